Source: an optimization exercise on an open RTL-to-GDS flow (aim: small area). Production flows keep margins and buffers that such runs may drop.
In this exercise RTL edits were held to simulation tests only and were not proved equivalent to the original.
The runs stand in the order in which they began. Some may have run side by side, so a run need not build on the results above it, and the first need not be the original design.
Not every run is shown, and edits may drop behaviour that the tests do not exercise.
In runs 13 to 26 the design's own scripts or RTL, not TritonCTS, make the clock network.
No driver is modelled on the clock port, so clock power and skew are understated where the tree is cut down; a real chip needs a root buffer or a tree.

==> flow/design.v <==
module Bin_to_Display #(parameter INLEN = 4)(
	input [INLEN-1:0] b_num,
	output reg [6:0] seg
);
	always @(*) begin
		case (b_num)
			4'd0: seg = 7'b1000000;
			4'd1: seg = 7'b1111001;
			4'd2: seg = 7'b0100100;
			4'd3: seg = 7'b0110000;
			4'd4: seg = 7'b0011001;
			4'd5: seg = 7'b0010010;
			4'd6: seg = 7'b0000010;
			4'd7: seg = 7'b1111000;
			4'd8: seg = 7'b0000000;
			4'd9: seg = 7'b0010000;
			default: seg = 7'b1111111;
		endcase
	end
endmodule
module ServoController (
	input clk,
	input reset,
	input gate_trigger,
	output pwm,
	output reg done_moving
);
	reg [9:0] counter;
	reg [6:0] current_threshold;
	reg [15:0] step_timer;
	assign pwm = (counter < current_threshold);
	always @(posedge clk or negedge reset) begin
		if (!reset) begin
			counter <= 0;
			current_threshold <= 7'd50;
			step_timer <= 0;
			done_moving <= 1'b0;
		end else begin
		if (counter == 10'd1000)
			counter <= 0;
		else
			counter <= counter + 1;
		if ((gate_trigger && current_threshold < 100) || (!gate_trigger && current_threshold > 50)) begin
			done_moving <= 1'b0;
		end
		step_timer <= step_timer + 1;
		if (step_timer >= 16'd1000) begin
			step_timer <= 0;
			if (gate_trigger && current_threshold < 7'd100) begin
				current_threshold <= current_threshold + 1;
				done_moving <= 0;
			end else if (!gate_trigger && current_threshold > 7'd50) begin
				current_threshold <= current_threshold - 1;
				done_moving <= 0;
			end else begin
				done_moving <= 1;
			end
		end
		end
	end
endmodule
module CarParking (
    input clk,
    input InSig,
    input OutSig,
    input reset,
    output [6:0] HEX0,
    output [6:0] HEX1,
	 output [6:0] HEX4,
    output ClosedLight,
    output OpenLight,
    output reg WarningLight,
    output motor
);
    reg [3:0] tens;
    reg [3:0] ones;
    reg [6:0] CarCount;
    parameter IDLE = 1'b0;
    parameter OPEN = 1'b1;
    reg state;
    always @(*) begin
        tens = 0;
        ones = 0;
        if (CarCount >= 30) begin
            tens = 3;
            ones = CarCount - 30;
        end else if (CarCount >= 20) begin
            tens = 2;
            ones = CarCount - 20;
        end else if (CarCount >= 10) begin
            tens = 1;
            ones = CarCount - 10;
        end else begin
            tens = 0;
            ones = CarCount[3:0];
        end
    end
    assign ClosedLight = (CarCount >= 35);
    assign OpenLight   = !ClosedLight;
    Bin_to_Display Display0 (.b_num(ones), .seg(HEX0));
    Bin_to_Display Display1 (.b_num(tens), .seg(HEX1));
	 Bin_to_Display #(.INLEN(1)) Display4 (.b_num(state), .seg(HEX4));
	 wire done_moving;
    reg gate_trigger;
    ServoController Motor1 (
        .clk(clk),
        .reset(reset),
        .gate_trigger(gate_trigger),
        .pwm(motor),
        .done_moving(done_moving)
    );
    reg [9:0] in_db, out_db;
    reg In_Button, Out_Button;
    reg In_Prev, Out_Prev;
    always @(posedge clk or negedge reset) begin
        if (!reset) begin
            in_db <= 0;
            out_db <= 0;
            In_Button <= 0;
            Out_Button <= 0;
        end else begin
            if (!InSig)
                in_db <= (in_db < 10'd1_000) ? in_db + 1 : in_db;
            else
                in_db <= 0;
				if (!OutSig)
                out_db <= (out_db < 10'd1_000) ? out_db + 1 : out_db;
            else
                out_db <= 0;
            In_Button <= (in_db >= 10'd1_000);
				Out_Button <= (out_db >= 10'd1_000);
        end
    end
    reg [14:0] blink_count;
    always @(posedge clk or negedge reset) begin
        if (!reset) begin
            blink_count <= 0;
            WarningLight <= 0;
        end else begin
            blink_count <= blink_count + 1;
            if (blink_count >= 15'd25_000) begin
                blink_count <= 0;
                if (CarCount > 30 && CarCount < 35)
                    WarningLight <= ~WarningLight;
                else
                    WarningLight <= 0;
            end
        end
    end
	 reg [16:0] open_timer;
    always @(posedge clk or negedge reset) begin
        if (!reset) begin
            state <= IDLE;
            CarCount <= 0;
				gate_trigger <= 0;
        end else begin
            case (state)
               IDLE: begin
						gate_trigger <= 0;
						if ((In_Button && !In_Prev && CarCount < 35) || (Out_Button && !Out_Prev && CarCount > 0)) begin
							if (In_Button) CarCount <= CarCount + 1;
							else CarCount <= CarCount - 1;
							gate_trigger <= 1;
							open_timer   <= 0;  
							state        <= OPEN;
						end
					end
                OPEN: begin
						if (open_timer < 100000)    
							open_timer <= open_timer + 1;
						else if (!In_Button && !Out_Button) begin
							gate_trigger <= 0;
							state <= IDLE;
						end
					 end
            endcase
            In_Prev  <= In_Button;
            Out_Prev <= Out_Button;
        end
    end
endmodule
==> flow/run.sh <==
#!/bin/bash
# synth_recipe.tcl (not shown) runs the flow's synth.tcl, then flattens the netlist and writes it again
# the make line also repeats each setting of config.mk as NAME=value (left out here)
make -C /OpenROAD-flow-scripts/flow DESIGN_CONFIG=/design/flow/config.mk WORK_HOME=/design/flow/orfs CLKGATE_MAP_FILE= SYNTH_SCRIPT=/design/flow/synth_recipe.tcl finish
==> flow/config.mk <==
export PLATFORM = sky130hd
export DESIGN_NAME = CarParking
export DESIGN_NICKNAME = CarParking
export VERILOG_FILES = /design/flow/design.v
export SDC_FILE = /design/flow/constraint.sdc
export NUM_CORES = 4
export LEC_CHECK = 0
export CAP_MARGIN = 20
export CORE_MARGIN = 2
export CORE_UTILIZATION = 40
export SLEW_MARGIN = 20
==> flow/constraint.sdc <==
create_clock -name core_clock -period 10.0 [get_ports {clk}]
set_input_delay 2.0000 -clock core_clock [delete_from_list [all_inputs] [get_ports {clk}]]
set_output_delay 2.0000 -clock core_clock [all_outputs]
set_load 0.01 [all_outputs]
==> results.cfg, run 1 <==
[global_routing]
antenna_found_initial = 0
grt_first_pass_wirelength_um = 17600
grt_pass1_vias = 3908
grt_usage = 0.142
grt_overflow_total = 0
grt_max_degree = 64

[synthesis]
ys_warn_count = 4
synth_top_cell_by_area = dfrtp_1
seq_area_frac_synth = 0.449
synth_edf_count = 19
netlist_area_sq_um = 5730
async_flop_share = 0.808
ys_ff_latch = 99
synthCells = 580
synth_area_leaders = dfrtp_1 (34%), edfxtp_1 (9.9%), ha_1 (8.1%)
postSynthAreaPerCell_sq_um = 9.89
synth_ff_type = dfrtp_1
yosysTopAreaCellShare = 0.336
synth.distinct_cells = 61

[floorplan]
initial_core_util = 0.412
core-area_sq_um = 13900
die_w_um = 124
row_count = 43
die_area_sq_um = 15300
die_h_um = 124
ios = 29

[final_layout]
nNetsFinal = 646
drive_gt1_frac = 0.0658
final_cell_mix = dfrtp_1 (77), nor2_1 (61), nand2_1 (43)
final_common_cell = dfrtp_1
synthToLayoutAreaGrowth_pct = 11.8
fin_util = 0.460
num_antenna_cells = 0

[clocking]
cts.clk_slew.worst_paths_ns = 0.07
htree_levels = 3
cts_resized = 0
cts_buffer_depth = 2
cts_sinks = 99
cts_buffers = 9
clkLatencyLatePin_ns = 0.35
cts-root-buf = clkbuf_16
hold_buffers = 0
post_cts_buffers = 0
cts_tree = done

[sta]
finalCritPeriodShare = 0.588
fin_ws_ns = 4.12
finalSetupTns_ns = 0
hold_viol = 0
max_freq_ghz = 0.170
fin_worst_skew_ns = 0.0118
rsz0062_at_grt = false
relSlewSlack = 0.362
tightest_slew_ns = 0.949
final.min_clock_period_ns = 5.88
setup_violations = 0
slew_violations = 0

[critical_path]
worstSetupStartpointType = flop
critPathKind = reg -> out
path_max_fanout = 13
crit_arrival_ns = 3.88
cp.required_ns = 8.00
endpoint_kind = output port

[route]
drt_iter0_drc = 241
postRouteAntennaNets = 0
drt-total-wl_um = 9940
routedWlPerCell_um = 12.6
vias_per_cell = 5.12
drc = 0
vias = 4038
first_pass_iters = 4

[place]
pre_cts_ws_ns = 4.49
port_buffers = 24
dp_hpwl_um = 6850
gp_congestion = 0.837

[status]
status = complete, no violations

[worst_hold_path]
hp-class = reg -> reg

[job]
maxCapViolations = 0
-- worst paths after layout --
check / start / endpoint / slack [ns] / cells after the start
max reg2reg: CarCount[2] / open_timer[6] / 7.37 / 8
min in group asynchronous: reset / Motor1.step_timer[3] / 1.53 / 1
max in group asynchronous: reset / blink_count[11] / 7.38 / 2
max: CarCount[3] / HEX0[5] / 4.12 / 13
min: WarningLight / WarningLight / 0.47 / 1
min reg2reg: WarningLight / WarningLight / 0.47 / 1
-- registers in the layout, summed over array words and instances (netlist names), 7 cells and up --
name,count
CarCount,7
Motor1.counter,10
Motor1.current_threshold,7
Motor1.step_timer,16
blink_count,15
in_db,10
open_timer,17
out_db,10
-- through the flow --
step | cell area (sq um) | hold slack [ns] | std cells
after floorplan | 5760 | 0.450 | 588
after global placement | 6120 | 0.462 | 772
after detailed placement | 6120 | 0.470 | 772
after CTS | 6410 | 0.480 | 788
after global routing | 6410 | 0.508 | 788
final | 6410 | 0.473 | 788
-- routing by layer --
layer | vias up | GRT usage | wire length, um
met5 | - | 0 | 0
met4 | 0 | 0.0696 | 210
met3 | 15 | 0.0234 | 306
met2 | 64 | 0.222 | 4460
met1 | 1927 | 0.192 | 4960
li1 | 2032 | - | -
-- critical path, stage by stage, from the launching register on --
cell and delay, ns:
dfrtp_1 0.54, inv_1 0.14, ha_1 0.14, or3b_4 0.40, a21oi_4 0.21, inv_2 0.08
o21ai_0 0.16, nand2_1 0.16, xnor2_1 0.28, inv_1 0.12, ha_1 0.20, or3_1 0.38
a22oi_2 0.15, clkdlybuf4s50_1 0.56
-- synth_stat cells, types with 2 or more instances --
master / count
a31oi_1: 5
a2111oi_2: 2
edfxtp_1: 19
a21oi_1: 21
o21ai_0: 25
ha_1: 37
nor2b_1: 7
a211o_1: 2
nor3_1: 9
nor4_1: 5
dfrtp_1: 77
and2_1: 16
buf_2: 3
nor2_1: 61
o211ai_1: 2
clkbuf_1: 9
nand4_1: 16
nand2_1: 43
fa_1: 2
buf_4: 9
and4_1: 3
a21o_1: 10
a21boi_0: 5
o311ai_0: 2
or3_1: 9
a22oi_1: 2
xor2_1: 35
and3_1: 13
o21a_1: 3
xnor2_1: 32
inv_1: 34
o21bai_1: 3
mux2_2: 2
dfstp_2: 3
a31o_2: 2
mux2i_1: 3
nand2b_1: 3
buf_1: 2
nand3_1: 21
conb_1: 2
-- cells by family after synthesis --
| family | share of synthesized area |
|---|---|
| and+or+nand+nor | 0.187 |
| buffers and inverters | 0.0465 |
| DFF | 0.449 |
| adders and majority gates | 0.0877 |
| other | 0.00131 |
| muxes | 0.00916 |
| AOI/OAI and AO/OA | 0.117 |
| xor gates and xnor gates | 0.102 |
-- cell type report --
class	instances	area, sq um
clock inverters	5	33.8
clock buffers	11	254
repair buffers	28	268
inverters	35	131
fillers	1312	7520
flip-flops and latches	99	2580
well taps	180	225
multi-input cells	430	2920
Power of run 1 is not shown: the default activity estimate is doubtful for this run.
==> run 2: changes to the inputs <==
==> flow/design.v (replaced) <==
module Bin_to_Display #(parameter INLEN = 4)(
	input [INLEN-1:0] b_num,
	output reg [6:0] seg
);
	always @(*) begin
		case (b_num)
			4'd0: seg = 7'b1000000;
			4'd1: seg = 7'b1111001;
			4'd2: seg = 7'b0100100;
			4'd3: seg = 7'b0110000;
			4'd4: seg = 7'b0011001;
			4'd5: seg = 7'b0010010;
			4'd6: seg = 7'b0000010;
			4'd7: seg = 7'b1111000;
			4'd8: seg = 7'b0000000;
			4'd9: seg = 7'b0010000;
			default: seg = 7'b1111111;
		endcase
	end
endmodule
module ServoController (
	input clk,
	input reset,
	input gate_trigger,
	output pwm
);
	reg [9:0] counter;
	reg [6:0] current_threshold;
	wire wrap = counter[9] & counter[8] & counter[7] & counter[6] & counter[5] & counter[3];
	assign pwm = !reset || (counter < current_threshold);
	always @(posedge clk)
		counter <= (wrap || !reset) ? 10'd0 : counter + 10'd1;
	always @(posedge clk or negedge reset) begin
		if (!reset) begin
			current_threshold <= 7'd50;
		end else if (wrap) begin
			if (gate_trigger && current_threshold < 7'd100)
				current_threshold <= current_threshold + 7'd1;
			else if (!gate_trigger && current_threshold > 7'd50)
				current_threshold <= current_threshold - 7'd1;
		end
	end
endmodule
module CarParking (
    input clk,
    input InSig,
    input OutSig,
    input reset,
    output [6:0] HEX0,
    output [6:0] HEX1,
    output [6:0] HEX4,
    output ClosedLight,
    output OpenLight,
    output reg WarningLight,
    output motor
);
    reg [3:0] tens;
    reg [3:0] ones;
    reg [6:0] CarCount;
    reg state;
    always @(*) begin
        if (CarCount >= 30) begin
            tens = 3;
            ones = CarCount - 30;
        end else if (CarCount >= 20) begin
            tens = 2;
            ones = CarCount - 20;
        end else if (CarCount >= 10) begin
            tens = 1;
            ones = CarCount - 10;
        end else begin
            tens = 0;
            ones = CarCount[3:0];
        end
    end
    assign ClosedLight = (CarCount >= 35);
    assign OpenLight   = !ClosedLight;
    Bin_to_Display Display0 (.b_num(ones), .seg(HEX0));
    Bin_to_Display Display1 (.b_num(tens), .seg(HEX1));
    Bin_to_Display #(.INLEN(1)) Display4 (.b_num(state), .seg(HEX4));
    ServoController Motor1 (
        .clk(clk),
        .reset(reset),
        .gate_trigger(state),
        .pwm(motor)
    );
    reg [9:0] in_lfsr, out_lfsr;
    reg in_full, out_full;
    reg In_Button, Out_Button;
    reg In_Prev, Out_Prev;
    wire in_clr  = InSig  || !reset;
    wire out_clr = OutSig || !reset;
    always @(posedge clk) begin
        in_lfsr  <= in_clr  ? 10'd0 : {in_lfsr[8:0],  ~(in_lfsr[9]  ^ in_lfsr[6])};
        out_lfsr <= out_clr ? 10'd0 : {out_lfsr[8:0], ~(out_lfsr[9] ^ out_lfsr[6])};
        in_full  <= !in_clr  && (in_full  || in_lfsr  == 10'h2b2);
        out_full <= !out_clr && (out_full || out_lfsr == 10'h2b2);
        In_Button  <= reset && in_full;
        Out_Button <= reset && out_full;
        In_Prev  <= reset && In_Button;
        Out_Prev <= reset && Out_Button;
    end
    reg [14:0] blink_lfsr;
    wire blink_end = (blink_lfsr == 15'h6f73);
    always @(posedge clk)
        blink_lfsr <= (blink_end || !reset) ? 15'd0 :
                      {blink_lfsr[13:0], ~(blink_lfsr[14] ^ blink_lfsr[13])};
    always @(posedge clk or negedge reset) begin
        if (!reset)
            WarningLight <= 0;
        else if (blink_end)
            WarningLight <= (CarCount > 30 && CarCount < 35) ? ~WarningLight : 1'b0;
    end
    reg [16:0] open_lfsr;
    reg timer_seen;
    wire timer_end = timer_seen || (open_lfsr == 17'ha8d7);
    wire accept = !state && ((In_Button && !In_Prev && CarCount < 35) ||
                             (Out_Button && !Out_Prev && CarCount != 0));
    always @(posedge clk) begin
        open_lfsr  <= accept ? 17'd0 : {open_lfsr[15:0], ~(open_lfsr[16] ^ open_lfsr[13])};
        timer_seen <= !accept && timer_end;
    end
    always @(posedge clk or negedge reset) begin
        if (!reset) begin
            state <= 1'b0;
            CarCount <= 0;
        end else begin
            if (accept) begin
                CarCount <= In_Button ? CarCount + 7'd1 : CarCount - 7'd1;
                state <= 1'b1;
            end else if (state && timer_end && !In_Button && !Out_Button)
                state <= 1'b0;
        end
    end
endmodule
==> results.cfg, run 2 <==
[critical_path]
cpMaxStageDelayCell = a311oi_2
r2r_cells = 9
worstPathBufferInverterCount = 3
max_stage_delay_ns = 0.55
path_cells = ha_1 -> a311oi_2 -> o21ai_1 -> o22ai_1 -> xnor2_2 -> inv_2 -> ha_1 -> inv_1 -> mux2i_1 -> a21oi_1 -> clkdlybuf4s50_1
worst_path_most_repeated_cell = ha_1
critPathKind = reg -> out
endpoint_kind = output port
worstSetupStartpointType = flop
r2r_slack_ns = 7.39
path_max_fanout = 9
cpLargestDelayFamily = compound AO/OA/AOI/OAI gates
cp.required_ns = 8.00
r2r_start = Motor1.current_threshold[3]
worstReg2RegEnd = Motor1.current_threshold[6]
crit_arrival_ns = 3.58

[global_routing]
grt_pass1_vias = 2564
grt_first_pass_wirelength_um = 12000
grt_overflow_total = 0
grt_usage = 0.136
antenna_found_initial = 0
grt_max_degree = 29

[synthesis]
ys_ff_latch = 85
ys_top_cells_by_count = dfxtp_1 (69), and2_1 (39), nor2_1 (30)
postSynthAreaPerCell_sq_um = 10.0
ys_warn_count = 4
netlist_area_sq_um = 3970
seq_area_frac_synth = 0.450
synth_ff_type = dfxtp_1
yosysMostFrequentCell = dfxtp_1
synth_top_cell_by_area = dfxtp_1
synthCells = 396
async_flop_share = 0.188
synth.distinct_cells = 54
synth_area_leaders = dfxtp_1 (35%), ha_1 (8.8%), dfrtp_1 (8.2%)
synth_edf_count = 0
yosysTopAreaCellShare = 0.348

[status]
status = complete, no violations

[sta]
whs_ns = 0.454
setup_violations = 0
final.min_clock_period_ns = 5.58
max_freq_ghz = 0.179
rsz0062_at_grt = false
tightest_slew_ns = 0.633
slew_violations = 0
relSlewSlack = 0.577
hold_viol = 0
finalSetupTns_ns = 0
fin_worst_skew_ns = 0.0100
finalCritPeriodShare = 0.558

[final_layout]
synthToLayoutAreaGrowth_pct = 13.8
num_antenna_cells = 0
stdcell_area_sq_um = 4510
regArea_sq_um = 1790
reg_top3 = open_lfsr x17, blink_lfsr x15
nNetsFinal = 451
drive_gt1_frac = 0.0758
multiInputGateArea_sq_um = 2020
final_common_cell = dfxtp_1
largest_register = open_lfsr
largest_register_ffs = 17
fill_cells = 924
fin_util = 0.466
final_cell_mix = dfxtp_1 (69), and2_1 (39), nor2_1 (30)

[place]
port_buffers = 24
placed_cell_area_sq_um = 4290
dp_hpwl_um = 4740
gp_congestion = 0.794

[clocking]
cts_resized = 0
cts_tree = done
cts_buffer_depth = 2
cts-root-buf = clkbuf_8
hold_buffers = 0
cts_buffers = 9
cts.clk_slew.worst_paths_ns = 0.08
htree_levels = 3
clkLatencyLatePin_ns = 0.35
cts_sinks = 85
post_cts_buffers = 0

[floorplan]
die_w_um = 104
initial_core_util = 0.410
core-area_sq_um = 9680
ios = 29
die_h_um = 104
die_area_sq_um = 10700
row_count = 36

[route]
drt_iter0_drc = 114
first_pass_iters = 4
postRouteAntennaNets = 0
vias_per_cell = 4.74
drt-total-wl_um = 6570
vias = 2630
drc = 0
routedWlPerCell_um = 11.8

[worst_hold_path]
min_from = blink_lfsr[2]
min_path_cells = 1
hold_path_end = blink_lfsr[3]
hp-class = reg -> reg

[job]
maxCapViolations = 0
## run 2: worst register-to-register path: cells and delay by family (launching register included)
kind,cells,cell delay (ns)
AOI/OAI and AO/OA,4,0.91
adders and majority gates,1,0.49
DFF,1,0.43
and+or+nand+nor,2,0.37
muxes,1,0.17
xor gates and xnor gates,1,0.14
## run 2: cell families after synthesis
family,count (synthesis),synth area share
simple gates,149,0.212
flops,85,0.450
compound gates,53,0.0949
buf+inv,36,0.0438
fa+ha+maj,30,0.0984
xor+xnor,25,0.0571
mux,16,0.0419
other cells,2,0.00189
## run 2: worst max path at each step
stage,depth (start not counted),startpoint,slack (ns),endpoint
after detailed placement,4,reset,4.57,motor
final,11,CarCount[1],4.42,HEX0[5]
after floorplan,10,CarCount[1],5.59,HEX0[5]
after global placement,4,reset,4.59,motor
after CTS,11,CarCount[1],4.41,HEX0[5]
after global routing,11,CarCount[1],4.08,HEX0[5]
## run 2: per-layer routing
layer  GRT usage  part of all wire
met4      0.0627             0.020
met3      0.0390             0.036
met5           0                 0
met2       0.192              0.40
met1       0.191              0.54
## run 2: metrics by stage
stage                     cells  setup WS, ns
after floorplan             398          5.59
after global routing        555          4.08
after global placement      539          4.59
after CTS                   555          4.41
after detailed placement    539          4.57
final                       555          4.42
## run 2: final cells by class
type / instances / share of cell area
clock inverters: 7 / 0.0213
inverters: 19 / 0.0158
multi-input cells: 277 / 0.448
clock buffers: 9 / 0.0274
well taps: 133 / 0.0369
flip-flops and latches: 85 / 0.396
repair buffers: 25 / 0.0549
Power of run 2 is not shown: the default activity estimate is doubtful for this run.
==> run 3: changes to the inputs <==
--- a/flow/design.v
+++ b/flow/design.v
@@ -28,15 +28,17 @@
 	reg [6:0] current_threshold;
 	wire wrap = counter[9] & counter[8] & counter[7] & counter[6] & counter[5] & counter[3];
-	assign pwm = !reset || (counter < current_threshold);
-	always @(posedge clk)
-		counter <= (wrap || !reset) ? 10'd0 : counter + 10'd1;
+	assign pwm = (counter < current_threshold);
 	always @(posedge clk or negedge reset) begin
 		if (!reset) begin
+			counter <= 0;
 			current_threshold <= 7'd50;
-		end else if (wrap) begin
-			if (gate_trigger && current_threshold < 7'd100)
-				current_threshold <= current_threshold + 7'd1;
-			else if (!gate_trigger && current_threshold > 7'd50)
-				current_threshold <= current_threshold - 7'd1;
+		end else begin
+			counter <= wrap ? 10'd0 : counter + 10'd1;
+			if (wrap) begin
+				if (gate_trigger && current_threshold < 7'd100)
+					current_threshold <= current_threshold + 7'd1;
+				else if (!gate_trigger && current_threshold > 7'd50)
+					current_threshold <= current_threshold - 7'd1;
+			end
 		end
 	end
@@ -85,40 +87,46 @@
         .pwm(motor)
     );
-    reg [9:0] in_lfsr, out_lfsr;
-    reg in_full, out_full;
+    reg [9:0] in_db, out_db;
     reg In_Button, Out_Button;
     reg In_Prev, Out_Prev;
-    wire in_clr  = InSig  || !reset;
-    wire out_clr = OutSig || !reset;
-    always @(posedge clk) begin
-        in_lfsr  <= in_clr  ? 10'd0 : {in_lfsr[8:0],  ~(in_lfsr[9]  ^ in_lfsr[6])};
-        out_lfsr <= out_clr ? 10'd0 : {out_lfsr[8:0], ~(out_lfsr[9] ^ out_lfsr[6])};
-        in_full  <= !in_clr  && (in_full  || in_lfsr  == 10'h2b2);
-        out_full <= !out_clr && (out_full || out_lfsr == 10'h2b2);
-        In_Button  <= reset && in_full;
-        Out_Button <= reset && out_full;
-        In_Prev  <= reset && In_Button;
-        Out_Prev <= reset && Out_Button;
+    wire in_full  = in_db[9] & in_db[8] & in_db[7] & in_db[6] & in_db[5] & in_db[3];
+    wire out_full = out_db[9] & out_db[8] & out_db[7] & out_db[6] & out_db[5] & out_db[3];
+    always @(posedge clk or negedge reset) begin
+        if (!reset) begin
+            in_db <= 0;
+            out_db <= 0;
+            In_Button <= 0;
+            Out_Button <= 0;
+            In_Prev <= 0;
+            Out_Prev <= 0;
+        end else begin
+            in_db  <= InSig  ? 10'd0 : in_db + {9'd0, !in_full};
+            out_db <= OutSig ? 10'd0 : out_db + {9'd0, !out_full};
+            In_Button  <= in_full;
+            Out_Button <= out_full;
+            In_Prev  <= In_Button;
+            Out_Prev <= Out_Button;
+        end
     end
-    reg [14:0] blink_lfsr;
-    wire blink_end = (blink_lfsr == 15'h6f73);
-    always @(posedge clk)
-        blink_lfsr <= (blink_end || !reset) ? 15'd0 :
-                      {blink_lfsr[13:0], ~(blink_lfsr[14] ^ blink_lfsr[13])};
+    reg [14:0] blink_count;
+    wire blink_end = blink_count[14] & blink_count[13] & blink_count[8] &
+                     blink_count[7] & blink_count[5] & blink_count[3];
     always @(posedge clk or negedge reset) begin
-        if (!reset)
+        if (!reset) begin
+            blink_count <= 0;
             WarningLight <= 0;
-        else if (blink_end)
-            WarningLight <= (CarCount > 30 && CarCount < 35) ? ~WarningLight : 1'b0;
+        end else begin
+            blink_count <= blink_end ? 15'd0 : blink_count + 15'd1;
+            if (blink_end)
+                WarningLight <= (CarCount > 30 && CarCount < 35) ? ~WarningLight : 1'b0;
+        end
     end
-    reg [16:0] open_lfsr;
-    reg timer_seen;
-    wire timer_end = timer_seen || (open_lfsr == 17'ha8d7);
+    reg [16:0] open_timer;
+    wire timer_end = open_timer[16] & open_timer[15] & open_timer[10] &
+                     open_timer[9] & open_timer[7] & open_timer[5];
     wire accept = !state && ((In_Button && !In_Prev && CarCount < 35) ||
                              (Out_Button && !Out_Prev && CarCount != 0));
-    always @(posedge clk) begin
-        open_lfsr  <= accept ? 17'd0 : {open_lfsr[15:0], ~(open_lfsr[16] ^ open_lfsr[13])};
-        timer_seen <= !accept && timer_end;
-    end
+    always @(posedge clk)
+        open_timer <= accept ? 17'd0 : open_timer + {16'd0, !timer_end};
     always @(posedge clk or negedge reset) begin
         if (!reset) begin
==> results.cfg, run 3 <==
[final_layout]
num_antenna_cells = 0
largest_register = open_timer
largest_register_ffs = 17
final_common_cell = nor2_1
nNetsFinal = 557
final_cell_mix = nor2_1 (65), dfrtp_1 (62), ha_1 (34)
drive_gt1_frac = 0.0709
synthToLayoutAreaGrowth_pct = 12.3
reg_top3 = open_timer x17, blink_count x15

[route]
drt-total-wl_um = 8440
drc = 0
postRouteAntennaNets = 0
vias = 3436
drt_iter0_drc = 154
first_pass_iters = 4
vias_per_cell = 5.17
routedWlPerCell_um = 12.7

[floorplan]
initial_core_util = 0.411
die_h_um = 113
row_count = 39
ios = 29
core-area_sq_um = 11500
die_w_um = 113
die_area_sq_um = 12700

[clocking]
clkLatencyLatePin_ns = 0.34
cts.clk_slew.worst_paths_ns = 0.06
htree_levels = 3
cts_resized = 0
cts-root-buf = clkbuf_16
cts_tree = done
cts_buffer_depth = 2
cts_sinks = 82
post_cts_buffers = 0
hold_buffers = 0
cts_buffers = 9

[place]
port_buffers = 24
pre_cts_ws_ns = 4.92
gp_congestion = 0.832
dp_hpwl_um = 5920

[sta]
hold_viol = 0
finalSetupTns_ns = 0
setup_violations = 0
fin_ws_ns = 4.58
slew_violations = 0
finalCritPeriodShare = 0.542
max_freq_ghz = 0.184
relSlewSlack = 0.314
rsz0062_at_grt = false
tightest_slew_ns = 1.02
final.min_clock_period_ns = 5.42
fin_worst_skew_ns = 0.00615

[global_routing]
antenna_found_initial = 0
grt_pass1_vias = 3365
grt_usage = 0.143
grt_first_pass_wirelength_um = 14900
grt_max_degree = 66
grt_overflow_total = 0

[critical_path]
cpMaxStageDelayCell = clkdlybuf4s50_1
critPathKind = reg -> out
cp.required_ns = 8.00
path_cells = inv_1 -> ha_1 -> nor3b_4 -> nor3_2 -> o22ai_1 -> xnor2_1 -> inv_1 -> ha_1 -> mux2_4 -> a22oi_2 -> clkdlybuf4s50_1
path_max_fanout = 8
worstSetupStartpointType = flop
endpoint_kind = output port
max_stage_delay_ns = 0.55
crit_arrival_ns = 3.42

[synthesis]
seq_area_frac_synth = 0.418
postSynthAreaPerCell_sq_um = 9.41
async_flop_share = 0.793
netlist_area_sq_um = 4710
yosysTopAreaCellShare = 0.329
ys_warn_count = 4
ys_top_cells_by_count = nor2_1 (65), dfrtp_1 (62), ha_1 (34)
ys_ff_latch = 82
synth_area_leaders = dfrtp_1 (33%), ha_1 (9.0%), dfxtp_1 (7.2%)
yosysMostFrequentCell = nor2_1
synth.distinct_cells = 56
synth_edf_count = 0
synth_ff_type = dfrtp_1
synth_top_cell_by_area = dfrtp_1
synthCells = 501

[job]
maxCapViolations = 0

[status]
status = complete, no violations

[worst_hold_path]
hp-class = reg -> reg
## run 3: changes by cell type after synthesis, sizes merged, moves of 6 or more
cell   before  now
dfxtp      69   17
dfrtp      13   62
and2       39    3
nor2       30   66
nand3      11   31
xor2        9   29
nand2      15   31
and3        4   15
nor2b      22   11
o21ai      10   21
nand4       3   12
xnor2      16   25
or3         2   10
ha         28   34
## run 3: worst max-delay path, delay by kind of cell, from the launching register on
| family | cells | cell delay, ns |
|---|---|---|
| AO/OA/AOI/OAI | 2 | 0.26 |
| adder cells (fa/ha/maj) | 2 | 0.45 |
| multiplexers | 1 | 0.27 |
| flip-flops | 1 | 0.49 |
| AND/OR/NAND/NOR | 2 | 0.36 |
| buffers and inverters | 3 | 0.91 |
| XOR/XNOR | 1 | 0.35 |
## run 3: cell families (layout without fill, tap and decap cells)
family | count (synthesis) | after routing | share of synthesized area
AOI/OAI and AO/OA | 71 | 71 | 0.0953
xor gates and xnor gates | 54 | 54 | 0.100
adders and majority gates | 36 | 36 | 0.0988
buffers and inverters | 46 | 65 | 0.0502
DFF | 82 | 82 | 0.418
muxes | 11 | 11 | 0.0255
other | 2 | 4 | 0.00159
and+or+nand+nor | 199 | 199 | 0.210
## run 3: final timing paths
kind	cells after the start	endpoint	from	slack, ns
min in group asynchronous	2	Motor1.counter[1]	reset	1.84
worst max-delay path	11	HEX0[4]	CarCount[3]	4.58
worst max register to register	9	Motor1.current_threshold[6]	Motor1.current_threshold[2]	7.40
max in group asynchronous	2	Motor1.counter[9]	reset	7.61
worst min register to register	0	Out_Prev	Out_Button	0.42
worst min-delay path	0	Out_Prev	Out_Button	0.42
## run 3: stage by stage
step | std cells | utilization | area (sq um) | hold WS, ns
after global routing | 665 | 0.461 | 5290 | 0.434
after global placement | 649 | 0.436 | 5000 | 0.390
after CTS | 665 | 0.461 | 5290 | 0.418
after floorplan | 503 | - | 4720 | 0.375
final | 665 | 0.461 | 5290 | 0.415
after detailed placement | 649 | 0.436 | 5000 | 0.404
## run 3: per-layer routing
metal  up-vias  track usage  routed length (um)
met3         8       0.0319                 292
li1       1740            -                   -
met1      1626        0.189                4200
met2        62        0.230                3790
met4         0       0.0561                 150
met5         -            0                   0
## run 3: cell type report
| type | count | area, sq um |
|---|---|---|
| Clock buffer | 9 | 225 |
| Clock inverter | 7 | 70.1 |
| Fill cell | 1049 | 6180 |
| Inverter | 24 | 90.1 |
| Multi-Input combinational cell | 375 | 2510 |
| Sequential cell | 82 | 1970 |
| Tap cell | 143 | 179 |
| Timing Repair Buffer | 25 | 243 |
Power of run 3 is not shown: the default activity estimate is doubtful for this run.
==> run 4: changes to the inputs <==
==> flow/design.v (replaced) <==
module Bin_to_Display #(parameter INLEN = 4)(
	input [INLEN-1:0] b_num,
	output reg [6:0] seg
);
	always @(*) begin
		case (b_num)
			4'd0: seg = 7'b1000000;
			4'd1: seg = 7'b1111001;
			4'd2: seg = 7'b0100100;
			4'd3: seg = 7'b0110000;
			4'd4: seg = 7'b0011001;
			4'd5: seg = 7'b0010010;
			4'd6: seg = 7'b0000010;
			4'd7: seg = 7'b1111000;
			4'd8: seg = 7'b0000000;
			4'd9: seg = 7'b0010000;
			default: seg = 7'b1111111;
		endcase
	end
endmodule
module ServoController (
	input clk,
	input reset,
	input gate_trigger,
	output pwm
);
	reg [9:0] counter;
	reg [6:0] thr;
	wire wrap = counter[9] & counter[8] & counter[7] & counter[6] & counter[5] & counter[3];
	assign pwm = !reset || (counter[9:7] == 3'd0 && counter[6:0] < thr);
	always @(posedge clk)
		counter <= (wrap || !reset) ? 10'd0 : counter + 10'd1;
	wire at100 = thr[6] & thr[5] & thr[2];
	wire at50  = !thr[6] & thr[5] & thr[4] & thr[1] & !thr[3] & !thr[2] & !thr[0];
	wire up = gate_trigger;
	wire en = wrap & (up ? !at100 : !at50);
	wire [6:0] cu, cd;
	assign cu[0] = 1'b1; assign cd[0] = 1'b1;
	genvar i;
	generate for (i = 1; i < 7; i = i + 1) begin : g
		assign cu[i] = cu[i-1] & thr[i-1];
		assign cd[i] = cd[i-1] & !thr[i-1];
	end endgenerate
	wire [6:0] tg = up ? cu : cd;
	always @(posedge clk or negedge reset)
		if (!reset) thr <= 7'd50;
		else if (en) thr <= thr ^ tg;
endmodule
module CarParking (
    input clk,
    input InSig,
    input OutSig,
    input reset,
    output [6:0] HEX0,
    output [6:0] HEX1,
    output [6:0] HEX4,
    output ClosedLight,
    output OpenLight,
    output reg WarningLight,
    output motor
);
    reg cf;
    reg [6:0] cb;
    reg state;
    wire ge35   = cf && (cb >= 7'd5);           
    wire warn   = cf && cb != 0 && cb < 7'd5;   
    wire nonzero = cf || cb != 0;
    assign ClosedLight = ge35;
    assign OpenLight   = !ge35;
    Bin_to_Display Display0 (.b_num(cb[3:0]), .seg(HEX0));
    Bin_to_Display #(.INLEN(2)) Display1 (.b_num(cf ? 2'd3 : cb[5:4]), .seg(HEX1));
    Bin_to_Display #(.INLEN(1)) Display4 (.b_num(state), .seg(HEX4));
    ServoController Motor1 (
        .clk(clk),
        .reset(reset),
        .gate_trigger(state),
        .pwm(motor)
    );
    reg [9:0] in_q, out_q;
    reg In_Button, Out_Button;
    reg In_Prev, Out_Prev;
    wire in_clr  = InSig  || !reset;
    wire out_clr = OutSig || !reset;
    wire in_m    = (in_q[8:0]  == 9'h0aa);
    wire out_m   = (out_q[8:0] == 9'h0aa);
    wire in_fb   = !in_m  && !(in_q[9]  ^ in_q[6]);
    wire out_fb  = !out_m && !(out_q[9] ^ out_q[6]);
    always @(posedge clk) begin
        in_q  <= in_clr  ? 10'h0a6 : {~in_q[8:0],  in_fb};
        out_q <= out_clr ? 10'h0a6 : {~out_q[8:0], out_fb};
        In_Button  <= reset && in_m  && in_q[9];
        Out_Button <= reset && out_m && out_q[9];
        In_Prev  <= In_Button;
        Out_Prev <= Out_Button;
    end
    reg [14:0] blink_q;
    wire blink_end = (blink_q == 15'h252e);
    always @(posedge clk)
        blink_q <= (blink_end || !reset) ? 15'd0 : {~blink_q[13:0], !(blink_q[14] ^ blink_q[13])};
    always @(posedge clk or negedge reset) begin
        if (!reset)
            WarningLight <= 0;
        else if (blink_end)
            WarningLight <= warn ? ~WarningLight : 1'b0;
    end
    reg [16:0] open_q;
    wire open_m = (open_q[15:0] == 16'haaaa);
    wire timer_end = open_m && !open_q[16];
    wire accept = !state && ((In_Button && !In_Prev && !ge35) ||
                             (Out_Button && !Out_Prev && nonzero));
    always @(posedge clk)
        open_q <= accept ? 17'h1a35c : {~open_q[15:0], !open_m && !(open_q[16] ^ open_q[13])};
    always @(posedge clk or negedge reset) begin
        if (!reset) begin
            state <= 1'b0;
            cf <= 1'b0;
            cb <= 7'd0;
        end else begin
            if (accept) begin
                state <= 1'b1;
                if (In_Button) begin
                    if (!cf && cb[3:0] == 4'd9) begin
                        if (cb[5:4] == 2'd2) begin
                            cf <= 1'b1;
                            cb <= 7'd0;
                        end else
                            cb <= cb + 7'd7;
                    end else if (cf && cb == 7'd97) begin
                        cf <= 1'b0;
                        cb <= 7'd0;
                    end else
                        cb <= cb + 7'd1;
                end else begin
                    if (!cf && cb[3:0] == 4'd0)
                        cb <= cb - 7'd7;
                    else if (cf && cb == 7'd0) begin
                        cf <= 1'b0;
                        cb <= 7'd41;
                    end else
                        cb <= cb - 7'd1;
                end
            end else if (state && timer_end && !In_Button && !Out_Button)
                state <= 1'b0;
        end
    end
endmodule
==> results.cfg, run 4 <==
[status]
status = complete, no violations

[critical_path]
r2r_cells = 7
path_cells = clkdlybuf4s50_1 -> buf_4 -> o41a_1 -> a31oi_1 -> clkdlybuf4s50_1
cpMaxStageDelayCell = clkdlybuf4s50_1
path_max_fanout = 29
r2r_slack_ns = 7.03
r2r_start = cb[1]
worstReg2RegEnd = cb[4]
worstSetupStartpointType = input port
max_stage_delay_ns = 0.50
worst_path_most_repeated_cell = clkdlybuf4s50_1
crit_arrival_ns = 3.55
endpoint_kind = output port
cp.required_ns = 8.00
critPathKind = in -> out

[floorplan]
row_count = 35
die_h_um = 100
ios = 29
core-area_sq_um = 9150
initial_core_util = 0.407
die_w_um = 100
die_area_sq_um = 10100

[job]
maxCapViolations = 0

[synthesis]
postSynthAreaPerCell_sq_um = 8.99
synthCells = 414
ys_warn_count = 5
yosysTopAreaCellShare = 0.355
yosysMostFrequentCell = dfxtp_1
netlist_area_sq_um = 3720
synth_area_leaders = dfxtp_1 (36%), dfrtp_1 (9.4%), nor2_1 (6.5%)
async_flop_share = 0.205
synth_ff_type = dfxtp_1
ys_top_cells_by_count = dfxtp_1 (66), nor2_1 (64), nand2_1 (34)
synth_edf_count = 0
synth.distinct_cells = 66
ys_ff_latch = 83
synth_top_cell_by_area = dfxtp_1
seq_area_frac_synth = 0.470

[clocking]
hold_buffers = 0
cts.clk_slew.worst_paths_ns = 0.08
cts_buffer_depth = 2
cts-root-buf = clkbuf_8
cts_buffers = 9
htree_levels = 3
clkLatencyLatePin_ns = 0.35
cts_sinks = 83
post_cts_buffers = 0
cts_tree = done
cts_resized = 0

[route]
postRouteAntennaNets = 0
drc = 0
first_pass_iters = 5
routedWlPerCell_um = 13.1
vias_per_cell = 5.22
vias = 2801
drt_iter0_drc = 136
drt-total-wl_um = 7060

[place]
dp_hpwl_um = 4870
gp_congestion = 0.850
port_buffers = 24
placed_cell_area_sq_um = 3930

[global_routing]
grt_first_pass_wirelength_um = 12200
grt_max_degree = 30
antenna_found_initial = 0
grt_overflow_total = 0
grt_usage = 0.149
grt_pass1_vias = 2670

[sta]
hold_viol = 0
whs_ns = 0.380
final.min_clock_period_ns = 5.55
rsz0062_at_grt = false
relSlewSlack = 0.353
finalSetupTns_ns = 0
max_freq_ghz = 0.180
setup_violations = 0
slew_violations = 0
tightest_slew_ns = 0.965
fin_worst_skew_ns = 0.0137
finalCritPeriodShare = 0.555

[final_layout]
largest_register = open_q
nNetsFinal = 437
synthToLayoutAreaGrowth_pct = 10.4
stdcell_area_sq_um = 4110
reg_top3 = open_q x17, blink_q x15
final_cell_mix = dfxtp_1 (66), nor2_1 (64), nand2_1 (34)
final_common_cell = dfxtp_1
drive_gt1_frac = 0.0775
largest_register_ffs = 17
num_antenna_cells = 0

[worst_hold_path]
min_from = open_q[7]
hold_path_end = open_q[8]
min_path_cells = 1
hp-class = reg -> reg
run 4: changes by cell type after synthesis, moves of 7 or more:
cell and change:
and3_1 -9, dfrtp_1 -48, xor2_1 -22, nand4_1 -7, nand3_1 -19, or3_1 -8, ha_1 -22, xnor2_1 -13
dfxtp_1 +49, inv_1 -10
run 4: worst max-delay path by stage:
stage                      from    end  slack (ns)
final                     reset  motor        4.45
after global routing      reset  motor        4.33
after CTS                 reset  motor        4.42
after detailed placement  reset  motor        4.43
after global placement    reset  motor        4.43
after floorplan           reset  motor        5.48
run 4: area by class of cell:
cell class / count / area, sq um
fill: 887 / 5050
sequential: 83 / 1750
multi-input combinational: 287 / 1740
timing repair buffer: 25 / 248
tap: 111 / 139
clock buffer: 10 / 128
inverter: 15 / 56.3
clock inverter: 6 / 47.5
run 4: kinds of logic after synthesis:
logic type,count (synthesis),synth area share
mux,1,0.00303
other cells,2,0.00202
simple gates,172,0.235
flops,83,0.470
compound gates,79,0.140
buf+inv,46,0.0646
xor+xnor,19,0.0447
fa+ha+maj,12,0.0403
run 4: routing by layer:
metal | vias up | share of wire | GRT usage
met5 | - | 0 | 0
li1 | 1440 | - | -
met4 | 0 | 0.0072 | 0.0527
met3 | 6 | 0.038 | 0.0340
met2 | 55 | 0.46 | 0.244
met1 | 1300 | 0.50 | 0.194
run 4: stage by stage:
stage / std cells / utilization / worst slack [ns]
finish: 537 / 0.449 / 4.45
global route: 537 / 0.449 / 4.33
CTS: 537 / 0.449 / 4.42
detailed placement: 521 / 0.430 / 4.43
global placement: 521 / 0.430 / 4.43
floorplan: 416 / - / 5.48
run 4: critical path, delay by kind of cell:
kind                   cells  cell delay, ns
buffers and inverters      3            1.28
AOI/OAI and AO/OA          2            0.25
Power of run 4 is not shown: the default activity estimate is doubtful for this run.
==> run 5: changes to the inputs <==
==> flow/flow/run.sh (new file) <==
#!/bin/bash
# Standard ORFS layout with a leaner clock tree (no dummy loads, larger
# clusters) and the smallest buffer on each port. Each tool's output is in
# orfs/logs; standard.sh's own output is in standard.log.
set -e
export CTS_ARGS="-sink_clustering_enable -repair_clock_nets -dont_use_dummy_load -sink_clustering_size 30 -sink_clustering_max_diameter 200 -buf_list {sky130_fd_sc_hd__clkbuf_4 sky130_fd_sc_hd__clkbuf_8}"
export BUFFER_PORTS_ARGS="-buffer_cell sky130_fd_sc_hd__buf_1"
bash standard.sh > standard.log 2>&1
==> flow/standard.sh (new file) <==
#!/bin/bash
# synth_recipe.tcl (not shown) runs the flow's synth.tcl, then flattens the netlist and writes it again
# the make line also repeats each setting of config.mk as NAME=value (left out here)
make -C /OpenROAD-flow-scripts/flow DESIGN_CONFIG=/design/flow/config.mk WORK_HOME=/design/flow/orfs CLKGATE_MAP_FILE= SYNTH_SCRIPT=/design/flow/synth_recipe.tcl "${@:-finish}"
removed: flow/run.sh
==> results.cfg, run 5 <==
[final_layout]
fill_cells = 904
final_common_cell = dfxtp_1
num_antenna_cells = 0
drive_gt1_frac = 0.0644
largest_register = open_q
final_cell_mix = dfxtp_1 (66), nor2_1 (64), nand2_1 (34)
reg_top3 = open_q x17, blink_q x15
stdcell_area_sq_um = 3910
nNetsFinal = 437
multiInputGateArea_sq_um = 1740
synthToLayoutAreaGrowth_pct = 4.94
largest_register_ffs = 17
regArea_sq_um = 1750

[synthesis]
ys_top_cells_by_count = dfxtp_1 (66), nor2_1 (64), nand2_1 (34)
async_flop_share = 0.205
synth.distinct_cells = 66
yosysTopAreaCellShare = 0.355
synth_edf_count = 0
synth_ff_type = dfxtp_1
synth_area_leaders = dfxtp_1 (36%), dfrtp_1 (9.4%), nor2_1 (6.5%)
seq_area_frac_synth = 0.470
ys_ff_latch = 83
yosysMostFrequentCell = dfxtp_1
ys_warn_count = 5
synthCells = 414
synth_top_cell_by_area = dfxtp_1
netlist_area_sq_um = 3720
postSynthAreaPerCell_sq_um = 8.99

[job]
maxCapViolations = 0

[floorplan]
die_h_um = 100
row_count = 35
ios = 29
core-area_sq_um = 9150
initial_core_util = 0.407
die_w_um = 100
die_area_sq_um = 10100

[route]
routedWlPerCell_um = 13.0
first_pass_iters = 5
drc = 0
postRouteAntennaNets = 0
drt-total-wl_um = 6870
vias_per_cell = 5.24
drt_iter0_drc = 120
vias = 2776

[sta]
finalSetupTns_ns = 0
finalCritPeriodShare = 0.482
relSlewSlack = 0.307
max_freq_ghz = 0.208
slew_violations = 0
fin_worst_skew_ns = 0.0217
tightest_slew_ns = 1.03
hold_viol = 0
rsz0062_at_grt = false
setup_violations = 0
final.min_clock_period_ns = 4.82

[critical_path]
r2r_start = cb[1]
path_max_fanout = 29
crit_arrival_ns = 2.82
worstReg2RegEnd = cb[2]
r2r_cells = 7
worstSetupStartpointType = input port
r2r_slack_ns = 7.03
cp.required_ns = 8.00
endpoint_kind = output port
critPathKind = in -> out

[global_routing]
grt_pass1_vias = 2656
grt_overflow_total = 0
grt_usage = 0.150
antenna_found_initial = 0
grt_max_degree = 30
grt_first_pass_wirelength_um = 12100

[clocking]
post_cts_buffers = 0
htree_levels = 3
cts_buffer_depth = 2
cts_buffers = 9
cts.clk_slew.worst_paths_ns = 0.06
cts-root-buf = clkbuf_8
clkLatencyLatePin_ns = 0.34
hold_buffers = 0
cts_resized = 0
cts_tree = done
cts_sinks = 83

[worst_hold_path]
min_from = open_q[1]
hp-class = reg -> reg
hold_path_end = open_q[2]
min_path_cells = 1

[place]
gp_congestion = 0.824
port_buffers = 24
dp_hpwl_um = 4840
placed_cell_area_sq_um = 3780

[status]
status = complete, no violations
[run 5: worst max-delay path, stage by stage]
cell and delay [ns]:
buf_1 0.08, buf_4 0.32, o41a_1 0.21, a31oi_1 0.04
buf_1 0.15
[run 5: how the worst max path moves through the flow]
| stage | startpoint | endpoint |
|---|---|---|
| 3_5_place_dp | reset | motor |
| 6_report | reset | motor |
| 3_3_place_gp | reset | motor |
| 5_1_grt | reset | motor |
| 4_1_cts | reset | motor |
| 2_1_floorplan | reset | motor |
[run 5: kinds of logic after synthesis]
group,Yosys count,share of synthesized area
other,2,0.00202
AO/OA/AOI/OAI,79,0.140
multiplexers,1,0.00303
buffers and inverters,46,0.0646
adder cells (fa/ha/maj),12,0.0403
flip-flops,83,0.470
AND/OR/NAND/NOR,172,0.235
XOR/XNOR,19,0.0447
[run 5: per-layer routing]
metal | GRT usage | vias up | wire (um)
li1 | - | 1430 | -
met1 | 0.186 | 1281 | 3290
met2 | 0.244 | 54 | 3170
met3 | 0.0416 | 11 | 281
met4 | 0.0685 | 0 | 131
met5 | 0 | - | 0
[run 5: through the flow]
step | hold slack [ns] | cells | worst slack (ns) | util
2_1_floorplan | 0.329 | 416 | 5.48 | -
3_3_place_gp | 0.359 | 521 | 5.16 | 0.413
3_5_place_dp | 0.366 | 521 | 5.14 | 0.413
4_1_cts | 0.379 | 530 | 5.14 | 0.427
5_1_grt | 0.398 | 530 | 5.05 | 0.427
6_report | 0.372 | 530 | 5.18 | 0.427
[run 5: area by class of cell]
class | count | share of cell area
clock buffer | 9 | 0.0317
multi-input combinational | 287 | 0.445
sequential | 83 | 0.448
timing repair buffer | 25 | 0.0250
inverter | 15 | 0.0144
tap | 111 | 0.0356
Power of run 5 is not shown: the default activity estimate is doubtful for this run.
==> run 6: changes to the inputs <==
==> flow/flow/run.sh (replaced) <==
#!/bin/bash
set -e
export CTS_ARGS="-sink_clustering_enable -repair_clock_nets -dont_use_dummy_load"
bash standard.sh > standard.log 2>&1
==> results.cfg, run 6 <==
[route]
drt-total-wl_um = 7040
postRouteAntennaNets = 0
routedWlPerCell_um = 13.3
vias_per_cell = 5.27
first_pass_iters = 4
vias = 2792
drt_iter0_drc = 114
drc = 0

[floorplan]
row_count = 35
ios = 29
die_w_um = 100
die_h_um = 100
initial_core_util = 0.407
die_area_sq_um = 10100
core-area_sq_um = 9150

[job]
maxCapViolations = 0

[synthesis]
yosysMostFrequentCell = dfxtp_1
ys_top_cells_by_count = dfxtp_1 (66), nor2_1 (64), nand2_1 (34)
synth_area_leaders = dfxtp_1 (36%), dfrtp_1 (9.4%), nor2_1 (6.5%)
yosysTopAreaCellShare = 0.355
async_flop_share = 0.205
synth_edf_count = 0
synthCells = 414
synth_ff_type = dfxtp_1
ys_ff_latch = 83
seq_area_frac_synth = 0.470
synth_top_cell_by_area = dfxtp_1
netlist_area_sq_um = 3720
postSynthAreaPerCell_sq_um = 8.99
ys_warn_count = 5
synth.distinct_cells = 66

[critical_path]
path_cells = clkdlybuf4s50_1 -> buf_4 -> o41a_1 -> a31oi_1 -> clkdlybuf4s50_1
worstSetupStartpointType = input port
crit_arrival_ns = 3.55
max_stage_delay_ns = 0.50
path_max_fanout = 29
endpoint_kind = output port
worst_path_most_repeated_cell = clkdlybuf4s50_1
critPathKind = in -> out
cp.required_ns = 8.00
cpMaxStageDelayCell = clkdlybuf4s50_1

[sta]
max_freq_ghz = 0.180
fin_worst_skew_ns = 0.0257
setup_violations = 0
slew_violations = 0
hold_viol = 0
rsz0062_at_grt = false
finalSetupTns_ns = 0
relSlewSlack = 0.351
finalCritPeriodShare = 0.555
final.min_clock_period_ns = 5.55
tightest_slew_ns = 0.968
whs_ns = 0.363

[global_routing]
grt_usage = 0.150
grt_max_degree = 30
grt_pass1_vias = 2675
grt_first_pass_wirelength_um = 12300
grt_overflow_total = 0
antenna_found_initial = 0

[place]
gp_congestion = 0.850
dp_hpwl_um = 4870
port_buffers = 24

[final_layout]
drive_gt1_frac = 0.0644
synthToLayoutAreaGrowth_pct = 8.98
largest_register_ffs = 17
final_cell_mix = dfxtp_1 (66), nor2_1 (64), nand2_1 (34)
largest_register = open_q
final_common_cell = dfxtp_1
reg_top3 = open_q x17, blink_q x15
nNetsFinal = 437
num_antenna_cells = 0

[clocking]
clkLatencyLatePin_ns = 0.35
cts_resized = 0
cts_buffer_depth = 2
cts-root-buf = clkbuf_8
hold_buffers = 0
cts_sinks = 83
post_cts_buffers = 0
cts_buffers = 9
cts.clk_slew.worst_paths_ns = 0.08
htree_levels = 3
cts_tree = done

[worst_hold_path]
hp-class = reg -> reg

[status]
status = complete, no violations
run 6: kinds of logic after synthesis:
kind of cell / synth area share
xor+xnor: 0.0447
other cells: 0.00202
compound gates: 0.140
simple gates: 0.235
flops: 0.470
mux: 0.00303
buf+inv: 0.0646
fa+ha+maj: 0.0403
run 6: path summary, 6_finish.rpt:
path | slack, ns | to | start | cells past startpoint
worst min-delay path | 0.36 | open_q[3] | open_q[2] | 1
worst min register to register | 0.36 | open_q[3] | open_q[2] | 1
worst max register to register | 7.00 | cb[4] | cb[1] | 7
worst max-delay path | 4.45 | motor | reset | 5
max in group asynchronous | 7.65 | Motor1.thr[1] | reset | 2
min in group asynchronous | 2.02 | cb[2] | reset | 2
run 6: final cells by class:
| cell class | count | area [sq um] |
|---|---|---|
| Tap cell | 111 | 139 |
| Sequential cell | 83 | 1750 |
| Fill cell | 885 | 5100 |
| Clock buffer | 9 | 124 |
| Inverter | 15 | 56.3 |
| Timing Repair Buffer | 25 | 248 |
| Multi-Input combinational cell | 287 | 1740 |
run 6: through the flow:
step | cell area (sq um) | worst slack (ns) | utilization | instances
5_1_grt | 4060 | 4.33 | 0.443 | 530
3_3_place_gp | 3930 | 4.43 | 0.430 | 521
2_1_floorplan | 3730 | 5.48 | - | 416
3_5_place_dp | 3930 | 4.43 | 0.430 | 521
6_report | 4060 | 4.45 | 0.443 | 530
4_1_cts | 4060 | 4.42 | 0.443 | 530
run 6: layer usage:
metal / track usage / vias up / share of wire
met5: 0 / - / 0
met4: 0.0653 / 0 / 0.019
met3: 0.0298 / 12 / 0.043
met2: 0.244 / 59 / 0.45
met1: 0.195 / 1296 / 0.49
li1: - / 1425 / -
run 6: critical path: cells and delay by family:
kind	cells	cell delay [ns]
AOI/OAI and AO/OA	2	0.25
buffers and inverters	3	1.28
Power of run 6 is not shown: the default activity estimate is doubtful for this run.
==> run 7: changes to the inputs <==
==> flow/flow/run.sh (replaced) <==
#!/bin/bash
set -e
export CTS_ARGS="-dont_use_dummy_load -buf_list {sky130_fd_sc_hd__clkbuf_16} -root_buf sky130_fd_sc_hd__clkbuf_16"
export BUFFER_PORTS_ARGS="-buffer_cell sky130_fd_sc_hd__buf_1"
bash standard.sh > standard.log 2>&1
==> results.cfg, run 7 <==
[sta]
tightest_slew_ns = 1.03
rsz0062_at_grt = false
slew_violations = 0
final.min_clock_period_ns = 4.82
finalSetupTns_ns = 0
setup_violations = 0
max_freq_ghz = 0.208
relSlewSlack = 0.307
finalCritPeriodShare = 0.482
fin_worst_skew_ns = 0.0174
hold_viol = 0

[floorplan]
die_area_sq_um = 10100
die_h_um = 100
row_count = 35
die_w_um = 100
core-area_sq_um = 9150
ios = 29
initial_core_util = 0.407

[synthesis]
netlist_area_sq_um = 3720
postSynthAreaPerCell_sq_um = 8.99
synth_ff_type = dfxtp_1
synth_top_cell_by_area = dfxtp_1
async_flop_share = 0.205
ys_ff_latch = 83
synthCells = 414
yosysMostFrequentCell = dfxtp_1
synth_area_leaders = dfxtp_1 (36%), dfrtp_1 (9.4%), nor2_1 (6.5%)
ys_warn_count = 5
yosysTopAreaCellShare = 0.355
synth.distinct_cells = 66
ys_top_cells_by_count = dfxtp_1 (66), nor2_1 (64), nand2_1 (34)
seq_area_frac_synth = 0.470
synth_edf_count = 0

[route]
vias_per_cell = 5.23
first_pass_iters = 4
drt-total-wl_um = 6870
drc = 0
routedWlPerCell_um = 13.0
drt_iter0_drc = 99
postRouteAntennaNets = 0
vias = 2770

[global_routing]
grt_usage = 0.151
grt_pass1_vias = 2677
grt_use_met2 = 0.245
grt_first_pass_wirelength_um = 12200
gr-usage-met1 = 0.187
grt_overflow_total = 0
use_met3 = 0.0395
antenna_found_initial = 0
grt_most_used_layer = met2
grt_max_degree = 30

[final_layout]
largest_register = open_q
largest_register_ffs = 17
nNetsFinal = 437
reg_top3 = open_q x17, blink_q x15
final_common_cell = dfxtp_1
final_cell_mix = dfxtp_1 (66), nor2_1 (64), nand2_1 (34)
synthToLayoutAreaGrowth_pct = 7.67
num_antenna_cells = 0
drive_gt1_frac = 0.0644
fill_cells = 889

[clocking]
cts_sinks = 83
cts_buffer_depth = 2
cts_tree = done
cts_buffers = 9
htree_levels = 3
hold_buffers = 0
cts_resized = 0
cts-root-buf = clkbuf_16
clkLatencyLatePin_ns = 0.33
cts.clk_slew.worst_paths_ns = 0.05
post_cts_buffers = 0

[critical_path]
r2r_cells = 7
max_stage_delay_ns = 0.32
endpoint = motor
cp.required_ns = 8.00
path_cells = buf_1 -> buf_4 -> o41a_1 -> a31oi_1 -> buf_1
worstReg2RegEnd = cb[2]
crit_start = reset
cpMaxStageDelayCell = buf_4
worst_path_most_repeated_cell = buf_1
crit_arrival_ns = 2.82
critPathKind = in -> out
endpoint_kind = output port
r2r_start = cb[1]
path_max_fanout = 29
worstSetupStartpointType = input port
r2r_slack_ns = 7.04

[place]
port_buffers = 24
dp_hpwl_um = 4840
gp_congestion = 0.824

[job]
maxCapViolations = 0

[status]
status = complete, no violations

[worst_hold_path]
hp-class = reg -> reg
run 7: cell counts after synthesis:
No cell type changed its count.
run 7: how the worst min path moves through the flow:
stage | start | to | slack (ns) | cells past startpoint
2_1_floorplan | In_Button | In_Prev | 0.33 | 0
4_1_cts | out_q[4] | out_q[5] | 0.38 | 1
5_1_grt | in_q[1] | in_q[2] | 0.39 | 1
6_report | open_q[1] | open_q[2] | 0.37 | 1
3_5_place_dp | in_q[1] | in_q[2] | 0.37 | 1
3_3_place_gp | open_q[1] | open_q[2] | 0.36 | 1
run 7: worst max-delay path, delay by kind of cell:
kind | cells | cell delay (ns)
AO/OA/AOI/OAI | 2 | 0.25
buffers and inverters | 3 | 0.55
run 7: stage by stage:
stage / setup WS [ns] / instances / hold WS [ns] / instance area (sq um) / util
floorplan: 5.48 / 416 / 0.329 / 3730 / -
global placement: 5.16 / 521 / 0.359 / 3780 / 0.413
detailed placement: 5.14 / 521 / 0.366 / 3780 / 0.413
CTS: 5.14 / 530 / 0.378 / 4010 / 0.438
global route: 5.05 / 530 / 0.392 / 4010 / 0.438
finish: 5.18 / 530 / 0.371 / 4010 / 0.438
run 7: cell type report:
| class | count | area, sq um | share of cell area |
|---|---|---|---|
| flip-flops and latches | 83 | 1750 | 0.437 |
| multi-input cells | 287 | 1740 | 0.434 |
| clock buffers | 9 | 225 | 0.0562 |
| well taps | 111 | 139 | 0.0347 |
| repair buffers | 25 | 97.6 | 0.0244 |
| inverters | 15 | 56.3 | 0.0141 |
run 7: per-layer routing:
layer  part of all wire  up-vias
met4              0.018        0
met5                  0        -
met2               0.46       45
met1               0.48     1283
li1                   -     1432
met3              0.033       10
run 7: kinds of logic (layout without fill, tap and decap cells):
family          after synthesis  in the layout  synth area share
mux                           1              1           0.00303
flops                        83             83             0.470
compound gates               79             79             0.140
buf+inv                      46             49            0.0646
xor+xnor                     19             19            0.0447
fa+ha+maj                    12             12            0.0403
other cells                   2              4           0.00202
simple gates                172            172             0.235
Power of run 7 is not shown: the default activity estimate is doubtful for this run.
==> run 8: changes to the inputs <==
==> flow/flow/run.sh (replaced) <==
#!/bin/bash
set -e
export CTS_ARGS="-repair_clock_nets -dont_use_dummy_load -buf_list {sky130_fd_sc_hd__clkbuf_8 sky130_fd_sc_hd__clkbuf_16} -root_buf sky130_fd_sc_hd__clkbuf_8 -sink_clustering_enable -sink_clustering_size 40 -sink_clustering_max_diameter 500 -sink_clustering_levels 1"
export BUFFER_PORTS_ARGS="-buffer_cell sky130_fd_sc_hd__buf_1"
bash standard.sh > standard.log 2>&1
==> results.cfg, run 8 <==
[status]
status = complete, no violations

[critical_path]
cp.required_ns = 8.00
critPathKind = in -> out
endpoint_kind = output port
crit_arrival_ns = 2.82
worstSetupStartpointType = input port
path_max_fanout = 29

[synthesis]
yosysMostFrequentCell = dfxtp_1
synth_area_leaders = dfxtp_1 (36%), dfrtp_1 (9.4%), nor2_1 (6.5%)
netlist_area_sq_um = 3720
yosysTopAreaCellShare = 0.355
seq_area_frac_synth = 0.470
synth_top_cell_by_area = dfxtp_1
ys_warn_count = 5
synth_edf_count = 0
ys_ff_latch = 83
ys_top_cells_by_count = dfxtp_1 (66), nor2_1 (64), nand2_1 (34)
synth.distinct_cells = 66
synth_ff_type = dfxtp_1
synthCells = 414
postSynthAreaPerCell_sq_um = 8.99
async_flop_share = 0.205

[sta]
finalCritPeriodShare = 0.482
max_freq_ghz = 0.208
finalSetupTns_ns = 0
hold_viol = 0
slew_violations = 0
fin_worst_skew_ns = 0.0217
rsz0062_at_grt = false
relSlewSlack = 0.307
setup_violations = 0
tightest_slew_ns = 1.03
final.min_clock_period_ns = 4.82

[global_routing]
gr-usage-met1 = 0.186
grt_max_degree = 30
use_met3 = 0.0416
grt_pass1_vias = 2656
grt_use_met2 = 0.244
grt_most_used_layer = met2
grt_first_pass_wirelength_um = 12100
grt_usage = 0.150
grt_overflow_total = 0
antenna_found_initial = 0

[route]
routedWlPerCell_um = 13.0
drc = 0
drt_iter0_drc = 120
drt-total-wl_um = 6870
vias = 2776
first_pass_iters = 5
vias_per_cell = 5.24
postRouteAntennaNets = 0

[final_layout]
regArea_sq_um = 1750
stdcell_area_sq_um = 3910
fill_cells = 904
final_common_cell = dfxtp_1
largest_register = open_q
stdcell_count = 530
largest_register_ffs = 17
multiInputGateArea_sq_um = 1740
nNetsFinal = 437
drive_gt1_frac = 0.0644
num_antenna_cells = 0
final_cell_mix = dfxtp_1 (66), nor2_1 (64), nand2_1 (34)
reg_top3 = open_q x17, blink_q x15
synthToLayoutAreaGrowth_pct = 4.94

[floorplan]
row_count = 35
die_area_sq_um = 10100
ios = 29
core-area_sq_um = 9150
die_h_um = 100
initial_core_util = 0.407
die_w_um = 100

[clocking]
post_cts_buffers = 0
cts_resized = 0
htree_levels = 3
cts-root-buf = clkbuf_8
cts.clk_slew.worst_paths_ns = 0.06
clkLatencyLatePin_ns = 0.34
hold_buffers = 0
cts_buffer_depth = 2
cts_tree = done
cts_sinks = 83
cts_buffers = 9

[place]
placed_cell_area_sq_um = 3780
gp_congestion = 0.824
dp_cells = 521
port_buffers = 24
dp_hpwl_um = 4840

[job]
maxCapViolations = 0

[worst_hold_path]
hp-class = reg -> reg
==> run 8: cell counts after synthesis <==
Identical to the previous run, type by type.
==> run 8: area by class of cell <==
| cell class | count | share of cell area |
|---|---|---|
| Sequential cell | 83 | 0.448 |
| Multi-Input combinational cell | 287 | 0.445 |
| Tap cell | 111 | 0.0356 |
| Clock buffer | 9 | 0.0317 |
| Timing Repair Buffer | 25 | 0.0250 |
| Inverter | 15 | 0.0144 |
==> run 8: metrics by stage <==
step	hold WS, ns	setup slack, ns	utilization
floorplan	0.329	5.48	-
global placement	0.359	5.16	0.413
detailed placement	0.366	5.14	0.413
CTS	0.379	5.14	0.427
global route	0.398	5.05	0.427
finish	0.372	5.18	0.427
==> run 8: final timing paths <==
kind / from / end / slack [ns] / cells after the start
max in group asynchronous: reset / Motor1.thr[4] / 8.02 / 2
max: reset / motor / 5.18 / 5
max reg2reg: cb[1] / cb[2] / 7.03 / 7
min: open_q[1] / open_q[2] / 0.37 / 1
min reg2reg: open_q[1] / open_q[2] / 0.37 / 1
min in group asynchronous: reset / cb[2] / 1.66 / 2
==> run 8: cells by family after synthesis <==
logic type	synth area share
muxes	0.00303
buffers and inverters	0.0646
xor gates and xnor gates	0.0447
and+or+nand+nor	0.235
adders and majority gates	0.0403
AOI/OAI and AO/OA	0.140
DFF	0.470
other	0.00202
==> run 8: critical path, cell delays in order <==
cell and delay [ns]:
buf_1 0.08, buf_4 0.32, o41a_1 0.21, a31oi_1 0.04, buf_1 0.15
==> run 8: layer usage <==
layer / routed length (um) / share of wire
met2: 3170 / 0.46
met5: 0 / 0
met1: 3290 / 0.48
met4: 131 / 0.019
met3: 281 / 0.041
Power of run 8 is not shown: the default activity estimate is doubtful for this run.
==> run 9: changes to the inputs <==
==> flow/design.v (replaced) <==
module Bin_to_Display #(parameter INLEN = 4)(
	input [INLEN-1:0] b_num,
	output reg [6:0] seg
);
	always @(*) begin
		case (b_num)
			4'd0: seg = 7'b1000000;
			4'd1: seg = 7'b1111001;
			4'd2: seg = 7'b0100100;
			4'd3: seg = 7'b0110000;
			4'd4: seg = 7'b0011001;
			4'd5: seg = 7'b0010010;
			4'd6: seg = 7'b0000010;
			4'd7: seg = 7'b1111000;
			4'd8: seg = 7'b0000000;
			4'd9: seg = 7'b0010000;
			default: seg = 7'b1111111;
		endcase
	end
endmodule
module ServoController (
	input clk,
	input reset,
	input gate_trigger,
	output pwm
);
	reg [9:0] k;
	reg [5:0] u;
	wire wrap = k[9] & k[8] & k[7] & !k[6] & k[5] & k[4] & k[2] & k[1];
	assign pwm = !reset || (&k[9:6]) || (k[9:6] == 4'd0 && k[5:0] < u);
	always @(posedge clk)
		k <= (wrap || !reset) ? 10'd974 : k + 10'd1;
	wire at50 = u[5] & u[4] & u[1];     
	wire at0  = (u == 6'd0);
	wire up = gate_trigger;
	wire en = wrap & (up ? !at50 : !at0);
	wire [5:0] cu, cd;
	assign cu[0] = 1'b1;
	assign cd[0] = 1'b1;
	genvar i;
	generate for (i = 1; i < 6; i = i + 1) begin : g
		assign cu[i] = cu[i-1] & u[i-1];
		assign cd[i] = cd[i-1] & !u[i-1];
	end endgenerate
	wire [5:0] tg = up ? cu : cd;
	always @(posedge clk or negedge reset)
		if (!reset) u <= 6'd0;
		else if (en) u <= u ^ tg;
endmodule
module CarParking (
    input clk,
    input InSig,
    input OutSig,
    input reset,
    output [6:0] HEX0,
    output [6:0] HEX1,
    output [6:0] HEX4,
    output ClosedLight,
    output OpenLight,
    output reg WarningLight,
    output motor
);
    reg [3:0] tens;
    reg [3:0] ones;
    reg [6:0] CarCount;
    reg state;
    always @(*) begin
        if (CarCount >= 30) begin
            tens = 3;
            ones = CarCount - 30;
        end else if (CarCount >= 20) begin
            tens = 2;
            ones = CarCount - 20;
        end else if (CarCount >= 10) begin
            tens = 1;
            ones = CarCount - 10;
        end else begin
            tens = 0;
            ones = CarCount[3:0];
        end
    end
    assign ClosedLight = (CarCount >= 35);
    assign OpenLight   = !ClosedLight;
    Bin_to_Display Display0 (.b_num(ones), .seg(HEX0));
    Bin_to_Display Display1 (.b_num(tens), .seg(HEX1));
    Bin_to_Display #(.INLEN(1)) Display4 (.b_num(state), .seg(HEX4));
    ServoController Motor1 (
        .clk(clk),
        .reset(reset),
        .gate_trigger(state),
        .pwm(motor)
    );
    reg [9:0] in_q, out_q;
    reg In_Button, Out_Button;
    reg In_Prev, Out_Prev;
    wire in_clr  = InSig  || !reset;
    wire out_clr = OutSig || !reset;
    wire in_m    = (in_q[8:0]  == 9'h0aa);
    wire out_m   = (out_q[8:0] == 9'h0aa);
    wire in_fb   = !in_m  && !(in_q[9]  ^ in_q[6]);
    wire out_fb  = !out_m && !(out_q[9] ^ out_q[6]);
    always @(posedge clk) begin
        in_q  <= in_clr  ? 10'h0a6 : {~in_q[8:0],  in_fb};
        out_q <= out_clr ? 10'h0a6 : {~out_q[8:0], out_fb};
        In_Button  <= reset && in_m  && in_q[9];
        Out_Button <= reset && out_m && out_q[9];
        In_Prev  <= In_Button;
        Out_Prev <= Out_Button;
    end
    reg [14:0] blink_q;
    wire blink_end = (blink_q == 15'h252e);
    always @(posedge clk)
        blink_q <= (blink_end || !reset) ? 15'd0 : {~blink_q[13:0], !(blink_q[14] ^ blink_q[13])};
    always @(posedge clk or negedge reset) begin
        if (!reset)
            WarningLight <= 0;
        else if (blink_end)
            WarningLight <= (CarCount > 30 && CarCount < 35) ? ~WarningLight : 1'b0;
    end
    reg [16:0] open_q;
    wire open_m = (open_q[15:0] == 16'haaaa);
    wire timer_end = open_m && !open_q[16];
    wire accept = !state && ((In_Button && !In_Prev && CarCount < 35) ||
                             (Out_Button && !Out_Prev && CarCount != 0));
    always @(posedge clk)
        open_q <= accept ? 17'h1a35c : {~open_q[15:0], !open_m && !(open_q[16] ^ open_q[13])};
    wire [6:0] cnt_up, cnt_dn;
    assign cnt_up[0] = 1'b1;
    assign cnt_dn[0] = 1'b1;
    genvar i;
    generate for (i = 1; i < 7; i = i + 1) begin : g_cnt
        assign cnt_up[i] = cnt_up[i-1] & CarCount[i-1];
        assign cnt_dn[i] = cnt_dn[i-1] & !CarCount[i-1];
    end endgenerate
    always @(posedge clk or negedge reset) begin
        if (!reset) begin
            state <= 1'b0;
            CarCount <= 0;
        end else begin
            if (accept) begin
                CarCount <= CarCount ^ (In_Button ? cnt_up : cnt_dn);
                state <= 1'b1;
            end else if (state && timer_end && !In_Button && !Out_Button)
                state <= 1'b0;
        end
    end
endmodule
==> flow/flow/run.sh (replaced) <==
#!/bin/bash
# Layout flow: the standard ORFS flow (standard.sh) with these changes:
#  - synthesis: synth_recipe.tcl unchanged except that ABC maps with an
#    area-oriented script (abc_area.script) and adders are left to ABC
#    instead of being mapped to ha/fa cells first (ADDER_MAP_FILE empty);
#  - each port gets the smallest buffer (buf_1);
#  - clock tree without dummy load cells.
# Each tool's log is in orfs/logs/; make's output is in flow_standard.log.
set -euo pipefail
here=$PWD
export FLOW_ABC_SCRIPT=$here/flow/abc_area.script
cat $here/flow/abc_override.tcl $here/synth_recipe.tcl > $here/flow_synth.tcl
sed -e "s#SYNTH_SCRIPT=[^ ]*#SYNTH_SCRIPT=$here/flow_synth.tcl ADDER_MAP_FILE=#" $here/standard.sh > $here/flow_standard.sh
export CTS_ARGS="${FLOW_CTS_ARGS:--sink_clustering_enable -repair_clock_nets -dont_use_dummy_load -buf_list {sky130_fd_sc_hd__clkbuf_8}}"
export BUFFER_PORTS_ARGS="-buffer_cell sky130_fd_sc_hd__buf_1"
bash $here/flow_standard.sh > $here/flow_standard.log 2>&1
==> flow/flow/abc_area.script (new file) <==
strash
&get -n
&fraig -x
&put
scorr
dc2
strash
&get -n
&dch -f
&nf -R 1000
&put
mfs2
strash
&get -n
&dch -f
&nf -a -R 1000
&put
==> flow/flow/abc_override.tcl (new file) <==
# Map the logic with an area-oriented ABC script (flow/abc_area.script)
# instead of ORFS's delay-oriented one; registers are untouched.
proc abc {args} {
  set i [lsearch -exact $args -script]
  if {$i >= 0} { lset args [expr {$i + 1}] $::env(FLOW_ABC_SCRIPT) }
  yosys abc {*}$args
}
==> results.cfg, run 9 <==
[status]
status = complete, no violations

[clocking]
htree_levels = 3
cts.clk_slew.worst_paths_ns = 0.09
cts_resized = 0
post_cts_buffers = 0
cts_tree = done
cts_buffer_depth = 2
cts_buffers = 9
clkLatencyLatePin_ns = 0.35
cts-root-buf = clkbuf_8
hold_buffers = 0
cts_sinks = 81

[floorplan]
die_area_sq_um = 8350
die_h_um = 91.4
ios = 29
die_w_um = 91.4
core-area_sq_um = 7330
initial_core_util = 0.417
row_count = 31

[synthesis]
synth_ff_type = dfxtp_1
netlist_area_sq_um = 3050
synth_edf_count = 0
synthCells = 327
synth_top_cell_by_area = dfxtp_1
ys_ff_latch = 81
seq_area_frac_synth = 0.556
async_flop_share = 0.185
ys_top_cells_by_count = dfxtp_1 (66), nor2_1 (51), nand2_1 (39)
yosysMostFrequentCell = dfxtp_1
yosysTopAreaCellShare = 0.433
synth_area_leaders = dfxtp_1 (43%), dfrtp_1 (12%), nor2_1 (6.3%)
ys_warn_count = 4
postSynthAreaPerCell_sq_um = 9.34
synth.distinct_cells = 40

[place]
placed_cell_area_sq_um = 3220
port_buffers = 24
gp_congestion = 0.793
dp_hpwl_um = 3550
dp_cells = 444

[final_layout]
synthToLayoutAreaGrowth_pct = 9.34
final_common_cell = dfxtp_1
stdcell_area_sq_um = 3340
fill_cells = 721
stdcell_count = 453
num_antenna_cells = 0
drive_gt1_frac = 0.0282
reg_top3 = open_q x17, blink_q x15
largest_register = open_q
final_cell_mix = dfxtp_1 (66), nor2_1 (51), nand2_1 (39)
nNetsFinal = 360
largest_register_ffs = 17

[global_routing]
grt_first_pass_wirelength_um = 9260
grt_max_degree = 26
antenna_found_initial = 0
grt_usage = 0.137
grt_pass1_vias = 2093
grt_overflow_total = 0

[critical_path]
r2r_slack_ns = 7.22
worstSetupStartpointType = flop
crit_arrival_ns = 3.05
endpoint_kind = output port
critPathKind = reg -> out
path_max_fanout = 13
cp.required_ns = 8.00

[sta]
finalSetupTns_ns = 0
setup_violations = 0
relSlewSlack = 0.590
finalCritPeriodShare = 0.505
rsz0062_at_grt = false
max_freq_ghz = 0.198
slew_violations = 0
whs_ns = 0.369
hold_viol = 0
final.min_clock_period_ns = 5.05
tightest_slew_ns = 0.610
fin_worst_skew_ns = 0.0267

[route]
drt-total-wl_um = 5080
routedWlPerCell_um = 11.2
vias = 2178
vias_per_cell = 4.81
first_pass_iters = 5
drt_iter0_drc = 66
drc = 0
postRouteAntennaNets = 0

[worst_hold_path]
hp-class = reg -> reg

[job]
maxCapViolations = 0
run 9: cell types whose count changed in the layout (fill, tap and decap cells not counted), moves of 6 or more:
cell and change:
a21oi_1 -8, clkinv_1 +9, ha_1 -12, inv_1 -14
nand3_1 -6, nor2_1 -13, o21ai_0 -6, xnor2_1 +7
run 9: through the flow:
step / util / setup WS (ns)
floorplan: - / 5.48
global placement: 0.439 / 5.35
detailed placement: 0.439 / 5.34
CTS: 0.456 / 4.96
global route: 0.456 / 4.67
finish: 0.456 / 4.95
run 9: critical path, stage by stage, from the launching register on:
cell,delay (ns)
dfrtp_1,0.53
o21a_1,0.26
nor3_1,0.31
nor2_1,0.13
or2_0,0.27
xor2_1,0.46
o21ai_0,0.22
xnor2_1,0.19
a41o_1,0.22
buf_1,0.12
run 9: per-layer routing:
layer | vias to the layer above | GRT usage | wire length (um)
met2 | 37 | 0.203 | 2070
met4 | 0 | 0.0682 | 89
met1 | 989 | 0.184 | 2750
met3 | 9 | 0.0349 | 166
met5 | - | 0 | 0
li1 | 1143 | - | -
run 9: final cells by class:
cell class	count	area (sq um)	area share
Inverter	10	37.5	0.0112
Multi-Input combinational cell	229	1260	0.377
Tap cell	99	124	0.0371
Clock buffer	9	124	0.0371
Sequential cell	81	1700	0.508
Timing Repair Buffer	25	97.6	0.0292
run 9: cells by family (layout without fill, tap and decap cells):
group           Yosys count  after routing  share of synthesized area
xor+xnor                 28             28                     0.0803
buf+inv                  19             44                     0.0344
flops                    81             81                      0.556
compound gates           43             43                     0.0852
other cells               2              4                    0.00246
simple gates            151            151                      0.232
fa+ha+maj                 3              3                    0.00983
run 9: final timing paths:
check / depth (start not counted) / end / startpoint
worst min-delay path: 1 / open_q[2] / open_q[1]
worst max register to register: 8 / CarCount[6] / CarCount[2]
worst min register to register: 1 / open_q[2] / open_q[1]
worst max-delay path: 9 / HEX0[3] / CarCount[1]
min in group asynchronous: 2 / WarningLight / reset
max in group asynchronous: 2 / Motor1.u[4] / reset
Power of run 9 is not shown: the default activity estimate is doubtful for this run.
==> run 10: changes to the inputs <==
--- a/flow/flow/run.sh
+++ b/flow/flow/run.sh
@@ -12,5 +12,5 @@
 cat $here/flow/abc_override.tcl $here/synth_recipe.tcl > $here/flow_synth.tcl
 sed -e "s#SYNTH_SCRIPT=[^ ]*#SYNTH_SCRIPT=$here/flow_synth.tcl ADDER_MAP_FILE=#" $here/standard.sh > $here/flow_standard.sh
-export CTS_ARGS="${FLOW_CTS_ARGS:--sink_clustering_enable -repair_clock_nets -dont_use_dummy_load -buf_list {sky130_fd_sc_hd__clkbuf_8}}"
+export CTS_ARGS="${FLOW_CTS_ARGS:--sink_clustering_enable -repair_clock_nets -dont_use_dummy_load -buf_list {sky130_fd_sc_hd__clkbuf_4} -root_buf sky130_fd_sc_hd__clkbuf_8}"
 export BUFFER_PORTS_ARGS="-buffer_cell sky130_fd_sc_hd__buf_1"
 bash $here/flow_standard.sh > $here/flow_standard.log 2>&1
==> results.cfg, run 10 <==
[synthesis]
seq_area_frac_synth = 0.556
synthCells = 327
synth_edf_count = 0
netlist_area_sq_um = 3050
synth.distinct_cells = 40
async_flop_share = 0.185
synth_top_cell_by_area = dfxtp_1
postSynthAreaPerCell_sq_um = 9.34
synth_ff_type = dfxtp_1
yosysTopAreaCellShare = 0.433
ys_ff_latch = 81
synth_area_leaders = dfxtp_1 (43%), dfrtp_1 (12%), nor2_1 (6.3%)
ys_warn_count = 4
ys_top_cells_by_count = dfxtp_1 (66), nor2_1 (51), nand2_1 (39)
yosysMostFrequentCell = dfxtp_1

[floorplan]
die_h_um = 91.4
initial_core_util = 0.417
ios = 29
die_w_um = 91.4
row_count = 31

[place]
port_buffers = 24
gp_congestion = 0.793
pre_cts_ws_ns = 5.34
dp_hpwl_um = 3550

[status]
status = did not finish
stop_error = [ERROR CTS-0126] No physical master cell found for buffer -root_buf.
haltStage = clock tree synthesis
==> run 10: cell counts after synthesis <==
No cell type changed its count.
==> run 10: logic make-up after synthesis <==
| group | synth area share |
|---|---|
| AOI/OAI and AO/OA | 0.0852 |
| and+or+nand+nor | 0.232 |
| DFF | 0.556 |
| xor gates and xnor gates | 0.0803 |
| adders and majority gates | 0.00983 |
| buffers and inverters | 0.0344 |
| other | 0.00246 |
==> run 10: worst max path at each step <==
stage / start / end
after detailed placement: CarCount[5] / HEX0[3]
after global placement: reset / motor
after floorplan: CarCount[1] / HEX0[3]
==> run 10: stage by stage <==
| step | instances | area (sq um) |
|---|---|---|
| after floorplan | 329 | 3060 |
| after detailed placement | 444 | 3220 |
| after global placement | 444 | 3220 |
==> run 11: changes to the inputs <==
--- a/flow/flow/run.sh
+++ b/flow/flow/run.sh
@@ -12,5 +12,5 @@
 cat $here/flow/abc_override.tcl $here/synth_recipe.tcl > $here/flow_synth.tcl
 sed -e "s#SYNTH_SCRIPT=[^ ]*#SYNTH_SCRIPT=$here/flow_synth.tcl ADDER_MAP_FILE=#" $here/standard.sh > $here/flow_standard.sh
-export CTS_ARGS="${FLOW_CTS_ARGS:--sink_clustering_enable -repair_clock_nets -dont_use_dummy_load -buf_list {sky130_fd_sc_hd__clkbuf_4} -root_buf sky130_fd_sc_hd__clkbuf_8}"
+export CTS_ARGS="-sink_clustering_enable -repair_clock_nets -dont_use_dummy_load -buf_list {sky130_fd_sc_hd__clkbuf_8}"
 export BUFFER_PORTS_ARGS="-buffer_cell sky130_fd_sc_hd__buf_1"
 bash $here/flow_standard.sh > $here/flow_standard.log 2>&1
==> results.cfg, run 11 <==
[clocking]
cts-root-buf = clkbuf_8
hold_buffers = 0
cts_tree = done
htree_levels = 3
cts_buffers = 9
clkLatencyLatePin_ns = 0.35
cts_resized = 0
cts.clk_slew.worst_paths_ns = 0.09
cts_buffer_depth = 2
cts_sinks = 81
post_cts_buffers = 0

[critical_path]
worstSetupStartpointType = flop
max_stage_delay_ns = 0.53
cp.required_ns = 8.00
cpLargestDelayFamily = simple AND/OR/NAND/NOR gates
r2r_start = CarCount[2]
cpMaxStageDelayCell = dfrtp_1
crit_start = CarCount[1]
crit_arrival_ns = 3.05
critPathKind = reg -> out
endpoint_kind = output port
path_max_fanout = 13
path_cells = o21a_1 -> nor3_1 -> nor2_1 -> or2_0 -> xor2_1 -> o21ai_0 -> xnor2_1 -> a41o_1 -> buf_1
path_depth = 9
r2r_cells = 8
worstPathBufferInverterCount = 1

[place]
pre_cts_ws_ns = 5.34
port_buffers = 24
gp_congestion = 0.793
dp_hpwl_um = 3550

[global_routing]
grt_usage = 0.137
grt_overflow_total = 0
antenna_found_initial = 0
grt_pass1_vias = 2093
grt_max_degree = 26
grt_first_pass_wirelength_um = 9260

[sta]
setup_violations = 0
finalSetupTns_ns = 0
relSlewSlack = 0.590
hold_viol = 0
final.min_clock_period_ns = 5.05
fin_ws_ns = 4.95
max_freq_ghz = 0.198
fin_worst_skew_ns = 0.0267
slew_violations = 0
rsz0062_at_grt = false
tightest_slew_ns = 0.610
finalCritPeriodShare = 0.505

[job]
maxCapViolations = 0

[final_layout]
drive_gt1_frac = 0.0282
final_common_cell = dfxtp_1
final_cell_mix = dfxtp_1 (66), nor2_1 (51), nand2_1 (39)
nNetsFinal = 360
num_antenna_cells = 0
fin_util = 0.456
synthToLayoutAreaGrowth_pct = 9.34
largest_register_ffs = 17
fill_cells = 721
largest_register = open_q
reg_top3 = open_q x17, blink_q x15

[synthesis]
ys_warn_count = 4
ys_top_cells_by_count = dfxtp_1 (66), nor2_1 (51), nand2_1 (39)
synthXorXnorAreaFrac = 0.0803
synthCells = 327
yosysMostFrequentCell = dfxtp_1
ys_ff_latch = 81
synth_area_leaders = dfxtp_1 (43%), dfrtp_1 (12%), nor2_1 (6.3%)
yosysTopAreaCellShare = 0.433
netlist_area_sq_um = 3050
seq_area_frac_synth = 0.556
synth_ff_type = dfxtp_1
synth_edf_count = 0
synth_top_cell_by_area = dfxtp_1
synth.distinct_cells = 40
async_flop_share = 0.185
synthMuxAreaShare = 0
postSynthAreaPerCell_sq_um = 9.34
synth-compound-area-share = 0.0852
synth_top_family_by_area = simple AND/OR/NAND/NOR gates
yosys.area_share.simple = 0.232
synth_fa_ha_area_frac = 0.00983

[route]
drt-total-wl_um = 5080
drt_iter0_drc = 66
vias_per_cell = 4.81
postRouteAntennaNets = 0
routedWlPerCell_um = 11.2
vias = 2178
first_pass_iters = 5
drc = 0

[floorplan]
row_count = 31
core-area_sq_um = 7330
die_h_um = 91.4
ios = 29
die_w_um = 91.4
initial_core_util = 0.417
die_area_sq_um = 8350

[worst_hold_path]
min_path_cells = 1
min_from = open_q[1]
hp-class = reg -> reg

[status]
status = complete, no violations
-- run 11: cells by family (layout without fill, tap and decap cells) --
kind of cell             count (synthesis)  in the layout
buffers and inverters                   19             44
AND/OR/NAND/NOR                        151            151
adder cells (fa/ha/maj)                  3              3
XOR/XNOR                                28             28
other                                    2              4
AO/OA/AOI/OAI                           43             43
flip-flops                              81             81
-- run 11: area by class of cell --
type	count	area, sq um	area share
multi-input cells	229	1260	0.377
repair buffers	25	97.6	0.0292
well taps	99	124	0.0371
inverters	10	37.5	0.0112
clock buffers	9	124	0.0371
flip-flops and latches	81	1700	0.508
-- run 11: path summary, 6_finish.rpt --
check / end / slack (ns)
worst max-delay path: HEX0[3] / 4.95
worst min-delay path: open_q[2] / 0.37
worst max register to register: CarCount[6] / 7.22
worst min register to register: open_q[2] / 0.37
max in group asynchronous: Motor1.u[4] / 8.14
min in group asynchronous: WarningLight / 1.62
-- run 11: metal layers --
metal	up-vias	GRT usage	wire length [um]	share of wire
met5	-	0	0	0
met4	0	0.0682	89	0.018
met3	9	0.0349	166	0.033
met2	37	0.203	2070	0.41
met1	989	0.184	2750	0.54
li1	1143	-	-	-
-- run 11: worst register-to-register path, stage by stage (launching register included) --
cell,delay (ns)
dfrtp_1,0.49
or2_0,0.32
o31ai_1,0.57
nand3b_1,0.12
o21ai_0,0.12
and2_0,0.48
o21ai_0,0.26
nor2_1,0.18
xor2_1,0.16
-- run 11: per-stage QoR --
stage / instance area (sq um) / hold slack (ns) / std cells
final: 3340 / 0.369 / 453
after global routing: 3340 / 0.383 / 453
after CTS: 3340 / 0.368 / 453
after detailed placement: 3220 / 0.366 / 444
after global placement: 3220 / 0.362 / 444
after floorplan: 3060 / 0.351 / 329
Power of run 11 is not shown: the default activity estimate is doubtful for this run.
==> run 12: changes to the inputs <==
--- a/flow/flow/run.sh
+++ b/flow/flow/run.sh
@@ -12,5 +12,5 @@
 cat $here/flow/abc_override.tcl $here/synth_recipe.tcl > $here/flow_synth.tcl
 sed -e "s#SYNTH_SCRIPT=[^ ]*#SYNTH_SCRIPT=$here/flow_synth.tcl ADDER_MAP_FILE=#" $here/standard.sh > $here/flow_standard.sh
-export CTS_ARGS="-sink_clustering_enable -repair_clock_nets -dont_use_dummy_load -buf_list {sky130_fd_sc_hd__clkbuf_8}"
+export CTS_ARGS="-sink_clustering_enable -repair_clock_nets -dont_use_dummy_load -buf_list {sky130_fd_sc_hd__clkbuf_4} -root_buf sky130_fd_sc_hd__clkbuf_8"
 export BUFFER_PORTS_ARGS="-buffer_cell sky130_fd_sc_hd__buf_1"
 bash $here/flow_standard.sh > $here/flow_standard.log 2>&1
==> results.cfg, run 12 <==
[sta]
setup_violations = 0
hold_viol = 0
final.min_clock_period_ns = 5.05
relSlewSlack = 0.590
finalSetupTns_ns = 0
rsz0062_at_grt = false
slew_violations = 0
whs_ns = 0.369
fin_worst_skew_ns = 0.0267
tightest_slew_ns = 0.610
max_freq_ghz = 0.198
finalCritPeriodShare = 0.505

[global_routing]
antenna_found_initial = 0
grt_max_degree = 26
grt_first_pass_wirelength_um = 9260
grt_usage = 0.137
grt_pass1_vias = 2093
grt_overflow_total = 0

[synthesis]
ys_top_cells_by_count = dfxtp_1 (66), nor2_1 (51), nand2_1 (39)
seq_area_frac_synth = 0.556
yosysTopAreaCellShare = 0.433
ys_warn_count = 4
synth_edf_count = 0
synth_top_cell_by_area = dfxtp_1
synthCells = 327
ys_ff_latch = 81
yosysMostFrequentCell = dfxtp_1
postSynthAreaPerCell_sq_um = 9.34
synth_area_leaders = dfxtp_1 (43%), dfrtp_1 (12%), nor2_1 (6.3%)
async_flop_share = 0.185
synth.distinct_cells = 40
synth_ff_type = dfxtp_1
netlist_area_sq_um = 3050

[final_layout]
num_antenna_cells = 0
largest_register_ffs = 17
nNetsFinal = 360
reg_top3 = open_q x17, blink_q x15
fin_util = 0.456
synthToLayoutAreaGrowth_pct = 9.34
final_cell_mix = dfxtp_1 (66), nor2_1 (51), nand2_1 (39)
multiInputGateArea_sq_um = 1260
regArea_sq_um = 1700
drive_gt1_frac = 0.0282
largest_register = open_q
fill_cells = 721
final_common_cell = dfxtp_1

[critical_path]
cp.required_ns = 8.00
critPathKind = reg -> out
crit_arrival_ns = 3.05
path_max_fanout = 13
endpoint_kind = output port
worstSetupStartpointType = flop

[floorplan]
die_area_sq_um = 8350
core-area_sq_um = 7330
row_count = 31
initial_core_util = 0.417
ios = 29
die_h_um = 91.4
die_w_um = 91.4

[clocking]
hold_buffers = 0
cts.clk_slew.worst_paths_ns = 0.09
cts_buffer_depth = 2
cts_buffers = 9
post_cts_buffers = 0
cts-root-buf = clkbuf_8
clkLatencyLatePin_ns = 0.35
cts_resized = 0
cts_tree = done
cts_sinks = 81
htree_levels = 3

[place]
gp_congestion = 0.793
port_buffers = 24
dp_hpwl_um = 3550

[route]
postRouteAntennaNets = 0
routedWlPerCell_um = 11.2
vias = 2178
drc = 0
vias_per_cell = 4.81
drt-total-wl_um = 5080
first_pass_iters = 5
drt_iter0_drc = 66

[worst_hold_path]
hp-class = reg -> reg

[job]
maxCapViolations = 0

[status]
status = complete, no violations
==> run 12: cell counts after synthesis <==
No cell type changed its count.
==> run 12: worst paths after layout <==
kind,startpoint,to,slack (ns),cells after the start
hold / removal,open_q[1],open_q[2],0.37,1
max in group asynchronous,reset,Motor1.u[4],8.14,2
setup / recovery,CarCount[1],HEX0[3],4.95,9
setup reg to reg,CarCount[2],CarCount[6],7.22,8
min in group asynchronous,reset,WarningLight,1.62,2
hold reg to reg,open_q[1],open_q[2],0.37,1
==> run 12: final cells by class <==
| class | instances | area share |
|---|---|---|
| flip-flops and latches | 81 | 0.508 |
| repair buffers | 25 | 0.0292 |
| well taps | 99 | 0.0371 |
| multi-input cells | 229 | 0.377 |
| clock buffers | 9 | 0.0371 |
| inverters | 10 | 0.0112 |
==> run 12: through the flow <==
stage          std cells  cell area (sq um)  setup slack (ns)
6_report             453               3340              4.95
5_1_grt              453               3340              4.67
3_5_place_dp         444               3220              5.34
4_1_cts              453               3340              4.96
2_1_floorplan        329               3060              5.48
3_3_place_gp         444               3220              5.35
==> run 12: layer usage <==
layer  routed length, um  share of wire  GRT usage
met4                  89          0.018     0.0682
met5                   0              0          0
met2                2070           0.41      0.203
met3                 166          0.033     0.0349
met1                2750           0.54      0.184
==> run 12: kinds of logic after synthesis <==
logic type      share of synthesized area
fa+ha+maj                         0.00983
flops                               0.556
simple gates                        0.232
compound gates                     0.0852
xor+xnor                           0.0803
buf+inv                            0.0344
other cells                       0.00246
==> run 12: worst max-delay path, cell delays in order (launching register included) <==
cell and delay (ns):
dfrtp_1 0.53, o21a_1 0.26, nor3_1 0.31, nor2_1 0.13
or2_0 0.27, xor2_1 0.46, o21ai_0 0.22, xnor2_1 0.19
a41o_1 0.22, buf_1 0.12
Power of run 12 is not shown: the default activity estimate is doubtful for this run.
==> run 13: changes to the inputs <==
==> flow/flow/run.sh (replaced) <==
#!/bin/bash
# Layout flow: the standard ORFS flow (standard.sh) with these changes:
#  - synthesis: synth_recipe.tcl unchanged except that ABC maps with an
#    area-oriented script (abc_area.script) and adders are left to ABC
#    instead of being mapped to ha/fa cells first (ADDER_MAP_FILE empty);
#  - each port gets the smallest buffer (buf_1);
#  - clock tree: one level of clock buffers over balanced sink groups
#    (manual_cts.tcl, run in place of TritonCTS).
# Each tool's log is in orfs/logs/; make's output is in flow_standard.log.
set -euo pipefail
here=$PWD
export FLOW_ABC_SCRIPT=$here/flow/abc_area.script
cat $here/flow/abc_override.tcl $here/synth_recipe.tcl > $here/flow_synth.tcl
sed -e "s#SYNTH_SCRIPT=[^ ]*#SYNTH_SCRIPT=$here/flow_synth.tcl ADDER_MAP_FILE=#" $here/standard.sh > $here/flow_standard.sh
export PRE_CTS_TCL=$here/flow/manual_cts.tcl
export FLOW_CTS_LEVELS=2
export FLOW_CTS_BUF=sky130_fd_sc_hd__clkbuf_8
export BUFFER_PORTS_ARGS="-buffer_cell sky130_fd_sc_hd__buf_1"
bash $here/flow_standard.sh > $here/flow_standard.log 2>&1
==> flow/flow/manual_cts.tcl (new file) <==
# Clock tree for a small design, used in place of TritonCTS: the clock
# sinks are split into FLOW_CTS_CLUSTERS balanced groups by recursive
# bisection of their placement, and each group gets one FLOW_CTS_BUF
# clock buffer, placed at the group's centre and fed from the clock port.
# All sinks are one buffer away from the port; the groups are the same
# size, so the buffers' loads (and the clock arrivals) match closely.
rename clock_tree_synthesis triton_clock_tree_synthesis

proc flow_bisect {items depth} {
  # items: list of {x y iterm}; returns a list of groups
  if {$depth == 0 || [llength $items] < 2} { return [list $items] }
  set xs [lsort -real [lmap i $items {lindex $i 0}]]
  set ys [lsort -real [lmap i $items {lindex $i 1}]]
  set axis [expr {([lindex $xs end] - [lindex $xs 0]) >= ([lindex $ys end] - [lindex $ys 0]) ? 0 : 1}]
  set sorted [lsort -real -index $axis $items]
  set half [expr {[llength $sorted] / 2}]
  set a [lrange $sorted 0 [expr {$half - 1}]]
  set b [lrange $sorted $half end]
  return [concat [flow_bisect $a [expr {$depth - 1}]] [flow_bisect $b [expr {$depth - 1}]]]
}

proc clock_tree_synthesis {args} {
  set levels $::env(FLOW_CTS_LEVELS)
  set block [ord::get_db_block]
  set master [[ord::get_db] findMaster $::env(FLOW_CTS_BUF)]
  foreach clk [all_clocks] {
    foreach src [get_property $clk sources] {
      set bterm [$block findBTerm [get_full_name $src]]
      set root [$bterm getNet]
      set items {}
      foreach it [$root getITerms] {
        set inst [$it getInst]
        set bb [$inst getBBox]
        lappend items [list [expr {([$bb xMin] + [$bb xMax]) / 2.0}] [expr {([$bb yMin] + [$bb yMax]) / 2.0}] $it]
      }
      set k 0
      foreach group [flow_bisect $items $levels] {
        set name "clkbuf_m_${k}_[$root getName]"
        set buf [odb::dbInst_create $block $master $name]
        set net [odb::dbNet_create $block "clknet_m_${k}_[$root getName]"]
        $net setSigType CLOCK
        set sx 0.0; set sy 0.0
        foreach i $group {
          set it [lindex $i 2]
          $it disconnect
          $it connect $net
          set sx [expr {$sx + [lindex $i 0]}]
          set sy [expr {$sy + [lindex $i 1]}]
        }
        set n [llength $group]
        [$buf findITerm A] connect $root
        [$buf findITerm X] connect $net
        set w [[$buf getMaster] getWidth]
        set h [[$buf getMaster] getHeight]
        $buf setLocation [expr {int($sx / $n - $w / 2)}] [expr {int($sy / $n - $h / 2)}]
        $buf setPlacementStatus PLACED
        puts "manual CTS: $name drives $n sinks"
        incr k
      }
    }
  }
  global_connect
  set_propagated_clock [all_clocks]
}
==> results.cfg, run 13 <==
[status]
status = complete, no violations

[route]
vias = 2146
routedWlPerCell_um = 10.9
drt_iter0_drc = 82
first_pass_iters = 4
drc = 0
postRouteAntennaNets = 0
vias_per_cell = 4.79
drt-total-wl_um = 4890

[synthesis]
synth_top_cell_by_area = dfxtp_1
yosysMostFrequentCell = dfxtp_1
synth.distinct_cells = 40
ys_top_cells_by_count = dfxtp_1 (66), nor2_1 (51), nand2_1 (39)
netlist_area_sq_um = 3050
ys_ff_latch = 81
ys_warn_count = 4
synthCells = 327
async_flop_share = 0.185
postSynthAreaPerCell_sq_um = 9.34
synth_area_leaders = dfxtp_1 (43%), dfrtp_1 (12%), nor2_1 (6.3%)
synth_ff_type = dfxtp_1
seq_area_frac_synth = 0.556
synth_edf_count = 0
yosysTopAreaCellShare = 0.433

[critical_path]
crit_start = CarCount[1]
critPathKind = reg -> out
cp.required_ns = 8.00
r2r_start = CarCount[2]
path_max_fanout = 13
crit_arrival_ns = 2.89
worstSetupStartpointType = flop
cpMaxStageDelayCell = dfrtp_1
path_cells = o21a_1 -> nor3_1 -> nor2_1 -> or2_0 -> xor2_1 -> o21ai_0 -> xnor2_1 -> a41o_1 -> buf_1
endpoint_kind = output port
max_stage_delay_ns = 0.54

[clocking]
clkLatencyLatePin_ns = 0.17
cts_resized = 0
hold_buffers = 0
post_cts_buffers = 0
cts.clk_slew.worst_paths_ns = 0.11

[sta]
setup_violations = 0
final.min_clock_period_ns = 4.89
finalCritPeriodShare = 0.489
relSlewSlack = 0.590
fin_worst_skew_ns = 0.00763
hold_viol = 0
rsz0062_at_grt = false
max_freq_ghz = 0.204
slew_violations = 0
tightest_slew_ns = 0.611
finalSetupTns_ns = 0

[place]
gp_congestion = 0.793
port_buffers = 24
dp_hpwl_um = 3550

[job]
maxCapViolations = 0

[global_routing]
antenna_found_initial = 0
grt_max_degree = 26
grt_usage = 0.122
grt_overflow_total = 0
grt_pass1_vias = 2059
grt_first_pass_wirelength_um = 9000

[floorplan]
core-area_sq_um = 7330
die_w_um = 91.4
row_count = 31
initial_core_util = 0.417
die_area_sq_um = 8350
ios = 29
die_h_um = 91.4

[final_layout]
nNetsFinal = 355
reg_top3 = open_q x17, blink_q x15
largest_register_ffs = 17
largest_register = open_q
synthToLayoutAreaGrowth_pct = 7.09
drive_gt1_frac = 0.0143
num_antenna_cells = 0
final_common_cell = dfxtp_1
final_cell_mix = dfxtp_1 (66), nor2_1 (51), nand2_1 (39)

[worst_hold_path]
hp-class = reg -> reg
min_from = in_q[1]
[run 13: worst max-delay path: cells and delay by family (launching register included)]
family                    cells  cell delay (ns)
and+or+nand+nor               3             0.72
AOI/OAI and AO/OA             3             0.70
xor gates and xnor gates      2             0.65
DFF                           1             0.54
buffers and inverters         1             0.12
[run 13: metal layers]
layer | part of all wire | up-vias | routed length [um] | track usage
met4 | 0.013 | 0 | 63 | 0.0126
met3 | 0.032 | 5 | 157 | 0.0108
met2 | 0.41 | 31 | 1990 | 0.200
met1 | 0.55 | 970 | 2690 | 0.179
met5 | 0 | - | 0 | 0
li1 | - | 1140 | - | -
[run 13: worst paths after layout]
check	end	slack, ns	depth (start not counted)
worst max-delay path	HEX0[3]	5.11	9
worst min-delay path	in_q[2]	0.39	1
worst max register to register	CarCount[6]	7.21	8
worst min register to register	in_q[2]	0.39	1
max in group asynchronous	WarningLight	8.01	2
min in group asynchronous	Motor1.u[5]	1.77	2
[run 13: area by class of cell]
type,instances,area [sq um]
fill,723,4060
sequential,81,1700
multi-input combinational,229,1260
tap,99,124
timing repair buffer,25,97.6
buffer,4,55.1
inverter,10,37.5
[run 13: logic make-up (layout without fill, tap and decap cells)]
kind of cell / count (synthesis) / in the layout / synth area share
AOI/OAI and AO/OA: 43 / 43 / 0.0852
xor gates and xnor gates: 28 / 28 / 0.0803
adders and majority gates: 3 / 3 / 0.00983
buffers and inverters: 19 / 39 / 0.0344
DFF: 81 / 81 / 0.556
other: 2 / 4 / 0.00246
and+or+nand+nor: 151 / 151 / 0.232
[run 13: metrics by stage]
step / setup slack [ns] / hold slack (ns) / std cells / util / instance area, sq um
2_1_floorplan: 5.48 / 0.351 / 329 / - / 3060
3_3_place_gp: 5.35 / 0.362 / 444 / 0.439 / 3220
3_5_place_dp: 5.34 / 0.366 / 444 / 0.439 / 3220
4_1_cts: 5.12 / 0.395 / 448 / 0.446 / 3270
5_1_grt: 4.83 / 0.407 / 448 / 0.446 / 3270
6_report: 5.11 / 0.392 / 448 / 0.446 / 3270
Power of run 13 is not shown: the default activity estimate is doubtful for this run.
==> run 14: changes to the inputs <==
--- a/flow/config.mk
+++ b/flow/config.mk
@@ -8,4 +8,4 @@
 export CAP_MARGIN = 20
 export CORE_MARGIN = 2
-export CORE_UTILIZATION = 40
+export CORE_UTILIZATION = 65
 export SLEW_MARGIN = 20
==> results.cfg, run 14 <==
[status]
status = complete, no violations

[route]
first_pass_iters = 4
vias_per_cell = 5.43
drt-total-wl_um = 4810
postRouteAntennaNets = 0
drt_iter0_drc = 130
routedWlPerCell_um = 12.0
vias = 2179
drc = 0

[critical_path]
critPathKind = reg -> out
path_max_fanout = 13
endpoint_kind = output port
crit_arrival_ns = 2.86
worstSetupStartpointType = flop
cp.required_ns = 8.00

[clocking]
post_cts_buffers = 0
hold_buffers = 0
cts_resized = 0
cts.clk_slew.worst_paths_ns = 0.12
clkLatencyLatePin_ns = 0.17

[sta]
final.min_clock_period_ns = 4.86
max_freq_ghz = 0.206
rsz0062_at_grt = false
setup_violations = 0
finalCritPeriodShare = 0.486
tightest_slew_ns = 0.599
fin_worst_skew_ns = 0.0145
slew_violations = 0
relSlewSlack = 0.597
finalSetupTns_ns = 0
hold_viol = 0

[floorplan]
die_w_um = 72.5
die_h_um = 72.5
row_count = 24
die_area_sq_um = 5260
initial_core_util = 0.687
ios = 29
core-area_sq_um = 4440

[synthesis]
async_flop_share = 0.185
synth.distinct_cells = 40
yosysMostFrequentCell = dfxtp_1
synth_top_cell_by_area = dfxtp_1
synthCells = 327
synth_area_leaders = dfxtp_1 (43%), dfrtp_1 (12%), nor2_1 (6.3%)
ys_ff_latch = 81
yosysTopAreaCellShare = 0.433
seq_area_frac_synth = 0.556
postSynthAreaPerCell_sq_um = 9.34
ys_top_cells_by_count = dfxtp_1 (66), nor2_1 (51), nand2_1 (39)
ys_warn_count = 4
synth_edf_count = 0
netlist_area_sq_um = 3050
synth_ff_type = dfxtp_1

[global_routing]
grt_pass1_vias = 1879
grt_usage = 0.181
grt_first_pass_wirelength_um = 8040
antenna_found_initial = 0
grt_max_degree = 26
grt_overflow_total = 0

[final_layout]
final_common_cell = dfxtp_1
fill_cells = 356
largest_register = open_q
num_antenna_cells = 0
reg_top3 = open_q x17, blink_q x15
drive_gt1_frac = 0.0143
final_cell_mix = dfxtp_1 (66), nor2_1 (51), nand2_1 (39)
largest_register_ffs = 17
nNetsFinal = 355
synthToLayoutAreaGrowth_pct = 5.16

[place]
port_buffers = 24
gp_congestion = 0.802
dp_hpwl_um = 3440

[worst_hold_path]
hp-class = reg -> reg

[job]
maxCapViolations = 0
run 14: cell counts in the layout (fill, tap and decap cells not counted):
No cell type changed its count.
run 14: logic make-up after synthesis:
kind of cell | count (synthesis) | synth area share
other cells | 2 | 0.00246
compound gates | 43 | 0.0852
xor+xnor | 28 | 0.0803
flops | 81 | 0.556
buf+inv | 19 | 0.0344
fa+ha+maj | 3 | 0.00983
simple gates | 151 | 0.232
run 14: cell type report:
cell class / instances / area (sq um) / area share
plain buffers: 4 / 55.1 / 0.0171
inverters: 10 / 37.5 / 0.0117
multi-input cells: 229 / 1260 / 0.392
flip-flops and latches: 81 / 1700 / 0.528
well taps: 52 / 65.1 / 0.0203
repair buffers: 25 / 97.6 / 0.0304
run 14: worst paths after layout:
path,from,to,slack (ns),cells after the start
worst max-delay path,CarCount[1],HEX0[3],5.14,9
worst min-delay path,open_q[15],open_q[16],0.38,1
worst max register to register,CarCount[2],CarCount[6],7.15,8
worst min register to register,open_q[15],open_q[16],0.38,1
max in group asynchronous,reset,Motor1.u[0],7.99,2
min in group asynchronous,reset,WarningLight,1.77,2
run 14: routing by layer:
| layer | global-route usage | share of wire | up-vias |
|---|---|---|---|
| met5 | 0 | 0 | - |
| met4 | 0.0144 | 0.0075 | 0 |
| met3 | 0.0167 | 0.035 | 4 |
| met2 | 0.311 | 0.44 | 39 |
| met1 | 0.262 | 0.52 | 995 |
| li1 | - | - | 1141 |
run 14: critical path: stages, from the launching register on:
cell,delay [ns]
dfrtp_1,0.54
o21a_1,0.26
nor3_1,0.31
nor2_1,0.12
or2_0,0.27
xor2_1,0.46
o21ai_0,0.22
xnor2_1,0.18
a41o_1,0.21
buf_1,0.12
run 14: per-stage QoR:
stage | hold WS (ns) | setup slack [ns] | area [sq um] | utilization | cells
6_report | 0.376 | 5.14 | 3210 | 0.723 | 401
5_1_grt | 0.405 | 4.88 | 3210 | 0.723 | 401
4_1_cts | 0.387 | 5.15 | 3210 | 0.723 | 401
3_5_place_dp | 0.369 | 5.32 | 3160 | 0.710 | 397
3_3_place_gp | 0.361 | 5.36 | 3160 | 0.710 | 397
2_1_floorplan | 0.351 | 5.48 | 3060 | - | 329
Power of run 14 is not shown: the default activity estimate is doubtful for this run.
==> run 15: changes to the inputs <==
--- a/flow/flow/run.sh
+++ b/flow/flow/run.sh
@@ -16,4 +16,6 @@
 export FLOW_CTS_LEVELS=2
 export FLOW_CTS_BUF=sky130_fd_sc_hd__clkbuf_8
+export FLOW_CTS_BIG_BUF=sky130_fd_sc_hd__clkbuf_16
+export FLOW_CTS_MAX_SLEW=0.090
 export BUFFER_PORTS_ARGS="-buffer_cell sky130_fd_sc_hd__buf_1"
 bash $here/flow_standard.sh > $here/flow_standard.log 2>&1
--- a/flow/flow/manual_cts.tcl
+++ b/flow/flow/manual_cts.tcl
@@ -5,4 +5,6 @@
 # All sinks are one buffer away from the port; the groups are the same
 # size, so the buffers' loads (and the clock arrivals) match closely.
+# A group whose estimated clock-pin slew exceeds FLOW_CTS_MAX_SLEW (in
+# the STA's user time unit) gets the stronger FLOW_CTS_BIG_BUF instead.
 rename clock_tree_synthesis triton_clock_tree_synthesis
 
@@ -35,4 +37,5 @@
       }
       set k 0
+      set bufs {}
       foreach group [flow_bisect $items $levels] {
         set name "clkbuf_m_${k}_[$root getName]"
@@ -56,4 +59,5 @@
         $buf setPlacementStatus PLACED
         puts "manual CTS: $name drives $n sinks"
+        lappend bufs $buf
         incr k
       }
@@ -62,3 +66,23 @@
   global_connect
   set_propagated_clock [all_clocks]
+  # Upsize any group buffer whose sinks' estimated clock slew is high.
+  estimate_parasitics -placement
+  set big [[ord::get_db] findMaster $::env(FLOW_CTS_BIG_BUF)]
+  foreach buf $bufs {
+    set net [[$buf findITerm X] getNet]
+    set worst 0.0
+    foreach pin [get_pins -of_objects [get_nets [$net getName]]] {
+      if {[get_property $pin direction] ne "input"} { continue }
+      foreach edge {rise fall} {
+        set s [sta::time_sta_ui [get_property $pin slew_max_$edge]]
+        if {$s > $worst} { set worst $s }
+      }
+    }
+    puts "manual CTS: [$buf getName] estimated sink slew $worst"
+    if {$worst > $::env(FLOW_CTS_MAX_SLEW)} {
+      $buf swapMaster $big
+      puts "manual CTS: [$buf getName] upsized to $::env(FLOW_CTS_BIG_BUF)"
+    }
+  }
+  estimate_parasitics -placement
 }
--- a/flow/config.mk
+++ b/flow/config.mk
@@ -8,4 +8,4 @@
 export CAP_MARGIN = 20
 export CORE_MARGIN = 2
-export CORE_UTILIZATION = 65
+export CORE_UTILIZATION = 40
 export SLEW_MARGIN = 20
==> results.cfg, run 15 <==
[worst_hold_path]
hp-class = reg -> reg
min_from = open_q[12]
hold_path_end = open_q[13]
min_path_cells = 1

[critical_path]
r2r_cells = 8
cp.required_ns = 8.00
endpoint_kind = output port
r2r_start = CarCount[2]
crit_arrival_ns = 2.85
r2r_slack_ns = 7.22
path_max_fanout = 13
critPathKind = reg -> out
worstReg2RegEnd = CarCount[6]
worstSetupStartpointType = flop

[global_routing]
grt_usage = 0.121
use_met3 = 0.00664
gr-usage-met1 = 0.178
grt_max_degree = 26
grt_first_pass_wirelength_um = 8960
grt_use_met2 = 0.200
antenna_found_initial = 0
grt_most_used_layer = met2
grt_overflow_total = 0
grt_pass1_vias = 2056

[synthesis]
yosys.area_share.simple = 0.232
ys_warn_count = 4
ys_ff_latch = 81
synth_edf_count = 0
synthMuxAreaShare = 0
synth_top_cell_by_area = dfxtp_1
postSynthAreaPerCell_sq_um = 9.34
synthXorXnorAreaFrac = 0.0803
yosysTopAreaCellShare = 0.433
synth_fa_ha_area_frac = 0.00983
netlist_area_sq_um = 3050
synth-compound-area-share = 0.0852
synthCells = 327
synth_ff_type = dfxtp_1
synth.distinct_cells = 40
synth_area_leaders = dfxtp_1 (43%), dfrtp_1 (12%), nor2_1 (6.3%)
synth_top_family_by_area = simple AND/OR/NAND/NOR gates
async_flop_share = 0.185
yosysMostFrequentCell = dfxtp_1
seq_area_frac_synth = 0.556
ys_top_cells_by_count = dfxtp_1 (66), nor2_1 (51), nand2_1 (39)

[final_layout]
largest_register_ffs = 17
final_common_cell = dfxtp_1
num_antenna_cells = 0
nNetsFinal = 355
fill_cells = 715
reg_top3 = open_q x17, blink_q x15
drive_gt1_frac = 0.0143
final_cell_mix = dfxtp_1 (66), nor2_1 (51), nand2_1 (39)
synthToLayoutAreaGrowth_pct = 8.56
largest_register = open_q

[sta]
finalSetupTns_ns = 0
setup_violations = 0
max_freq_ghz = 0.206
hold_viol = 0
rsz0062_at_grt = false
slew_violations = 0
tightest_slew_ns = 0.607
finalCritPeriodShare = 0.485
fin_worst_skew_ns = 0.00639
final.min_clock_period_ns = 4.85
relSlewSlack = 0.592

[route]
routedWlPerCell_um = 10.9
drt_iter0_drc = 74
first_pass_iters = 4
vias = 2151
vias_per_cell = 4.80
drt-total-wl_um = 4910
postRouteAntennaNets = 0
drc = 0

[clocking]
hold_buffers = 0
clkLatencyLatePin_ns = 0.15
cts.clk_slew.worst_paths_ns = 0.08
post_cts_buffers = 0
cts_resized = 0

[place]
port_buffers = 24
gp_congestion = 0.793
dp_hpwl_um = 3550

[floorplan]
initial_core_util = 0.417
core-area_sq_um = 7330
row_count = 31
ios = 29
die_w_um = 91.4
die_h_um = 91.4
die_area_sq_um = 8350

[job]
maxCapViolations = 0

[status]
status = complete, no violations
-- run 15: cell counts after synthesis --
Identical to the previous run, type by type.
-- run 15: worst max-delay path, cell delays in order (launching register included) --
cell and delay, ns:
dfrtp_1 0.53, o21a_1 0.26, nor3_1 0.32, nor2_1 0.13
or2_0 0.27, xor2_1 0.46, o21ai_0 0.22, xnor2_1 0.19
a41o_1 0.22, buf_1 0.12
-- run 15: stage by stage --
step	setup slack [ns]	hold slack (ns)	util	std cells	cell area [sq um]
2_1_floorplan	5.48	0.351	-	329	3060
5_1_grt	4.88	0.401	0.452	448	3320
4_1_cts	5.16	0.387	0.452	448	3320
3_3_place_gp	5.35	0.362	0.439	444	3220
6_report	5.15	0.384	0.452	448	3320
3_5_place_dp	5.34	0.366	0.439	444	3220
-- run 15: worst max path at each step --
| stage | from | endpoint | slack (ns) | depth (start not counted) |
|---|---|---|---|---|
| detailed placement | CarCount[5] | HEX0[3] | 5.34 | 9 |
| global route | CarCount[1] | HEX0[3] | 4.88 | 9 |
| finish | CarCount[1] | HEX0[3] | 5.15 | 9 |
| floorplan | CarCount[1] | HEX0[3] | 5.48 | 8 |
| CTS | CarCount[5] | HEX0[3] | 5.16 | 9 |
| global placement | reset | motor | 5.35 | 4 |
-- run 15: cell type report --
type                            count  area [sq um]  share of cell area
Inverter                           10          37.5              0.0113
Multi-Input combinational cell    229          1260               0.380
Buffer                              4           100              0.0302
Tap cell                           99           124              0.0374
Sequential cell                    81          1700               0.512
Timing Repair Buffer               25          97.6              0.0294
-- run 15: logic make-up (layout without fill, tap and decap cells) --
group / after synthesis / in the layout
other cells: 2 / 4
fa+ha+maj: 3 / 3
simple gates: 151 / 151
xor+xnor: 28 / 28
buf+inv: 19 / 39
compound gates: 43 / 43
flops: 81 / 81
-- run 15: metal layers --
layer,part of all wire,vias up,routed length [um]
met5,0,-,0
met4,0.019,0,92
met3,0.025,5,125
met2,0.41,31,2010
met1,0.55,978,2680
li1,-,1137,-
Power of run 15 is not shown: the default activity estimate is doubtful for this run.
==> run 16: changes to the inputs <==
==> flow/flow/run.sh (replaced) <==
#!/bin/bash
# Layout flow: the standard ORFS flow (standard.sh) with these changes:
#  - synthesis: synth_recipe.tcl unchanged except that ABC maps with an
#    area-oriented script (abc_area.script) and adders are left to ABC
#    instead of being mapped to ha/fa cells first (ADDER_MAP_FILE empty);
#  - each port gets the smallest buffer (buf_1);
#  - clock tree: a root inverter driving one inverter per group of nearby
#    registers (manual_cts.tcl, run in place of TritonCTS).
# Each tool's log is in orfs/logs/; make's output is in flow_standard.log.
set -euo pipefail
here=$PWD
export FLOW_ABC_SCRIPT=$here/flow/abc_area.script
cat $here/flow/abc_override.tcl $here/synth_recipe.tcl > $here/flow_synth.tcl
sed -e "s#SYNTH_SCRIPT=[^ ]*#SYNTH_SCRIPT=$here/flow_synth.tcl ADDER_MAP_FILE=#" $here/standard.sh > $here/flow_standard.sh
export PRE_CTS_TCL=$here/flow/manual_cts.tcl
export FLOW_CTS_GROUPS=6
export FLOW_CTS_LEAF=sky130_fd_sc_hd__inv_4
export FLOW_CTS_ROOT=sky130_fd_sc_hd__inv_4
export BUFFER_PORTS_ARGS="-buffer_cell sky130_fd_sc_hd__buf_1"
bash $here/flow_standard.sh > $here/flow_standard.log 2>&1
==> flow/flow/manual_cts.tcl (replaced) <==
# Clock tree for a small design, used in place of TritonCTS.
# The clock sinks are split into FLOW_CTS_GROUPS groups of equal size by
# recursive bisection of their placement. Each group is driven by one
# FLOW_CTS_LEAF cell placed at the group's centre; the leaf cells are
# driven by one FLOW_CTS_ROOT cell, which the clock port drives. Both are
# inverters, so the registers see the clock's own polarity, and every
# register is exactly two cells from the port, with equal-sized groups.
rename clock_tree_synthesis triton_clock_tree_synthesis

proc flow_split {items n} {
  # items: list of {x y iterm}; returns n groups of near-equal size
  if {$n <= 1 || [llength $items] < 2} { return [list $items] }
  set xs [lsort -real [lmap i $items {lindex $i 0}]]
  set ys [lsort -real [lmap i $items {lindex $i 1}]]
  set axis [expr {([lindex $xs end] - [lindex $xs 0]) >= ([lindex $ys end] - [lindex $ys 0]) ? 0 : 1}]
  set sorted [lsort -real -index $axis $items]
  set na [expr {$n / 2}]
  set cut [expr {int(round([llength $sorted] * double($na) / $n))}]
  set a [lrange $sorted 0 [expr {$cut - 1}]]
  set b [lrange $sorted $cut end]
  return [concat [flow_split $a $na] [flow_split $b [expr {$n - $na}]]]
}

proc flow_place_at {inst x y} {
  set w [[$inst getMaster] getWidth]
  set h [[$inst getMaster] getHeight]
  $inst setLocation [expr {int($x - $w / 2)}] [expr {int($y - $h / 2)}]
  $inst setPlacementStatus PLACED
}

proc clock_tree_synthesis {args} {
  set block [ord::get_db_block]
  set leaf_master [[ord::get_db] findMaster $::env(FLOW_CTS_LEAF)]
  set root_master [[ord::get_db] findMaster $::env(FLOW_CTS_ROOT)]
  foreach clk [all_clocks] {
    foreach src [get_property $clk sources] {
      set bterm [$block findBTerm [get_full_name $src]]
      set port_net [$bterm getNet]
      set cname [$port_net getName]
      set items {}
      foreach it [$port_net getITerms] {
        set bb [[$it getInst] getBBox]
        lappend items [list [expr {([$bb xMin] + [$bb xMax]) / 2.0}] [expr {([$bb yMin] + [$bb yMax]) / 2.0}] $it]
      }
      set root [odb::dbInst_create $block $root_master "clkroot_m_${cname}"]
      set root_net [odb::dbNet_create $block "clknet_root_m_${cname}"]
      $root_net setSigType CLOCK
      [$root findITerm A] connect $port_net
      [$root findITerm Y] connect $root_net
      set k 0
      set tx 0.0; set ty 0.0
      set groups [flow_split $items $::env(FLOW_CTS_GROUPS)]
      foreach group $groups {
        set leaf [odb::dbInst_create $block $leaf_master "clkleaf_m_${k}_${cname}"]
        set net [odb::dbNet_create $block "clknet_m_${k}_${cname}"]
        $net setSigType CLOCK
        set sx 0.0; set sy 0.0
        foreach i $group {
          set it [lindex $i 2]
          $it disconnect
          $it connect $net
          set sx [expr {$sx + [lindex $i 0]}]
          set sy [expr {$sy + [lindex $i 1]}]
        }
        set n [llength $group]
        [$leaf findITerm A] connect $root_net
        [$leaf findITerm Y] connect $net
        flow_place_at $leaf [expr {$sx / $n}] [expr {$sy / $n}]
        set tx [expr {$tx + $sx / $n}]
        set ty [expr {$ty + $sy / $n}]
        puts "manual CTS: [$leaf getName] drives $n sinks"
        incr k
      }
      flow_place_at $root [expr {$tx / $k}] [expr {$ty / $k}]
    }
  }
  global_connect
  set_propagated_clock [all_clocks]
  estimate_parasitics -placement
  foreach pin [all_registers -clock_pins -edge_triggered] {
    foreach edge {rise fall} {
      set s [get_property $pin slew_max_$edge]
      if {![info exists worst] || $s > $worst} { set worst $s }
    }
  }
  puts "manual CTS: estimated worst register clock slew $worst"
}
==> results.cfg, run 16 <==
[status]
status = complete, no violations

[clocking]
clkLatencyLatePin_ns = 0.20
post_cts_buffers = 0
hold_buffers = 0
cts_resized = 0
cts.clk_slew.worst_paths_ns = 0.11

[worst_hold_path]
hp-class = reg -> reg

[critical_path]
critPathKind = reg -> out
r2r_start = CarCount[2]
crit_start = CarCount[1]
worstSetupStartpointType = flop
r2r_cells = 8
crit_arrival_ns = 2.93
endpoint_kind = output port
worstReg2RegEnd = CarCount[6]
endpoint = HEX0[3]
path_max_fanout = 13
cp.required_ns = 8.00
r2r_slack_ns = 7.20

[sta]
hold_viol = 0
max_freq_ghz = 0.203
tightest_slew_ns = 0.619
slew_violations = 0
finalSetupTns_ns = 0
relSlewSlack = 0.584
fin_worst_skew_ns = 0.0104
finalCritPeriodShare = 0.493
final.min_clock_period_ns = 4.93
setup_violations = 0
rsz0062_at_grt = false
whs_ns = 0.385

[final_layout]
final_cell_mix = dfxtp_1 (66), nor2_1 (51), nand2_1 (39)
largest_register = open_q
multiInputGateArea_sq_um = 1260
nNetsFinal = 358
num_antenna_cells = 0
regArea_sq_um = 1700
stdcell_area_sq_um = 3260
fill_cells = 725
reg_top3 = open_q x17, blink_q x15
drive_gt1_frac = 0.0227
synthToLayoutAreaGrowth_pct = 6.72
largest_register_ffs = 17
final_common_cell = dfxtp_1

[global_routing]
grt_overflow_total = 0
grt_most_used_layer = met2
grt_first_pass_wirelength_um = 9070
grt_pass1_vias = 2078
gr-usage-met1 = 0.177
grt_usage = 0.123
grt_use_met2 = 0.202
antenna_found_initial = 0
grt_max_degree = 26
use_met3 = 0.0166

[floorplan]
initial_core_util = 0.417
row_count = 31
die_area_sq_um = 8350
die_h_um = 91.4
ios = 29
die_w_um = 91.4
core-area_sq_um = 7330

[synthesis]
yosysMostFrequentCell = dfxtp_1
synth_area_leaders = dfxtp_1 (43%), dfrtp_1 (12%), nor2_1 (6.3%)
postSynthAreaPerCell_sq_um = 9.34
synthCells = 327
async_flop_share = 0.185
synth_ff_type = dfxtp_1
ys_warn_count = 4
netlist_area_sq_um = 3050
synth_top_cell_by_area = dfxtp_1
synth.distinct_cells = 40
ys_ff_latch = 81
synth_edf_count = 0
ys_top_cells_by_count = dfxtp_1 (66), nor2_1 (51), nand2_1 (39)
seq_area_frac_synth = 0.556
yosysTopAreaCellShare = 0.433

[route]
drt-total-wl_um = 4930
routedWlPerCell_um = 10.9
vias_per_cell = 4.81
vias = 2171
postRouteAntennaNets = 0
drc = 0
first_pass_iters = 4
drt_iter0_drc = 60

[job]
maxCapViolations = 0

[place]
port_buffers = 24
placed_cell_area_sq_um = 3220
gp_congestion = 0.793
dp_hpwl_um = 3550
[run 16: changes by cell type in the layout (fill, tap and decap cells not counted)]
cell / previous run / this run
inv_4: 0 / 7
clkbuf_16: 4 / 0
[run 16: cells by family after synthesis]
group,count (synthesis),synth area share
simple gates,151,0.232
flops,81,0.556
compound gates,43,0.0852
xor+xnor,28,0.0803
buf+inv,19,0.0344
fa+ha+maj,3,0.00983
other cells,2,0.00246
[run 16: worst max-delay path, stage by stage, from the launching register on]
cell and delay [ns]:
dfrtp_1 0.54, o21a_1 0.26, nor3_1 0.32, nor2_1 0.13
or2_0 0.27, xor2_1 0.46, o21ai_0 0.22, xnor2_1 0.19
a41o_1 0.22, buf_1 0.12
[run 16: worst min-delay path by stage]
stage | start | endpoint | cells past startpoint
2_1_floorplan | Out_Button | Out_Prev | 0
3_3_place_gp | in_q[4] | in_q[5] | 1
3_5_place_dp | open_q[5] | open_q[6] | 1
4_1_cts | Out_Button | Out_Prev | 0
5_1_grt | Out_Button | Out_Prev | 0
6_report | Out_Button | Out_Prev | 0
[run 16: layer usage]
metal / part of all wire / wire length, um
met5: 0 / 0
met4: 0.016 / 78
met3: 0.041 / 201
met2: 0.41 / 2010
met1: 0.54 / 2640
[run 16: area by class of cell]
class | count | share of cell area
inverters | 17 | 0.0250
well taps | 99 | 0.0380
multi-input cells | 229 | 0.387
flip-flops and latches | 81 | 0.521
repair buffers | 25 | 0.0299
[run 16: through the flow]
step           cells  setup WS [ns]  utilization
4_1_cts          451           5.07        0.445
3_5_place_dp     444           5.34        0.439
2_1_floorplan    329           5.48            -
3_3_place_gp     444           5.35        0.439
5_1_grt          451           4.78        0.445
6_report         451           5.07        0.445
Power of run 16 is not shown: the default activity estimate is doubtful for this run.
==> run 17: changes to the inputs <==
--- a/flow/flow/run.sh
+++ b/flow/flow/run.sh
@@ -14,7 +14,7 @@
 sed -e "s#SYNTH_SCRIPT=[^ ]*#SYNTH_SCRIPT=$here/flow_synth.tcl ADDER_MAP_FILE=#" $here/standard.sh > $here/flow_standard.sh
 export PRE_CTS_TCL=$here/flow/manual_cts.tcl
-export FLOW_CTS_GROUPS=6
+export FLOW_CTS_GROUPS=8
 export FLOW_CTS_LEAF=sky130_fd_sc_hd__inv_4
-export FLOW_CTS_ROOT=sky130_fd_sc_hd__inv_4
+export FLOW_CTS_ROOT=sky130_fd_sc_hd__inv_8
 export BUFFER_PORTS_ARGS="-buffer_cell sky130_fd_sc_hd__buf_1"
 bash $here/flow_standard.sh > $here/flow_standard.log 2>&1
==> results.cfg, run 17 <==
[synthesis]
netlist_area_sq_um = 3050
ys_warn_count = 4
seq_area_frac_synth = 0.556
synth_top_cell_by_area = dfxtp_1
yosysTopAreaCellShare = 0.433
synth.distinct_cells = 40
yosysMostFrequentCell = dfxtp_1
synth_area_leaders = dfxtp_1 (43%), dfrtp_1 (12%), nor2_1 (6.3%)
synth_edf_count = 0
ys_top_cells_by_count = dfxtp_1 (66), nor2_1 (51), nand2_1 (39)
synthCells = 327
postSynthAreaPerCell_sq_um = 9.34
synth_ff_type = dfxtp_1
async_flop_share = 0.185
ys_ff_latch = 81

[place]
port_buffers = 24
gp_congestion = 0.793
dp_hpwl_um = 3550

[critical_path]
critPathKind = reg -> out
path_max_fanout = 10
worstSetupStartpointType = flop
r2r_start = CarCount[2]
r2r_cells = 8
crit_arrival_ns = 2.87
endpoint_kind = output port
r2r_slack_ns = 7.20
crit_start = CarCount[5]
cp.required_ns = 8.00

[floorplan]
die_h_um = 91.4
ios = 29
initial_core_util = 0.417
die_w_um = 91.4
row_count = 31
die_area_sq_um = 8350
core-area_sq_um = 7330

[route]
drc = 0
drt-total-wl_um = 4990
vias = 2206
routedWlPerCell_um = 11.0
first_pass_iters = 4
drt_iter0_drc = 58
postRouteAntennaNets = 0
vias_per_cell = 4.87

[final_layout]
largest_register_ffs = 17
nNetsFinal = 360
fill_cells = 731
num_antenna_cells = 0
final_cell_mix = dfxtp_1 (66), nor2_1 (51), nand2_1 (39)
reg_top3 = open_q x17, blink_q x15
final_common_cell = dfxtp_1
synthToLayoutAreaGrowth_pct = 7.29
largest_register = open_q
drive_gt1_frac = 0.0282

[global_routing]
antenna_found_initial = 0
grt_usage = 0.124
grt_overflow_total = 0
grt_first_pass_wirelength_um = 9180
grt_pass1_vias = 2107
grt_max_degree = 26

[clocking]
cts_resized = 0
cts.clk_slew.worst_paths_ns = 0.09
post_cts_buffers = 0
hold_buffers = 0
clkLatencyLatePin_ns = 0.16

[sta]
final.min_clock_period_ns = 4.87
rsz0062_at_grt = false
tightest_slew_ns = 0.615
finalCritPeriodShare = 0.487
max_freq_ghz = 0.205
hold_viol = 0
setup_violations = 0
finalSetupTns_ns = 0
relSlewSlack = 0.586
fin_worst_skew_ns = 0.00896
slew_violations = 0

[worst_hold_path]
hp-class = reg -> reg
min_path_cells = 0
min_from = Out_Button

[job]
maxCapViolations = 0

[status]
status = complete, no violations
[run 17: cell counts after synthesis]
Identical to the previous run, type by type.
[run 17: cells by family after synthesis]
kind of cell,Yosys count,share of synthesized area
AND/OR/NAND/NOR,151,0.232
flip-flops,81,0.556
AO/OA/AOI/OAI,43,0.0852
XOR/XNOR,28,0.0803
buffers and inverters,19,0.0344
adder cells (fa/ha/maj),3,0.00983
other,2,0.00246
[run 17: layer usage]
metal | vias to the layer above | GRT usage | wire [um]
li1 | 1153 | - | -
met1 | 996 | 0.182 | 2700
met2 | 44 | 0.199 | 1970
met3 | 13 | 0.0116 | 169
met4 | 0 | 0.0278 | 144
met5 | - | 0 | 0
[run 17: layout make-up]
| type | count | area [sq um] | area share |
|---|---|---|---|
| inverter | 19 | 98.8 | 0.0302 |
| sequential | 81 | 1700 | 0.518 |
| multi-input combinational | 229 | 1260 | 0.384 |
| timing repair buffer | 25 | 97.6 | 0.0298 |
| tap | 99 | 124 | 0.0378 |
[run 17: stage by stage]
step,hold WS (ns),cells,utilization,area [sq um],worst slack [ns]
finish,0.385,453,0.447,3280,5.13
global route,0.404,453,0.447,3280,4.85
CTS,0.390,453,0.447,3280,5.14
detailed placement,0.366,444,0.439,3220,5.34
global placement,0.362,444,0.439,3220,5.35
floorplan,0.351,329,-,3060,5.48
[run 17: path summary, 6_finish.rpt]
check / endpoint
min in group asynchronous: Motor1.u[5]
hold / removal: Out_Prev
hold reg to reg: Out_Prev
setup reg to reg: CarCount[6]
max in group asynchronous: CarCount[0]
setup / recovery: HEX0[3]
[run 17: critical path: stages (launching register included)]
cell and delay, ns:
dfrtp_1 0.44, or2_0 0.35, nor3_1 0.32, nor2_1 0.13, or2_0 0.27, xor2_1 0.46, o21ai_0 0.22, xnor2_1 0.19
a41o_1 0.22, buf_1 0.12
Power of run 17 is not shown: the default activity estimate is doubtful for this run.
==> run 18: changes to the inputs <==
--- a/flow/flow/abc_area.script
+++ b/flow/flow/abc_area.script
@@ -5,4 +5,8 @@
 scorr
 dc2
+strash
+&get -n
+&deepsyn -T 60
+&put
 strash
 &get -n
==> results.cfg, run 18 <==
[critical_path]
path_max_fanout = 8
crit_arrival_ns = 2.67
r2r_slack_ns = 5.81
worstReg2RegEnd = CarCount[6]
r2r_start = CarCount[5]
endpoint_kind = output port
critPathKind = reg -> out
worstSetupStartpointType = flop
cp.required_ns = 8.00
r2r_cells = 17

[synthesis]
yosysMostFrequentCell = dfxtp_1
synth.distinct_cells = 34
synth_edf_count = 0
synth_ff_type = dfxtp_1
ys_ff_latch = 81
synth_area_leaders = dfxtp_1 (44%), dfrtp_1 (12%), nor2_1 (5.6%)
seq_area_frac_synth = 0.559
netlist_area_sq_um = 3040
postSynthAreaPerCell_sq_um = 9.28
synth_top_cell_by_area = dfxtp_1
ys_top_cells_by_count = dfxtp_1 (66), nor2_1 (45), nand2_1 (43)
ys_warn_count = 4
yosysTopAreaCellShare = 0.435
synthCells = 327
async_flop_share = 0.185

[floorplan]
die_area_sq_um = 8300
core-area_sq_um = 7290
initial_core_util = 0.416
row_count = 31
die_w_um = 91.1
ios = 29
die_h_um = 91.1

[sta]
finalCritPeriodShare = 0.467
fin_worst_skew_ns = 0.00849
tightest_slew_ns = 0.832
setup_violations = 0
fin_ws_ns = 5.33
max_freq_ghz = 0.214
rsz0062_at_grt = false
finalSetupTns_ns = 0
relSlewSlack = 0.445
final.min_clock_period_ns = 4.67
slew_violations = 0
hold_viol = 0

[clocking]
cts.clk_slew.worst_paths_ns = 0.09
cts_resized = 0
hold_buffers = 0
post_cts_buffers = 0
clkLatencyLatePin_ns = 0.15

[final_layout]
largest_register = open_q
reg_top3 = open_q x17, blink_q x15
num_antenna_cells = 0
final_cell_mix = dfxtp_1 (66), nor2_1 (45), nand2_1 (43)
drive_gt1_frac = 0.0282
final_common_cell = dfxtp_1
largest_register_ffs = 17
nNetsFinal = 360
stdcell_count = 453
synthToLayoutAreaGrowth_pct = 7.34

[global_routing]
grt_max_degree = 27
grt_first_pass_wirelength_um = 9050
antenna_found_initial = 0
grt_usage = 0.123
grt_pass1_vias = 2065
grt_overflow_total = 0

[worst_hold_path]
min_from = open_q[12]
min_path_cells = 1
hp-class = reg -> reg
hold_path_end = open_q[13]

[place]
gp_congestion = 0.823
pre_cts_ws_ns = 5.34
dp_cells = 444
port_buffers = 24
dp_hpwl_um = 3510

[route]
routedWlPerCell_um = 11.0
first_pass_iters = 4
postRouteAntennaNets = 0
drt-total-wl_um = 4990
vias_per_cell = 4.87
vias = 2204
drt_iter0_drc = 109
drc = 0

[status]
status = complete, no violations

[job]
maxCapViolations = 0
==> run 18: changes by cell type in the layout (fill, tap and decap cells not counted), moves of 4 or more <==
cell	previous run	this run
nor2_1	51	45
nand2_1	39	43
nand3_1	6	10
nor2b_1	4	8
nor3_1	13	17
nor4_1	2	6
==> run 18: final cells by class <==
cell class	instances	area, sq um
inverters	19	98.8
well taps	99	124
repair buffers	25	97.6
flip-flops and latches	81	1700
fillers	731	4030
multi-input cells	229	1240
==> run 18: critical path, cell delays in order (launching register included) <==
cell and delay, ns:
dfrtp_1 0.43, or2_0 0.36, or3_1 0.41, o21ai_0 0.15, nor3_1 0.09, a31oi_1 0.19
and3_1 0.20, nor3_1 0.06, a211oi_1 0.25, a21boi_0 0.20, buf_1 0.17
==> run 18: cell families (layout without fill, tap and decap cells) <==
kind of cell,Yosys count,in the layout,share of synthesized area
XOR/XNOR,25,25,0.0721
AND/OR/NAND/NOR,161,161,0.252
adder cells (fa/ha/maj),1,1,0.00330
flip-flops,81,81,0.559
other,2,4,0.00247
AO/OA/AOI/OAI,38,38,0.0763
buffers and inverters,19,44,0.0346
==> run 18: worst max path at each step <==
stage                     start       to  slack [ns]
floorplan           CarCount[5]  HEX0[2]        5.45
global placement          reset    motor        5.34
detailed placement        reset    motor        5.34
CTS                 CarCount[5]  HEX0[2]        5.29
global route        CarCount[5]  HEX0[2]        4.98
finish              CarCount[5]  HEX0[2]        5.33
==> run 18: metal layers <==
metal,global-route usage,share of wire,routed length [um]
met5,0,0,0
met4,0.0227,0.018,90
met3,0.0158,0.047,234
met2,0.202,0.42,2110
met1,0.176,0.51,2560
==> run 18: per-stage QoR <==
stage,area (sq um),hold slack (ns),utilization
after floorplan,3040,0.351,-
after global placement,3200,0.360,0.438
after detailed placement,3200,0.367,0.438
after CTS,3260,0.389,0.447
after global routing,3260,0.393,0.447
final,3260,0.385,0.447
Power of run 18 is not shown: the default activity estimate is doubtful for this run.
==> run 19: changes to the inputs <==
--- a/flow/flow/run.sh
+++ b/flow/flow/run.sh
@@ -14,6 +14,6 @@
 sed -e "s#SYNTH_SCRIPT=[^ ]*#SYNTH_SCRIPT=$here/flow_synth.tcl ADDER_MAP_FILE=#" $here/standard.sh > $here/flow_standard.sh
 export PRE_CTS_TCL=$here/flow/manual_cts.tcl
-export FLOW_CTS_GROUPS=8
-export FLOW_CTS_LEAF=sky130_fd_sc_hd__inv_4
+export FLOW_CTS_GROUPS=4
+export FLOW_CTS_LEAF=sky130_fd_sc_hd__inv_8
 export FLOW_CTS_ROOT=sky130_fd_sc_hd__inv_8
 export BUFFER_PORTS_ARGS="-buffer_cell sky130_fd_sc_hd__buf_1"
==> flow/flow/abc_area.script (replaced) <==
strash
&get -n
&fraig -x
&put
scorr
dc2
strash
&get -n
&dch -f
&nf -R 1000
&put
mfs2
strash
&get -n
&dch -f
&nf -a -R 1000
&put
==> results.cfg, run 19 <==
[route]
drt_iter0_drc = 75
drt-total-wl_um = 4910
drc = 0
routedWlPerCell_um = 10.9
vias = 2174
vias_per_cell = 4.84
postRouteAntennaNets = 0
first_pass_iters = 4

[place]
placed_cell_area_sq_um = 3220
dp_hpwl_um = 3550
pre_cts_ws_ns = 5.34
port_buffers = 24
gp_congestion = 0.793

[floorplan]
ios = 29
die_area_sq_um = 8350
core-area_sq_um = 7330
row_count = 31
initial_core_util = 0.417
die_h_um = 91.4
die_w_um = 91.4

[job]
maxCapViolations = 0

[critical_path]
worst_path_most_repeated_cell = or2_0
endpoint = HEX0[3]
worstReg2RegEnd = CarCount[6]
cp.required_ns = 8.00
r2r_slack_ns = 7.21
endpoint_kind = output port
worstSetupStartpointType = flop
cpMaxStageDelayCell = xor2_1
max_stage_delay_ns = 0.46
path_max_fanout = 10
path_cells = or2_0 -> nor3_1 -> nor2_1 -> or2_0 -> xor2_1 -> o21ai_0 -> xnor2_1 -> a41o_1 -> buf_1
crit_arrival_ns = 2.87
critPathKind = reg -> out
r2r_start = CarCount[2]
r2r_cells = 8
crit_start = CarCount[5]

[global_routing]
grt_usage = 0.122
grt_overflow_total = 0
antenna_found_initial = 0
grt_first_pass_wirelength_um = 9030
grt_max_degree = 26
grt_pass1_vias = 2076

[final_layout]
final_common_cell = dfxtp_1
final_cell_mix = dfxtp_1 (66), nor2_1 (51), nand2_1 (39)
drive_gt1_frac = 0.0171
stdcell_area_sq_um = 3270
nNetsFinal = 356
largest_register = open_q
synthToLayoutAreaGrowth_pct = 7.13
reg_top3 = open_q x17, blink_q x15
fill_cells = 721
num_antenna_cells = 0
largest_register_ffs = 17

[synthesis]
netlist_area_sq_um = 3050
synth_area_leaders = dfxtp_1 (43%), dfrtp_1 (12%), nor2_1 (6.3%)
async_flop_share = 0.185
synth_ff_type = dfxtp_1
synth_top_cell_by_area = dfxtp_1
ys_ff_latch = 81
synthCells = 327
ys_top_cells_by_count = dfxtp_1 (66), nor2_1 (51), nand2_1 (39)
yosysMostFrequentCell = dfxtp_1
postSynthAreaPerCell_sq_um = 9.34
seq_area_frac_synth = 0.556
synth.distinct_cells = 40
yosysTopAreaCellShare = 0.433
ys_warn_count = 4
synth_edf_count = 0

[sta]
whs_ns = 0.385
slew_violations = 0
finalCritPeriodShare = 0.487
max_freq_ghz = 0.205
final.min_clock_period_ns = 4.87
hold_viol = 0
fin_ws_ns = 5.13
relSlewSlack = 0.586
rsz0062_at_grt = false
setup_violations = 0
finalSetupTns_ns = 0
tightest_slew_ns = 0.615
fin_worst_skew_ns = 0.00670

[clocking]
cts.clk_slew.worst_paths_ns = 0.10
post_cts_buffers = 0
clkLatencyLatePin_ns = 0.15
hold_buffers = 0
cts_resized = 0

[worst_hold_path]
min_path_cells = 0
hp-class = reg -> reg

[status]
status = complete, no violations
-- run 19: changes by cell type in the layout (fill, tap and decap cells not counted), sizes merged, moves of 4 or more --
cell | previous run | this run
nor2 | 45 | 51
nand2 | 43 | 39
nor3 | 17 | 13
nor2b | 8 | 4
inv | 9 | 5
nand3 | 10 | 6
nor4 | 6 | 2
-- run 19: kinds of logic (layout without fill, tap and decap cells) --
kind of cell	Yosys count	count (layout)	share of synthesized area
DFF	81	81	0.556
other	2	4	0.00246
xor gates and xnor gates	28	28	0.0803
and+or+nand+nor	151	151	0.232
AOI/OAI and AO/OA	43	43	0.0852
adders and majority gates	3	3	0.00983
buffers and inverters	19	40	0.0344
-- run 19: metal layers --
layer  track usage  vias to the layer above  wire (um)
met2         0.200                       34       2000
li1              -                     1144          -
met1         0.180                      989       2670
met5             0                        -          0
met4        0.0215                        0        103
met3       0.00830                        7        143
-- run 19: layout make-up --
type	count	area (sq um)	area share
Multi-Input combinational cell	229	1260	0.385
Inverter	15	93.8	0.0287
Sequential cell	81	1700	0.519
Timing Repair Buffer	25	97.6	0.0298
Tap cell	99	124	0.0379
-- run 19: stage by stage --
| stage | instances | util |
|---|---|---|
| finish | 449 | 0.446 |
| global route | 449 | 0.446 |
| CTS | 449 | 0.446 |
| detailed placement | 444 | 0.439 |
| global placement | 444 | 0.439 |
| floorplan | 329 | - |
-- run 19: worst max-delay path, delay by kind of cell (launching register included) --
kind	cells	cell delay [ns]
compound gates	2	0.44
simple gates	4	1.07
flops	1	0.44
xor+xnor	2	0.65
buf+inv	1	0.12
-- run 19: worst min path at each step --
stage                           end  slack (ns)       start
after CTS                   in_q[5]        0.39     in_q[4]
after global placement      in_q[5]        0.36     in_q[4]
after global routing       Out_Prev        0.40  Out_Button
final                      Out_Prev        0.39  Out_Button
after floorplan            Out_Prev        0.35  Out_Button
after detailed placement  open_q[6]        0.37   open_q[5]
Power of run 19 is not shown: the default activity estimate is doubtful for this run.
==> run 20: changes to the inputs <==
--- a/flow/design.v
+++ b/flow/design.v
@@ -96,6 +96,6 @@
     wire in_clr  = InSig  || !reset;
     wire out_clr = OutSig || !reset;
-    wire in_m    = (in_q[8:0]  == 9'h0aa);
-    wire out_m   = (out_q[8:0] == 9'h0aa);
+    wire in_m    = ({in_q[8:6],  in_q[4:0]}  == 8'b01001010);
+    wire out_m   = ({out_q[8:6], out_q[4:0]} == 8'b01001010);
     wire in_fb   = !in_m  && !(in_q[9]  ^ in_q[6]);
     wire out_fb  = !out_m && !(out_q[9] ^ out_q[6]);
@@ -109,5 +109,5 @@
     end
     reg [14:0] blink_q;
-    wire blink_end = (blink_q == 15'h252e);
+    wire blink_end = ({blink_q[14:11], blink_q[9:7], blink_q[5:0]} == 13'b0100_010_101110);
     always @(posedge clk)
         blink_q <= (blink_end || !reset) ? 15'd0 : {~blink_q[13:0], !(blink_q[14] ^ blink_q[13])};
@@ -119,5 +119,5 @@
     end
     reg [16:0] open_q;
-    wire open_m = (open_q[15:0] == 16'haaaa);
+    wire open_m = ({open_q[15:12], open_q[10:9], open_q[7:0]} == 14'b1010_01_10101010);
     wire timer_end = open_m && !open_q[16];
     wire accept = !state && ((In_Button && !In_Prev && CarCount < 35) ||
--- a/flow/flow/abc_area.script
+++ b/flow/flow/abc_area.script
@@ -5,4 +5,8 @@
 scorr
 dc2
+strash
+&get -n
+&deepsyn -T 60
+&put
 strash
 &get -n
==> results.cfg, run 20 <==
[sta]
hold_viol = 0
fin_worst_skew_ns = 0.00679
max_freq_ghz = 0.215
finalSetupTns_ns = 0
slew_violations = 0
finalCritPeriodShare = 0.464
final.min_clock_period_ns = 4.64
rsz0062_at_grt = false
setup_violations = 0
tightest_slew_ns = 0.686
relSlewSlack = 0.541

[final_layout]
reg_top3 = open_q x17, blink_q x15
largest_register_ffs = 17
nNetsFinal = 349
fill_cells = 736
largest_register = open_q
synthToLayoutAreaGrowth_pct = 7.27
final_common_cell = dfxtp_1
stdcell_count = 442
drive_gt1_frac = 0.0175
num_antenna_cells = 0
final_cell_mix = dfxtp_1 (66), nor2_1 (42), nand2_1 (41)

[global_routing]
grt_max_degree = 29
grt_pass1_vias = 2054
grt_overflow_total = 0
antenna_found_initial = 0
grt_first_pass_wirelength_um = 8850
grt_usage = 0.121

[synthesis]
yosysMostFrequentCell = dfxtp_1
synth_area_leaders = dfxtp_1 (44%), dfrtp_1 (13%), nor2_1 (5.3%)
ys_top_cells_by_count = dfxtp_1 (66), nor2_1 (42), nand2_1 (41)
synth_edf_count = 0
synth.distinct_cells = 38
synth_ff_type = dfxtp_1
yosysTopAreaCellShare = 0.441
synth_top_cell_by_area = dfxtp_1
netlist_area_sq_um = 2990
synthCells = 320
ys_warn_count = 4
seq_area_frac_synth = 0.567
postSynthAreaPerCell_sq_um = 9.35
ys_ff_latch = 81
async_flop_share = 0.185

[place]
port_buffers = 24
gp_congestion = 0.889
dp_hpwl_um = 3530
dp_cells = 437

[critical_path]
crit_start = reset
cp.required_ns = 8.00
endpoint_kind = output port
r2r_start = CarCount[2]
critPathKind = in -> out
r2r_slack_ns = 6.13
endpoint = motor
worstSetupStartpointType = input port
path_max_fanout = 28
crit_arrival_ns = 2.64
r2r_cells = 14
worstReg2RegEnd = CarCount[5]

[status]
status = complete, no violations

[clocking]
cts_resized = 0
cts.clk_slew.worst_paths_ns = 0.10
clkLatencyLatePin_ns = 0.15
post_cts_buffers = 0
hold_buffers = 0

[floorplan]
initial_core_util = 0.413
core-area_sq_um = 7250
ios = 29
die_area_sq_um = 8190
die_w_um = 90.5
die_h_um = 90.5
row_count = 31

[route]
routedWlPerCell_um = 11.3
drt-total-wl_um = 4980
first_pass_iters = 4
postRouteAntennaNets = 0
drc = 0
vias_per_cell = 4.91
drt_iter0_drc = 46
vias = 2170

[job]
maxCapViolations = 0

[worst_hold_path]
hp-class = reg -> reg
[run 20: final cells by class]
type	count	area, sq um	area share
inverter	16	97.6	0.0304
sequential	81	1700	0.528
timing repair buffer	25	97.6	0.0304
tap	99	124	0.0386
multi-input combinational	221	1190	0.372
[run 20: per-layer routing]
metal / GRT usage / vias to the layer above / wire [um]
met2: 0.197 / 48 / 2110
met3: 0.0142 / 5 / 230
met4: 0.0192 / 0 / 68
met5: 0 / - / 0
met1: 0.177 / 1002 / 2570
li1: - / 1115 / -
[run 20: metrics by stage]
stage,instance area (sq um),utilization,hold WS (ns),setup WS (ns)
after floorplan,3000,-,0.343,5.90
after global placement,3150,0.435,0.346,5.34
after detailed placement,3150,0.435,0.356,5.33
after CTS,3210,0.443,0.379,5.32
after global routing,3210,0.443,0.393,5.24
final,3210,0.443,0.376,5.36
[run 20: logic make-up (layout without fill, tap and decap cells)]
kind of cell | count (synthesis) | count (layout) | synth area share
multiplexers | 2 | 2 | 0.00711
XOR/XNOR | 21 | 21 | 0.0615
adder cells (fa/ha/maj) | 1 | 1 | 0.00334
other | 2 | 4 | 0.00251
flip-flops | 81 | 81 | 0.567
buffers and inverters | 20 | 41 | 0.0364
AND/OR/NAND/NOR | 147 | 147 | 0.236
AO/OA/AOI/OAI | 46 | 46 | 0.0865
[run 20: worst min-delay path by stage]
stage / depth (start not counted) / start / to
3_5_place_dp: 1 / open_q[8] / open_q[9]
2_1_floorplan: 1 / open_q[8] / open_q[9]
3_3_place_gp: 1 / open_q[8] / open_q[9]
5_1_grt: 0 / Out_Button / Out_Prev
6_report: 1 / open_q[8] / open_q[9]
4_1_cts: 1 / open_q[8] / open_q[9]
[run 20: worst max-delay path, stage by stage]
cell	delay [ns]
buf_1	0.07
buf_4	0.30
nand3_1	0.12
buf_1	0.15
Power of run 20 is not shown: the default activity estimate is doubtful for this run.
==> run 21: changes to the inputs <==
--- a/flow/flow/run.sh
+++ b/flow/flow/run.sh
@@ -2,6 +2,7 @@
 # Layout flow: the standard ORFS flow (standard.sh) with these changes:
 #  - synthesis: synth_recipe.tcl unchanged except that ABC maps with an
-#    area-oriented script (abc_area.script) and adders are left to ABC
-#    instead of being mapped to ha/fa cells first (ADDER_MAP_FILE empty);
+#    area-oriented script (abc_area.script, run for a few seeds of its
+#    randomised step, keeping the smallest result) and adders are left to
+#    ABC instead of being mapped to ha/fa cells first (ADDER_MAP_FILE empty);
 #  - each port gets the smallest buffer (buf_1);
 #  - clock tree: a root inverter driving one inverter per group of nearby
@@ -11,4 +12,6 @@
 here=$PWD
 export FLOW_ABC_SCRIPT=$here/flow/abc_area.script
+export FLOW_ABC_SEEDS="3"
+export FLOW_ABC_TMP=$here
 cat $here/flow/abc_override.tcl $here/synth_recipe.tcl > $here/flow_synth.tcl
 sed -e "s#SYNTH_SCRIPT=[^ ]*#SYNTH_SCRIPT=$here/flow_synth.tcl ADDER_MAP_FILE=#" $here/standard.sh > $here/flow_standard.sh
--- a/flow/flow/abc_area.script
+++ b/flow/flow/abc_area.script
@@ -7,5 +7,5 @@
 strash
 &get -n
-&deepsyn -T 60
+&deepsyn -T 60 -S SEED
 &put
 strash
==> flow/flow/abc_override.tcl (replaced) <==
# Map the logic with an area-oriented ABC script (FLOW_ABC_SCRIPT) instead
# of ORFS's delay-oriented one; registers are untouched. The script's
# &deepsyn step is randomised: ABC is run once per seed in FLOW_ABC_SEEDS
# on the same netlist, and the mapping with the smallest cell area is kept.
proc abc {args} {
  set i [lsearch -exact $args -script]
  set l [lsearch -exact $args -liberty]
  set lib [lindex $args [expr {$l + 1}]]
  set fh [open $::env(FLOW_ABC_SCRIPT)]
  set template [read $fh]
  close $fh
  yosys design -save flow_pre_abc
  set best_area ""
  foreach seed $::env(FLOW_ABC_SEEDS) {
    yosys design -load flow_pre_abc
    set script "$::env(FLOW_ABC_TMP)/abc_seed_$seed.script"
    set fh [open $script w]
    puts -nonewline $fh [string map [list SEED $seed] $template]
    close $fh
    lset args [expr {$i + 1}] $script
    yosys abc {*}$args
    set st [yosys tee -q -s result.string stat -liberty $lib]
    regexp {Chip area for module[^:]*:\s*([0-9.]+)} $st -> area
    puts "flow abc: seed $seed area $area"
    if {$best_area eq "" || $area < $best_area} {
      set best_area $area
      set best_seed $seed
      yosys design -save flow_best_abc
    }
  }
  yosys design -load flow_best_abc
  puts "flow abc: kept seed $best_seed, area $best_area"
}
--- a/flow/config.mk
+++ b/flow/config.mk
@@ -6,6 +6,6 @@
 export NUM_CORES = 4
 export LEC_CHECK = 0
-export CAP_MARGIN = 20
+export CAP_MARGIN = 5
 export CORE_MARGIN = 2
 export CORE_UTILIZATION = 40
-export SLEW_MARGIN = 20
+export SLEW_MARGIN = 5
==> results.cfg, run 21 <==
[final_layout]
reg_top3 = open_q x17, blink_q x15
final_common_cell = dfxtp_1
regArea_sq_um = 1700
nNetsFinal = 343
largest_register_ffs = 17
stdcell_count = 436
fill_cells = 720
largest_register = open_q
final_cell_mix = dfxtp_1 (66), nand2_1 (42), nor2_1 (36)
synthToLayoutAreaGrowth_pct = 7.31
drive_gt1_frac = 0.0178
multiInputGateArea_sq_um = 1170
num_antenna_cells = 0

[worst_hold_path]
min_path_cells = 1
hold_path_end = open_q[9]
hp-class = reg -> reg
min_from = open_q[8]

[synthesis]
synth.distinct_cells = 37
async_flop_share = 0.185
synthXorXnorAreaFrac = 0.0765
ys_ff_latch = 81
netlist_area_sq_um = 2980
synth-compound-area-share = 0.0828
postSynthAreaPerCell_sq_um = 9.48
synth_area_leaders = dfxtp_1 (44%), dfrtp_1 (13%), xnor2_1 (5.6%)
synthCells = 314
synth_fa_ha_area_frac = 0.00336
ys_top_cells_by_count = dfxtp_1 (66), nand2_1 (42), nor2_1 (36)
yosysTopAreaCellShare = 0.444
seq_area_frac_synth = 0.570
synth_top_cell_by_area = dfxtp_1
synth_top_family_by_area = simple AND/OR/NAND/NOR gates
synthMuxAreaShare = 0.00378
yosysMostFrequentCell = dfxtp_1
synth_edf_count = 0
synth_ff_type = dfxtp_1
ys_warn_count = 4
yosys.area_share.simple = 0.222

[critical_path]
endpoint_kind = output port
r2r_cells = 17
cp.required_ns = 8.00
worstReg2RegEnd = CarCount[4]
path_max_fanout = 10
r2r_start = CarCount[1]
crit_arrival_ns = 3.09
worstSetupStartpointType = flop
r2r_slack_ns = 5.63
critPathKind = reg -> out

[floorplan]
die_h_um = 90.3
core-area_sq_um = 7210
die_area_sq_um = 8150
ios = 29
initial_core_util = 0.413
row_count = 31
die_w_um = 90.3

[sta]
relSlewSlack = 0.565
slew_violations = 0
tightest_slew_ns = 0.644
fin_worst_skew_ns = 0.0117
finalSetupTns_ns = 0
whs_ns = 0.377
max_freq_ghz = 0.196
hold_viol = 0
final.min_clock_period_ns = 5.09
setup_violations = 0
rsz0062_at_grt = false
finalCritPeriodShare = 0.509

[route]
wl_met1_um = 2510
dr_wl_met3_um = 205
drt-total-wl_um = 4840
first_pass_iters = 4
vias = 2046
routedWlPerCell_um = 11.1
top_layer_used = met4
dr_wl_met2_um = 2050
vias_per_cell = 4.69
drt_iter0_drc = 98
postRouteAntennaNets = 0
drc = 0

[clocking]
clkLatencyLatePin_ns = 0.16
cts_resized = 0
hold_buffers = 0
cts.clk_slew.worst_paths_ns = 0.11
post_cts_buffers = 0

[place]
dp_cells = 431
gp_congestion = 0.913
port_buffers = 24
dp_hpwl_um = 3500

[global_routing]
antenna_found_initial = 0
grt_overflow_total = 0
grt_max_degree = 29
grt_usage = 0.124
grt_pass1_vias = 2033
grt_first_pass_wirelength_um = 9030

[status]
status = complete, no violations

[job]
maxCapViolations = 0
==> run 21: critical path, cell delays in order, from the launching register on <==
cell      delay (ns)
dfrtp_1         0.51
or2_0           0.31
a21oi_1         0.26
a21oi_1         0.16
nor2_1          0.11
o21ai_0         0.16
and2_0          0.22
nand2_1         0.08
and3_1          0.15
a21oi_1         0.06
o41ai_1         0.56
clkinv_1        0.19
buf_1           0.17
==> run 21: per-stage QoR <==
step	util	worst slack, ns	area [sq um]
3_5_place_dp	0.435	5.14	3140
6_report	0.443	4.91	3190
2_1_floorplan	-	5.18	2980
3_3_place_gp	0.435	5.34	3140
5_1_grt	0.443	4.56	3190
4_1_cts	0.443	4.92	3190
==> run 21: routing by layer <==
metal	vias to the layer above	GRT usage
met5	-	0
met4	0	0.0128
met1	920	0.178
li1	1086	-
met2	35	0.208
met3	5	0.0150
==> run 21: worst max path at each step <==
stage               slack [ns]         from     endpoint
finish                    4.91  CarCount[1]  ClosedLight
global route              4.56  CarCount[1]  ClosedLight
CTS                       4.92  CarCount[1]  ClosedLight
detailed placement        5.14  CarCount[1]  ClosedLight
global placement          5.34        reset        motor
floorplan                 5.18  CarCount[1]  ClosedLight
==> run 21: area by class of cell <==
| class | count | area share |
|---|---|---|
| Sequential cell | 81 | 0.531 |
| Multi-Input combinational cell | 213 | 0.367 |
| Tap cell | 99 | 0.0388 |
| Inverter | 18 | 0.0329 |
| Timing Repair Buffer | 25 | 0.0306 |
==> run 21: logic make-up after synthesis <==
group	count (synthesis)
xor gates and xnor gates	26
other	2
adders and majority gates	1
buffers and inverters	22
and+or+nand+nor	138
AOI/OAI and AO/OA	43
DFF	81
muxes	1
Power of run 21 is not shown: the default activity estimate is doubtful for this run.
==> run 22: changes to the inputs <==
--- a/flow/flow/run.sh
+++ b/flow/flow/run.sh
@@ -12,5 +12,5 @@
 here=$PWD
 export FLOW_ABC_SCRIPT=$here/flow/abc_area.script
-export FLOW_ABC_SEEDS="3"
+export FLOW_ABC_SEEDS="1 2 3 4 5"
 export FLOW_ABC_TMP=$here
 cat $here/flow/abc_override.tcl $here/synth_recipe.tcl > $here/flow_synth.tcl
--- a/flow/config.mk
+++ b/flow/config.mk
@@ -6,6 +6,6 @@
 export NUM_CORES = 4
 export LEC_CHECK = 0
-export CAP_MARGIN = 5
+export CAP_MARGIN = 20
 export CORE_MARGIN = 2
 export CORE_UTILIZATION = 40
-export SLEW_MARGIN = 5
+export SLEW_MARGIN = 20
==> results.cfg, run 22 <==
[place]
port_buffers = 24
gp_congestion = 0.913
placed_cell_area_sq_um = 3140
dp_cells = 431
dp_hpwl_um = 3500

[global_routing]
grt_usage = 0.124
grt_max_degree = 29
grt_first_pass_wirelength_um = 9030
antenna_found_initial = 0
grt_overflow_total = 0
grt_pass1_vias = 2033

[critical_path]
worstReg2RegEnd = CarCount[4]
r2r_slack_ns = 5.63
path_max_fanout = 10
cp.required_ns = 8.00
worstSetupStartpointType = flop
r2r_start = CarCount[1]
endpoint_kind = output port
critPathKind = reg -> out
r2r_cells = 17
crit_arrival_ns = 3.09

[clocking]
cts.clk_slew.worst_paths_ns = 0.11
clkLatencyLatePin_ns = 0.16
cts_resized = 0
post_cts_buffers = 0
hold_buffers = 0

[final_layout]
largest_register_ffs = 17
stdcell_count = 436
fill_cells = 720
synthToLayoutAreaGrowth_pct = 7.31
num_antenna_cells = 0
multiInputGateArea_sq_um = 1170
reg_top3 = open_q x17, blink_q x15
nNetsFinal = 343
stdcell_area_sq_um = 3190
largest_register = open_q
final_common_cell = dfxtp_1
final_cell_mix = dfxtp_1 (66), nand2_1 (42), nor2_1 (36)
drive_gt1_frac = 0.0178
regArea_sq_um = 1700

[sta]
slew_violations = 0
hold_viol = 0
final.min_clock_period_ns = 5.09
rsz0062_at_grt = false
max_freq_ghz = 0.196
relSlewSlack = 0.565
setup_violations = 0
fin_worst_skew_ns = 0.0117
tightest_slew_ns = 0.644
finalCritPeriodShare = 0.509
finalSetupTns_ns = 0

[synthesis]
synth.distinct_cells = 37
async_flop_share = 0.185
yosysMostFrequentCell = dfxtp_1
ys_warn_count = 4
synth_ff_type = dfxtp_1
synth_area_leaders = dfxtp_1 (44%), dfrtp_1 (13%), xnor2_1 (5.6%)
synthCells = 314
seq_area_frac_synth = 0.570
synth_edf_count = 0
synth_top_cell_by_area = dfxtp_1
ys_top_cells_by_count = dfxtp_1 (66), nand2_1 (42), nor2_1 (36)
netlist_area_sq_um = 2980
postSynthAreaPerCell_sq_um = 9.48
yosysTopAreaCellShare = 0.444
ys_ff_latch = 81

[route]
drt_iter0_drc = 98
routedWlPerCell_um = 11.1
postRouteAntennaNets = 0
drc = 0
drt-total-wl_um = 4840
vias = 2046
vias_per_cell = 4.69
first_pass_iters = 4

[floorplan]
initial_core_util = 0.413
ios = 29
die_area_sq_um = 8150
core-area_sq_um = 7210
die_h_um = 90.3
die_w_um = 90.3
row_count = 31

[worst_hold_path]
hold_path_end = open_q[9]
min_path_cells = 1
min_from = open_q[8]
hp-class = reg -> reg

[status]
status = complete, no violations

[job]
maxCapViolations = 0
## run 22: cell counts in the layout (fill, tap and decap cells not counted)
No cell type changed its count.
## run 22: logic make-up (layout without fill, tap and decap cells)
| family | Yosys count | in the layout | share of synthesized area |
|---|---|---|---|
| buffers and inverters | 22 | 43 | 0.0391 |
| AO/OA/AOI/OAI | 43 | 43 | 0.0828 |
| AND/OR/NAND/NOR | 138 | 138 | 0.222 |
| adder cells (fa/ha/maj) | 1 | 1 | 0.00336 |
| flip-flops | 81 | 81 | 0.570 |
| XOR/XNOR | 26 | 26 | 0.0765 |
| multiplexers | 1 | 1 | 0.00378 |
| other | 2 | 4 | 0.00252 |
## run 22: metrics by stage
| step | utilization | hold slack (ns) | worst slack, ns |
|---|---|---|---|
| after detailed placement | 0.435 | 0.352 | 5.14 |
| after floorplan | - | 0.343 | 5.18 |
| after global placement | 0.435 | 0.346 | 5.34 |
| final | 0.443 | 0.377 | 4.91 |
| after global routing | 0.443 | 0.392 | 4.56 |
| after CTS | 0.443 | 0.379 | 4.92 |
## run 22: worst max-delay path by stage
stage           startpoint     endpoint  slack [ns]  cells past startpoint
2_1_floorplan  CarCount[1]  ClosedLight        5.18                     12
5_1_grt        CarCount[1]  ClosedLight        4.56                     12
3_5_place_dp   CarCount[1]  ClosedLight        5.14                     12
4_1_cts        CarCount[1]  ClosedLight        4.92                     12
3_3_place_gp         reset        motor        5.34                      4
6_report       CarCount[1]  ClosedLight        4.91                     12
## run 22: final cells by class
cell class / count / area share
Timing Repair Buffer: 25 / 0.0306
Sequential cell: 81 / 0.531
Inverter: 18 / 0.0329
Tap cell: 99 / 0.0388
Multi-Input combinational cell: 213 / 0.367
## run 22: worst max-delay path, stage by stage, from the launching register on
cell and delay, ns:
dfrtp_1 0.51, or2_0 0.31, a21oi_1 0.26, a21oi_1 0.16, nor2_1 0.11, o21ai_0 0.16
and2_0 0.22, nand2_1 0.08, and3_1 0.15, a21oi_1 0.06, o41ai_1 0.56, clkinv_1 0.19
buf_1 0.17
## run 22: metal layers
layer	wire [um]	share of wire	track usage
met5	0	0	0
met2	2050	0.42	0.208
met3	205	0.042	0.0150
met4	66	0.014	0.0128
met1	2510	0.52	0.178
Power of run 22 is not shown: the default activity estimate is doubtful for this run.
==> run 23: changes to the inputs <==
--- a/flow/design.v
+++ b/flow/design.v
@@ -93,5 +93,4 @@
     reg [9:0] in_q, out_q;
     reg In_Button, Out_Button;
-    reg In_Prev, Out_Prev;
     wire in_clr  = InSig  || !reset;
     wire out_clr = OutSig || !reset;
@@ -105,6 +104,4 @@
         In_Button  <= reset && in_m  && in_q[9];
         Out_Button <= reset && out_m && out_q[9];
-        In_Prev  <= In_Button;
-        Out_Prev <= Out_Button;
     end
     reg [14:0] blink_q;
@@ -121,6 +118,6 @@
     wire open_m = ({open_q[15:12], open_q[10:9], open_q[7:0]} == 14'b1010_01_10101010);
     wire timer_end = open_m && !open_q[16];
-    wire accept = !state && ((In_Button && !In_Prev && CarCount < 35) ||
-                             (Out_Button && !Out_Prev && CarCount != 0));
+    wire accept = !state && ((In_Button && CarCount < 35) ||
+                             (Out_Button && CarCount != 0));
     always @(posedge clk)
         open_q <= accept ? 17'h1a35c : {~open_q[15:0], !open_m && !(open_q[16] ^ open_q[13])};
==> results.cfg, run 23 <==
[job]
maxCapViolations = 0

[synthesis]
synth_fa_ha_area_frac = 0.00344
synth_top_family_by_area = simple AND/OR/NAND/NOR gates
synth_area_leaders = dfxtp_1 (44%), dfrtp_1 (13%), nand2_1 (5.8%)
yosysMostFrequentCell = dfxtp_1
seq_area_frac_synth = 0.570
synth-compound-area-share = 0.0900
synth_ff_type = dfxtp_1
synth_edf_count = 0
async_flop_share = 0.190
synth_top_cell_by_area = dfxtp_1
synthMuxAreaShare = 0
ys_ff_latch = 79
synthXorXnorAreaFrac = 0.0723
synth.distinct_cells = 38
postSynthAreaPerCell_sq_um = 9.35
synthCells = 311
yosys.area_share.simple = 0.224
ys_warn_count = 4
ys_top_cells_by_count = dfxtp_1 (64), nand2_1 (45), nor2_1 (43)
yosysTopAreaCellShare = 0.441
netlist_area_sq_um = 2910

[global_routing]
grt_overflow_total = 0
grt_pass1_vias = 1898
grt_first_pass_wirelength_um = 8360
antenna_found_initial = 0
grt_max_degree = 29
grt_usage = 0.125

[sta]
slew_violations = 0
fin_worst_skew_ns = 0.00500
relSlewSlack = 0.463
tightest_slew_ns = 0.795
hold_viol = 0
final.min_clock_period_ns = 5.20
finalSetupTns_ns = 0
max_freq_ghz = 0.192
rsz0062_at_grt = false
setup_violations = 0
finalCritPeriodShare = 0.520

[floorplan]
die_w_um = 89.2
row_count = 31
core-area_sq_um = 7140
die_area_sq_um = 7960
initial_core_util = 0.407
ios = 29
die_h_um = 89.2

[route]
wl_met1_um = 2500
postRouteAntennaNets = 0
dr_wl_met2_um = 2210
routedWlPerCell_um = 11.4
vias = 2075
drt_iter0_drc = 119
first_pass_iters = 4
drc = 0
dr_wl_met3_um = 175
drt-total-wl_um = 4950
vias_per_cell = 4.79
top_layer_used = met4

[clocking]
hold_buffers = 0
cts_resized = 0
post_cts_buffers = 0
clkLatencyLatePin_ns = 0.15
cts.clk_slew.worst_paths_ns = 0.09

[place]
port_buffers = 24
gp_congestion = 0.895
dp_hpwl_um = 3560

[final_layout]
synthToLayoutAreaGrowth_pct = 7.49
nNetsFinal = 340
largest_register = open_q
largest_register_ffs = 17
reg_top3 = open_q x17, blink_q x15
num_antenna_cells = 0
drive_gt1_frac = 0.0180
final_cell_mix = dfxtp_1 (64), nand2_1 (45), nor2_1 (43)
final_common_cell = dfxtp_1

[critical_path]
path_max_fanout = 9
max_stage_delay_ns = 0.66
worstSetupStartpointType = flop
crit_arrival_ns = 3.20
worst_path_most_repeated_cell = a21oi_1
endpoint_kind = output port
cp.required_ns = 8.00
cpLargestDelayFamily = compound AO/OA/AOI/OAI gates
cpMaxStageDelayCell = o41ai_1
path_cells = nor2_1 -> clkinv_1 -> a21oi_1 -> a21oi_1 -> xnor2_1 -> a21oi_1 -> nor2_1 -> nand2_1 -> o21a_1 -> o41ai_1 -> clkinv_1 -> buf_1
worstPathBufferInverterCount = 3
critPathKind = reg -> out

[status]
status = complete, no violations

[worst_hold_path]
hp-class = reg -> reg
run 23: cell count changes after synthesis, sizes merged, moves of 3 or more:
cell and delta:
nor3 -4, nand2 +3, a21oi -4, a22oi +3, nand3 +4, nor2 +7
run 23: layout make-up:
class / count / area, sq um
Inverter: 16 / 97.6
Timing Repair Buffer: 25 / 97.6
Tap cell: 99 / 124
Fill cell: 713 / 4010
Sequential cell: 79 / 1660
Multi-Input combinational cell: 214 / 1150
run 23: kinds of logic (layout without fill, tap and decap cells):
group | after synthesis | in the layout
buffers and inverters | 20 | 41
DFF | 79 | 79
other | 2 | 4
adders and majority gates | 1 | 1
and+or+nand+nor | 141 | 141
xor gates and xnor gates | 24 | 24
AOI/OAI and AO/OA | 44 | 44
run 23: worst paths after layout:
| check | to | slack [ns] | from | cells past startpoint |
|---|---|---|---|---|
| min reg2reg | open_q[9] | 0.38 | open_q[8] | 1 |
| min in group asynchronous | WarningLight | 1.82 | reset | 2 |
| min | open_q[9] | 0.38 | open_q[8] | 1 |
| max | ClosedLight | 4.80 | CarCount[1] | 12 |
| max reg2reg | CarCount[6] | 5.69 | CarCount[1] | 17 |
| max in group asynchronous | CarCount[1] | 7.94 | reset | 2 |
run 23: worst register-to-register path, delay by kind of cell, from the launching register on:
family | cells | cell delay [ns]
AO/OA/AOI/OAI | 9 | 2.24
XOR/XNOR | 2 | 0.42
buffers and inverters | 1 | 0.10
flip-flops | 1 | 0.50
AND/OR/NAND/NOR | 5 | 0.96
run 23: per-layer routing:
layer / global-route usage / vias to the layer above
li1: - / 1081
met1: 0.184 / 959
met2: 0.205 / 28
met3: 0.0129 / 7
met4: 0.0163 / 0
met5: 0 / -
run 23: stage by stage:
step                hold slack [ns]  std cells  instance area (sq um)  utilization  setup slack, ns
CTS                           0.387        433                   3120        0.438             4.81
floorplan                     0.343        313                   2910            -             4.90
global route                  0.403        433                   3120        0.438             4.37
detailed placement            0.353        428                   3070        0.430             5.01
global placement              0.353        428                   3070        0.430             5.33
finish                        0.384        433                   3120        0.438             4.80
Power of run 23 is not shown: the default activity estimate is doubtful for this run.
==> run 24: changes to the inputs <==
--- a/flow/flow/run.sh
+++ b/flow/flow/run.sh
@@ -12,5 +12,5 @@
 here=$PWD
 export FLOW_ABC_SCRIPT=$here/flow/abc_area.script
-export FLOW_ABC_SEEDS="1 2 3 4 5"
+export FLOW_ABC_SEEDS="1 2 3 4 5 6 7 8"
 export FLOW_ABC_TMP=$here
 cat $here/flow/abc_override.tcl $here/synth_recipe.tcl > $here/flow_synth.tcl
==> results.cfg, run 24 <==
[sta]
tightest_slew_ns = 0.795
finalCritPeriodShare = 0.520
final.min_clock_period_ns = 5.20
max_freq_ghz = 0.192
hold_viol = 0
fin_worst_skew_ns = 0.00500
finalSetupTns_ns = 0
setup_violations = 0
whs_ns = 0.384
fin_ws_ns = 4.80
slew_violations = 0
relSlewSlack = 0.463
rsz0062_at_grt = false

[synthesis]
async_flop_share = 0.190
seq_area_frac_synth = 0.570
synthMuxAreaShare = 0
synth_area_leaders = dfxtp_1 (44%), dfrtp_1 (13%), nand2_1 (5.8%)
ys_warn_count = 4
synth.distinct_cells = 38
yosysMostFrequentCell = dfxtp_1
netlist_area_sq_um = 2910
ys_top_cells_by_count = dfxtp_1 (64), nand2_1 (45), nor2_1 (43)
synth_fa_ha_area_frac = 0.00344
yosysTopAreaCellShare = 0.441
yosys.area_share.simple = 0.224
synth_top_family_by_area = simple AND/OR/NAND/NOR gates
synth-compound-area-share = 0.0900
postSynthAreaPerCell_sq_um = 9.35
synth_top_cell_by_area = dfxtp_1
synthXorXnorAreaFrac = 0.0723
ys_ff_latch = 79
synth_edf_count = 0
synth_ff_type = dfxtp_1
synthCells = 311

[clocking]
cts.clk_slew.worst_paths_ns = 0.09
hold_buffers = 0
post_cts_buffers = 0
cts_resized = 0
clkLatencyLatePin_ns = 0.15

[critical_path]
path_max_fanout = 9
r2r_cells = 17
endpoint = ClosedLight
worstReg2RegEnd = CarCount[6]
crit_start = CarCount[1]
endpoint_kind = output port
r2r_slack_ns = 5.69
r2r_start = CarCount[1]
worstSetupStartpointType = flop
crit_arrival_ns = 3.20
cp.required_ns = 8.00
critPathKind = reg -> out

[floorplan]
die_w_um = 89.2
die_h_um = 89.2
die_area_sq_um = 7960
ios = 29
row_count = 31
core-area_sq_um = 7140
initial_core_util = 0.407

[global_routing]
grt_use_met2 = 0.205
grt_first_pass_wirelength_um = 8360
use_met3 = 0.0129
grt_max_degree = 29
antenna_found_initial = 0
gr-usage-met1 = 0.184
grt_pass1_vias = 1898
grt_most_used_layer = met2
grt_usage = 0.125
grt_overflow_total = 0

[place]
gp_congestion = 0.895
dp_hpwl_um = 3560
placed_cell_area_sq_um = 3070
pre_cts_ws_ns = 5.01
port_buffers = 24

[final_layout]
reg_top3 = open_q x17, blink_q x15
drive_gt1_frac = 0.0180
largest_register_ffs = 17
multiInputGateArea_sq_um = 1150
synthToLayoutAreaGrowth_pct = 7.49
num_antenna_cells = 0
final_cell_mix = dfxtp_1 (64), nand2_1 (45), nor2_1 (43)
stdcell_area_sq_um = 3120
largest_register = open_q
nNetsFinal = 340
fill_cells = 713
final_common_cell = dfxtp_1
regArea_sq_um = 1660

[status]
status = complete, no violations

[route]
vias = 2075
routedWlPerCell_um = 11.4
postRouteAntennaNets = 0
vias_per_cell = 4.79
first_pass_iters = 4
drc = 0
drt-total-wl_um = 4950
drt_iter0_drc = 119

[worst_hold_path]
min_from = open_q[8]
hp-class = reg -> reg

[job]
maxCapViolations = 0
-- run 24: cell counts after synthesis --
No cell type changed its count.
-- run 24: worst min path at each step --
stage / slack [ns] / end / cells after the start
global placement: 0.35 / open_q[9] / 1
detailed placement: 0.35 / open_q[9] / 1
CTS: 0.39 / open_q[9] / 1
floorplan: 0.34 / open_q[9] / 1
finish: 0.38 / open_q[9] / 1
global route: 0.40 / open_q[6] / 1
-- run 24: critical path, cell delays in order, from the launching register on --
cell and delay, ns:
dfrtp_1 0.50, nor2_1 0.26, clkinv_1 0.10, a21oi_1 0.24
a21oi_1 0.15, xnor2_1 0.27, a21oi_1 0.14, nor2_1 0.20
nand2_1 0.10, o21a_1 0.14, o41ai_1 0.66, clkinv_1 0.14
buf_1 0.16
-- run 24: area by class of cell --
class | count | share of cell area
inverters | 16 | 0.0312
multi-input cells | 214 | 0.368
flip-flops and latches | 79 | 0.530
well taps | 99 | 0.0396
repair buffers | 25 | 0.0312
-- run 24: cell families (layout without fill, tap and decap cells) --
kind of cell,Yosys count,in the layout
and+or+nand+nor,141,141
AOI/OAI and AO/OA,44,44
xor gates and xnor gates,24,24
DFF,79,79
other,2,4
adders and majority gates,1,1
buffers and inverters,20,41
-- run 24: metal layers --
layer / vias to the layer above / share of wire
li1: 1081 / -
met1: 959 / 0.50
met2: 28 / 0.45
met3: 7 / 0.035
met4: 0 / 0.013
met5: - / 0
-- run 24: metrics by stage --
step | cells | utilization
floorplan | 313 | -
global placement | 428 | 0.430
detailed placement | 428 | 0.430
CTS | 433 | 0.438
global route | 433 | 0.438
finish | 433 | 0.438
Power of run 24 is not shown: the default activity estimate is doubtful for this run.
==> run 25: changes to the inputs <==
--- a/flow/flow/run.sh
+++ b/flow/flow/run.sh
@@ -12,12 +12,12 @@
 here=$PWD
 export FLOW_ABC_SCRIPT=$here/flow/abc_area.script
-export FLOW_ABC_SEEDS="1 2 3 4 5 6 7 8"
+export FLOW_ABC_SEEDS="2"
 export FLOW_ABC_TMP=$here
 cat $here/flow/abc_override.tcl $here/synth_recipe.tcl > $here/flow_synth.tcl
 sed -e "s#SYNTH_SCRIPT=[^ ]*#SYNTH_SCRIPT=$here/flow_synth.tcl ADDER_MAP_FILE=#" $here/standard.sh > $here/flow_standard.sh
 export PRE_CTS_TCL=$here/flow/manual_cts.tcl
-export FLOW_CTS_GROUPS=4
-export FLOW_CTS_LEAF=sky130_fd_sc_hd__inv_8
-export FLOW_CTS_ROOT=sky130_fd_sc_hd__inv_8
+export FLOW_CTS_GROUPS=6
+export FLOW_CTS_LEAF=sky130_fd_sc_hd__inv_4
+export FLOW_CTS_ROOT=sky130_fd_sc_hd__inv_6
 export BUFFER_PORTS_ARGS="-buffer_cell sky130_fd_sc_hd__buf_1"
 bash $here/flow_standard.sh > $here/flow_standard.log 2>&1
==> results.cfg, run 25 <==
[sta]
finalCritPeriodShare = 0.523
fin_worst_skew_ns = 0.0139
tightest_slew_ns = 0.818
slew_violations = 0
relSlewSlack = 0.455
final.min_clock_period_ns = 5.23
max_freq_ghz = 0.191
finalSetupTns_ns = 0
rsz0062_at_grt = false
setup_violations = 0
hold_viol = 0
whs_ns = 0.380

[synthesis]
synth_fa_ha_area_frac = 0.00344
synth_top_cell_by_area = dfxtp_1
synth_edf_count = 0
postSynthAreaPerCell_sq_um = 9.35
yosysMostFrequentCell = dfxtp_1
netlist_area_sq_um = 2910
yosys.area_share.simple = 0.224
synth_top_family_by_area = simple AND/OR/NAND/NOR gates
seq_area_frac_synth = 0.570
synthCells = 311
synth_ff_type = dfxtp_1
synth_area_leaders = dfxtp_1 (44%), dfrtp_1 (13%), nand2_1 (5.8%)
synth.distinct_cells = 38
synthMuxAreaShare = 0
synth-compound-area-share = 0.0900
ys_top_cells_by_count = dfxtp_1 (64), nand2_1 (45), nor2_1 (43)
async_flop_share = 0.190
yosysTopAreaCellShare = 0.441
ys_ff_latch = 79
ys_warn_count = 4
synthXorXnorAreaFrac = 0.0723

[floorplan]
core-area_sq_um = 7140
initial_core_util = 0.407
die_w_um = 89.2
die_area_sq_um = 7960
row_count = 31
ios = 29
die_h_um = 89.2

[worst_hold_path]
min_path_cells = 1
hp-class = reg -> reg
min_from = open_q[8]

[final_layout]
reg_top3 = open_q x17, blink_q x15
nNetsFinal = 342
synthToLayoutAreaGrowth_pct = 7.15
num_antenna_cells = 0
final_common_cell = dfxtp_1
largest_register = open_q
fill_cells = 713
stdcell_count = 435
stdcell_area_sq_um = 3110
largest_register_ffs = 17
drive_gt1_frac = 0.0238
final_cell_mix = dfxtp_1 (64), nand2_1 (45), nor2_1 (43)

[route]
routedWlPerCell_um = 11.3
vias_per_cell = 4.83
drt-total-wl_um = 4930
first_pass_iters = 4
drc = 0
postRouteAntennaNets = 0
vias = 2099
drt_iter0_drc = 105

[place]
dp_hpwl_um = 3560
dp_cells = 428
gp_congestion = 0.895
placed_cell_area_sq_um = 3070
port_buffers = 24

[critical_path]
path_max_fanout = 9
r2r_slack_ns = 5.70
crit_start = CarCount[1]
r2r_cells = 17
endpoint_kind = output port
crit_arrival_ns = 3.23
worstSetupStartpointType = flop
r2r_start = CarCount[1]
critPathKind = reg -> out
cp.required_ns = 8.00

[global_routing]
antenna_found_initial = 0
grt_first_pass_wirelength_um = 8350
grt_overflow_total = 0
grt_max_degree = 29
grt_usage = 0.125
grt_pass1_vias = 1894

[clocking]
hold_buffers = 0
cts.clk_slew.worst_paths_ns = 0.11
post_cts_buffers = 0
clkLatencyLatePin_ns = 0.18
cts_resized = 0

[status]
status = complete, no violations

[job]
maxCapViolations = 0
run 25: cell counts after synthesis:
No cell type changed its count.
run 25: worst max-delay path: stages, from the launching register on:
cell      delay [ns]
dfrtp_1         0.51
nor2_1          0.26
clkinv_1        0.10
a21oi_1         0.24
a21oi_1         0.15
xnor2_1         0.27
a21oi_1         0.14
nor2_1          0.20
nand2_1         0.10
o21a_1          0.14
o41ai_1         0.66
clkinv_1        0.14
buf_1           0.16
run 25: final timing paths:
check / endpoint
min in group asynchronous: Motor1.u[3]
worst max-delay path: ClosedLight
worst min register to register: open_q[9]
worst min-delay path: open_q[9]
max in group asynchronous: Motor1.u[0]
worst max register to register: CarCount[6]
run 25: per-stage QoR:
step            util  setup slack (ns)
2_1_floorplan      -              4.90
3_3_place_gp   0.430              5.33
3_5_place_dp   0.430              5.01
4_1_cts        0.436              4.78
5_1_grt        0.436              4.33
6_report       0.436              4.77
run 25: logic make-up (layout without fill, tap and decap cells):
logic type | after synthesis | in the layout
AND/OR/NAND/NOR | 141 | 141
XOR/XNOR | 24 | 24
flip-flops | 79 | 79
AO/OA/AOI/OAI | 44 | 44
adder cells (fa/ha/maj) | 1 | 1
other | 2 | 4
buffers and inverters | 20 | 43
run 25: metal layers:
layer,GRT usage,vias up,wire length (um)
li1,-,1083,-
met3,0.0166,5,205
met4,0.0149,0,60
met2,0.207,35,2230
met5,0,-,0
met1,0.180,976,2430
run 25: area by class of cell:
cell class / instances / area (sq um) / area share
Tap cell: 99 / 124 / 0.0398
Timing Repair Buffer: 25 / 97.6 / 0.0313
Multi-Input combinational cell: 214 / 1150 / 0.369
Sequential cell: 79 / 1660 / 0.532
Inverter: 18 / 87.6 / 0.0281
Power of run 25 is not shown: the default activity estimate is doubtful for this run.
==> run 26: changes to the inputs <==
--- a/flow/flow/run.sh
+++ b/flow/flow/run.sh
@@ -12,12 +12,12 @@
 here=$PWD
 export FLOW_ABC_SCRIPT=$here/flow/abc_area.script
-export FLOW_ABC_SEEDS="2"
+export FLOW_ABC_SEEDS="2 9 10 11 12 13 14 15"
 export FLOW_ABC_TMP=$here
 cat $here/flow/abc_override.tcl $here/synth_recipe.tcl > $here/flow_synth.tcl
 sed -e "s#SYNTH_SCRIPT=[^ ]*#SYNTH_SCRIPT=$here/flow_synth.tcl ADDER_MAP_FILE=#" $here/standard.sh > $here/flow_standard.sh
 export PRE_CTS_TCL=$here/flow/manual_cts.tcl
-export FLOW_CTS_GROUPS=6
-export FLOW_CTS_LEAF=sky130_fd_sc_hd__inv_4
-export FLOW_CTS_ROOT=sky130_fd_sc_hd__inv_6
+export FLOW_CTS_GROUPS=4
+export FLOW_CTS_LEAF=sky130_fd_sc_hd__inv_8
+export FLOW_CTS_ROOT=sky130_fd_sc_hd__inv_8
 export BUFFER_PORTS_ARGS="-buffer_cell sky130_fd_sc_hd__buf_1"
 bash $here/flow_standard.sh > $here/flow_standard.log 2>&1
--- a/flow/flow/abc_area.script
+++ b/flow/flow/abc_area.script
@@ -7,5 +7,5 @@
 strash
 &get -n
-&deepsyn -T 60 -S SEED
+&deepsyn -T 90 -S SEED
 &put
 strash
==> results.cfg, run 26 <==
[floorplan]
die_h_um = 89.2
initial_core_util = 0.407
die_area_sq_um = 7960
die_w_um = 89.2
ios = 29
core-area_sq_um = 7140
row_count = 31

[synthesis]
synth_edf_count = 0
postSynthAreaPerCell_sq_um = 9.35
ys_warn_count = 4
yosysTopAreaCellShare = 0.441
synth_top_cell_by_area = dfxtp_1
async_flop_share = 0.190
synth_area_leaders = dfxtp_1 (44%), dfrtp_1 (13%), nand2_1 (5.8%)
ys_ff_latch = 79
seq_area_frac_synth = 0.570
synth.distinct_cells = 38
synth_ff_type = dfxtp_1
yosysMostFrequentCell = dfxtp_1
ys_top_cells_by_count = dfxtp_1 (64), nand2_1 (45), nor2_1 (43)
netlist_area_sq_um = 2910
synthCells = 311

[final_layout]
num_antenna_cells = 0
largest_register = open_q
final_common_cell = dfxtp_1
fill_cells = 713
synthToLayoutAreaGrowth_pct = 7.49
final_cell_mix = dfxtp_1 (64), nand2_1 (45), nor2_1 (43)
nNetsFinal = 340
drive_gt1_frac = 0.0180
reg_top3 = open_q x17, blink_q x15
largest_register_ffs = 17

[global_routing]
grt_overflow_total = 0
grt_usage = 0.125
antenna_found_initial = 0
grt_first_pass_wirelength_um = 8360
grt_pass1_vias = 1898
grt_max_degree = 29

[sta]
fin_worst_skew_ns = 0.00500
setup_violations = 0
final.min_clock_period_ns = 5.20
finalCritPeriodShare = 0.520
tightest_slew_ns = 0.795
rsz0062_at_grt = false
hold_viol = 0
finalSetupTns_ns = 0
slew_violations = 0
relSlewSlack = 0.463
max_freq_ghz = 0.192

[route]
vias_per_cell = 4.79
first_pass_iters = 4
postRouteAntennaNets = 0
drt_iter0_drc = 119
drc = 0
routedWlPerCell_um = 11.4
vias = 2075
drt-total-wl_um = 4950

[critical_path]
critPathKind = reg -> out
cp.required_ns = 8.00
crit_arrival_ns = 3.20
worstSetupStartpointType = flop
endpoint_kind = output port
path_max_fanout = 9

[place]
port_buffers = 24
dp_hpwl_um = 3560
gp_congestion = 0.895

[clocking]
post_cts_buffers = 0
cts.clk_slew.worst_paths_ns = 0.09
clkLatencyLatePin_ns = 0.15
cts_resized = 0
hold_buffers = 0

[worst_hold_path]
hp-class = reg -> reg

[status]
status = complete, no violations

[job]
maxCapViolations = 0
## run 26: cell counts after synthesis
No cell type changed its count.
## run 26: cells by family after synthesis
family                   count (synthesis)  share of synthesized area
adder cells (fa/ha/maj)                  1                    0.00344
AND/OR/NAND/NOR                        141                      0.224
other                                    2                    0.00258
buffers and inverters                   20                     0.0375
flip-flops                              79                      0.570
AO/OA/AOI/OAI                           44                     0.0900
XOR/XNOR                                24                     0.0723
## run 26: layout make-up
cell class,count,area (sq um),share of cell area
flip-flops and latches,79,1660,0.530
multi-input cells,214,1150,0.368
well taps,99,124,0.0396
repair buffers,25,97.6,0.0312
inverters,16,97.6,0.0312
## run 26: worst max-delay path: stages (launching register included)
cell      delay [ns]
dfrtp_1         0.50
nor2_1          0.26
clkinv_1        0.10
a21oi_1         0.24
a21oi_1         0.15
xnor2_1         0.27
a21oi_1         0.14
nor2_1          0.20
nand2_1         0.10
o21a_1          0.14
o41ai_1         0.66
clkinv_1        0.14
buf_1           0.16
## run 26: worst paths after layout
check                                 start            to  slack, ns  cells past startpoint
min in group asynchronous             reset  WarningLight       1.82                      2
worst min register to register    open_q[8]     open_q[9]       0.38                      1
max in group asynchronous             reset   CarCount[1]       7.94                      2
worst max register to register  CarCount[1]   CarCount[6]       5.69                     17
worst min-delay path              open_q[8]     open_q[9]       0.38                      1
worst max-delay path            CarCount[1]   ClosedLight       4.80                     12
## run 26: per-layer routing
layer	GRT usage	part of all wire
met1	0.184	0.50
met2	0.205	0.45
met3	0.0129	0.035
met4	0.0163	0.013
met5	0	0
## run 26: per-stage QoR
| stage | cells | util | hold WS, ns | instance area (sq um) | setup WS (ns) |
|---|---|---|---|---|---|
| global placement | 428 | 0.430 | 0.353 | 3070 | 5.33 |
| global route | 433 | 0.438 | 0.403 | 3120 | 4.37 |
| CTS | 433 | 0.438 | 0.387 | 3120 | 4.81 |
| finish | 433 | 0.438 | 0.384 | 3120 | 4.80 |
| detailed placement | 428 | 0.430 | 0.353 | 3070 | 5.01 |
| floorplan | 313 | - | 0.343 | 2910 | 4.90 |
Power of run 26 is not shown: the default activity estimate is doubtful for this run.

re-timing with driven ports:
In the flow no input, the clock included, has a driving cell. The finished layouts below were timed again as built, in two steps. Step 1 sets driving cells, clkbuf_16 on the clock port and buf_2 on the other inputs (assumed; they add their load-dependent delay and slew). Step 2, shift: input delay + t, output delay - t, t = (earliest + latest rising clock arrival at the registers) / 2. This alone moves slack from input paths to output paths. a / b / c = no drivers / after step 1 / after step 2; a / b = the first two.
run | t (ns) | slack for setup (ns) | slew at the worst register clock pin (ns)
run 1 | 0.380 | 4.116 / 4.076 / 4.455 | 0.07 / 0.07
run 2 | 0.377 | 4.425 / 4.395 / 4.587 | 0.09 / 0.09
run 3 | 0.370 | 4.577 / 4.539 / 4.910 | 0.06 / 0.06
run 4 | 0.371 | 4.450 / 4.423 / 4.423 | 0.09 / 0.09
run 5 | 0.364 | 5.182 / 5.158 / 5.158 | 0.08 / 0.08
run 6 | 0.372 | 4.454 / 4.427 / 4.427 | 0.09 / 0.09
run 7 | 0.352 | 5.182 / 5.158 / 5.158 | 0.06 / 0.06
run 8 | 0.364 | 5.182 / 5.158 / 5.158 | 0.08 / 0.08
run 9 | 0.362 | 4.950 / 4.921 / 5.283 | 0.09 / 0.09
run 11 | 0.362 | 4.950 / 4.921 / 5.283 | 0.09 / 0.09
run 12 | 0.362 | 4.950 / 4.921 / 5.283 | 0.09 / 0.09
run 13 | 0.222 | 5.108 / 5.051 / 5.273 | 0.12 / 0.12
run 14 | 0.218 | 5.136 / 5.083 / 5.301 | 0.12 / 0.12
run 15 | 0.218 | 5.147 / 5.071 / 5.289 | 0.08 / 0.08
run 16 | 0.232 | 5.069 / 5.036 / 5.268 | 0.11 / 0.11
run 17 | 0.197 | 5.130 / 5.083 / 5.279 | 0.10 / 0.10
run 18 | 0.196 | 5.329 / 5.283 / 5.354 | 0.09 / 0.09
run 19 | 0.196 | 5.128 / 5.080 / 5.276 | 0.10 / 0.10
run 20 | 0.196 | 5.356 / 5.332 / 5.332 | 0.10 / 0.10
run 21 | 0.198 | 4.906 / 4.860 / 5.058 | 0.11 / 0.11
run 22 | 0.198 | 4.906 / 4.860 / 5.058 | 0.11 / 0.11
run 23 | 0.195 | 4.799 / 4.754 / 4.949 | 0.09 / 0.09
run 24 | 0.195 | 4.799 / 4.754 / 4.949 | 0.09 / 0.09
run 25 | 0.209 | 4.770 / 4.730 / 4.939 | 0.12 / 0.12
run 26 | 0.195 | 4.799 / 4.754 / 4.949 | 0.09 / 0.09
After both steps every run listed still meets setup and hold.
